From an optimization exercise on the open Yosys and OpenROAD flow, aimed at small area, a short achievable clock period and few clock cycles; shortcuts taken in it are not production practice.
Where RTL was checked, it was by simulation tests only, not by an equivalence proof against the original.
The runs stand in the order in which they began. Some may have run side by side, so a run need not build on the results above it, and the first need not be the original design.
Some runs may be left out. An edit can pass the tests and still lose a function that they never use.
The RTL of runs 2 to 6, 8, 9, 13 and 19 was laid out without a check of its function.

===== flow/run.sh =====
#!/bin/bash
# synth_recipe.tcl (not shown) runs the flow's synth.tcl, then flattens the netlist and writes it again
# the make line also repeats each setting of config.mk as NAME=value (left out here)
make -C /OpenROAD-flow-scripts/flow DESIGN_CONFIG=/design/flow/config.mk WORK_HOME=/design/flow/orfs CLKGATE_MAP_FILE= SYNTH_SCRIPT=/design/flow/synth_recipe.tcl finish

===== flow/config.mk =====
export PLATFORM = sky130hd
export DESIGN_NAME = divisor_clk
export DESIGN_NICKNAME = divisor_clk
export VERILOG_FILES = /design/flow/design.v
export SDC_FILE = /design/flow/constraint.sdc
export NUM_CORES = 4
export LEC_CHECK = 0
export CAP_MARGIN = 20
export CORE_MARGIN = 2
export CORE_UTILIZATION = 40
export PLACE_DENSITY = 0.6
export SLEW_MARGIN = 20

===== flow/constraint.sdc =====
create_clock -name core_clock -period 110.0 [get_ports {clk}]
set_input_delay 22.0000 -clock core_clock [delete_from_list [all_inputs] [get_ports {clk}]]
set_output_delay 22.0000 -clock core_clock [all_outputs]
set_load 0.01 [all_outputs]

===== flow/design.v =====
`timescale 1ns / 1ps
module divisor_clk #(parameter WIDTH = 24,
                 parameter WIDTHZ = (WIDTH*2)) 
(
    input logic clk,          
    input logic arst,         
    input logic start, 
    input logic [WIDTH-1:0] a, 
    input logic [WIDTH-1:0] b, 
    output logic done, 
    output logic div_by_zero,               
    output logic [WIDTH-1:0] q, 
    output logic [WIDTH-1:0] f,
    output logic [WIDTHZ-1:0] z
);
    typedef enum logic [1:0] {
        IDLE, COMPUTE_INT, COMPUTE_FRAC, DONE
    } state_t;
    state_t state, next_state;
    logic [WIDTH:0] part_r, next_part_r;
    logic [WIDTH:0] d, next_d;
    logic [WIDTH-1:0] q_i, next_q_i; 
    logic [WIDTH-1:0] next_q, next_f;
    logic [5:0] bit_counter, next_bit_counter;
    logic next_done, next_div_by_zero;
    logic [WIDTHZ-1:0] next_z;
    always_comb begin
        next_state = state;
        next_part_r = part_r;
        next_q_i = q_i;
        next_q = q;
        next_f = f;
        next_bit_counter = bit_counter;
        next_done = 0;
        next_div_by_zero = div_by_zero;
        next_d = d;
        next_z = z;
        case (state)
            IDLE: begin
                if (start) begin
                    next_div_by_zero = 0;
                    if (b == 0) begin
                        next_div_by_zero = 1;
                        next_q = 0;
                        next_f = 0;
                        next_state = DONE;
                    end else if (a < b) begin
                        next_q = 0;
                        next_part_r = {1'b0, a};
                        next_bit_counter = 0;
                        next_f = 0;
                        next_state = COMPUTE_FRAC;
                    end else begin
                        next_div_by_zero = 0;
                        next_part_r = 0;
                        next_q_i = 0;
                        next_bit_counter = WIDTH;
                        next_state = COMPUTE_INT;
                    end
                end
            end
            COMPUTE_INT: begin
                if (bit_counter > 0) begin
                    next_part_r = {part_r[WIDTH-1:0], a[bit_counter-1]};
                    next_d = next_part_r - {1'b0, b};
                    if (next_d[WIDTH] == 0) begin
                        next_q_i = {q_i[WIDTH-2:0], 1'b1};
                        next_part_r = next_d;
                    end else begin
                        next_q_i = {q_i[WIDTH-2:0], 1'b0};
                    end
                    next_bit_counter = bit_counter - 1;
                end else begin
                    next_q = q_i;
                    next_bit_counter = 0;
                    next_f = 0;
                    next_state = COMPUTE_FRAC;
                end
            end
            COMPUTE_FRAC: begin
                for (int i = 0; i < WIDTH; i = i + 1) begin
                    next_part_r = next_part_r << 1;
                    if (next_part_r >= {1'b0, b}) begin
                        next_part_r = next_part_r - {1'b0, b};
                        next_f = {next_f[WIDTH-2:0], 1'b1};
                    end else begin
                        next_f = {next_f[WIDTH-2:0], 1'b0};
                    end
                end
                next_state = DONE;
            end
            DONE: begin
                next_done = 1;
                next_z = {next_q, next_f};
                if (!start) begin  
                    next_state = IDLE;
                end
            end
        endcase
    end
    always_ff @(posedge clk or posedge arst) begin
        if (arst) begin
            q <= 0;
            f <= 0;
            part_r <= 0;
            div_by_zero <= 0;
            done <= 0;
            state <= IDLE;
            bit_counter <= 0;
            z <= 0;
        end else begin
            q <= next_q;
            f <= next_f;
            part_r <= next_part_r;
            div_by_zero <= next_div_by_zero;
            done <= next_done;
            state <= next_state;
            bit_counter <= next_bit_counter;
            q_i <= next_q_i;
            d <= next_d;
            z <= next_z;
        end
    end
endmodule

==> results of run 1 <==
-- path summary, 6_finish.rpt --
kind | startpoint | end | depth (start not counted)
max in group asynchronous | arst | z[4] | 3
worst min-delay path | div_by_zero | div_by_zero | 2
worst max-delay path | b[18] | part_r[5] | 466
worst max register to register | part_r[0] | part_r[5] | 465
worst min register to register | div_by_zero | div_by_zero | 2
min in group asynchronous | arst | done | 2
-- kinds of logic (layout without fill, tap and decap cells) --
group,count (synthesis),count (layout),share of synthesized area
compound gates,1803,1803,0.2841
other cells,0,3,0
mux,480,480,0.1291
xor+xnor,389,389,0.08178
fa+ha+maj,586,586,0.1763
simple gates,1705,1705,0.1906
buf+inv,441,2079,0.04265
flops,154,154,0.09538
-- cell type report --
type	instances	area (sq um)	area share
tap	1380	1727	0.02988
sequential	154	3974	0.06877
timing repair buffer	1776	13790	0.2386
multi-input combinational	4963	36650	0.6342
antenna	3	7.507	0.0001299
clock inverter	15	192.7	0.003334
clock buffer	17	425.4	0.007362
inverter	271	1023	0.01771
-- repair_timing --
item                                    4_1_cts  5_1_grt
hold buffers                                  0        0
pin swaps                                     5       53
gates resized for setup                      50      249
hold endpoints to repair                      0        0
gates cloned                                  0        0
endpoints found under the setup margin       25       26
setup buffers                                 1       20
-- critical path, delay by kind of cell --
| kind | cells | cell delay [ps] |
|---|---|---|
| buffers and inverters | 35 | 5220 |
| xor gates and xnor gates | 1 | 220 |
| AOI/OAI and AO/OA | 336 | 56230 |
| adders and majority gates | 24 | 7110 |
| and+or+nand+nor | 52 | 8150 |
| muxes | 18 | 5250 |
-- metrics by stage --
stage	util	hold WS, ps
2_1_floorplan	-	471.9
3_3_place_gp	0.5462	476.5
3_5_place_dp	0.5462	472.5
4_1_cts	0.5530	495.8
5_1_grt	0.5591	520.1
6_report	0.5591	488.3
-- flip-flops by register name, indices dropped and copies added (netlist names) --
register,flops
div_by_zero,1
part_r,24
q,24
z,48
q_i,24
done,1
f,24
bit_counter,6
state,2
-- metal layers --
layer  wire length, um  vias up  part of all wire  GRT usage
li1                  -    23850                 -          -
met4              5683        6             0.031     0.1003
met5                39        -           0.00021          0
met2             76780     1903              0.42     0.4994
met3             16370      327             0.090    0.06103
met1             83780    23576              0.46     0.4684
-- cell usage in the layout (no fill, tap or decap), types with 38 or more instances in the layout --
master,n
nor3_1,114
nor2_1,490
a211oi_1,47
a21o_1,239
and2_1,65
o21bai_1,55
o21a_1,127
inv_1,255
a21oi_1,417
xor2_1,149
buf_4,1618
nand4_1,107
mux2i_1,92
o211ai_1,38
nand3_1,71
a21boi_1,41
dfrtp_1,130
xnor2_1,239
nand2b_1,70
ha_1,582
a31oi_1,43
mux2_2,361
nor2b_1,62
o21ai_1,110
o21ai_0,292
nand2_1,530
clkdlybuf4s50_1,137
and3_1,40
==> summary.md, run 1 <==
| Metric | Value |
|---|---|
| Status | timing/DRC/antenna clean |
| Iter 0 DRT Violations | 4222 |
| Via count | 49662 |
| CP max FO | 14 |
| Count leader, synth | ha_1 |
| Chip width | 326.7 um |
| Number of standard cells after synthesis | 5558 |
| Fin nets | 7820 |
| Starting density of the core | 0.4031 |
| Final Critical Period | 104080 ps |
| Slew Limit Fails | 0 |
| Largest net degree at the start of global routing | 72 |
| Final hold vios | 0 |
| Die area | 106800 sq um |
| Setup total negative slack | 0 ps |
| Most used cell, CP | o21ai_1 |
| Synthesized flop and latch total | 154 |
| First-pass GRT wire length | 275.5 mm |
| Worst slack at placement | -2465 ps |
| Area grow syn2layout | 38.70% |
| Core Rows | 118 |
| Largest stage delay, worst path | 690 ps |
| Seq/Total Area, Yosys | 0.09538 |
| Avg Cell Area, Syn | 7.496 sq um |
| Fraction of layout cells with a size suffix above 1 | 0.3128 |
| Routed WL per cell | 21.29 um |
| Fillers | 9902 |
| Number of global-route vias before repair | 47086 |
| Critical path's slowest cell | clkdlybuf4s50_1 |
| Worst hold path class | register to register |
| Worst Max-Slew Pin Slew | 914.6 ps |
| Root Driver | clkbuf_16 |
| Final std cells w/o fill | 8579 |
| DRC viols | 0 |
| Clock Path Buffers | 2 |
| Syn nets | 6195 |
| Yosys cell types | 110 |
| Post-Place Cells | 8522 |
| Relative slew slack | 0.3856 |
| Tcrit/Tclk final | 0.9462 |
| CTS tree | done |
| Post-route cell area | 57790 sq um |
| Final WL | 182.6 mm |
| Hpwl dp | 146.6 mm |
| Synth area leaders | ha_1, mux2_2, dfrtp_1 |
| Area after DPL | 56450 sq um |
| Mapped Area | 41660 sq um |
| Fmax | 0.009608 GHz |
| Most instantiated cells after synthesis | ha_1, nand2_1, nor2_1 |
| First-pass iteration count of the detailed router | 6 |
| Critical Path RT | 110370 ps |
| Post-synth top area cell | ha_1 |
| Num Clock Sinks | 154 |
| Port bufs | 148 |
| Die Height | 326.7 um |
| Synth top area share | 0.1754 |
| H-tree depth | 4 |
| # IOs | 149 |
| Crit Path Class | primary input to register |
| Final WS setup | 5923 ps |
| EDFF count, synth | 24 |
| Endpoints failing setup | 0 |
| Clock Latency Late Sink | 510 ps |
| Yosys warns | 1 |
| Worst Setup End Kind | register |
| Post-synth ARST share | 0.8442 |
| CTS clk-pin slew, worst paths | 90 ps |
| Slack of the worst reg-to-reg path | 27600 ps |
| Antenna violations before repair | 6 |
| Via density per instance | 5.789 |
| Arr. time, crit path | 104450 ps |
| Gpl congestion | 1.013 |
| Total CTS buffers | 17 |
| Post-DRT Antenna Nets | 0 |
| Gr usage total | 0.3290 |
| Grt ovf | 0 |
| Worst clock skew | 24.21 ps |
| Max cap viols | 0 |
| CP startpoint kind | primary input |
| Synth Flop Type | dfrtp_1 |
| Core area | 103300 sq um |
Testbench counts, summed over its fixed seeds: cycles 46,719.
Power of run 1 is left out: the tool's default activity adds up to more than one toggle a clock period on the data nets, which glitch-free logic cannot reach.
==> run 2: changes to the inputs <==
==> flow/design.v (replaced) <==
`timescale 1ns / 1ps
module divisor_clk #(parameter WIDTH = 24,
                 parameter WIDTHZ = (WIDTH*2))
(
    input logic clk,
    input logic arst,
    input logic start,
    input logic [WIDTH-1:0] a,
    input logic [WIDTH-1:0] b,
    output logic done,
    output logic div_by_zero,
    output logic [WIDTH-1:0] q,
    output logic [WIDTH-1:0] f,
    output logic [WIDTHZ-1:0] z
);
    localparam K = 6;
    logic             busy;
    logic [2:0]       cnt;         
    logic [WIDTH-1:0] rem;         
    logic [WIDTH-1:0] div;         
    logic [WIDTHZ-1:0] qd;         
    logic b_zero;
    logic [WIDTH-1:0]  rem_init;
    logic [WIDTHZ-1:0] qd_init;
    logic [2:0]       cnt_init;
    assign b_zero = (b == 0);
    logic ok18;
    assign ok18 = (a[23:6] < b);
    logic ok24;
    assign ok24 = (a < b);
    always_comb begin
        rem_init = '0;
        qd_init  = {a, 24'b0};
        cnt_init = 3'd7;
        if (ok18) begin
            rem_init = {18'b0, a[23:6]};
            qd_init  = {a[5:0], 42'b0};
            cnt_init = 3'd4;
        end
        if (ok24) begin
            rem_init = a;
            qd_init  = '0;
            cnt_init = 3'd3;
        end
    end
    logic [WIDTH-1:0]  r_s [0:K];
    logic [WIDTHZ-1:0] q_s [0:K];
    assign r_s[0] = rem;
    assign q_s[0] = qd;
    for (genvar i = 0; i < K; i++) begin : g_step
        logic [WIDTH:0] x, y, t;
        logic qb;
        assign x = {r_s[i], q_s[i][WIDTHZ-1]};
        assign y = {1'b0, div};
        logic [WIDTH+1:0] g, p;
        logic [WIDTH+2:0] bw;
        assign g = {1'b0, ~x & y};
        assign p = {1'b0, ~(x ^ y)};
        assign bw[0] = 1'b0;
        for (genvar j = 0; j <= WIDTH; j = j + 2) begin : g_grp
            logic gg, pp;
            assign gg = g[j+1] | (p[j+1] & g[j]);
            assign pp = p[j+1] & p[j];
            assign bw[j+1] = g[j] | (p[j] & bw[j]);
            assign bw[j+2] = gg | (pp & bw[j]);
        end
        assign t = x ^ y ^ bw[WIDTH:0];
        assign qb = ~t[WIDTH];
        assign r_s[i+1] = qb ? t[WIDTH-1:0] : x[WIDTH-1:0];
        assign q_s[i+1] = {q_s[i][WIDTHZ-2:0], qb};
    end
    always_ff @(posedge clk or posedge arst) begin
        if (arst) begin
            busy <= 1'b0;
            done <= 1'b0;
            cnt <= '0;
            div_by_zero <= 1'b0;
        end else begin
            done <= 1'b0;
            if (busy) begin
                if (cnt == 0) begin
                    busy <= 1'b0;
                    done <= 1'b1;
                end
                cnt <= cnt - 1'b1;
            end else if (start) begin
                div_by_zero <= b_zero;
                if (b_zero) begin
                    done <= 1'b1;
                end else begin
                    busy <= 1'b1;
                    cnt <= cnt_init;
                end
            end
        end
    end
    always_ff @(posedge clk) begin
        div <= b;
        if (busy) begin
            rem <= r_s[K];
            qd  <= q_s[K];
        end else if (b_zero) begin
            rem <= '0;
            qd  <= '0;
        end else begin
            rem <= rem_init;
            qd  <= qd_init;
        end
    end
    assign q = qd[WIDTHZ-1:WIDTH];
    assign f = qd[WIDTH-1:0];
    assign z = qd;
endmodule
==> run 2 against run 1 <==
  * Setup slack improved by 76000 ps
  * Non-clock buffer count fell by 1617
  * Clock-buffer cell count shrank 5
  * Critical path type unchanged
  * Final area shrank 74%
  * Synthesized cell count is 74% lower
  * Clock skew decreased by 19 ps
  * Sequential share of layout area up 7.2 points
  * Flip-flop and latch count fell by 52
  * Routed wire length decreased by 80%
  * Synthesized area shrank 69%
  * First-iteration DRC count down 88%
  * Die area down 69%
==> summary.md, run 2 <==
| Metric | Value |
|---|---|
| EDFF count, synth | 0 |
| Largest net degree at the start of global routing | 71 |
| N_diodes | 0 |
| Final WL | 37.18 mm |
| Commonest non-fill, non-tap cell in the layout | ha_1 |
| Area grow syn2layout | 15.16% |
| Synthesized flop and latch total | 102 |
| Tcrit/Tclk final | 0.2516 |
| Delay-heaviest family, CP | compound AO/OA/AOI/OAI gates |
| Clock Path Buffers | 2 |
| Largest regs | qd x48, div x24, rem x24 |
| CTS clk-pin slew, worst paths | 70 ps |
| Critical Path RT | 110230 ps |
| Mapped Area | 12810 sq um |
| Post-synth top area cell | ha_1 |
| Area after DPL | 14430 sq um |
| Crit Path Class | primary input to register |
| Yosys warns | 3 |
| RSZ-0062 raised after global routing | no |
| Endpoints failing setup | 0 |
| Final Critical Period | 27680 ps |
| Setup total negative slack | 0 ps |
| Worst Reg-to-Reg Cells | 71 |
| Via count | 10903 |
| Gpl congestion | 0.8861 |
| Relative slew slack | 0.2519 |
| Worst clock skew | 5.293 ps |
| Core Rows | 65 |
| Via density per instance | 5.583 |
| Port bufs | 148 |
| Syn nets | 1762 |
| Seq/Total Area, Yosys | 0.1617 |
| H-tree depth | 3 |
| Post-CTS Setup Inserts | 0 |
| Die area | 33470 sq um |
| Reg2reg end | rem[6] |
| Fraction of layout cells with a size suffix above 1 | 0.06512 |
| Hold depth | 1 |
| Number of global-route vias before repair | 11270 |
| Hold EP | qd[22] |
| Buf+Inv Stages, Crit Path | 2 |
| Synth Flop Type | dfxtp_1 |
| Yosys cell types | 79 |
| Worst Setup End Kind | register |
| Routed WL per cell | 19.04 um |
| Slack of the worst reg-to-reg path | 89920 ps |
| Hold-fix buffers, CTS | 0 |
| Fmax | 0.03613 GHz |
| Largest stage delay, worst path | 600 ps |
| Fillers | 3035 |
| Total CTS buffers | 9 |
| First-pass iteration count of the detailed router | 5 |
| Root Driver | clkbuf_16 |
| CTS tree | done |
| Iter 0 DRT Violations | 519 |
| First-pass GRT wire length | 59.71 mm |
| Clock Latency Late Sink | 340 ps |
| Status | timing/DRC/antenna clean |
| Fin nets | 1846 |
| Count leader, synth | ha_1 |
| Grt ovf | 0 |
| Largest Register | qd |
| Starting density of the core | 0.4060 |
| Antenna violations before repair | 1 |
| DRC viols | 0 |
| CP startpoint kind | primary input |
| Number of standard cells after synthesis | 1462 |
| Chip width | 183.0 um |
| CP max FO | 17 |
| Hpwl dp | 31.26 mm |
| Die Height | 183.0 um |
| Worst Hold Launch | qd[16] |
| Core area | 31560 sq um |
| Slew Limit Fails | 0 |
| Post-DRT Antenna Nets | 0 |
| R2r startpoint | div[1] |
| Worst Max-Slew Pin Slew | 1113 ps |
| Max cap viols | 0 |
| Commonest cells after routing, fill and taps aside | ha_1, clkdlybuf4s50_1, inv_1 |
| Post-synth ARST share | 0.05882 |
| Worst hold path class | register to register |
| Synth top area share | 0.1787 |
| Arr. time, crit path | 27910 ps |
| Final hold vios | 0 |
| Most instantiated cells after synthesis | ha_1, inv_1, a21oi_1 |
| Post-route cell area | 14750 sq um |
| Post-CTS sizing | 0 |
| Num Clock Sinks | 102 |
| Avg Cell Area, Syn | 8.763 sq um |
| Most used cell, CP | a21o_1 |
| Synth area leaders | ha_1, dfxtp_1, fa_1 |
| Critical path's slowest cell | a21oi_1 |
| # IOs | 149 |
| Max reg flops | 48 |
| Gr usage total | 0.2263 |
## run 2: cell types whose count changed in the layout (fill, tap and decap cells not counted), moves of 140 or more
| cell | before | now |
|---|---|---|
| a21o_1 | 239 | 79 |
| buf_4 | 1618 | 11 |
| nor2_1 | 490 | 69 |
| ha_1 | 582 | 183 |
| nand2_1 | 530 | 98 |
| xnor2_1 | 239 | 59 |
| inv_1 | 255 | 115 |
| o21ai_0 | 292 | 75 |
| mux2_2 | 361 | 43 |
| a21oi_1 | 417 | 103 |
## run 2: cell families (layout without fill, tap and decap cells)
family	count (synthesis)	in the layout	share of synthesized area
xor+xnor	77	77	0.05381
mux	102	102	0.08546
fa+ha+maj	249	249	0.2819
simple gates	320	320	0.1223
flops	102	102	0.1617
buf+inv	202	291	0.07501
compound gates	410	410	0.2198
## run 2: worst max-delay path by stage
| stage | startpoint | to | slack [ps] | cells past startpoint |
|---|---|---|---|---|
| 2_1_floorplan | b[1] | rem[10] | 82970 | 28 |
| 3_3_place_gp | b[1] | rem[3] | 81970 | 28 |
| 3_5_place_dp | b[1] | rem[13] | 81950 | 28 |
| 4_1_cts | b[1] | rem[13] | 82270 | 28 |
| 5_1_grt | b[1] | rem[8] | 82050 | 28 |
| 6_report | b[1] | rem[13] | 82320 | 28 |
## run 2: final cells by class
| type | count | area, sq um | share of cell area |
|---|---|---|---|
| clock buffer | 12 | 267.8 | 0.01815 |
| clock inverter | 4 | 52.55 | 0.003562 |
| inverter | 116 | 435.4 | 0.02951 |
| multi-input combinational | 1158 | 9857 | 0.6681 |
| sequential | 102 | 2073 | 0.1405 |
| tap | 402 | 503.0 | 0.03409 |
| timing repair buffer | 159 | 1564 | 0.1060 |
## run 2: worst reg2reg max path: cells and delay by family, from the launching register on
family,cells,cell delay [ps]
buffers and inverters,8,3100
AO/OA/AOI/OAI,35,8910
flip-flops,1,510
adder cells (fa/ha/maj),6,2300
multiplexers,7,2750
XOR/XNOR,5,980
AND/OR/NAND/NOR,10,1400
## run 2: routing by layer
| metal | share of wire | vias up | track usage |
|---|---|---|---|
| li1 | - | 5337 | - |
| met1 | 0.46 | 5259 | 0.2979 |
| met2 | 0.48 | 272 | 0.4012 |
| met3 | 0.043 | 35 | 0.01946 |
| met4 | 0.019 | 0 | 0.05344 |
| met5 | 0 | - | 0 |
## run 2: per-stage QoR
step / hold WS, ps / worst slack [ps] / utilization / std cells
final: 501.6 / 82320 / 0.4675 / 1953
after global routing: 527.2 / 82050 / 0.4675 / 1953
after CTS: 502.0 / 82270 / 0.4673 / 1953
after detailed placement: 473.9 / 81950 / 0.4572 / 1937
after global placement: 484.1 / 81970 / 0.4572 / 1937
after floorplan: 473.9 / 82970 / - / 1462
Power of run 2 is left out for the same reason.
==> run 3: changes to the inputs <==
--- a/flow/design.v
+++ b/flow/design.v
@@ -13,34 +13,34 @@
     output logic [WIDTH-1:0] f,
     output logic [WIDTHZ-1:0] z
 );
-    localparam K = 6;
+    localparam K = 2;
     logic             busy;
-    logic [2:0]       cnt;         
+    logic [4:0]       cnt;         
     logic [WIDTH-1:0] rem;         
     logic [WIDTH-1:0] div;         
     logic [WIDTHZ-1:0] qd;         
     logic b_zero;
     logic [WIDTH-1:0]  rem_init;
     logic [WIDTHZ-1:0] qd_init;
-    logic [2:0]       cnt_init;
+    logic [4:0]       cnt_init;
     assign b_zero = (b == 0);
-    logic ok18;
-    assign ok18 = (a[23:6] < b);
-    logic ok24;
-    assign ok24 = (a < b);
+    logic ok22;
+    assign ok22 = (a[23:2] < b);
+    logic ok34;
+    assign ok34 = ({a, 10'b0} < {10'b0, b});
     always_comb begin
         rem_init = '0;
         qd_init  = {a, 24'b0};
-        cnt_init = 3'd7;
-        if (ok18) begin
-            rem_init = {18'b0, a[23:6]};
-            qd_init  = {a[5:0], 42'b0};
-            cnt_init = 3'd4;
+        cnt_init = 5'd23;
+        if (ok22) begin
+            rem_init = {22'b0, a[23:2]};
+            qd_init  = {a[1:0], 46'b0};
+            cnt_init = 5'd12;
         end
-        if (ok24) begin
-            rem_init = a;
+        if (ok34) begin
+            rem_init = {a[13:0], 10'b0};
             qd_init  = '0;
-            cnt_init = 3'd3;
+            cnt_init = 5'd6;
         end
     end
     logic [WIDTH-1:0]  r_s [0:K];
@@ -52,17 +52,10 @@
         logic qb;
         assign x = {r_s[i], q_s[i][WIDTHZ-1]};
         assign y = {1'b0, div};
-        logic [WIDTH+1:0] g, p;
-        logic [WIDTH+2:0] bw;
-        assign g = {1'b0, ~x & y};
-        assign p = {1'b0, ~(x ^ y)};
+        logic [WIDTH+1:0] bw;
         assign bw[0] = 1'b0;
-        for (genvar j = 0; j <= WIDTH; j = j + 2) begin : g_grp
-            logic gg, pp;
-            assign gg = g[j+1] | (p[j+1] & g[j]);
-            assign pp = p[j+1] & p[j];
-            assign bw[j+1] = g[j] | (p[j] & bw[j]);
-            assign bw[j+2] = gg | (pp & bw[j]);
+        for (genvar j = 0; j <= WIDTH; j++) begin : g_bit
+            assign bw[j+1] = (~x[j] & y[j]) | (~(x[j] ^ y[j]) & bw[j]);
         end
         assign t = x ^ y ^ bw[WIDTH:0];
         assign qb = ~t[WIDTH];
==> run 3 against run 2 <==
  * Die area fell by 51%
  * Non-clock buffer count shrank 6
  * Clock skew up 0.94 ps
  * Final cell count fell by 56%
  * Critical path type unchanged
  * Global-route usage down 1.7 points
  * Register-to-register slack got worse by 1400 ps
  * Synthesized cell count is 61% lower
  * Largest cell class unchanged
  * Highest routed layer unchanged
==> summary.md, run 3 <==
| Metric | Value |
|---|---|
| Status | timing/DRC/antenna clean |
| Fin nets | 801 |
| Avg Cell Area, Syn | 10.82 sq um |
| Commonest non-fill, non-tap cell in the layout | clkdlybuf4s50_1 |
| Met2 Resource Use GR | 0.3466 |
| Slew Limit Fails | 0 |
| # IOs | 149 |
| Worst Setup End Kind | register |
| Fmax | 0.04022 GHz |
| Synthesized flop and latch total | 104 |
| CTS tree | done |
| Worst hold path class | register to register |
| Hold-fix buffers, CTS | 0 |
| Final hold vios | 0 |
| Starting density of the core | 0.4074 |
| Area grow syn2layout | 25.95% |
| Crit Path Class | primary input to register |
| Post-synth top area cell | dfxtp_1 |
| Yosys cell types | 51 |
| Via count | 4504 |
| Met1 Usage GRT | 0.2812 |
| CTS clk-pin slew, worst paths | 80 ps |
| Relative slew slack | 0.4175 |
| Port bufs | 148 |
| Die area | 16380 sq um |
| Synth area leaders | dfxtp_1, fa_1, ha_1 |
| Mapped Area | 6147 sq um |
| Clock Latency Late Sink | 360 ps |
| Post-CTS sizing | 0 |
| Antenna violations before repair | 0 |
| Commonest cells after routing, fill and taps aside | clkdlybuf4s50_1, dfxtp_1, inv_1 |
| Setup total negative slack | 0 ps |
| Arr. time, crit path | 25160 ps |
| Largest net degree at the start of global routing | 58 |
| RSZ-0062 raised after global routing | no |
| Fraction of layout cells with a size suffix above 1 | 0.07612 |
| Post-CTS Setup Inserts | 0 |
| Hold WS | 476.5 ps |
| Routed WL per cell | 19.16 um |
| Largest Register | qd |
| CP max FO | 12 |
| Critical Path RT | 110300 ps |
| Core Rows | 45 |
| Endpoints failing setup | 0 |
| Most instantiated cells after synthesis | dfxtp_1, inv_1, buf_4 |
| N_diodes | 0 |
| Gr usage total | 0.2089 |
| EDFF count, synth | 0 |
| First-pass GRT wire length | 25.90 mm |
| Post-synth ARST share | 0.07692 |
| Total CTS buffers | 9 |
| Post-DRT Antenna Nets | 0 |
| Final WS setup | 85140 ps |
| Synth Flop Type | dfxtp_1 |
| H-tree depth | 3 |
| Hpwl dp | 12.84 mm |
| Final WL | 16.44 mm |
| Num Clock Sinks | 104 |
| Worst clock skew | 6.229 ps |
| Count leader, synth | dfxtp_1 |
| Synth top area share | 0.3126 |
| DRC viols | 0 |
| CP startpoint kind | primary input |
| Root Driver | clkbuf_16 |
| Clock Path Buffers | 2 |
| Largest regs | qd x48, div x24, rem x24 |
| First-pass iteration count of the detailed router | 4 |
| Seq/Total Area, Yosys | 0.3452 |
| Max cap viols | 0 |
| Iter 0 DRT Violations | 216 |
| Syn nets | 704 |
| Grt peak-use layer | met2 |
| Gpl congestion | 0.8867 |
| Number of global-route vias before repair | 4675 |
| Worst slack at placement | 84810 ps |
| Chip width | 128.0 um |
| Core area | 15090 sq um |
| Final Critical Period | 24860 ps |
| Yosys warns | 3 |
| Via density per instance | 5.249 |
| Worst Max-Slew Pin Slew | 869.1 ps |
| Tcrit/Tclk final | 0.2260 |
| Number of standard cells after synthesis | 568 |
| Die Height | 128.0 um |
| Core Util, Final | 0.5131 |
| Met3 GRT Util | 0.03339 |
| Grt ovf | 0 |
| Max reg flops | 48 |
==> run 3: cell count changes after synthesis, sizes merged, moves of 63 or more <==
cell | previous run | this run
a21o | 80 | 6
a21oi | 105 | 9
ha | 183 | 39
nand2 | 98 | 16
o21ai | 79 | 14
xnor2 | 63 | 0
==> run 3: kinds of logic (layout without fill, tap and decap cells) <==
| group | Yosys count | count (layout) | share of synthesized area |
|---|---|---|---|
| DFF | 104 | 104 | 0.3452 |
| muxes | 46 | 46 | 0.07938 |
| and+or+nand+nor | 107 | 107 | 0.09526 |
| xor gates and xnor gates | 4 | 4 | 0.008142 |
| AOI/OAI and AO/OA | 100 | 100 | 0.1321 |
| buffers and inverters | 122 | 224 | 0.1107 |
| adders and majority gates | 85 | 85 | 0.2292 |
==> run 3: layer usage <==
| layer | vias up | share of wire |
|---|---|---|
| met5 | - | 0 |
| met4 | 0 | 0.016 |
| met3 | 20 | 0.050 |
| met2 | 138 | 0.48 |
| met1 | 2221 | 0.45 |
| li1 | 2125 | - |
==> run 3: layout make-up <==
cell class                 count  area (sq um)
tap                          188         235.2
timing repair buffer         153          1519
clock buffer                   9         225.2
sequential                   104          2122
clock inverter                 7         81.33
fill                        1397          7347
inverter                      55         206.4
multi-input combinational    342          3353
==> run 3: critical path, stage by stage <==
cell and delay, ps:
clkdlybuf4s50_1 700, ha_1 320, a21o_1 180, a221oi_1 550, o211ai_1 260, a21oi_4 360, and2_1 530, a221o_1 250
==> run 3: through the flow <==
step	area [sq um]	instances
after global routing	7742	858
final	7742	858
after CTS	7742	858
after global placement	7427	842
after detailed placement	7436	842
after floorplan	6147	568
==> run 3: final timing paths <==
check / slack [ps] / from / cells after the start / end
min in group asynchronous: 21900 / arst / 2 / div_by_zero
min: 480 / qd[2] / 1 / qd[4]
max in group asynchronous: 87850 / arst / 2 / cnt[0]
min reg2reg: 480 / qd[2] / 1 / qd[4]
max reg2reg: 88560 / qd[47] / 56 / rem[11]
max: 85140 / a[5] / 8 / rem[13]
Power of run 3 is not shown: the default activity estimate is doubtful for this run.
==> run 4: changes to the inputs <==
--- a/flow/design.v
+++ b/flow/design.v
@@ -13,34 +13,34 @@
     output logic [WIDTH-1:0] f,
     output logic [WIDTHZ-1:0] z
 );
-    localparam K = 2;
+    localparam K = 5;
     logic             busy;
-    logic [4:0]       cnt;         
+    logic [3:0]       cnt;         
     logic [WIDTH-1:0] rem;         
     logic [WIDTH-1:0] div;         
     logic [WIDTHZ-1:0] qd;         
     logic b_zero;
     logic [WIDTH-1:0]  rem_init;
     logic [WIDTHZ-1:0] qd_init;
-    logic [4:0]       cnt_init;
+    logic [3:0]       cnt_init;
     assign b_zero = (b == 0);
-    logic ok22;
-    assign ok22 = (a[23:2] < b);
-    logic ok34;
-    assign ok34 = ({a, 10'b0} < {10'b0, b});
+    logic ok13;
+    assign ok13 = (|b[23:13]);
+    logic ok23;
+    assign ok23 = b[23];
     always_comb begin
         rem_init = '0;
-        qd_init  = {a, 24'b0};
-        cnt_init = 5'd23;
-        if (ok22) begin
-            rem_init = {22'b0, a[23:2]};
-            qd_init  = {a[1:0], 46'b0};
-            cnt_init = 5'd12;
+        qd_init  = {2'b0, a, 22'b0};
+        cnt_init = 4'd9;
+        if (ok13) begin
+            rem_init = {13'b0, a[23:11]};
+            qd_init  = {a[10:0], 37'b0};
+            cnt_init = 4'd6;
         end
-        if (ok34) begin
-            rem_init = {a[13:0], 10'b0};
-            qd_init  = '0;
-            cnt_init = 5'd6;
+        if (ok23) begin
+            rem_init = {23'b0, a[23:1]};
+            qd_init  = {a[0:0], 47'b0};
+            cnt_init = 4'd4;
         end
     end
     logic [WIDTH-1:0]  r_s [0:K];
@@ -52,10 +52,17 @@
         logic qb;
         assign x = {r_s[i], q_s[i][WIDTHZ-1]};
         assign y = {1'b0, div};
-        logic [WIDTH+1:0] bw;
+        logic [WIDTH+1:0] g, p;
+        logic [WIDTH+2:0] bw;
+        assign g = {1'b0, ~x & y};
+        assign p = {1'b0, ~(x ^ y)};
         assign bw[0] = 1'b0;
-        for (genvar j = 0; j <= WIDTH; j++) begin : g_bit
-            assign bw[j+1] = (~x[j] & y[j]) | (~(x[j] ^ y[j]) & bw[j]);
+        for (genvar j = 0; j <= WIDTH; j = j + 2) begin : g_grp
+            logic gg, pp;
+            assign gg = g[j+1] | (p[j+1] & g[j]);
+            assign pp = p[j+1] & p[j];
+            assign bw[j+1] = g[j] | (p[j] & bw[j]);
+            assign bw[j+2] = gg | (pp & bw[j]);
         end
         assign t = x ^ y ^ bw[WIDTH:0];
         assign qb = ~t[WIDTH];
==> run 4 against run 3 <==
  * Global-route usage rose by 2.7 points
  * Utilization fell by 3.7 points
  * Routed wire length rose by 99%
  * Sequential share of layout area fell by 10 points
  * Final area rose by 60%
  * Synthesized cell count rose by 110%
  * Fmax rose by 4.1%
  * First-iteration DRC count rose to 2.9 times the previous value
  * Register-to-register slack improved by 3500 ps
  * Final cell count rose by 91%
  * Critical endpoint is now cnt[1]
==> summary.md, run 4 <==
| Metric | Value |
|---|---|
| Clock Latency Late Sink | 360 ps |
| Main combinational cell family by area after synthesis | adder cells |
| Avg Cell Area, Syn | 8.729 sq um |
| Root Driver | clkbuf_16 |
| Yosys cell types | 77 |
| Number of global-route vias before repair | 8869 |
| Worst Hold Launch | qd[13] |
| Max cap viols | 0 |
| First-pass GRT wire length | 51.84 mm |
| Mux share of post-synthesis cell area | 0.08075 |
| Crit Path Class | primary input to register |
| # IOs | 149 |
| Commonest cells after routing, fill and taps aside | clkdlybuf4s50_1, ha_1, dfxtp_1 |
| CP startpoint kind | primary input |
| Relative slew slack | 0.3291 |
| Fin nets | 1521 |
| Largest regs | qd x48, div x24, rem x24 |
| Number of standard cells after synthesis | 1216 |
| Final Critical Period | 23880 ps |
| Reg2reg end | rem[23] |
| Seq/Total Area, Yosys | 0.1976 |
| Setup total negative slack | 0 ps |
| Synth top area share | 0.1811 |
| Count leader, synth | ha_1 |
| Gpl congestion | 0.8774 |
| Most used cell, CP | nor2_1 |
| Gr usage total | 0.2363 |
| WP depth | 8 |
| R2r startpoint | div[1] |
| Slew Limit Fails | 0 |
| Largest stage delay, worst path | 450 ps |
| Slack of the worst reg-to-reg path | 92080 ps |
| Post-CTS sizing | 0 |
| Hold WS | 496.6 ps |
| Most instantiated cells after synthesis | ha_1, dfxtp_1, nand2_1 |
| Hold-fix buffers, CTS | 0 |
| H-tree depth | 3 |
| Num Clock Sinks | 103 |
| Fmax | 0.04188 GHz |
| Post-synth top area cell | dfxtp_1 |
| Routed WL per cell | 19.96 um |
| CTS tree | done |
| Post-CTS Setup Inserts | 0 |
| Critical path's slowest cell | clkdlybuf4s50_1 |
| Final hold vios | 0 |
| CP max FO | 5 |
| Critical Path RT | 110240 ps |
| Synth area leaders | dfxtp_1, ha_1, fa_1 |
| First-pass iteration count of the detailed router | 6 |
| Chip width | 166.9 um |
| Status | timing/DRC/antenna clean |
| Crit path launch | b[1] |
| EDFF count, synth | 0 |
| Synth Flop Type | dfxtp_1 |
| Port bufs | 148 |
| N_diodes | 0 |
| DRC viols | 0 |
| Post-Synth Adder-Cell Area | 0.2457 |
| Arr. time, crit path | 24120 ps |
| Largest net degree at the start of global routing | 67 |
| Hpwl dp | 27.16 mm |
| Delay-heaviest family, CP | simple AND/OR/NAND/NOR gates |
| Starting density of the core | 0.4073 |
| Core area | 26060 sq um |
| Commonest non-fill, non-tap cell in the layout | clkdlybuf4s50_1 |
| Syn nets | 1441 |
| Final WL | 32.65 mm |
| Worst Setup End Kind | register |
| Area grow syn2layout | 16.80% |
| Post-Synth Simple-Gate Area | 0.1312 |
| Worst clock skew | 13.87 ps |
| Antenna violations before repair | 0 |
| Iter 0 DRT Violations | 629 |
| Clock Path Buffers | 2 |
| Fraction of layout cells with a size suffix above 1 | 0.06687 |
| Mapped Area | 10610 sq um |
| Crit path to | cnt[1] |
| Post-synth ARST share | 0.06796 |
| CTS clk-pin slew, worst paths | 90 ps |
| Fillers | 2582 |
| Grt ovf | 0 |
| Tcrit/Tclk final | 0.2171 |
| Largest Register | qd |
| Yosys warns | 3 |
| Total CTS buffers | 9 |
| Worst Max-Slew Pin Slew | 1006 ps |
| Core Rows | 59 |
| Crit path cell chain | clkdlybuf4s50_1 > nor4_1 > nand4_1 > nor2_1 > nor2_1 > mux2_2 > nand2_1 > o21ai_0 |
| Worst Reg-to-Reg Cells | 54 |
| RSZ-0062 raised after global routing | no |
| Worst hold path class | register to register |
| Post-DRT Antenna Nets | 0 |
| Post-Synth XOR/XNOR Area | 0.06024 |
| Synth Area in Compound Gates | 0.2056 |
| Die Height | 166.9 um |
| Die area | 27850 sq um |
| Synthesized flop and latch total | 103 |
| Buf+Inv Stages, Crit Path | 1 |
| Endpoints failing setup | 0 |
| Via density per instance | 5.543 |
| Max reg flops | 48 |
| Via count | 9068 |
## run 4: cells by family (layout without fill, tap and decap cells)
kind of cell / after synthesis / count (layout)
fa+ha+maj: 175 / 175
flops: 103 / 103
simple gates: 293 / 293
buf+inv: 170 / 255
compound gates: 325 / 325
mux: 80 / 80
xor+xnor: 70 / 70
## run 4: how the worst min path moves through the flow
stage,endpoint,slack [ps],depth (start not counted)
2_1_floorplan,cnt[0],480,1
3_3_place_gp,qd[13],470,1
3_5_place_dp,qd[19],470,1
4_1_cts,qd[19],500,1
5_1_grt,qd[19],520,1
6_report,qd[18],500,1
## run 4: final cells by class
class	instances	area [sq um]	area share
clock buffer	9	225.2	0.01817
clock inverter	7	96.34	0.007771
inverter	81	304.0	0.02453
multi-input combinational	943	7697	0.6209
sequential	103	2098	0.1693
tap	335	419.2	0.03381
timing repair buffer	158	1556	0.1256
## run 4: per-layer routing
| metal | GRT usage | wire [um] |
|---|---|---|
| met1 | 0.3302 | 15350 |
| met2 | 0.3969 | 15390 |
| met3 | 0.02329 | 1262 |
| met4 | 0.04910 | 647 |
| met5 | 0 | 0 |
## run 4: worst reg2reg max path: cells and delay by family, from the launching register on
family | cells | cell delay, ps
AO/OA/AOI/OAI | 25 | 7680
adder cells (fa/ha/maj) | 5 | 2000
AND/OR/NAND/NOR | 11 | 2790
buffers and inverters | 6 | 2010
multiplexers | 4 | 1900
XOR/XNOR | 3 | 880
flip-flops | 1 | 520
## run 4: stage by stage
step,setup slack (ps),std cells,area [sq um],util
final,86120,1636,12400,0.4757
after global routing,85980,1636,12400,0.4757
after CTS,86140,1636,12400,0.4757
after detailed placement,85760,1620,12080,0.4634
after global placement,85790,1620,12080,0.4634
after floorplan,86370,1216,10610,-
Power of run 4 is left out: the tool's default activity adds up to more than one toggle a clock period on the data nets, which glitch-free logic cannot reach.
==> run 5: changes to the inputs <==
--- a/flow/design.v
+++ b/flow/design.v
@@ -13,34 +13,34 @@
     output logic [WIDTH-1:0] f,
     output logic [WIDTHZ-1:0] z
 );
-    localparam K = 5;
+    localparam K = 7;
     logic             busy;
-    logic [3:0]       cnt;         
+    logic [2:0]       cnt;         
     logic [WIDTH-1:0] rem;         
     logic [WIDTH-1:0] div;         
     logic [WIDTHZ-1:0] qd;         
     logic b_zero;
     logic [WIDTH-1:0]  rem_init;
     logic [WIDTHZ-1:0] qd_init;
-    logic [3:0]       cnt_init;
+    logic [2:0]       cnt_init;
     assign b_zero = (b == 0);
     logic ok13;
     assign ok13 = (|b[23:13]);
-    logic ok23;
-    assign ok23 = b[23];
+    logic ok20;
+    assign ok20 = (|b[23:20]);
     always_comb begin
         rem_init = '0;
-        qd_init  = {2'b0, a, 22'b0};
-        cnt_init = 4'd9;
+        qd_init  = {1'b0, a, 23'b0};
+        cnt_init = 3'd6;
         if (ok13) begin
             rem_init = {13'b0, a[23:11]};
             qd_init  = {a[10:0], 37'b0};
-            cnt_init = 4'd6;
+            cnt_init = 3'd4;
         end
-        if (ok23) begin
-            rem_init = {23'b0, a[23:1]};
-            qd_init  = {a[0:0], 47'b0};
-            cnt_init = 4'd4;
+        if (ok20) begin
+            rem_init = {20'b0, a[23:4]};
+            qd_init  = {a[3:0], 44'b0};
+            cnt_init = 3'd3;
         end
     end
     logic [WIDTH-1:0]  r_s [0:K];
==> run 5 against run 4 <==
  * Still clean
  * Global-route usage up 1.5 points
  * First-iteration DRC count up 31%
  * Clock-buffer cell count up 1
  * Sequential share of layout area down 3.6 points
  * Utilization down 1.1 points
  * Non-clock buffer count up 9
  * Final cell count up 27%
  * Critical path depth down 1
  * Via count up 33%
  * Routed wire length up 35%
  * Clock skew down 3.7 ps
  * Largest cell class unchanged
  * Highest routed layer unchanged
==> summary.md, run 5 <==
| Metric | Value |
|---|---|
| Status | timing/DRC/antenna clean |
| Post-DRT Antenna Nets | 0 |
| Count leader, synth | ha_1 |
| N_diodes | 0 |
| EDFF count, synth | 0 |
| Arr. time, crit path | 25060 ps |
| Fin nets | 1926 |
| Starting density of the core | 0.4048 |
| Gr usage total | 0.2517 |
| Via count | 12022 |
| Worst Hold Launch | qd[30] |
| Max cap viols | 0 |
| Clock Latency Late Sink | 360 ps |
| Reg2reg end | rem[13] |
| Core Rows | 67 |
| Routed WL per cell | 21.21 um |
| Iter 0 DRT Violations | 823 |
| H-tree depth | 3 |
| Critical Path RT | 110250 ps |
| First-pass iteration count of the detailed router | 5 |
| Crit Path Class | primary input to register |
| CP max FO | 14 |
| Syn nets | 1846 |
| Hold EP | qd[37] |
| Area grow syn2layout | 14.78% |
| Port bufs | 148 |
| Post-synth top area cell | ha_1 |
| Worst hold path class | register to register |
| R2r startpoint | div[1] |
| Core area | 33360 sq um |
| Clock Path Buffers | 2 |
| Number of global-route vias before repair | 12181 |
| Largest Register | qd |
| Commonest non-fill, non-tap cell in the layout | ha_1 |
| # IOs | 149 |
| First-pass GRT wire length | 69.10 mm |
| Num Clock Sinks | 102 |
| Synthesized flop and latch total | 102 |
| Post-CTS sizing | 0 |
| Fmax | 0.04030 GHz |
| Hpwl dp | 36.44 mm |
| Post-synth ARST share | 0.05882 |
| Largest net degree at the start of global routing | 55 |
| Final hold vios | 0 |
| Via density per instance | 5.766 |
| DRC viols | 0 |
| Seq/Total Area, Yosys | 0.1534 |
| Worst Setup End Kind | register |
| Final WL | 44.23 mm |
| Yosys cell types | 94 |
| Commonest cells after routing, fill and taps aside | ha_1, clkdlybuf4s50_1, a21oi_1 |
| Synth area leaders | ha_1, dfxtp_1, fa_1 |
| Hold depth | 2 |
| Most instantiated cells after synthesis | ha_1, a21oi_1, nand2_1 |
| Total CTS buffers | 9 |
| Slew Limit Fails | 0 |
| Worst Max-Slew Pin Slew | 1023 ps |
| CTS tree | done |
| Relative slew slack | 0.3153 |
| Largest regs | qd x48, div x24, rem x24 |
| Setup total negative slack | 0 ps |
| Synth top area share | 0.1547 |
| Worst clock skew | 10.13 ps |
| Grt ovf | 0 |
| Endpoints failing setup | 0 |
| Post-CTS Setup Inserts | 0 |
| Yosys warns | 3 |
| Synth Flop Type | dfxtp_1 |
| Tcrit/Tclk final | 0.2256 |
| Number of standard cells after synthesis | 1552 |
| Fraction of layout cells with a size suffix above 1 | 0.08186 |
| Avg Cell Area, Syn | 8.702 sq um |
| Max reg flops | 48 |
| CP startpoint kind | primary input |
| Root Driver | clkbuf_16 |
| Gpl congestion | 0.9434 |
| Mapped Area | 13510 sq um |
| Die Height | 187.8 um |
| RSZ-0062 raised after global routing | no |
| CTS clk-pin slew, worst paths | 70 ps |
| Hold-fix buffers, CTS | 0 |
| Slack of the worst reg-to-reg path | 85980 ps |
| Final Critical Period | 24820 ps |
| Antenna violations before repair | 0 |
| Worst Reg-to-Reg Cells | 82 |
| Die area | 35250 sq um |
| Chip width | 187.8 um |
-- run 5: cell types whose count changed in the layout (fill, tap and decap cells not counted), moves of 10 or more --
cell,before,now
o21ai_0,81,71
nand3_1,22,32
nand2_1,94,106
fa_1,56,76
a21oi_1,91,119
a21o_1,40,70
nand4_1,11,22
ha_1,118,167
xor2_1,11,23
inv_1,80,99
mux2i_1,43,64
mux2_2,34,55
-- run 5: worst max-delay path by stage --
stage	slack, ps	to	from
2_1_floorplan	85810	qd[27]	b[23]
3_3_place_gp	84800	qd[25]	b[16]
3_5_place_dp	84760	qd[27]	b[16]
4_1_cts	85120	qd[25]	b[16]
5_1_grt	84300	rem[17]	div[1]
6_report	85180	qd[24]	b[16]
-- run 5: per-layer routing --
layer  GRT usage  vias up  share of wire
li1            -     5724              -
met1      0.3191     5808           0.44
met2      0.4365      421           0.47
met3     0.03481       69          0.057
met4     0.08934        0          0.032
met5           0        -              0
-- run 5: cell families after synthesis --
kind of cell             after synthesis  share of synthesized area
multiplexers                         119                    0.09329
adder cells (fa/ha/maj)              244                     0.2681
AO/OA/AOI/OAI                        417                     0.2135
XOR/XNOR                              91                    0.05901
buffers and inverters                199                    0.07106
flip-flops                           102                     0.1534
AND/OR/NAND/NOR                      380                     0.1416
-- run 5: per-stage QoR --
step | hold slack, ps | worst slack [ps] | instances | instance area, sq um | util
global route | 516.3 | 84300 | 2085 | 15500 | 0.4646
global placement | 480.1 | 84800 | 2069 | 15150 | 0.4542
detailed placement | 476.0 | 84760 | 2069 | 15150 | 0.4542
floorplan | 499.6 | 85810 | 1552 | 13510 | -
finish | 494.7 | 85180 | 2085 | 15500 | 0.4646
CTS | 497.3 | 85120 | 2085 | 15500 | 0.4645
-- run 5: layout make-up --
class / count / area [sq um]
sequential: 102 / 2073
inverter: 101 / 379.1
clock inverter: 6 / 115.1
tap: 448 / 560.5
timing repair buffer: 167 / 1624
clock buffer: 10 / 229.0
fill: 3265 / 17860
multi-input combinational: 1251 / 10520
-- run 5: critical path, stage by stage --
cell and delay [ps]:
clkdlybuf4s50_1 460, nor4_1 490, nand3_1 630, nor2_1 540, or3_1 350, nor2_1 300
a22o_1 280
Power of run 5 is left out for the same reason.
==> run 6: changes to the inputs <==
--- a/flow/design.v
+++ b/flow/design.v
@@ -13,34 +13,30 @@
     output logic [WIDTH-1:0] f,
     output logic [WIDTHZ-1:0] z
 );
-    localparam K = 7;
+    localparam K = 5;
     logic             busy;
-    logic [2:0]       cnt;         
+    logic [3:0]       cnt;         
     logic [WIDTH-1:0] rem;         
     logic [WIDTH-1:0] div;         
     logic [WIDTHZ-1:0] qd;         
-    logic b_zero;
+    logic             dz;          
+    assign dz = (div == '0);
     logic [WIDTH-1:0]  rem_init;
     logic [WIDTHZ-1:0] qd_init;
-    logic [2:0]       cnt_init;
-    assign b_zero = (b == 0);
-    logic ok13;
-    assign ok13 = (|b[23:13]);
-    logic ok20;
-    assign ok20 = (|b[23:20]);
+    logic [3:0]       cnt_init;
     always_comb begin
         rem_init = '0;
-        qd_init  = {1'b0, a, 23'b0};
-        cnt_init = 3'd6;
-        if (ok13) begin
+        qd_init  = {2'b0, a, 22'b0};
+        cnt_init = 4'd9;
+        if ((|b[23:13])) begin
             rem_init = {13'b0, a[23:11]};
             qd_init  = {a[10:0], 37'b0};
-            cnt_init = 3'd4;
+            cnt_init = 4'd6;
         end
-        if (ok20) begin
-            rem_init = {20'b0, a[23:4]};
-            qd_init  = {a[3:0], 44'b0};
-            cnt_init = 3'd3;
+        if (b[23]) begin
+            rem_init = {23'b0, a[23:1]};
+            qd_init  = {a[0:0], 47'b0};
+            cnt_init = 4'd4;
         end
     end
     logic [WIDTH-1:0]  r_s [0:K];
@@ -78,19 +74,15 @@
         end else begin
             done <= 1'b0;
             if (busy) begin
-                if (cnt == 0) begin
+                div_by_zero <= dz;
+                if (cnt == 0 || dz) begin
                     busy <= 1'b0;
                     done <= 1'b1;
                 end
                 cnt <= cnt - 1'b1;
             end else if (start) begin
-                div_by_zero <= b_zero;
-                if (b_zero) begin
-                    done <= 1'b1;
-                end else begin
-                    busy <= 1'b1;
-                    cnt <= cnt_init;
-                end
+                busy <= 1'b1;
+                cnt <= cnt_init;
             end
         end
     end
@@ -98,10 +90,7 @@
         div <= b;
         if (busy) begin
             rem <= r_s[K];
-            qd  <= q_s[K];
-        end else if (b_zero) begin
-            rem <= '0;
-            qd  <= '0;
+            qd  <= dz ? '0 : q_s[K];
         end else begin
             rem <= rem_init;
             qd  <= qd_init;
--- a/flow/config.mk
+++ b/flow/config.mk
@@ -5,6 +5,7 @@
 export SDC_FILE = /design/flow/constraint.sdc
 export NUM_CORES = 4
 export LEC_CHECK = 0
+export ABC_AREA = 1
 export CAP_MARGIN = 20
 export CORE_MARGIN = 2
 export CORE_UTILIZATION = 40
==> run 6 against run 5 <==
  * Still clean
  * Via count fell by 29%
  * Non-clock buffer count fell by 14
  * Sequential share of layout area rose by 4.4 points
  * Utilization rose by 0.49 points
==> summary.md, run 6 <==
| Metric | Value |
|---|---|
| Gr usage total | 0.2245 |
| Status | timing/DRC/antenna clean |
| CP startpoint kind | primary input |
| Max cap viols | 0 |
| First-pass iteration count of the detailed router | 5 |
| Slack of the worst reg-to-reg path | 93090 ps |
| CP max FO | 16 |
| CTS tree | done |
| Reg2reg end | rem[10] |
| Largest Register | qd |
| Largest net degree at the start of global routing | 47 |
| Multi-input gate area | 6701 sq um |
| Crit path cell chain | clkdlybuf4s50_1 > or4_1 > nor4_1 > nand2_1 > inv_1 > nor2_1 > a22oi_1 > nand2_1 |
| Worst Setup End Kind | register |
| First-pass GRT wire length | 46.48 mm |
| Area after DPL | 11490 sq um |
| Most used cell, CP | nand2_1 |
| Fillers | 2569 |
| Synthesized flop and latch total | 103 |
| Post-CTS sizing | 0 |
| Post-CTS Setup Inserts | 0 |
| Post-synth top area cell | dfxtp_1 |
| Via count | 8563 |
| Final hold vios | 0 |
| Crit path to | rem[2] |
| Worst Reg-to-Reg Cells | 140 |
| Hold-fix buffers, CTS | 0 |
| Most instantiated cells after synthesis | nand2_1, inv_1, ha_1 |
| Gpl congestion | 0.9100 |
| Grt ovf | 0 |
| Hpwl dp | 22.74 mm |
| R2r startpoint | div[0] |
| Synth area leaders | dfxtp_1, ha_1, fa_1 |
| Number of global-route vias before repair | 8585 |
| Syn nets | 1543 |
| Relative slew slack | 0.4384 |
| Synth Flop Type | dfxtp_1 |
| Worst slack at placement | 84840 ps |
| Synth top area share | 0.1882 |
| Post-synth ARST share | 0.06796 |
| Post-route cell area | 11790 sq um |
| Number of standard cells after synthesis | 1318 |
| Critical path's slowest cell | or4_1 |
| Antenna violations before repair | 0 |
| CTS clk-pin slew, worst paths | 80 ps |
| Iter 0 DRT Violations | 342 |
| Worst clock skew | 10.74 ps |
| Largest regs | qd x48, div x24, rem x24 |
| Fmax | 0.04033 GHz |
| Tcrit/Tclk final | 0.2254 |
| Root Driver | clkbuf_16 |
| Crit path launch | b[23] |
| Fraction of layout cells with a size suffix above 1 | 0.1091 |
| Fin nets | 1623 |
| Via density per instance | 4.941 |
| Total CTS buffers | 9 |
| Final WL | 28.66 mm |
| N_diodes | 0 |
| H-tree depth | 3 |
| Endpoints failing setup | 0 |
| Final Critical Period | 24800 ps |
| Post-DRT Antenna Nets | 0 |
| # IOs | 149 |
| Critical Path RT | 110260 ps |
| Setup total negative slack | 0 ps |
| Register area | 2097 sq um |
| Arr. time, crit path | 25050 ps |
| Commonest non-fill, non-tap cell in the layout | nand2_1 |
| Die area | 26820 sq um |
| Die Height | 163.8 um |
| Worst Max-Slew Pin Slew | 839.3 ps |
| Max reg flops | 48 |
| Count leader, synth | nand2_1 |
| Largest stage delay, worst path | 620 ps |
| Chip width | 163.8 um |
| Core Rows | 58 |
| Commonest cells after routing, fill and taps aside | nand2_1, inv_1, clkdlybuf4s50_1 |
| Routed WL per cell | 16.54 um |
| Seq/Total Area, Yosys | 0.2054 |
| DRC viols | 0 |
| Slew Limit Fails | 0 |
| Num Clock Sinks | 103 |
| Mapped Area | 10210 sq um |
| Starting density of the core | 0.4067 |
| Area grow syn2layout | 15.45% |
| EDFF count, synth | 0 |
| RSZ-0062 raised after global routing | no |
| Avg Cell Area, Syn | 7.747 sq um |
| Crit Path Class | primary input to register |
| Core area | 25110 sq um |
| Yosys warns | 3 |
| Hold WS | 460.7 ps |
| Final WS setup | 85200 ps |
| Yosys cell types | 45 |
| Port bufs | 148 |
| Clock Path Buffers | 2 |
| Worst hold path class | register to register |
| Clock Latency Late Sink | 370 ps |
## run 6: cell count changes in the layout (fill, tap and decap cells not counted), sizes merged, moves of 26 or more
cell / delta
a21o: -70
a21oi: -64
ha: -49
inv: +91
mux2: -44
mux2i: -62
nand2: +259
nand3: +68
nor2: -39
nor3: -30
xnor2: -26
## run 6: kinds of logic (layout without fill, tap and decap cells)
kind of cell	count (synthesis)	count (layout)	share of synthesized area
flip-flops	103	103	0.2054
AO/OA/AOI/OAI	167	167	0.09337
XOR/XNOR	57	57	0.04889
multiplexers	13	13	0.01409
AND/OR/NAND/NOR	519	519	0.2456
adder cells (fa/ha/maj)	174	174	0.2544
buffers and inverters	285	370	0.1383
## run 6: final cells by class
cell class | count | area share
Clock buffer | 9 | 0.01910
Clock inverter | 7 | 0.006580
Multi-Input combinational cell | 930 | 0.5685
Timing Repair Buffer | 153 | 0.1288
Sequential cell | 103 | 0.1779
Tap cell | 330 | 0.03502
Inverter | 201 | 0.06411
## run 6: how the worst min path moves through the flow
stage	end	depth (start not counted)	slack [ps]	from
after floorplan	cnt[1]	2	460	cnt[1]
after global placement	qd[13]	2	440	qd[8]
after detailed placement	qd[13]	2	450	qd[8]
after CTS	qd[13]	2	460	qd[8]
after global routing	qd[5]	2	480	qd[0]
final	qd[13]	2	460	qd[8]
## run 6: stage by stage
step,std cells,utilization
floorplan,1318,-
global placement,1717,0.4574
detailed placement,1717,0.4574
CTS,1733,0.4695
global route,1733,0.4695
finish,1733,0.4695
## run 6: metal layers
| layer | share of wire | track usage | vias to the layer above |
|---|---|---|---|
| met2 | 0.47 | 0.3825 | 236 |
| met4 | 0.018 | 0.05861 | 0 |
| met3 | 0.041 | 0.03005 | 30 |
| met5 | 0 | 0 | - |
| met1 | 0.47 | 0.2994 | 3981 |
| li1 | - | - | 4316 |
## run 6: critical path, delay by kind of cell
family / cells / cell delay, ps
AO/OA/AOI/OAI: 1 / 260
buffers and inverters: 2 / 1070
AND/OR/NAND/NOR: 5 / 1700
Power of run 6 is left out for the same reason.
==> run 7: changes to the inputs <==
--- a/flow/design.v
+++ b/flow/design.v
@@ -13,9 +13,9 @@
     output logic [WIDTH-1:0] f,
     output logic [WIDTHZ-1:0] z
 );
-    localparam K = 5;
+    localparam K = 7;
     logic             busy;
-    logic [3:0]       cnt;         
+    logic [2:0]       cnt;         
     logic [WIDTH-1:0] rem;         
     logic [WIDTH-1:0] div;         
     logic [WIDTHZ-1:0] qd;         
@@ -23,20 +23,20 @@
     assign dz = (div == '0);
     logic [WIDTH-1:0]  rem_init;
     logic [WIDTHZ-1:0] qd_init;
-    logic [3:0]       cnt_init;
+    logic [2:0]       cnt_init;
     always_comb begin
         rem_init = '0;
-        qd_init  = {2'b0, a, 22'b0};
-        cnt_init = 4'd9;
+        qd_init  = {1'b0, a, 23'b0};
+        cnt_init = 3'd6;
         if ((|b[23:13])) begin
             rem_init = {13'b0, a[23:11]};
             qd_init  = {a[10:0], 37'b0};
-            cnt_init = 4'd6;
+            cnt_init = 3'd4;
         end
-        if (b[23]) begin
-            rem_init = {23'b0, a[23:1]};
-            qd_init  = {a[0:0], 47'b0};
-            cnt_init = 4'd4;
+        if ((|b[23:20])) begin
+            rem_init = {20'b0, a[23:4]};
+            qd_init  = {a[3:0], 44'b0};
+            cnt_init = 3'd3;
         end
     end
     logic [WIDTH-1:0]  r_s [0:K];
==> run 7 against run 6 <==
  * Die area grew 22%
  * Non-clock buffer count grew 5
  * Routed wire length grew 24%
  * Final cell count grew 26%
  * Register-to-register slack lost 6300 ps
  * Worst hold slack lost 9.2 ps
==> summary.md, run 7 <==
| Metric | Value |
|---|---|
| Yosys cell types | 43 |
| Avg Cell Area, Syn | 7.350 sq um |
| Final WL | 35.42 mm |
| Hold-fix buffers, CTS | 0 |
| DRT met1 WL | 16.29 mm |
| Core area | 30670 sq um |
| Slack of the worst reg-to-reg path | 86840 ps |
| Largest stage delay, worst path | 610 ps |
| Total CTS buffers | 9 |
| Yosys warns | 3 |
| First-pass iteration count of the detailed router | 5 |
| Worst hold path class | register to register |
| Seq/Total Area, Yosys | 0.1658 |
| CP startpoint kind | primary input |
| Status | timing/DRC/antenna clean |
| # IOs | 149 |
| Most used cell, CP | inv_1 |
| Fin nets | 2070 |
| Mapped Area | 12500 sq um |
| Root Driver | clkbuf_16 |
| Arr. time, crit path | 24170 ps |
| Multi-input gate area | 8766 sq um |
| Number of standard cells after synthesis | 1700 |
| Slew Limit Fails | 0 |
| Final Critical Period | 23900 ps |
| Syn nets | 1994 |
| Hold WS | 451.5 ps |
| Worst clock skew | 13.45 ps |
| Largest regs | qd x48, div x24, rem x24 |
| Max cap viols | 0 |
| Commonest non-fill, non-tap cell in the layout | nand2_1 |
| Commonest cells after routing, fill and taps aside | nand2_1, inv_1, ha_1 |
| CTS tree | done |
| Post-CTS sizing | 0 |
| Post-Place Cells | 2161 |
| Largest net degree at the start of global routing | 47 |
| Clock Path Buffers | 2 |
| Max reg flops | 48 |
| Relative slew slack | 0.3484 |
| Area grow syn2layout | 13.58% |
| Synth Flop Type | dfxtp_1 |
| Port bufs | 148 |
| Fraction of layout cells with a size suffix above 1 | 0.09601 |
| Hpwl dp | 28.36 mm |
| Top sig layer | met4 |
| Clock Latency Late Sink | 380 ps |
| Routed WL per cell | 16.27 um |
| Starting density of the core | 0.4074 |
| Core Rows | 64 |
| Chip width | 180.7 um |
| Via count | 10796 |
| CTS clk-pin slew, worst paths | 80 ps |
| Final std cells w/o fill | 2177 |
| Count leader, synth | nand2_1 |
| Fmax | 0.04184 GHz |
| Crit Path Class | primary input to register |
| Critical Path RT | 110270 ps |
| Tcrit/Tclk final | 0.2173 |
| Gr usage total | 0.2205 |
| Register area | 2072 sq um |
| Worst Max-Slew Pin Slew | 975.1 ps |
| Largest Register | qd |
| Via density per instance | 4.959 |
| Gpl congestion | 0.8730 |
| DRC viols | 0 |
| Most instantiated cells after synthesis | nand2_1, inv_1, ha_1 |
| Final hold vios | 0 |
| First-pass GRT wire length | 57.20 mm |
| DR WL met3 | 1.682 mm |
| Worst Setup End Kind | register |
| Post-synth ARST share | 0.05882 |
| CP max FO | 21 |
| Synth top area share | 0.1672 |
| Iter 0 DRT Violations | 531 |
| Crit path cell chain | clkdlybuf4s50_1 > or4_1 > nor2_1 > nand2_1 > inv_1 > nor2_1 > inv_1 > o22ai_1 > inv_1 > nand2_1 |
| Num Clock Sinks | 102 |
| H-tree depth | 3 |
| EDFF count, synth | 0 |
| Critical path's slowest cell | or4_1 |
| Synthesized flop and latch total | 102 |
| Post-synth top area cell | ha_1 |
| Grt ovf | 0 |
| N_diodes | 0 |
| Number of global-route vias before repair | 10825 |
| RSZ-0062 raised after global routing | no |
| Fillers | 3066 |
| Die Height | 180.7 um |
| Endpoints failing setup | 0 |
| Post-CTS Setup Inserts | 0 |
| Setup total negative slack | 0 ps |
| Die area | 32670 sq um |
| Post-DRT Antenna Nets | 0 |
| Synth area leaders | ha_1, dfxtp_1, nand2_1 |
| Met2 Routed Length | 16.54 mm |
| Antenna violations before repair | 0 |
run 7: cell types whose count changed after synthesis, moves of 15 or more:
| cell | delta |
|---|---|
| a21oi_1 | +21 |
| fa_1 | +20 |
| ha_1 | +49 |
| inv_1 | +58 |
| nand2_1 | +139 |
| nand2_2 | +22 |
| nand3_1 | +15 |
| xnor2_1 | +20 |
run 7: area by class of cell:
class                      instances  share of cell area
multi-input combinational       1238              0.6176
sequential                       102              0.1460
timing repair buffer             158              0.1097
inverter                         267             0.07070
tap                              396             0.03491
clock buffer                      11             0.01781
clock inverter                     5            0.003262
run 7: kinds of logic (layout without fill, tap and decap cells):
| family | after synthesis | in the layout | synth area share |
|---|---|---|---|
| and+or+nand+nor | 692 | 692 | 0.2526 |
| DFF | 102 | 102 | 0.1658 |
| buffers and inverters | 360 | 441 | 0.1327 |
| xor gates and xnor gates | 81 | 81 | 0.05677 |
| AOI/OAI and AO/OA | 210 | 210 | 0.09252 |
| muxes | 12 | 12 | 0.01061 |
| adders and majority gates | 243 | 243 | 0.2890 |
run 7: per-stage QoR:
stage,cell area (sq um),setup WS (ps),util
floorplan,12500,86580,-
detailed placement,13890,85710,0.4530
finish,14190,86100,0.4628
global placement,13890,85740,0.4530
global route,14190,84160,0.4628
CTS,14190,86110,0.4628
run 7: final timing paths:
check                      startpoint  endpoint  cells past startpoint
setup / recovery                b[19]    rem[5]                     10
hold / removal                  qd[4]    qd[11]                      2
setup reg to reg               div[1]   rem[11]                    196
hold reg to reg                 qd[4]    qd[11]                      2
max in group asynchronous        arst    cnt[0]                      2
min in group asynchronous        arst    cnt[1]                      2
run 7: worst max-delay path: cells and delay by family:
family	cells	cell delay, ps
and+or+nand+nor	5	980
buffers and inverters	4	1040
AOI/OAI and AO/OA	1	140
run 7: per-layer routing:
layer  vias up  track usage
met2       267       0.3769
met3        47      0.03044
met5         -            0
li1       5490            -
met4         0      0.06839
met1      4992       0.2876
Testbench counts for the RTL of run 7, summed over its fixed seeds: cycles 16,768.
Power of run 7 is left out for the same reason.
==> run 8: changes to the inputs <==
--- a/flow/design.v
+++ b/flow/design.v
@@ -48,19 +48,31 @@
         logic qb;
         assign x = {r_s[i], q_s[i][WIDTHZ-1]};
         assign y = {1'b0, div};
-        logic [WIDTH+1:0] g, p;
-        logic [WIDTH+2:0] bw;
-        assign g = {1'b0, ~x & y};
-        assign p = {1'b0, ~(x ^ y)};
+        localparam G = 4;
+        localparam NG = (WIDTH + 1 + G - 1) / G;
+        logic [NG*G-1:0] xx, yy, d0, d1;
+        logic [NG:0] bw;
+        assign xx = {{(NG*G-WIDTH-1){1'b0}}, x};
+        assign yy = {{(NG*G-WIDTH-1){1'b0}}, y};
         assign bw[0] = 1'b0;
-        for (genvar j = 0; j <= WIDTH; j = j + 2) begin : g_grp
-            logic gg, pp;
-            assign gg = g[j+1] | (p[j+1] & g[j]);
-            assign pp = p[j+1] & p[j];
-            assign bw[j+1] = g[j] | (p[j] & bw[j]);
-            assign bw[j+2] = gg | (pp & bw[j]);
+        for (genvar j = 0; j < NG; j++) begin : g_grp
+            logic [G:0] b0, b1;
+            assign b0[0] = 1'b0;
+            assign b1[0] = 1'b1;
+            for (genvar k = 0; k < G; k++) begin : g_b
+                assign b0[k+1] = (~xx[j*G+k] & yy[j*G+k]) | (~(xx[j*G+k] ^ yy[j*G+k]) & b0[k]);
+                assign b1[k+1] = (~xx[j*G+k] & yy[j*G+k]) | (~(xx[j*G+k] ^ yy[j*G+k]) & b1[k]);
+            end
+            assign d0[j*G +: G] = xx[j*G +: G] ^ yy[j*G +: G] ^ b0[G-1:0];
+            assign d1[j*G +: G] = xx[j*G +: G] ^ yy[j*G +: G] ^ b1[G-1:0];
+            assign bw[j+1] = bw[j] ? b1[G] : b0[G];
         end
-        assign t = x ^ y ^ bw[WIDTH:0];
+        for (genvar j = 0; j < NG; j++) begin : g_sel
+            if (j*G <= WIDTH) begin : g_s
+                localparam HI = (j*G+G-1 > WIDTH) ? WIDTH : j*G+G-1;
+                assign t[HI:j*G] = bw[j] ? d1[HI:j*G] : d0[HI:j*G];
+            end
+        end
         assign qb = ~t[WIDTH];
         assign r_s[i+1] = qb ? t[WIDTH-1:0] : x[WIDTH-1:0];
         assign q_s[i+1] = {q_s[i][WIDTHZ-2:0], qb};
==> run 8 against run 7 <==
  * Routed wire length decreased by 10%
  * Via count decreased by 13%
  * Critical endpoint is now rem[11]
  * Critical path type is now register to register
  * Worst hold slack improved by 5.5 ps
  * Critical path depth increased by 223
  * Non-clock buffer count decreased by 7
  * Clock-buffer cell count decreased by 2
  * Global-route usage increased by 0.95 points
  * Final cell count decreased by 15%
  * Setup slack got worse by 27000 ps
  * Still clean
  * Fmax decreased by 53%
==> summary.md, run 8 <==
| Metric | Value |
|---|---|
| Fin nets | 1751 |
| N_diodes | 0 |
| Worst Max-Slew Pin Slew | 1083 ps |
| Status | timing/DRC/antenna clean |
| Commonest non-fill, non-tap cell in the layout | nand2_1 |
| Largest stage delay, worst path | 570 ps |
| EDFF count, synth | 0 |
| Max reg flops | 48 |
| # IOs | 149 |
| Slew Limit Fails | 0 |
| First-pass GRT wire length | 51.32 mm |
| Antenna violations before repair | 0 |
| Number of global-route vias before repair | 9339 |
| Hold-fix buffers, CTS | 0 |
| Worst Setup End Kind | register |
| Number of standard cells after synthesis | 1421 |
| Post-synth ARST share | 0.05882 |
| Most instantiated cells after synthesis | nand2_1, inv_1, ha_1 |
| Avg Cell Area, Syn | 7.732 sq um |
| Yosys warns | 3 |
| Clock Latency Late Sink | 380 ps |
| Die area | 28810 sq um |
| Count leader, synth | nand2_1 |
| Yosys cell types | 43 |
| Worst Hold Launch | qd[10] |
| Core Rows | 60 |
| Syn nets | 1677 |
| Largest net degree at the start of global routing | 42 |
| Final WL | 31.80 mm |
| Fraction of layout cells with a size suffix above 1 | 0.05533 |
| Worst clock skew | 21.16 ps |
| Synth area leaders | dfxtp_1, ha_1, fa_1 |
| Final WS setup | 59490 ps |
| DRC viols | 0 |
| Synth Flop Type | dfxtp_1 |
| Port bufs | 148 |
| CP max FO | 41 |
| Chip width | 169.7 um |
| Root Driver | clkbuf_16 |
| Clock Path Buffers | 2 |
| Die Height | 169.7 um |
| Via density per instance | 5.080 |
| Area after DPL | 12340 sq um |
| Fillers | 2644 |
| CTS clk-pin slew, worst paths | 80 ps |
| Area grow syn2layout | 15.03% |
| Largest regs | qd x48, div x24, rem x24 |
| CTS tree | done |
| Post-synth top area cell | dfxtp_1 |
| First-pass iteration count of the detailed router | 5 |
| Worst hold path class | register to register |
| Mapped Area | 10990 sq um |
| Gr usage total | 0.2300 |
| Post-route cell area | 12640 sq um |
| Starting density of the core | 0.4077 |
| Commonest cells after routing, fill and taps aside | nand2_1, inv_1, ha_1 |
| Critical path's slowest cell | dfxtp_1 |
| Synth top area share | 0.1749 |
| Largest Register | qd |
| Relative slew slack | 0.2779 |
| Tcrit/Tclk final | 0.4592 |
| Crit Path Class | register to register |
| Synthesized flop and latch total | 102 |
| Seq/Total Area, Yosys | 0.1886 |
| Critical Path RT | 110240 ps |
| Routed WL per cell | 17.27 um |
| Num Clock Sinks | 102 |
| R2r startpoint | div[0] |
| Iter 0 DRT Violations | 597 |
| Final Critical Period | 50510 ps |
| Worst slack at placement | 59780 ps |
| Core area | 26950 sq um |
| Crit path launch | div[0] |
| Grt ovf | 0 |
| CP startpoint kind | register |
| Most used cell, CP | fa_1 |
| Arr. time, crit path | 50750 ps |
| Via count | 9352 |
| H-tree depth | 3 |
| RSZ-0062 raised after global routing | no |
| Max cap viols | 0 |
| Gpl congestion | 0.8489 |
| Endpoints failing setup | 0 |
| Post-CTS sizing | 0 |
| Total CTS buffers | 9 |
| Post-CTS Setup Inserts | 0 |
| Setup total negative slack | 0 ps |
| Final hold vios | 0 |
| Post-DRT Antenna Nets | 0 |
| Fmax | 0.01980 GHz |
| Hpwl dp | 25.17 mm |
## run 8: cell count changes after synthesis, sizes merged, moves of 14 or more
cell | before | now
nor2 | 42 | 73
xnor2 | 62 | 77
clkinv | 18 | 1
nand3 | 110 | 78
a21o | 0 | 50
ha | 167 | 153
nand2 | 523 | 271
fa | 76 | 52
a22oi | 4 | 20
or2 | 0 | 16
a21oi | 78 | 30
o21a | 0 | 14
inv | 248 | 188
o21ai | 103 | 141
## run 8: metal layers
metal  up-vias  part of all wire  global-route usage
li1       4716                 -                   -
met1      4347              0.49              0.3315
met2       269              0.44              0.3695
met3        20             0.056             0.03078
met4         0             0.011             0.04311
met5         -                 0                   0
## run 8: kinds of logic after synthesis
| logic type | synth area share |
|---|---|
| AOI/OAI and AO/OA | 0.1552 |
| xor gates and xnor gates | 0.07972 |
| adders and majority gates | 0.2690 |
| buffers and inverters | 0.1172 |
| DFF | 0.1886 |
| muxes | 0.001822 |
| and+or+nand+nor | 0.1885 |
## run 8: area by class of cell
type,instances,area (sq um),area share
clock buffers,9,225.2,0.01782
flip-flops and latches,102,2072,0.1639
repair buffers,151,1504,0.1190
multi-input cells,1042,7632,0.6039
inverters,189,711.9,0.05633
clock inverters,7,66.31,0.005247
well taps,341,426.7,0.03376
## run 8: metrics by stage
step	hold slack [ps]	util	cells
after global placement	440.6	0.4579	1825
after floorplan	464.9	-	1421
after global routing	479.8	0.4689	1841
after CTS	454.8	0.4688	1841
after detailed placement	435.6	0.4579	1825
final	457.0	0.4689	1841
## run 8: critical path, delay by kind of cell (launching register included)
| kind | cells | cell delay [ps] |
|---|---|---|
| flip-flops | 1 | 570 |
| XOR/XNOR | 4 | 630 |
| buffers and inverters | 12 | 1320 |
| AO/OA/AOI/OAI | 106 | 18020 |
| AND/OR/NAND/NOR | 54 | 7060 |
| adder cells (fa/ha/maj) | 57 | 22650 |
## run 8: path summary, 6_finish.rpt
kind | endpoint | slack [ps] | cells past startpoint
max in group asynchronous | div_by_zero | 87970 | 2
worst max register to register | rem[11] | 59490 | 233
min in group asynchronous | cnt[0] | 21850 | 2
worst min-delay path | qd[17] | 460 | 2
worst min register to register | qd[17] | 460 | 2
worst max-delay path | rem[11] | 59490 | 233
Power of run 8 is left out for the same reason.
==> run 9: changes to the inputs <==
--- a/flow/design.v
+++ b/flow/design.v
@@ -48,31 +48,7 @@
         logic qb;
         assign x = {r_s[i], q_s[i][WIDTHZ-1]};
         assign y = {1'b0, div};
-        localparam G = 4;
-        localparam NG = (WIDTH + 1 + G - 1) / G;
-        logic [NG*G-1:0] xx, yy, d0, d1;
-        logic [NG:0] bw;
-        assign xx = {{(NG*G-WIDTH-1){1'b0}}, x};
-        assign yy = {{(NG*G-WIDTH-1){1'b0}}, y};
-        assign bw[0] = 1'b0;
-        for (genvar j = 0; j < NG; j++) begin : g_grp
-            logic [G:0] b0, b1;
-            assign b0[0] = 1'b0;
-            assign b1[0] = 1'b1;
-            for (genvar k = 0; k < G; k++) begin : g_b
-                assign b0[k+1] = (~xx[j*G+k] & yy[j*G+k]) | (~(xx[j*G+k] ^ yy[j*G+k]) & b0[k]);
-                assign b1[k+1] = (~xx[j*G+k] & yy[j*G+k]) | (~(xx[j*G+k] ^ yy[j*G+k]) & b1[k]);
-            end
-            assign d0[j*G +: G] = xx[j*G +: G] ^ yy[j*G +: G] ^ b0[G-1:0];
-            assign d1[j*G +: G] = xx[j*G +: G] ^ yy[j*G +: G] ^ b1[G-1:0];
-            assign bw[j+1] = bw[j] ? b1[G] : b0[G];
-        end
-        for (genvar j = 0; j < NG; j++) begin : g_sel
-            if (j*G <= WIDTH) begin : g_s
-                localparam HI = (j*G+G-1 > WIDTH) ? WIDTH : j*G+G-1;
-                assign t[HI:j*G] = bw[j] ? d1[HI:j*G] : d0[HI:j*G];
-            end
-        end
+        assign t = x - y;
         assign qb = ~t[WIDTH];
         assign r_s[i+1] = qb ? t[WIDTH-1:0] : x[WIDTH-1:0];
         assign q_s[i+1] = {q_s[i][WIDTHZ-2:0], qb};
==> run 9 against run 8 <==
  * Final area grew 24%
  * Largest cell class unchanged
  * Clock skew down 7.7 ps
  * Critical path type is now primary input to register
  * Non-clock buffer count increased by 8
  * Setup slack improved by 26000 ps
  * Via count rose by 54%
  * Worst hold slack got worse by 5.2 ps
  * Final cell count rose by 46%
  * Routed wire length grew 52%
  * Highest routed layer unchanged
  * Still clean on timing, DRC and antenna
==> summary.md, run 9 <==
| Metric | Value |
|---|---|
| Status | timing/DRC/antenna clean |
| Largest regs | qd x48, div x24, rem x24 |
| # IOs | 149 |
| Area grow syn2layout | 13.46% |
| Fraction of layout cells with a size suffix above 1 | 0.03747 |
| Post-CTS sizing | 0 |
| Fillers | 3608 |
| First-pass iteration count of the detailed router | 6 |
| Final Critical Period | 24470 ps |
| Grt ovf | 0 |
| Fin nets | 2465 |
| Clock Path Buffers | 2 |
| Hold-fix buffers, CTS | 0 |
| Final hold vios | 0 |
| Yosys cell types | 51 |
| Post-Synth Simple-Gate Area | 0.2728 |
| Commonest cells after routing, fill and taps aside | nand2_1, inv_1, a21oi_1 |
| Number of standard cells after synthesis | 2158 |
| Port bufs | 148 |
| Core Util, Final | 0.4566 |
| Chip width | 189.7 um |
| CP max FO | 14 |
| Endpoints failing setup | 0 |
| Antenna violations before repair | 0 |
| Clock Latency Late Sink | 350 ps |
| RSZ-0062 raised after global routing | no |
| CTS clk-pin slew, worst paths | 80 ps |
| Die area | 36000 sq um |
| Post-synth ARST share | 0.05882 |
| Gr usage total | 0.2637 |
| Mapped Area | 13800 sq um |
| Count leader, synth | nand2_1 |
| Hold depth | 2 |
| Root Driver | clkbuf_16 |
| Mux share of post-synthesis cell area | 0 |
| Crit path launch | b[20] |
| Multi-input gate area | 10130 sq um |
| Synthesized flop and latch total | 102 |
| Via count | 14423 |
| Syn nets | 2386 |
| Commonest non-fill, non-tap cell in the layout | nand2_1 |
| Post-DRT Antenna Nets | 0 |
| Largest Register | qd |
| Slack of the worst reg-to-reg path | 90290 ps |
| Critical Path RT | 110300 ps |
| Max reg flops | 48 |
| Post-Place Cells | 2681 |
| Seq/Total Area, Yosys | 0.1502 |
| Crit Path Class | primary input to register |
| Yosys warns | 3 |
| R2r startpoint | div[1] |
| Avg Cell Area, Syn | 6.394 sq um |
| Core area | 34290 sq um |
| CP startpoint kind | primary input |
| Synth Area in Compound Gates | 0.2022 |
| Hold EP | qd[8] |
| Starting density of the core | 0.4024 |
| Number of global-route vias before repair | 13733 |
| Final WL | 48.26 mm |
| Worst Setup End Kind | register |
| DRC viols | 0 |
| Most instantiated cells after synthesis | nand2_1, inv_1, a21oi_1 |
| Synth top area share | 0.1542 |
| Gpl congestion | 0.9241 |
| Slew Limit Fails | 0 |
| EDFF count, synth | 0 |
| Synth Flop Type | dfxtp_1 |
| Reg2reg end | rem[23] |
| Post-synth top area cell | ha_1 |
| Hpwl dp | 39.36 mm |
| Tcrit/Tclk final | 0.2225 |
| Routed WL per cell | 17.90 um |
| Post-Synth Adder-Cell Area | 0.1643 |
| CTS tree | done |
| Die Height | 189.7 um |
| Arr. time, crit path | 24770 ps |
| Fmax | 0.04086 GHz |
| Via density per instance | 5.348 |
| Register area | 2072 sq um |
| H-tree depth | 3 |
| Setup total negative slack | 0 ps |
| Post-CTS Setup Inserts | 0 |
| Total CTS buffers | 9 |
| Relative slew slack | 0.2615 |
| Main combinational cell family by area after synthesis | simple AND/OR/NAND/NOR gates |
| Core Rows | 68 |
| Worst Reg-to-Reg Cells | 93 |
| Largest net degree at the start of global routing | 51 |
| Worst Max-Slew Pin Slew | 1108 ps |
| Max cap viols | 0 |
| Worst Hold Launch | qd[1] |
| First-pass GRT wire length | 74.02 mm |
| N_diodes | 0 |
| Iter 0 DRT Violations | 1191 |
| Worst hold path class | register to register |
| Synth area leaders | ha_1, nand2_1, dfxtp_1 |
| Worst clock skew | 13.50 ps |
| Post-Synth XOR/XNOR Area | 0.09458 |
| Num Clock Sinks | 102 |
| Final std cells w/o fill | 2697 |
run 9: cell types whose count changed after synthesis, moves of 17 or more:
cell / before / now
a21o_1: 50 / 9
fa_1: 52 / 7
ha_1: 153 / 170
nand2_1: 249 / 519
a21oi_1: 30 / 185
o21ai_0: 95 / 175
o221ai_1: 1 / 18
nor3_1: 3 / 21
xor2_1: 23 / 80
nand3_1: 63 / 117
nor2_1: 73 / 123
inv_1: 182 / 264
run 9: layout make-up:
class                   instances  area share
multi-input cells            1697      0.6468
flip-flops and latches        102      0.1324
repair buffers                159     0.09990
inverters                     268     0.06426
well taps                     455     0.03637
clock buffers                   9     0.01439
clock inverters                 7    0.005914
run 9: worst max-delay path by stage:
| stage | to | slack (ps) | cells past startpoint |
|---|---|---|---|
| 3_3_place_gp | rem[2] | 85250 | 8 |
| 6_report | rem[2] | 85530 | 8 |
| 5_1_grt | rem[1] | 85200 | 8 |
| 2_1_floorplan | rem[1] | 86610 | 8 |
| 4_1_cts | rem[2] | 85610 | 8 |
| 3_5_place_dp | rem[2] | 85240 | 8 |
run 9: cell families after synthesis:
kind of cell	after synthesis
AND/OR/NAND/NOR	871
AO/OA/AOI/OAI	500
adder cells (fa/ha/maj)	177
buffers and inverters	359
XOR/XNOR	149
flip-flops	102
run 9: worst max-delay path, stage by stage:
cell	delay, ps
clkdlybuf4s50_1	420
nor4_1	680
nand2_1	170
nor2_1	730
inv_1	410
o22ai_1	220
inv_1	60
nand2_1	60
run 9: through the flow:
| step | hold WS, ps | setup slack (ps) | cell area, sq um |
|---|---|---|---|
| after floorplan | 464.9 | 86610 | 13800 |
| after global placement | 438.5 | 85250 | 15340 |
| after detailed placement | 437.9 | 85240 | 15340 |
| after CTS | 456.3 | 85610 | 15660 |
| after global routing | 469.8 | 85200 | 15660 |
| final | 451.8 | 85530 | 15660 |
run 9: per-layer routing:
layer,GRT usage,vias to the layer above,share of wire
met4,0.06798,0,0.024
met3,0.03173,68,0.057
met2,0.4491,406,0.46
met1,0.3529,6588,0.46
met5,0,-,0
li1,-,7361,-
Power of run 9 is left out for the same reason.
==> run 10: changes to the inputs <==
--- a/flow/design.v
+++ b/flow/design.v
@@ -48,7 +48,19 @@
         logic qb;
         assign x = {r_s[i], q_s[i][WIDTHZ-1]};
         assign y = {1'b0, div};
-        assign t = x - y;
+        logic [WIDTH+1:0] g, p;
+        logic [WIDTH+2:0] bw;
+        assign g = {1'b0, ~x & y};
+        assign p = {1'b0, ~(x ^ y)};
+        assign bw[0] = 1'b0;
+        for (genvar j = 0; j <= WIDTH; j = j + 2) begin : g_grp
+            logic gg, pp;
+            assign gg = g[j+1] | (p[j+1] & g[j]);
+            assign pp = p[j+1] & p[j];
+            assign bw[j+1] = g[j] | (p[j] & bw[j]);
+            assign bw[j+2] = gg | (pp & bw[j]);
+        end
+        assign t = x ^ y ^ bw[WIDTH:0];
         assign qb = ~t[WIDTH];
         assign r_s[i+1] = qb ? t[WIDTH-1:0] : x[WIDTH-1:0];
         assign q_s[i+1] = {q_s[i][WIDTHZ-2:0], qb};
==> flow/flow/run.sh (new file) <==
#!/bin/bash
set -euo pipefail
export BUFFER_PORTS_ARGS="-buffer_cell sky130_fd_sc_hd__buf_1"
bash standard.sh > standard.log 2>&1
==> flow/standard.sh (new file) <==
#!/bin/bash
# synth_recipe.tcl (not shown) runs the flow's synth.tcl, then flattens the netlist and writes it again
# the make line also repeats each setting of config.mk as NAME=value (left out here)
make -C /OpenROAD-flow-scripts/flow DESIGN_CONFIG=/design/flow/config.mk WORK_HOME=/design/flow/orfs CLKGATE_MAP_FILE= SYNTH_SCRIPT=/design/flow/synth_recipe.tcl "${@:-finish}"
--- a/flow/config.mk
+++ b/flow/config.mk
@@ -6,8 +6,8 @@
 export NUM_CORES = 4
 export LEC_CHECK = 0
 export ABC_AREA = 1
-export CAP_MARGIN = 20
+export CAP_MARGIN = 5
 export CORE_MARGIN = 2
 export CORE_UTILIZATION = 40
 export PLACE_DENSITY = 0.6
-export SLEW_MARGIN = 20
+export SLEW_MARGIN = 5
removed: flow/run.sh
==> run 10 against run 9 <==
  * Critical endpoint is now rem[7]
  * Critical path depth grew 2
  * Still clean
  * Final area fell by 15%
  * Final cell count decreased by 19%
  * Via count shrank 25%
  * Fmax grew 3.8%
  * Clock skew down 1.5 ps
  * Largest cell class unchanged
  * Worst hold slack got worse by 9.2 ps
  * Highest routed layer unchanged
==> summary.md, run 10 <==
| Metric | Value |
|---|---|
| Post-synth ARST share | 0.05882 |
| Relative slew slack | 0.3732 |
| Commonest cells after routing, fill and taps aside | nand2_1, inv_1, ha_1 |
| Setup total negative slack | 0 ps |
| Clock Latency Late Sink | 370 ps |
| Largest Register | qd |
| Final WL | 34.03 mm |
| Starting density of the core | 0.4074 |
| Arr. time, crit path | 23840 ps |
| Status | timing/DRC/antenna clean |
| Gpl congestion | 0.8675 |
| Chip width | 180.7 um |
| Yosys cell types | 43 |
| CTS tree | done |
| Port bufs | 148 |
| Crit path to | rem[7] |
| Number of standard cells after synthesis | 1700 |
| Syn nets | 1994 |
| Via count | 10755 |
| Worst Max-Slew Pin Slew | 937.9 ps |
| Endpoints failing setup | 0 |
| Routed WL per cell | 15.65 um |
| Root Driver | clkbuf_16 |
| Mapped Area | 12500 sq um |
| Core area | 30670 sq um |
| Number of global-route vias before repair | 10448 |
| First-pass iteration count of the detailed router | 7 |
| Max reg flops | 48 |
| R2r startpoint | div[1] |
| Worst Setup End Kind | register |
| Tcrit/Tclk final | 0.2143 |
| CP startpoint kind | primary input |
| Post-DRT Antenna Nets | 0 |
| DRC viols | 0 |
| Worst Reg-to-Reg Cells | 197 |
| Largest regs | qd x48, div x24, rem x24 |
| N_diodes | 0 |
| Crit path launch | b[19] |
| CP max FO | 21 |
| Num Clock Sinks | 102 |
| Synth top area share | 0.1672 |
| Yosys warns | 3 |
| Grt ovf | 0 |
| Fraction of layout cells with a size suffix above 1 | 0.09449 |
| Critical Path RT | 110260 ps |
| Reg2reg end | rem[11] |
| Gr usage total | 0.2126 |
| Iter 0 DRT Violations | 653 |
| Worst clock skew | 12.00 ps |
| Total CTS buffers | 9 |
| Final Critical Period | 23580 ps |
| Hold depth | 2 |
| Area grow syn2layout | 6.138% |
| RSZ-0062 raised after global routing | no |
| Commonest non-fill, non-tap cell in the layout | nand2_1 |
| EDFF count, synth | 0 |
| Die Height | 180.7 um |
| Slack of the worst reg-to-reg path | 86820 ps |
| # IOs | 149 |
| Worst hold path class | register to register |
| Die area | 32670 sq um |
| Post-synth top area cell | ha_1 |
| Avg Cell Area, Syn | 7.350 sq um |
| Largest net degree at the start of global routing | 47 |
| Fin nets | 2067 |
| Max cap viols | 0 |
| Synth area leaders | ha_1, dfxtp_1, nand2_1 |
| Via density per instance | 4.947 |
| Count leader, synth | nand2_1 |
| Hold-fix buffers, CTS | 0 |
| Final hold vios | 0 |
| Most instantiated cells after synthesis | nand2_1, inv_1, ha_1 |
| Seq/Total Area, Yosys | 0.1658 |
| Hpwl dp | 27.50 mm |
| Post-CTS sizing | 0 |
| Synth Flop Type | dfxtp_1 |
| Post-CTS Setup Inserts | 0 |
| Crit Path Class | primary input to register |
| Antenna violations before repair | 0 |
| Synthesized flop and latch total | 102 |
| Fmax | 0.04241 GHz |
| CTS clk-pin slew, worst paths | 70 ps |
| First-pass GRT wire length | 55.14 mm |
| Clock Path Buffers | 2 |
| Core Rows | 64 |
| Slew Limit Fails | 0 |
| H-tree depth | 3 |
==> run 10: final cells by class <==
cell class	instances	area [sq um]
Fill cell	3131	17410
Multi-Input combinational cell	1238	8766
Sequential cell	102	2072
Inverter	267	1003
Timing Repair Buffer	155	608.1
Tap cell	396	495.5
Clock buffer	11	252.7
Clock inverter	5	65.06
==> run 10: kinds of logic (layout without fill, tap and decap cells) <==
logic type	after synthesis	in the layout	synth area share
and+or+nand+nor	692	692	0.2526
buffers and inverters	360	438	0.1327
adders and majority gates	243	243	0.2890
AOI/OAI and AO/OA	210	210	0.09252
DFF	102	102	0.1658
xor gates and xnor gates	81	81	0.05677
muxes	12	12	0.01061
==> run 10: worst min-delay path by stage <==
stage                       from  endpoint
final                      qd[8]    qd[15]
after global routing      qd[12]    qd[19]
after CTS                  qd[8]    qd[15]
after detailed placement   qd[8]    qd[15]
after global placement     qd[9]    qd[16]
after floorplan            qd[3]    qd[10]
==> run 10: through the flow <==
step	hold slack, ps	util	cells	area [sq um]	setup WS [ps]
after floorplan	464.9	-	1700	12500	86580
after global placement	429.8	0.4221	2158	12940	86070
after detailed placement	436.6	0.4221	2158	12940	86030
after CTS	449.4	0.4324	2174	13260	86420
after global routing	469.4	0.4324	2174	13260	84470
final	442.6	0.4324	2174	13260	86420
==> run 10: metal layers <==
metal	up-vias	global-route usage	wire length, um
li1	5484	-	-
met1	4946	0.2741	15490
met2	270	0.3667	16020
met3	55	0.02882	1584
met4	0	0.06839	935
met5	-	0	0
==> run 10: worst max-delay path, cell delays in order <==
cell	delay [ps]
buf_1	80
or4_1	590
nor2_1	120
nand2_1	110
inv_1	90
nor2_1	90
inv_1	480
o22ai_1	150
inv_1	90
nand2_1	50
Testbench counts for the RTL of run 10, summed over its fixed seeds: cycles 16,768.
Power of run 10 is left out for the same reason.
==> run 11: changes to the inputs <==
--- a/flow/config.mk
+++ b/flow/config.mk
@@ -6,8 +6,8 @@
 export NUM_CORES = 4
 export LEC_CHECK = 0
 export ABC_AREA = 1
-export CAP_MARGIN = 5
+export CAP_MARGIN = 20
 export CORE_MARGIN = 2
 export CORE_UTILIZATION = 40
 export PLACE_DENSITY = 0.6
-export SLEW_MARGIN = 5
+export SLEW_MARGIN = 20
==> run 11 against run 10 <==
  * Still clean on timing, DRC and antenna
  * Synthesized cell count stayed put
  * Via count stayed put
  * Final cell count unchanged
  * Highest routed layer unchanged
==> summary.md, run 11 <==
| Metric | Value |
|---|---|
| # IOs | 149 |
| Number of global-route vias before repair | 10448 |
| Iter 0 DRT Violations | 653 |
| Post-CTS Setup Inserts | 0 |
| Final Critical Period | 23580 ps |
| Buf+Inv Stages, Crit Path | 4 |
| Largest net degree at the start of global routing | 47 |
| Total CTS buffers | 9 |
| Antenna violations before repair | 0 |
| CP startpoint kind | primary input |
| Number of standard cells after synthesis | 1700 |
| Area grow syn2layout | 6.138% |
| Seq/Total Area, Yosys | 0.1658 |
| Via count | 10755 |
| Post-route cell area | 13260 sq um |
| Critical path's slowest cell | or4_1 |
| Chip width | 180.7 um |
| EDFF count, synth | 0 |
| Clock Latency Late Sink | 370 ps |
| CTS clk-pin slew, worst paths | 70 ps |
| Final WL | 34.03 mm |
| Synthesized flop and latch total | 102 |
| Largest regs | qd x48, div x24, rem x24 |
| Root Driver | clkbuf_16 |
| Worst hold path class | register to register |
| Count leader, synth | nand2_1 |
| Multi-input gate area | 8766 sq um |
| Slew Limit Fails | 0 |
| Worst Max-Slew Pin Slew | 937.9 ps |
| Commonest non-fill, non-tap cell in the layout | nand2_1 |
| Tcrit/Tclk final | 0.2143 |
| Commonest cells after routing, fill and taps aside | nand2_1, inv_1, ha_1 |
| Largest stage delay, worst path | 590 ps |
| Crit Path Class | primary input to register |
| Grt ovf | 0 |
| Final std cells w/o fill | 2174 |
| Max cap viols | 0 |
| Port bufs | 148 |
| Delay-heaviest family, CP | simple AND/OR/NAND/NOR gates |
| Clock Path Buffers | 2 |
| Post-CTS sizing | 0 |
| Fmax | 0.04241 GHz |
| Die area | 32670 sq um |
| Largest Register | qd |
| Hold-fix buffers, CTS | 0 |
| Die Height | 180.7 um |
| Gr usage total | 0.2126 |
| Hpwl dp | 27.50 mm |
| Most instantiated cells after synthesis | nand2_1, inv_1, ha_1 |
| Fillers | 3131 |
| Yosys cell types | 43 |
| DRC viols | 0 |
| Core Rows | 64 |
| Core area | 30670 sq um |
| Post-DRT Antenna Nets | 0 |
| Setup total negative slack | 0 ps |
| Yosys warns | 3 |
| Endpoints failing setup | 0 |
| Mapped Area | 12500 sq um |
| Avg Cell Area, Syn | 7.350 sq um |
| Fin nets | 2067 |
| Post-synth ARST share | 0.05882 |
| Post-Place Cells | 2158 |
| RSZ-0062 raised after global routing | no |
| Synth Flop Type | dfxtp_1 |
| Synth top area share | 0.1672 |
| Fraction of layout cells with a size suffix above 1 | 0.09449 |
| Most used cell, CP | inv_1 |
| CTS tree | done |
| Area after DPL | 12940 sq um |
| Starting density of the core | 0.4074 |
| Crit path cell chain | buf_1 > or4_1 > nor2_1 > nand2_1 > inv_1 > nor2_1 > inv_1 > o22ai_1 > inv_1 > nand2_1 |
| Gpl congestion | 0.8675 |
| Worst clock skew | 12.00 ps |
| Relative slew slack | 0.3732 |
| Status | timing/DRC/antenna clean |
| Routed WL per cell | 15.65 um |
| First-pass GRT wire length | 55.14 mm |
| N_diodes | 0 |
| Worst Setup End Kind | register |
| Post-synth top area cell | ha_1 |
| Arr. time, crit path | 23840 ps |
| Final hold vios | 0 |
| Max reg flops | 48 |
| Critical Path RT | 110260 ps |
| Via density per instance | 4.947 |
| Synth area leaders | ha_1, dfxtp_1, nand2_1 |
| First-pass iteration count of the detailed router | 7 |
| Syn nets | 1994 |
| Register area | 2072 sq um |
| CP max FO | 21 |
| H-tree depth | 3 |
| Slack of the worst reg-to-reg path | 86820 ps |
| Num Clock Sinks | 102 |
==> run 11: cell counts after synthesis <==
No cell type changed its count.
==> run 11: stage by stage <==
step | setup slack (ps) | hold slack [ps] | utilization
detailed placement | 86030 | 436.6 | 0.4221
floorplan | 86580 | 464.9 | -
global placement | 86070 | 429.8 | 0.4221
CTS | 86420 | 449.4 | 0.4324
global route | 84470 | 469.4 | 0.4324
finish | 86420 | 442.6 | 0.4324
==> run 11: path summary, 6_finish.rpt <==
check,cells after the start,startpoint,to
max in group asynchronous,2,arst,busy
min,2,qd[8],qd[15]
min reg2reg,2,qd[8],qd[15]
min in group asynchronous,2,arst,cnt[2]
max reg2reg,197,div[1],rem[11]
max,10,b[19],rem[7]
==> run 11: cell families (layout without fill, tap and decap cells) <==
family / after synthesis / count (layout) / share of synthesized area
compound gates: 210 / 210 / 0.09252
xor+xnor: 81 / 81 / 0.05677
fa+ha+maj: 243 / 243 / 0.2890
buf+inv: 360 / 438 / 0.1327
flops: 102 / 102 / 0.1658
mux: 12 / 12 / 0.01061
simple gates: 692 / 692 / 0.2526
==> run 11: worst reg2reg max path, delay by kind of cell (launching register included) <==
kind	cells	cell delay, ps
AO/OA/AOI/OAI	10	1600
adder cells (fa/ha/maj)	7	2590
buffers and inverters	13	3040
flip-flops	1	740
multiplexers	1	440
AND/OR/NAND/NOR	166	14820
==> run 11: final cells by class <==
type                            instances  area share
Clock buffer                           11     0.01906
Clock inverter                          5    0.004906
Inverter                              267     0.07566
Multi-Input combinational cell       1238      0.6609
Sequential cell                       102      0.1562
Tap cell                              396     0.03736
Timing Repair Buffer                  155     0.04585
==> run 11: metal layers <==
| layer | global-route usage | wire length (um) | up-vias |
|---|---|---|---|
| met5 | 0 | 0 | - |
| met4 | 0.06839 | 935 | 0 |
| met3 | 0.02882 | 1584 | 55 |
| met2 | 0.3667 | 16020 | 270 |
| met1 | 0.2741 | 15490 | 4946 |
| li1 | - | - | 5484 |
Power of run 11 is left out for the same reason.
==> run 12: changes to the inputs <==
--- a/flow/config.mk
+++ b/flow/config.mk
@@ -9,5 +9,6 @@
 export CAP_MARGIN = 20
 export CORE_MARGIN = 2
 export CORE_UTILIZATION = 40
+export CTS_BUF_LIST = sky130_fd_sc_hd__clkbuf_8
 export PLACE_DENSITY = 0.6
 export SLEW_MARGIN = 20
==> run 12 against run 11 <==
  * Still clean
  * Flip-flop and latch count is the same
  * Via count shrank 0.66%
  * Sequential share of layout area grew 0.12 points
  * Synthesized area is the same
  * Critical path type unchanged
  * Critical endpoint unchanged
  * Largest cell class unchanged
==> summary.md, run 12 <==
| Metric | Value |
|---|---|
| Status | timing/DRC/antenna clean |
| Core Util, Final | 0.4291 |
| Via count | 10684 |
| Synthesized flop and latch total | 102 |
| Most used cell, CP | inv_1 |
| Synth top area share | 0.1672 |
| Die Height | 180.7 um |
| Clock Path Buffers | 2 |
| Yosys warns | 3 |
| Port bufs | 148 |
| Fraction of layout cells with a size suffix above 1 | 0.09449 |
| Area grow syn2layout | 5.327% |
| # IOs | 149 |
| Register area | 2072 sq um |
| Post-synth ARST share | 0.05882 |
| Iter 0 DRT Violations | 580 |
| Final WL | 33.87 mm |
| CTS clk-pin slew, worst paths | 100 ps |
| Max cap viols | 0 |
| Setup total negative slack | 0 ps |
| Synth area leaders | ha_1, dfxtp_1, nand2_1 |
| Via density per instance | 4.914 |
| Crit Path Class | primary input to register |
| Seq/Total Area, Yosys | 0.1658 |
| Final hold vios | 0 |
| H-tree depth | 3 |
| Worst Setup End Kind | register |
| Arr. time, crit path | 23860 ps |
| Post-DRT Antenna Nets | 0 |
| Post-CTS Setup Inserts | 0 |
| Crit path cell chain | buf_1 > or4_1 > nor2_1 > nand2_1 > inv_1 > nor2_1 > inv_1 > o22ai_1 > inv_1 > nand2_1 |
| Commonest non-fill, non-tap cell in the layout | nand2_1 |
| Avg Cell Area, Syn | 7.350 sq um |
| Number of global-route vias before repair | 10464 |
| Commonest cells after routing, fill and taps aside | nand2_1, inv_1, ha_1 |
| Number of standard cells after synthesis | 1700 |
| Routed WL per cell | 15.58 um |
| Largest stage delay, worst path | 590 ps |
| Post-synth top area cell | ha_1 |
| CP max FO | 21 |
| N_diodes | 0 |
| Total CTS buffers | 9 |
| Hold-fix buffers, CTS | 0 |
| Yosys cell types | 43 |
| Endpoints failing setup | 0 |
| Critical path's slowest cell | or4_1 |
| Worst hold path class | register to register |
| Multi-input gate area | 8766 sq um |
| Post-CTS sizing | 0 |
| Root Driver | clkbuf_8 |
| Most instantiated cells after synthesis | nand2_1, inv_1, ha_1 |
| Clock Latency Late Sink | 400 ps |
| Relative slew slack | 0.3789 |
| Die area | 32670 sq um |
| DRC viols | 0 |
| First-pass GRT wire length | 54.95 mm |
| CP startpoint kind | primary input |
| Largest net degree at the start of global routing | 47 |
| Num Clock Sinks | 102 |
| Slew Limit Fails | 0 |
| Core area | 30670 sq um |
| Grt ovf | 0 |
| EDFF count, synth | 0 |
| Largest regs | qd x48, div x24, rem x24 |
| Core Rows | 64 |
| Gpl congestion | 0.8675 |
| Max reg flops | 48 |
| Delay-heaviest family, CP | simple AND/OR/NAND/NOR gates |
| Critical Path RT | 110300 ps |
| Buf+Inv Stages, Crit Path | 4 |
| Worst Max-Slew Pin Slew | 929.4 ps |
| Fmax | 0.04244 GHz |
| Hpwl dp | 27.50 mm |
| Antenna violations before repair | 0 |
| Tcrit/Tclk final | 0.2142 |
| Count leader, synth | nand2_1 |
| Synth Flop Type | dfxtp_1 |
| Chip width | 180.7 um |
| CTS tree | done |
| RSZ-0062 raised after global routing | no |
| Fin nets | 2067 |
| Mapped Area | 12500 sq um |
| Final Critical Period | 23560 ps |
| Largest Register | qd |
| Syn nets | 1994 |
| Fillers | 3148 |
| First-pass iteration count of the detailed router | 6 |
| Worst clock skew | 14.53 ps |
| Gr usage total | 0.2111 |
| Starting density of the core | 0.4074 |
run 12: logic make-up (layout without fill, tap and decap cells):
family          Yosys count  count (layout)  share of synthesized area
fa+ha+maj               243             243                     0.2890
flops                   102             102                     0.1658
simple gates            692             692                     0.2526
buf+inv                 360             438                     0.1327
mux                      12              12                    0.01061
compound gates          210             210                    0.09252
xor+xnor                 81              81                    0.05677
run 12: path summary, 6_finish.rpt:
path                             start       to  slack [ps]  depth (start not counted)
max in group asynchronous         arst   cnt[1]       88330                          2
worst max-delay path             b[19]   rem[7]       86440                         10
worst max register to register  div[1]  rem[11]       86900                        197
worst min register to register   qd[8]   qd[15]         450                          2
min in group asynchronous         arst   cnt[2]       21470                          2
worst min-delay path             qd[8]   qd[15]         450                          2
run 12: final cells by class:
cell class	instances	share of cell area
multi-input cells	1238	0.6660
clock buffers	11	0.01150
flip-flops and latches	102	0.1574
inverters	267	0.07624
well taps	396	0.03765
repair buffers	155	0.04620
clock inverters	5	0.004943
run 12: through the flow:
step / cells / setup WS, ps / hold WS [ps] / instance area [sq um]
final: 2174 / 86440 / 450.3 / 13160
after global routing: 2174 / 84470 / 473.8 / 13160
after CTS: 2174 / 86470 / 453.8 / 13160
after detailed placement: 2158 / 86030 / 436.6 / 12940
after global placement: 2158 / 86070 / 429.8 / 12940
after floorplan: 1700 / 86580 / 464.9 / 12500
run 12: worst reg2reg max path: cells and delay by family, from the launching register on:
family | cells | cell delay [ps]
and+or+nand+nor | 166 | 14760
adders and majority gates | 7 | 2580
buffers and inverters | 13 | 3030
DFF | 1 | 740
AOI/OAI and AO/OA | 10 | 1560
muxes | 1 | 440
run 12: routing by layer:
metal  global-route usage  vias to the layer above  part of all wire
met5                    0                        -                 0
met4              0.06516                        0             0.027
met3              0.02862                       55             0.046
met2               0.3646                      275              0.47
met1               0.2728                     4871              0.46
li1                     -                     5483                 -
Power of run 12 is left out for the same reason.
==> run 13: changes to the inputs <==
--- a/flow/design.v
+++ b/flow/design.v
@@ -37,6 +37,16 @@
             rem_init = {20'b0, a[23:4]};
             qd_init  = {a[3:0], 44'b0};
             cnt_init = 3'd3;
+        end
+        if ((b[23] & ~|a[23:20])) begin
+            rem_init = {a[20:0], 3'b0};
+            qd_init  = '0;
+            cnt_init = 3'd2;
+        end
+        if ((b[23] & ~|a[23:13])) begin
+            rem_init = {a[13:0], 10'b0};
+            qd_init  = '0;
+            cnt_init = 3'd1;
         end
     end
     logic [WIDTH-1:0]  r_s [0:K];
--- a/flow/config.mk
+++ b/flow/config.mk
@@ -9,6 +9,5 @@
 export CAP_MARGIN = 20
 export CORE_MARGIN = 2
 export CORE_UTILIZATION = 40
-export CTS_BUF_LIST = sky130_fd_sc_hd__clkbuf_8
 export PLACE_DENSITY = 0.6
 export SLEW_MARGIN = 20
==> run 13 against run 12 <==
  * Clock skew fell by 0.56 ps
  * Non-clock buffer count rose by 3
  * Via count is 8.8% higher
  * Register-to-register slack got worse by 1200 ps
  * Setup slack worse by 760 ps
  * Final cell count increased by 6.3%
  * Synthesized cell count grew 5.7%
  * Routed wire length up 17%
  * Clock-buffer cell count shrank 2
  * Flip-flop and latch count stayed put
  * Global-route usage is 2.4 points higher
  * Highest routed layer unchanged
==> summary.md, run 13 <==
| Metric | Value |
|---|---|
| Status | timing/DRC/antenna clean |
| Final WL | 39.55 mm |
| Setup total negative slack | 0 ps |
| Hpwl dp | 32.02 mm |
| Slack of the worst reg-to-reg path | 85680 ps |
| First-pass iteration count of the detailed router | 7 |
| Most used cell, CP | nand2_1 |
| Largest net degree at the start of global routing | 47 |
| Die area | 34240 sq um |
| H-tree depth | 3 |
| Worst clock skew | 13.97 ps |
| Iter 0 DRT Violations | 550 |
| Synth top area share | 0.1594 |
| N_diodes | 0 |
| Worst Max-Slew Pin Slew | 867.6 ps |
| Max cap viols | 0 |
| Commonest non-fill, non-tap cell in the layout | nand2_1 |
| Final Critical Period | 24320 ps |
| Most instantiated cells after synthesis | nand2_1, inv_1, ha_1 |
| Port bufs | 148 |
| Arr. time, crit path | 24600 ps |
| Grt ovf | 0 |
| Yosys cell types | 53 |
| CTS clk-pin slew, worst paths | 80 ps |
| Gr usage total | 0.2349 |
| Routed WL per cell | 17.12 um |
| Antenna violations before repair | 0 |
| Avg Cell Area, Syn | 7.296 sq um |
| Synthesized flop and latch total | 102 |
| Largest regs | qd x48, div x24, rem x24 |
| Fillers | 3392 |
| Hold-fix buffers, CTS | 0 |
| Final hold vios | 0 |
| CP startpoint kind | register |
| Post-CTS Setup Inserts | 0 |
| Post-synth ARST share | 0.05882 |
| Crit Path Class | register to register |
| Fraction of layout cells with a size suffix above 1 | 0.1059 |
| Worst Reg-to-Reg Cells | 205 |
| Critical Path RT | 110280 ps |
| # IOs | 149 |
| CTS tree | done |
| CP max FO | 46 |
| R2r startpoint | div[1] |
| Slew Limit Fails | 0 |
| Gpl congestion | 0.9467 |
| Syn nets | 2091 |
| Post-DRT Antenna Nets | 0 |
| DRC viols | 0 |
| Synth area leaders | ha_1, dfxtp_1, nand2_1 |
| Mapped Area | 13110 sq um |
| Largest stage delay, worst path | 680 ps |
| Chip width | 185.0 um |
| Synth Flop Type | dfxtp_1 |
| Clock Latency Late Sink | 350 ps |
| Via count | 11620 |
| Max reg flops | 48 |
| Starting density of the core | 0.4050 |
| Critical path's slowest cell | dfxtp_1 |
| Area grow syn2layout | 6.108% |
| EDFF count, synth | 0 |
| Fmax | 0.04111 GHz |
| Seq/Total Area, Yosys | 0.1580 |
| RSZ-0062 raised after global routing | no |
| Hold EP | qd[20] |
| First-pass GRT wire length | 61.70 mm |
| Post-synth top area cell | ha_1 |
| Count leader, synth | nand2_1 |
| Core Rows | 66 |
| Post-Place Cells | 2295 |
| Commonest cells after routing, fill and taps aside | nand2_1, inv_1, ha_1 |
| Worst Setup End Kind | register |
| Number of standard cells after synthesis | 1797 |
| Yosys warns | 3 |
| Worst Hold Launch | qd[13] |
| Die Height | 185.0 um |
| Fin nets | 2158 |
| Hold depth | 2 |
| Post-CTS sizing | 0 |
| Number of global-route vias before repair | 11069 |
| Relative slew slack | 0.4208 |
| Root Driver | clkbuf_16 |
| Via density per instance | 5.028 |
| Multi-input gate area | 9358 sq um |
| Register area | 2073 sq um |
| Worst hold path class | register to register |
| Endpoints failing setup | 0 |
| Clock Path Buffers | 2 |
| Largest Register | qd |
| Tcrit/Tclk final | 0.2211 |
| Num Clock Sinks | 102 |
| Final std cells w/o fill | 2311 |
| Total CTS buffers | 9 |
| Reg2reg end | rem[23] |
| Core area | 32370 sq um |
run 13: changes by cell type after synthesis, moves of 8 or more:
| cell | before | now |
|---|---|---|
| a32o_1 | 0 | 11 |
| o22ai_1 | 10 | 18 |
| mux2_2 | 10 | 0 |
| nand2_1 | 437 | 450 |
| inv_2 | 14 | 22 |
| o21ai_0 | 82 | 101 |
| nand3_2 | 24 | 41 |
| nor2_1 | 42 | 55 |
run 13: cells by family after synthesis:
logic type	after synthesis	synth area share
AO/OA/AOI/OAI	247	0.1078
XOR/XNOR	81	0.05411
adder cells (fa/ha/maj)	243	0.2754
buffers and inverters	365	0.1283
flip-flops	102	0.1580
multiplexers	2	0.001527
AND/OR/NAND/NOR	757	0.2748
run 13: how the worst max path moves through the flow:
stage / start / endpoint / slack (ps) / depth (start not counted)
6_report: div[1] / rem[23] / 85680 / 205
2_1_floorplan: a[19] / rem[17] / 86330 / 7
5_1_grt: div[1] / rem[23] / 83180 / 205
3_3_place_gp: b[19] / qd[47] / 85480 / 9
4_1_cts: div[1] / rem[23] / 85490 / 205
3_5_place_dp: b[19] / qd[47] / 85440 / 9
run 13: per-stage QoR:
step / area [sq um] / setup WS (ps) / hold WS [ps] / util
2_1_floorplan: 13110 / 86330 / 459.0 / -
3_3_place_gp: 13600 / 85480 / 432.4 / 0.4202
3_5_place_dp: 13600 / 85440 / 437.9 / 0.4202
4_1_cts: 13910 / 85490 / 449.9 / 0.4298
5_1_grt: 13910 / 83180 / 468.8 / 0.4298
6_report: 13910 / 85680 / 446.2 / 0.4298
run 13: cell type report:
cell class	count	share of cell area
multi-input cells	1330	0.6726
flip-flops and latches	102	0.1490
inverters	263	0.07096
repair buffers	158	0.04533
well taps	442	0.03975
clock buffers	9	0.01619
clock inverters	7	0.006116
run 13: critical path: cells and delay by family, from the launching register on:
kind	cells	cell delay, ps
compound gates	7	1050
xor+xnor	1	130
mux	1	390
buf+inv	18	4940
flops	1	680
simple gates	170	13990
fa+ha+maj	8	2930
run 13: per-layer routing:
| metal | global-route usage | vias to the layer above | share of wire |
|---|---|---|---|
| li1 | - | 5840 | - |
| met1 | 0.2919 | 5449 | 0.45 |
| met2 | 0.4213 | 269 | 0.49 |
| met3 | 0.01612 | 62 | 0.029 |
| met4 | 0.09460 | 0 | 0.039 |
| met5 | 0 | - | 0 |
Power of run 13 is left out for the same reason.
==> run 14: changes to the inputs <==
--- a/flow/design.v
+++ b/flow/design.v
@@ -37,16 +37,6 @@
             rem_init = {20'b0, a[23:4]};
             qd_init  = {a[3:0], 44'b0};
             cnt_init = 3'd3;
-        end
-        if ((b[23] & ~|a[23:20])) begin
-            rem_init = {a[20:0], 3'b0};
-            qd_init  = '0;
-            cnt_init = 3'd2;
-        end
-        if ((b[23] & ~|a[23:13])) begin
-            rem_init = {a[13:0], 10'b0};
-            qd_init  = '0;
-            cnt_init = 3'd1;
         end
     end
     logic [WIDTH-1:0]  r_s [0:K];
--- a/flow/config.mk
+++ b/flow/config.mk
@@ -8,6 +8,7 @@
 export ABC_AREA = 1
 export CAP_MARGIN = 20
 export CORE_MARGIN = 2
-export CORE_UTILIZATION = 40
-export PLACE_DENSITY = 0.6
+export CORE_UTILIZATION = 60
+export CTS_BUF_LIST = sky130_fd_sc_hd__clkbuf_8
+export PLACE_DENSITY = 0.75
 export SLEW_MARGIN = 20
==> run 14 against run 13 <==
  * Via count down 5.8%
  * Worst hold slack better by 3.7 ps
  * Critical path depth down 5
  * Routed wire length down 18%
  * Synthesized area down 4.7%
  * Sequential share of layout area up 1.0 points
  * Die area down 36%
  * Synthesized cell count down 5.4%
  * Still clean on timing, DRC and antenna
  * Final area down 6.3%
  * Largest cell class unchanged
==> summary.md, run 14 <==
| Metric | Value |
|---|---|
| Status | timing/DRC/antenna clean |
| Buf+Inv Stages, Crit Path | 15 |
| Worst Max-Slew Pin Slew | 940.9 ps |
| Slew Limit Fails | 0 |
| Max reg flops | 48 |
| CP startpoint kind | register |
| Yosys cell types | 43 |
| Core Util, Final | 0.6400 |
| CP max FO | 46 |
| Worst slack at placement | 85900 ps |
| Largest stage delay, worst path | 660 ps |
| Arr. time, crit path | 24390 ps |
| N_diodes | 0 |
| Core area | 20360 sq um |
| Reg2reg end | rem[9] |
| Area grow syn2layout | 4.306% |
| Port bufs | 148 |
| Post-Synth Simple-Gate Area | 0.2526 |
| Synth Area in Compound Gates | 0.09252 |
| DRC viols | 0 |
| Area after DPL | 12790 sq um |
| Chip width | 148.3 um |
| Total CTS buffers | 9 |
| Die area | 22000 sq um |
| Gr usage total | 0.3011 |
| Core Rows | 52 |
| Gpl congestion | 0.9409 |
| Hpwl dp | 26.18 mm |
| # IOs | 149 |
| Grt ovf | 0 |
| Syn nets | 1994 |
| Fillers | 1861 |
| Crit path launch | div[1] |
| Post-synth ARST share | 0.05882 |
| Die Height | 148.3 um |
| Starting density of the core | 0.6136 |
| Endpoints failing setup | 0 |
| Main combinational cell family by area after synthesis | adder cells |
| WP depth | 200 |
| CTS clk-pin slew, worst paths | 110 ps |
| Post-route cell area | 13030 sq um |
| Largest Register | qd |
| CTS tree | done |
| Crit path to | rem[9] |
| Tcrit/Tclk final | 0.2188 |
| Hold depth | 2 |
| Number of global-route vias before repair | 10559 |
| Antenna violations before repair | 0 |
| Synth Flop Type | dfxtp_1 |
| Avg Cell Area, Syn | 7.350 sq um |
| Routed WL per cell | 15.87 um |
| Post-Synth XOR/XNOR Area | 0.05677 |
| Synth area leaders | ha_1, dfxtp_1, nand2_1 |
| Most instantiated cells after synthesis | nand2_1, inv_1, ha_1 |
| Root Driver | clkbuf_8 |
| Delay-heaviest family, CP | simple AND/OR/NAND/NOR gates |
| Number of standard cells after synthesis | 1700 |
| Most used cell, CP | nand2_1 |
| Final WL | 32.52 mm |
| Count leader, synth | nand2_1 |
| Post-CTS sizing | 0 |
| Fraction of layout cells with a size suffix above 1 | 0.09556 |
| Iter 0 DRT Violations | 651 |
| Post-synth top area cell | ha_1 |
| Final hold vios | 0 |
| EDFF count, synth | 0 |
| R2r startpoint | div[1] |
| First-pass GRT wire length | 52.89 mm |
| Final WS setup | 85940 ps |
| Clock Latency Late Sink | 380 ps |
| Post-DRT Antenna Nets | 0 |
| Largest net degree at the start of global routing | 47 |
| Fmax | 0.04156 GHz |
| Clock Path Buffers | 2 |
| Setup total negative slack | 0 ps |
| Slack of the worst reg-to-reg path | 85940 ps |
| H-tree depth | 3 |
| Post-Synth Adder-Cell Area | 0.2890 |
| RSZ-0062 raised after global routing | no |
| Largest regs | qd x48, div x24, rem x24 |
| Num Clock Sinks | 102 |
| Worst Reg-to-Reg Cells | 200 |
| Final Critical Period | 24060 ps |
| Seq/Total Area, Yosys | 0.1658 |
| Mapped Area | 12500 sq um |
| Post-CTS Setup Inserts | 0 |
| Commonest cells after routing, fill and taps aside | nand2_1, inv_1, ha_1 |
| Hold-fix buffers, CTS | 0 |
| Worst hold path class | register to register |
| Synthesized flop and latch total | 102 |
| First-pass iteration count of the detailed router | 5 |
| Worst Setup End Kind | register |
| Relative slew slack | 0.3718 |
| Mux share of post-synthesis cell area | 0.01061 |
| Critical path's slowest cell | dfxtp_1 |
| Fin nets | 2068 |
| Crit Path Class | register to register |
| Critical Path RT | 110330 ps |
| Via count | 10945 |
| Worst clock skew | 9.742 ps |
| Synth top area share | 0.1672 |
| Yosys warns | 3 |
| Max cap viols | 0 |
| Via density per instance | 5.342 |
| Commonest non-fill, non-tap cell in the layout | nand2_1 |
[run 14: changes by cell type after synthesis, sizes merged, moves of 8 or more]
| cell | change |
|---|---|
| nor2 | -13 |
| nand2 | -21 |
| a32o | -11 |
| clkbuf | -8 |
| nand3 | -25 |
| o21ai | -20 |
| mux2 | +10 |
| o22ai | -8 |
[run 14: worst min-delay path by stage]
| stage | start | to |
|---|---|---|
| floorplan | qd[3] | qd[10] |
| global placement | qd[12] | qd[19] |
| detailed placement | qd[4] | qd[11] |
| CTS | qd[12] | qd[19] |
| global route | qd[3] | qd[10] |
| finish | qd[3] | qd[10] |
[run 14: metrics by stage]
stage	instances	hold slack (ps)
after floorplan	1700	464.9
after global placement	2033	434.5
after detailed placement	2033	433.9
after CTS	2049	453.3
after global routing	2049	475.6
final	2049	449.9
[run 14: layer usage]
layer | wire [um] | vias up | track usage
met2 | 15630 | 356 | 0.5289
met3 | 2147 | 53 | 0.04202
met5 | 0 | - | 0
met1 | 13970 | 5057 | 0.3878
li1 | - | 5479 | -
met4 | 760 | 0 | 0.08524
[run 14: cell families (layout without fill, tap and decap cells)]
group / after synthesis / in the layout
and+or+nand+nor: 692 / 692
buffers and inverters: 360 / 439
adders and majority gates: 243 / 243
AOI/OAI and AO/OA: 210 / 210
DFF: 102 / 102
xor gates and xnor gates: 81 / 81
muxes: 12 / 12
[run 14: worst min-delay path, delay by kind of cell, from the launching register on]
kind | cells | cell delay (ps)
simple gates | 1 | 40
flops | 1 | 340
buf+inv | 1 | 50
[run 14: cell type report]
type / count / area [sq um] / share of cell area
Multi-Input combinational cell: 1238 / 8766 / 0.6726
Sequential cell: 102 / 2073 / 0.1591
Inverter: 267 / 1003 / 0.07699
Timing Repair Buffer: 156 / 615.6 / 0.04723
Tap cell: 270 / 337.8 / 0.02592
Clock buffer: 9 / 123.9 / 0.009504
Clock inverter: 7 / 113.9 / 0.008736
Testbench counts for the RTL of run 14, summed over its fixed seeds: cycles 16,768.
Power of run 14 is left out for the same reason.
==> run 15: changes to the inputs <==
--- a/flow/config.mk
+++ b/flow/config.mk
@@ -8,7 +8,7 @@
 export ABC_AREA = 1
 export CAP_MARGIN = 20
 export CORE_MARGIN = 2
-export CORE_UTILIZATION = 60
+export CORE_UTILIZATION = 75
 export CTS_BUF_LIST = sky130_fd_sc_hd__clkbuf_8
-export PLACE_DENSITY = 0.75
+export PLACE_DENSITY = 0.85
 export SLEW_MARGIN = 20
==> run 15 against run 14 <==
  * Synthesized area is the same
  * Via count grew 3.3%
  * Non-clock buffer count grew 3
  * Clock-buffer cell count is the same
  * Critical path depth grew 5
  * Global-route usage grew 7.6 points
  * Flip-flop and latch count is the same
  * Utilization grew 15 points
  * Final area shrank 0.61%
==> summary.md, run 15 <==
| Metric | Value |
|---|---|
| Die area | 17710 sq um |
| Slack of the worst reg-to-reg path | 85830 ps |
| Post-Place Cells | 1986 |
| Largest stage delay, worst path | 660 ps |
| Core area | 16410 sq um |
| Clock Path Buffers | 2 |
| Gpl congestion | 0.9346 |
| N_diodes | 0 |
| Fraction of layout cells with a size suffix above 1 | 0.09652 |
| Worst Hold Launch | qd[14] |
| Mapped Area | 12500 sq um |
| Hold depth | 2 |
| Worst hold path class | register to register |
| H-tree depth | 3 |
| Most used cell, CP | nand2_1 |
| Number of standard cells after synthesis | 1700 |
| Post-CTS sizing | 0 |
| Slew Limit Fails | 0 |
| Syn nets | 1994 |
| Most instantiated cells after synthesis | nand2_1, inv_1, ha_1 |
| Final Critical Period | 24170 ps |
| Commonest cells after routing, fill and taps aside | nand2_1, inv_1, ha_1 |
| Iter 0 DRT Violations | 853 |
| Max cap viols | 0 |
| Commonest non-fill, non-tap cell in the layout | nand2_1 |
| Critical Path RT | 110280 ps |
| Number of global-route vias before repair | 10772 |
| Synthesized flop and latch total | 102 |
| Post-Synth XOR/XNOR Area | 0.05677 |
| CP max FO | 46 |
| Root Driver | clkbuf_8 |
| Arr. time, crit path | 24440 ps |
| CP startpoint kind | register |
| Main combinational cell family by area after synthesis | adder cells |
| Endpoints failing setup | 0 |
| Post-Synth Simple-Gate Area | 0.2526 |
| Synth Flop Type | dfxtp_1 |
| Synth area leaders | ha_1, dfxtp_1, nand2_1 |
| Final WL | 32.97 mm |
| Relative slew slack | 0.4126 |
| Via count | 11301 |
| Port bufs | 148 |
| Yosys cell types | 43 |
| CTS tree | done |
| Worst slack at placement | 86190 ps |
| Crit Path Class | register to register |
| CTS clk-pin slew, worst paths | 120 ps |
| Fin nets | 2071 |
| Seq/Total Area, Yosys | 0.1658 |
| Gr usage total | 0.3771 |
| Final std cells w/o fill | 2002 |
| Tcrit/Tclk final | 0.2197 |
| Hold-fix buffers, CTS | 0 |
| RSZ-0062 raised after global routing | no |
| Antenna violations before repair | 0 |
| Hpwl dp | 26.27 mm |
| Via density per instance | 5.645 |
| Die Height | 133.1 um |
| Worst Reg-to-Reg Cells | 205 |
| Post-CTS Setup Inserts | 0 |
| Reg2reg end | rem[10] |
| Routed WL per cell | 16.47 um |
| Grt ovf | 0 |
| First-pass iteration count of the detailed router | 7 |
| DRC viols | 0 |
| First-pass GRT wire length | 53.01 mm |
| Critical path's slowest cell | dfxtp_1 |
| Fillers | 1242 |
| Worst Setup End Kind | register |
| Max reg flops | 48 |
| Largest Register | qd |
| Status | timing/DRC/antenna clean |
| # IOs | 149 |
| Worst Max-Slew Pin Slew | 879.9 ps |
| Clock Latency Late Sink | 390 ps |
| Num Clock Sinks | 102 |
| Yosys warns | 3 |
| Starting density of the core | 0.7616 |
| Multi-input gate area | 8766 sq um |
| Area grow syn2layout | 3.665% |
| Area after DPL | 12750 sq um |
| Mux share of post-synthesis cell area | 0.01061 |
| Post-Synth Adder-Cell Area | 0.2890 |
| EDFF count, synth | 0 |
| Post-route cell area | 12950 sq um |
| R2r startpoint | div[1] |
| Final hold vios | 0 |
| Chip width | 133.1 um |
| Fmax | 0.04138 GHz |
| Synth Area in Compound Gates | 0.09252 |
| Largest regs | qd x48, div x24, rem x24 |
| Post-synth ARST share | 0.05882 |
| Core Rows | 47 |
| Setup total negative slack | 0 ps |
| Post-synth top area cell | ha_1 |
| Post-DRT Antenna Nets | 0 |
| Avg Cell Area, Syn | 7.350 sq um |
| Register area | 2072 sq um |
| Hold EP | qd[21] |
| Worst clock skew | 16.92 ps |
| Synth top area share | 0.1672 |
| Largest net degree at the start of global routing | 47 |
| Total CTS buffers | 9 |
| Count leader, synth | nand2_1 |
| Final WS setup | 85830 ps |
run 15: cell counts after synthesis:
Identical to the previous run, type by type.
run 15: worst max-delay path by stage:
stage | start | end | slack, ps | cells after the start
finish | div[1] | rem[10] | 85830 | 205
global route | div[1] | rem[12] | 83870 | 206
CTS | div[1] | rem[10] | 86170 | 205
detailed placement | b[19] | rem[7] | 86190 | 10
global placement | b[19] | rem[9] | 86230 | 10
floorplan | b[19] | rem[1] | 86580 | 10
run 15: final cells by class:
cell class	count	area share
multi-input cells	1238	0.6767
flip-flops and latches	102	0.1600
well taps	220	0.02125
repair buffers	159	0.04926
clock buffers	9	0.009562
clock inverters	7	0.005795
inverters	267	0.07747
run 15: kinds of logic (layout without fill, tap and decap cells):
| family | count (synthesis) | after routing |
|---|---|---|
| and+or+nand+nor | 692 | 692 |
| adders and majority gates | 243 | 243 |
| muxes | 12 | 12 |
| AOI/OAI and AO/OA | 210 | 210 |
| xor gates and xnor gates | 81 | 81 |
| DFF | 102 | 102 |
| buffers and inverters | 360 | 442 |
run 15: metrics by stage:
| stage | utilization | hold slack [ps] |
|---|---|---|
| 2_1_floorplan | - | 464.9 |
| 3_3_place_gp | 0.7774 | 434.0 |
| 3_5_place_dp | 0.7774 | 430.3 |
| 4_1_cts | 0.7895 | 449.3 |
| 5_1_grt | 0.7895 | 469.2 |
| 6_report | 0.7895 | 454.6 |
run 15: worst max-delay path: cells and delay by family, from the launching register on:
kind                     cells  cell delay (ps)
multiplexers                 2              810
AND/OR/NAND/NOR            173            14860
flip-flops                   1              660
AO/OA/AOI/OAI                6              890
buffers and inverters       17             4160
adder cells (fa/ha/maj)      7             2480
run 15: routing by layer:
layer	GRT usage	vias to the layer above	wire, um
met3	0.05211	100	2337
met4	0.1679	0	1383
li1	-	5497	-
met5	0	-	0
met1	0.4767	5248	13660
met2	0.6434	456	15580
Power of run 15 is left out for the same reason.
==> run 16: changes to the inputs <==
--- a/flow/config.mk
+++ b/flow/config.mk
@@ -8,7 +8,8 @@
 export ABC_AREA = 1
 export CAP_MARGIN = 20
 export CORE_MARGIN = 2
-export CORE_UTILIZATION = 75
-export CTS_BUF_LIST = sky130_fd_sc_hd__clkbuf_8
-export PLACE_DENSITY = 0.85
+export CORE_UTILIZATION = 40
+export CTS_CLUSTER_DIAMETER = 200
+export CTS_CLUSTER_SIZE = 40
+export PLACE_DENSITY = 0.6
 export SLEW_MARGIN = 20
==> run 16 against run 15 <==
  * Flip-flop and latch count unchanged
  * Global-route usage decreased by 16 points
  * Die area is 84% higher
  * First-iteration DRC count is 23% lower
  * Setup slack better by 590 ps
  * Largest cell class unchanged
==> summary.md, run 16 <==
| Metric | Value |
|---|---|
| Fraction of layout cells with a size suffix above 1 | 0.09449 |
| Most used cell, CP | inv_1 |
| Commonest cells after routing, fill and taps aside | nand2_1, inv_1, ha_1 |
| Multi-input gate area | 8766 sq um |
| Crit Path Class | primary input to register |
| Final Critical Period | 23580 ps |
| Number of global-route vias before repair | 10448 |
| Met1 Usage GRT | 0.2741 |
| Synthesized flop and latch total | 102 |
| Count leader, synth | nand2_1 |
| Synth area leaders | ha_1, dfxtp_1, nand2_1 |
| Number of standard cells after synthesis | 1700 |
| Critical Path RT | 110260 ps |
| Grt ovf | 0 |
| Final hold vios | 0 |
| N_diodes | 0 |
| EDFF count, synth | 0 |
| Gpl congestion | 0.8675 |
| Fin nets | 2067 |
| Slew Limit Fails | 0 |
| Num Clock Sinks | 102 |
| Hold-fix buffers, CTS | 0 |
| Worst Max-Slew Pin Slew | 937.9 ps |
| Post-synth top area cell | ha_1 |
| Port bufs | 148 |
| Critical path's slowest cell | or4_1 |
| Largest Register | qd |
| Endpoints failing setup | 0 |
| Final WL | 34.03 mm |
| Post-CTS sizing | 0 |
| Met3 GRT Util | 0.02882 |
| First-pass iteration count of the detailed router | 7 |
| Commonest non-fill, non-tap cell in the layout | nand2_1 |
| Clock Path Buffers | 2 |
| Largest regs | qd x48, div x24, rem x24 |
| DRC viols | 0 |
| Worst clock skew | 12.00 ps |
| Core area | 30670 sq um |
| Relative slew slack | 0.3732 |
| Die area | 32670 sq um |
| Register area | 2072 sq um |
| CTS tree | done |
| Clock Latency Late Sink | 370 ps |
| Via count | 10755 |
| Fillers | 3131 |
| Worst Setup End Kind | register |
| Syn nets | 1994 |
| Routed WL per cell | 15.65 um |
| Buf+Inv Stages, Crit Path | 4 |
| Arr. time, crit path | 23840 ps |
| Max reg flops | 48 |
| Die Height | 180.7 um |
| CTS clk-pin slew, worst paths | 70 ps |
| H-tree depth | 3 |
| Antenna violations before repair | 0 |
| Largest stage delay, worst path | 590 ps |
| Synth top area share | 0.1672 |
| Post-CTS Setup Inserts | 0 |
| Met2 Resource Use GR | 0.3667 |
| CP max FO | 21 |
| Yosys warns | 3 |
| Yosys cell types | 43 |
| Delay-heaviest family, CP | simple AND/OR/NAND/NOR gates |
| Gr usage total | 0.2126 |
| Seq/Total Area, Yosys | 0.1658 |
| Starting density of the core | 0.4074 |
| Core Rows | 64 |
| Iter 0 DRT Violations | 653 |
| Mapped Area | 12500 sq um |
| First-pass GRT wire length | 55.14 mm |
| Post-synth ARST share | 0.05882 |
| Total CTS buffers | 9 |
| Hpwl dp | 27.50 mm |
| Setup total negative slack | 0 ps |
| Chip width | 180.7 um |
| Avg Cell Area, Syn | 7.350 sq um |
| Max cap viols | 0 |
| Most instantiated cells after synthesis | nand2_1, inv_1, ha_1 |
| Synth Flop Type | dfxtp_1 |
| Area grow syn2layout | 6.138% |
| Tcrit/Tclk final | 0.2143 |
| Fmax | 0.04241 GHz |
| Status | timing/DRC/antenna clean |
| Post-DRT Antenna Nets | 0 |
| Crit path cell chain | buf_1 > or4_1 > nor2_1 > nand2_1 > inv_1 > nor2_1 > inv_1 > o22ai_1 > inv_1 > nand2_1 |
| # IOs | 149 |
| Via density per instance | 4.947 |
| Largest net degree at the start of global routing | 47 |
| RSZ-0062 raised after global routing | no |
| Worst hold path class | register to register |
| CP startpoint kind | primary input |
| Grt peak-use layer | met2 |
| Root Driver | clkbuf_16 |
-- run 16: area by class of cell --
| cell class | count | share of cell area |
|---|---|---|
| timing repair buffer | 155 | 0.04585 |
| clock buffer | 11 | 0.01906 |
| sequential | 102 | 0.1562 |
| multi-input combinational | 1238 | 0.6609 |
| clock inverter | 5 | 0.004906 |
| tap | 396 | 0.03736 |
| inverter | 267 | 0.07566 |
-- run 16: kinds of logic (layout without fill, tap and decap cells) --
kind of cell	Yosys count	in the layout	share of synthesized area
and+or+nand+nor	692	692	0.2526
buffers and inverters	360	438	0.1327
adders and majority gates	243	243	0.2890
AOI/OAI and AO/OA	210	210	0.09252
DFF	102	102	0.1658
xor gates and xnor gates	81	81	0.05677
muxes	12	12	0.01061
-- run 16: worst reg2reg max path: cells and delay by family, from the launching register on --
kind / cells / cell delay, ps
buffers and inverters: 13 / 3040
AND/OR/NAND/NOR: 166 / 14820
AO/OA/AOI/OAI: 10 / 1600
adder cells (fa/ha/maj): 7 / 2590
flip-flops: 1 / 740
multiplexers: 1 / 440
-- run 16: worst paths after layout --
kind,from,to,slack [ps],cells after the start
max in group asynchronous,arst,busy,88290,2
min in group asynchronous,arst,cnt[2],21520,2
hold / removal,qd[8],qd[15],440,2
hold reg to reg,qd[8],qd[15],440,2
setup reg to reg,div[1],rem[11],86820,197
setup / recovery,b[19],rem[7],86420,10
-- run 16: stage by stage --
step / cells / util / hold WS [ps] / instance area, sq um / worst slack [ps]
2_1_floorplan: 1700 / - / 464.9 / 12500 / 86580
3_3_place_gp: 2158 / 0.4221 / 429.8 / 12940 / 86070
3_5_place_dp: 2158 / 0.4221 / 436.6 / 12940 / 86030
4_1_cts: 2174 / 0.4324 / 449.4 / 13260 / 86420
5_1_grt: 2174 / 0.4324 / 469.4 / 13260 / 84470
6_report: 2174 / 0.4324 / 442.6 / 13260 / 86420
-- run 16: routing by layer --
metal | wire length (um) | vias to the layer above
li1 | - | 5484
met1 | 15490 | 4946
met2 | 16020 | 270
met3 | 1584 | 55
met4 | 935 | 0
met5 | 0 | -
Power of run 16 is left out for the same reason.
==> run 17: changes to the inputs <==
==> flow/config.mk (replaced) <==
export PLATFORM = sky130hd
export DESIGN_NAME = divisor_clk
export DESIGN_NICKNAME = divisor_clk
export VERILOG_FILES = /design/flow/design.v
export SDC_FILE = /design/flow/constraint.sdc
export NUM_CORES = 4
export LEC_CHECK = 0
export ABC_AREA = 0
export CAP_MARGIN = 20
export CORE_MARGIN = 2
export CORE_UTILIZATION = 40
export PLACE_DENSITY = 0.6
export SLEW_MARGIN = 20
==> run 17 against run 16 <==
  * Clock skew increased by 1.4 ps
  * Routed wire length increased by 17%
  * Flip-flop and latch count unchanged
  * Critical path type unchanged
  * Non-clock buffer count increased by 13
  * First-iteration DRC count decreased by 1.7%
  * Critical endpoint is now qd[36]
  * Final cell count decreased by 10%
  * Die area increased by 2.9%
  * Final area increased by 4.6%
  * Fmax decreased by 2.2%
  * Critical path depth decreased by 4
  * Via count increased by 2.7%
  * Largest cell class unchanged
==> summary.md, run 17 <==
| Metric | Value |
|---|---|
| Status | timing/DRC/antenna clean |
| Worst clock skew | 13.41 ps |
| Root Driver | clkbuf_16 |
| Avg Cell Area, Syn | 8.864 sq um |
| Die Height | 183.4 um |
| Worst Max-Slew Pin Slew | 1065 ps |
| Synth Flop Type | dfxtp_1 |
| WP depth | 6 |
| DRC viols | 0 |
| Final hold vios | 0 |
| Crit Path Class | primary input to register |
| Setup total negative slack | 0 ps |
| Post-synth top area cell | ha_1 |
| Total CTS buffers | 9 |
| Post-synth ARST share | 0.05882 |
| Fraction of layout cells with a size suffix above 1 | 0.07498 |
| Critical path's slowest cell | nor2_1 |
| Final Critical Period | 24100 ps |
| Synthesized flop and latch total | 102 |
| Max reg flops | 48 |
| Slew Limit Fails | 0 |
| Core Rows | 65 |
| Number of standard cells after synthesis | 1452 |
| Met2 Resource Use GR | 0.4314 |
| Hold depth | 1 |
| Antenna violations before repair | 0 |
| Number of global-route vias before repair | 10915 |
| Gr usage total | 0.2402 |
| Met3 GRT Util | 0.01966 |
| Largest stage delay, worst path | 1000 ps |
| Relative slew slack | 0.2903 |
| Crit path cell chain | buf_1 > nor4_2 > buf_4 > nand3_1 > nor2_1 > a22o_1 |
| Post-CTS Setup Inserts | 0 |
| Grt peak-use layer | met2 |
| Chip width | 183.4 um |
| Core area | 31640 sq um |
| Gpl congestion | 0.9224 |
| CP startpoint kind | primary input |
| Mapped Area | 12870 sq um |
| Critical Path RT | 110310 ps |
| H-tree depth | 3 |
| Met1 Usage GRT | 0.3103 |
| Die area | 33620 sq um |
| Starting density of the core | 0.4068 |
| Worst Hold Launch | cnt[0] |
| Hold EP | cnt[0] |
| Worst Reg-to-Reg Cells | 92 |
| Yosys warns | 3 |
| First-pass GRT wire length | 61.91 mm |
| Arr. time, crit path | 24410 ps |
| Commonest cells after routing, fill and taps aside | ha_1, buf_1, a21oi_1 |
| EDFF count, synth | 0 |
| Post-DRT Antenna Nets | 0 |
| Most instantiated cells after synthesis | ha_1, a21oi_1, dfxtp_1 |
| Count leader, synth | ha_1 |
| Hpwl dp | 32.73 mm |
| N_diodes | 0 |
| Syn nets | 1746 |
| Worst Setup End Kind | register |
| Seq/Total Area, Yosys | 0.1610 |
| Clock Latency Late Sink | 380 ps |
| Tcrit/Tclk final | 0.2191 |
| # IOs | 149 |
| Port bufs | 148 |
| Synth top area share | 0.1624 |
| Max cap viols | 0 |
| Reg2reg end | rem[7] |
| Delay-heaviest family, CP | simple AND/OR/NAND/NOR gates |
| Num Clock Sinks | 102 |
| Hold-fix buffers, CTS | 0 |
| Slack of the worst reg-to-reg path | 87080 ps |
| Area grow syn2layout | 7.807% |
| First-pass iteration count of the detailed router | 5 |
| CP max FO | 14 |
| CTS clk-pin slew, worst paths | 80 ps |
| Clock Path Buffers | 2 |
| Routed WL per cell | 20.42 um |
| Endpoints failing setup | 0 |
| Iter 0 DRT Violations | 642 |
| Via count | 11044 |
| Fin nets | 1836 |
| Fmax | 0.04149 GHz |
| Via density per instance | 5.666 |
| Largest net degree at the start of global routing | 41 |
| Worst hold path class | register to register |
| Grt ovf | 0 |
| Buf+Inv Stages, Crit Path | 2 |
| Largest Register | qd |
| Synth area leaders | ha_1, dfxtp_1, fa_1 |
| Largest regs | qd x48, div x24, rem x24 |
| Commonest non-fill, non-tap cell in the layout | ha_1 |
| Yosys cell types | 76 |
| CTS tree | done |
| Post-CTS sizing | 0 |
| RSZ-0062 raised after global routing | no |
| R2r startpoint | div[1] |
| Final WL | 39.79 mm |
-- run 17: layout make-up --
type / instances / area, sq um
timing repair buffer: 168 / 705.7
multi-input combinational: 1167 / 9942
tap: 402 / 503.0
fill: 3094 / 17760
clock inverter: 7 / 73.82
sequential: 102 / 2072
clock buffer: 9 / 225.2
inverter: 94 / 352.8
-- run 17: layer usage --
| metal | routed length [um] | part of all wire |
|---|---|---|
| met1 | 17600 | 0.44 |
| met2 | 19590 | 0.49 |
| met3 | 1898 | 0.048 |
| met4 | 703 | 0.018 |
| met5 | 0 | 0 |
-- run 17: cells by family after synthesis --
kind of cell               Yosys count  share of synthesized area
AOI/OAI and AO/OA                  392                     0.2054
and+or+nand+nor                    317                     0.1176
adders and majority gates          246                     0.2830
buffers and inverters              183                    0.06922
muxes                              127                     0.1053
DFF                                102                     0.1610
xor gates and xnor gates            85                    0.05843
-- run 17: worst max path at each step --
stage                      start      to  slack (ps)
final                      b[23]  qd[36]       85900
after global routing      div[1]  rem[7]       85390
after CTS                  b[23]  rem[4]       85880
after detailed placement   b[23]  rem[4]       85510
after global placement     b[23]  qd[36]       85480
after floorplan            b[23]  rem[3]       86030
-- run 17: per-stage QoR --
stage	hold slack (ps)	cell area (sq um)	cells	util	worst slack, ps
floorplan	446.8	12870	1452	-	86030
global route	522.9	13870	1949	0.4386	85390
CTS	490.4	13870	1949	0.4386	85880
finish	489.8	13870	1949	0.4386	85900
global placement	468.5	13580	1933	0.4291	85480
detailed placement	478.7	13580	1933	0.4291	85510
Power of run 17 is left out for the same reason.
==> run 18: changes to the inputs <==
--- a/flow/design.v
+++ b/flow/design.v
@@ -29,12 +29,12 @@
         qd_init  = {1'b0, a, 23'b0};
         cnt_init = 3'd6;
         if ((|b[23:13])) begin
-            rem_init = {13'b0, a[23:11]};
+            rem_init = a >> 11;
             qd_init  = {a[10:0], 37'b0};
             cnt_init = 3'd4;
         end
         if ((|b[23:20])) begin
-            rem_init = {20'b0, a[23:4]};
+            rem_init = a >> 4;
             qd_init  = {a[3:0], 44'b0};
             cnt_init = 3'd3;
         end
--- a/flow/config.mk
+++ b/flow/config.mk
@@ -5,7 +5,7 @@
 export SDC_FILE = /design/flow/constraint.sdc
 export NUM_CORES = 4
 export LEC_CHECK = 0
-export ABC_AREA = 0
+export ABC_AREA = 1
 export CAP_MARGIN = 20
 export CORE_MARGIN = 2
 export CORE_UTILIZATION = 40
==> run 18 against run 17 <==
  * First-iteration DRC count grew 1.7%
  * Setup slack improved by 530 ps
  * Worst hold slack got worse by 47 ps
  * Synthesized cell count rose by 17%
  * Critical path type unchanged
  * Critical endpoint is now rem[7]
  * Final cell count increased by 12%
  * Non-clock buffer count down 13
  * Clock skew down 1.4 ps
  * Register-to-register slack lost 260 ps
  * Largest cell class unchanged
  * Global-route usage fell by 2.8 points
==> summary.md, run 18 <==
| Metric | Value |
|---|---|
| Grt ovf | 0 |
| Final Critical Period | 23580 ps |
| Most instantiated cells after synthesis | nand2_1, inv_1, ha_1 |
| Post-CTS sizing | 0 |
| Final WL | 34.03 mm |
| Die Height | 180.7 um |
| Critical Path RT | 110260 ps |
| Clock Latency Late Sink | 370 ps |
| Synth top area share | 0.1672 |
| Crit Path Class | primary input to register |
| Largest regs | qd x48, div x24, rem x24 |
| Routed WL per cell | 15.65 um |
| Max reg flops | 48 |
| Post-CTS Setup Inserts | 0 |
| # IOs | 149 |
| Crit path launch | b[19] |
| Antenna violations before repair | 0 |
| Final WS setup | 86420 ps |
| Endpoints failing setup | 0 |
| Relative slew slack | 0.3732 |
| Largest Register | qd |
| Register area | 2072 sq um |
| Final hold vios | 0 |
| R2r startpoint | div[1] |
| Fin nets | 2067 |
| Seq/Total Area, Yosys | 0.1658 |
| Via density per instance | 4.947 |
| Chip width | 180.7 um |
| Post-DRT Antenna Nets | 0 |
| Hpwl dp | 27.50 mm |
| H-tree depth | 3 |
| Num Clock Sinks | 102 |
| Yosys warns | 3 |
| Synthesized flop and latch total | 102 |
| Worst Max-Slew Pin Slew | 937.9 ps |
| Avg Cell Area, Syn | 7.350 sq um |
| Iter 0 DRT Violations | 653 |
| Number of standard cells after synthesis | 1700 |
| Commonest cells after routing, fill and taps aside | nand2_1, inv_1, ha_1 |
| Fmax | 0.04241 GHz |
| Worst hold path class | register to register |
| Setup total negative slack | 0 ps |
| CP startpoint kind | primary input |
| DRC viols | 0 |
| Post-synth top area cell | ha_1 |
| N_diodes | 0 |
| Fillers | 3131 |
| Worst Hold Launch | qd[8] |
| Post-synth ARST share | 0.05882 |
| Synth Flop Type | dfxtp_1 |
| Starting density of the core | 0.4074 |
| First-pass iteration count of the detailed router | 7 |
| Arr. time, crit path | 23840 ps |
| Hold-fix buffers, CTS | 0 |
| Commonest non-fill, non-tap cell in the layout | nand2_1 |
| Core area | 30670 sq um |
| Total CTS buffers | 9 |
| Fraction of layout cells with a size suffix above 1 | 0.09449 |
| First-pass GRT wire length | 55.14 mm |
| Count leader, synth | nand2_1 |
| Max cap viols | 0 |
| EDFF count, synth | 0 |
| Yosys cell types | 43 |
| Number of global-route vias before repair | 10448 |
| CTS clk-pin slew, worst paths | 70 ps |
| Largest net degree at the start of global routing | 47 |
| Multi-input gate area | 8766 sq um |
| Root Driver | clkbuf_16 |
| CP max FO | 21 |
| Clock Path Buffers | 2 |
| Die area | 32670 sq um |
| Status | timing/DRC/antenna clean |
| RSZ-0062 raised after global routing | no |
| Hold WS | 442.6 ps |
| Tcrit/Tclk final | 0.2143 |
| Worst slack at placement | 86030 ps |
| Worst clock skew | 12.00 ps |
| Slew Limit Fails | 0 |
| CTS tree | done |
| Core Rows | 64 |
| Gr usage total | 0.2126 |
| Synth area leaders | ha_1, dfxtp_1, nand2_1 |
| Syn nets | 1994 |
| Area grow syn2layout | 6.138% |
| Port bufs | 148 |
| Mapped Area | 12500 sq um |
| Worst Setup End Kind | register |
| Gpl congestion | 0.8675 |
| Via count | 10755 |
## run 18: layout make-up
type	instances	share of cell area
multi-input combinational	1238	0.6609
clock inverter	5	0.004906
clock buffer	11	0.01906
timing repair buffer	155	0.04585
sequential	102	0.1562
tap	396	0.03736
inverter	267	0.07566
## run 18: per-layer routing
| layer | up-vias | wire length, um | part of all wire | track usage |
|---|---|---|---|---|
| li1 | 5484 | - | - | - |
| met1 | 4946 | 15490 | 0.46 | 0.2741 |
| met2 | 270 | 16020 | 0.47 | 0.3667 |
| met3 | 55 | 1584 | 0.047 | 0.02882 |
| met4 | 0 | 935 | 0.027 | 0.06839 |
| met5 | - | 0 | 0 | 0 |
## run 18: worst paths after layout
| kind | end | slack, ps | cells after the start |
|---|---|---|---|
| worst max-delay path | rem[7] | 86420 | 10 |
| worst min-delay path | qd[15] | 440 | 2 |
| worst max register to register | rem[11] | 86820 | 197 |
| worst min register to register | qd[15] | 440 | 2 |
| max in group asynchronous | busy | 88290 | 2 |
| min in group asynchronous | cnt[2] | 21520 | 2 |
## run 18: stage by stage
step                std cells    util  cell area [sq um]
global placement         2158  0.4221              12940
detailed placement       2158  0.4221              12940
finish                   2174  0.4324              13260
CTS                      2174  0.4324              13260
global route             2174  0.4324              13260
floorplan                1700       -              12500
## run 18: cells by family (layout without fill, tap and decap cells)
family                     count (synthesis)  after routing  synth area share
and+or+nand+nor                          692            692            0.2526
buffers and inverters                    360            438            0.1327
adders and majority gates                243            243            0.2890
AOI/OAI and AO/OA                        210            210           0.09252
DFF                                      102            102            0.1658
xor gates and xnor gates                  81             81           0.05677
muxes                                     12             12           0.01061
## run 18: worst max-delay path, cell delays in order
cell     delay [ps]
buf_1            80
or4_1           590
nor2_1          120
nand2_1         110
inv_1            90
nor2_1           90
inv_1           480
o22ai_1         150
inv_1            90
nand2_1          50
Testbench counts for the RTL of run 18, summed over its fixed seeds: cycles 16,768.
Power of run 18 is left out for the same reason.
==> run 19: changes to the inputs <==
--- a/flow/design.v
+++ b/flow/design.v
@@ -37,6 +37,11 @@
             rem_init = a >> 4;
             qd_init  = {a[3:0], 44'b0};
             cnt_init = 3'd3;
+        end
+        if ((b[23] & ~|a[23:20])) begin
+            rem_init = a << 3;
+            qd_init  = '0;
+            cnt_init = 3'd2;
         end
     end
     logic [WIDTH-1:0]  r_s [0:K];
==> run 19 against run 18 <==
  * Largest cell class unchanged
  * Utilization shrank 0.16 points
  * Sequential share of layout area shrank 0.37 points
  * Setup slack lost 440 ps
  * Synthesized area grew 2.6%
  * Worst hold slack gained 7.4 ps
  * Final area grew 2.5%
  * Synthesized cell count grew 4.1%
  * Die area grew 2.6%
  * Critical path depth shrank 2
==> summary.md, run 19 <==
| Metric | Value |
|---|---|
| Post-synth ARST share | 0.05882 |
| Chip width | 183.1 um |
| R2r startpoint | div[1] |
| Met2 Resource Use GR | 0.4186 |
| Tcrit/Tclk final | 0.2184 |
| N_diodes | 0 |
| Core Rows | 65 |
| Grt ovf | 0 |
| Final std cells w/o fill | 2250 |
| Antenna violations before repair | 0 |
| CTS clk-pin slew, worst paths | 70 ps |
| Slew Limit Fails | 0 |
| H-tree depth | 3 |
| Hold depth | 2 |
| Met3 GRT Util | 0.01906 |
| Critical Path RT | 110280 ps |
| Fmax | 0.04163 GHz |
| Fraction of layout cells with a size suffix above 1 | 0.09632 |
| Port bufs | 148 |
| Slack of the worst reg-to-reg path | 86440 ps |
| Final Critical Period | 24020 ps |
| Count leader, synth | nand2_1 |
| Total CTS buffers | 9 |
| Commonest cells after routing, fill and taps aside | nand2_1, inv_1, ha_1 |
| Yosys cell types | 47 |
| Post-CTS sizing | 0 |
| Yosys warns | 3 |
| Iter 0 DRT Violations | 680 |
| Status | timing/DRC/antenna clean |
| Via density per instance | 5.133 |
| Grt peak-use layer | met2 |
| Avg Cell Area, Syn | 7.250 sq um |
| Max cap viols | 0 |
| Final WL | 38.23 mm |
| Num Clock Sinks | 102 |
| Arr. time, crit path | 24300 ps |
| Worst hold path class | register to register |
| Post-Place Cells | 2234 |
| Die area | 33510 sq um |
| Clock Latency Late Sink | 370 ps |
| Hold EP | qd[17] |
| # IOs | 149 |
| Worst Reg-to-Reg Cells | 207 |
| Number of standard cells after synthesis | 1769 |
| Worst clock skew | 13.62 ps |
| Endpoints failing setup | 0 |
| Via count | 11549 |
| Synthesized flop and latch total | 102 |
| Area grow syn2layout | 5.999% |
| Fin nets | 2137 |
| Reg2reg end | rem[9] |
| Crit Path Class | primary input to register |
| Syn nets | 2063 |
| Starting density of the core | 0.4065 |
| First-pass GRT wire length | 60.86 mm |
| Number of global-route vias before repair | 10992 |
| Largest Register | qd |
| Most instantiated cells after synthesis | nand2_1, inv_1, ha_1 |
| Root Driver | clkbuf_16 |
| Synth top area share | 0.1629 |
| CP startpoint kind | primary input |
| Clock Path Buffers | 2 |
| Worst Setup End Kind | register |
| Largest regs | qd x48, div x24, rem x24 |
| Met1 Usage GRT | 0.2971 |
| EDFF count, synth | 0 |
| Worst Max-Slew Pin Slew | 883.8 ps |
| CTS tree | done |
| Mapped Area | 12830 sq um |
| First-pass iteration count of the detailed router | 5 |
| Hold-fix buffers, CTS | 0 |
| CP max FO | 16 |
| Worst Hold Launch | qd[10] |
| Setup total negative slack | 0 ps |
| Relative slew slack | 0.4100 |
| Gpl congestion | 0.9577 |
| Final hold vios | 0 |
| Post-CTS Setup Inserts | 0 |
| Post-DRT Antenna Nets | 0 |
| Commonest non-fill, non-tap cell in the layout | nand2_1 |
| Routed WL per cell | 16.99 um |
| Max reg flops | 48 |
| Hpwl dp | 30.57 mm |
| Fillers | 3262 |
| Synth area leaders | ha_1, dfxtp_1, nand2_1 |
| Seq/Total Area, Yosys | 0.1615 |
| Post-synth top area cell | ha_1 |
| DRC viols | 0 |
| Die Height | 183.1 um |
| Largest net degree at the start of global routing | 58 |
| Synth Flop Type | dfxtp_1 |
| Core area | 31560 sq um |
| RSZ-0062 raised after global routing | no |
| Gr usage total | 0.2335 |
## run 19: how the worst max path moves through the flow
stage | slack, ps | to | cells after the start | startpoint
final | 85980 | qd[28] | 8 | b[23]
after global routing | 83830 | rem[9] | 208 | div[1]
after CTS | 86020 | qd[28] | 8 | b[23]
after detailed placement | 85650 | qd[23] | 8 | b[23]
after global placement | 85710 | qd[31] | 8 | b[23]
after floorplan | 86480 | rem[10] | 10 | b[19]
## run 19: worst max-delay path, stage by stage
cell and delay [ps]:
buf_1 110, nor3_1 240, inv_1 120, nor2_1 380, inv_1 370, nor2_1 440
nand2_1 360, o21ai_0 280
## run 19: layout make-up
| type | count | area, sq um | area share |
|---|---|---|---|
| inverters | 260 | 991.0 | 0.07289 |
| well taps | 402 | 503.0 | 0.03700 |
| clock buffers | 10 | 229.0 | 0.01684 |
| repair buffers | 162 | 660.6 | 0.04859 |
| flip-flops and latches | 102 | 2073 | 0.1525 |
| multi-input cells | 1308 | 9070 | 0.6671 |
| clock inverters | 6 | 68.82 | 0.005062 |
## run 19: kinds of logic after synthesis
logic type | share of synthesized area
and+or+nand+nor | 0.2685
buffers and inverters | 0.1313
adders and majority gates | 0.2815
AOI/OAI and AO/OA | 0.1003
DFF | 0.1615
xor gates and xnor gates | 0.05531
muxes | 0.001561
## run 19: stage by stage
step	hold WS (ps)	utilization	instance area, sq um	worst slack, ps
2_1_floorplan	459.0	-	12830	86480
3_3_place_gp	440.2	0.4214	13300	85710
4_1_cts	454.5	0.4308	13600	86020
5_1_grt	480.3	0.4308	13600	83830
3_5_place_dp	439.2	0.4214	13300	85650
6_report	450.0	0.4308	13600	85980
## run 19: routing by layer
metal / vias up / share of wire
met5: - / 0
met4: 0 / 0.027
met3: 61 / 0.047
met2: 332 / 0.49
met1: 5406 / 0.44
li1: 5750 / -
Power of run 19 is left out for the same reason.
==> run 20: changes to the inputs <==
--- a/flow/design.v
+++ b/flow/design.v
@@ -37,11 +37,6 @@
             rem_init = a >> 4;
             qd_init  = {a[3:0], 44'b0};
             cnt_init = 3'd3;
-        end
-        if ((b[23] & ~|a[23:20])) begin
-            rem_init = a << 3;
-            qd_init  = '0;
-            cnt_init = 3'd2;
         end
     end
     logic [WIDTH-1:0]  r_s [0:K];
==> flow/flow/run.sh (replaced) <==
#!/bin/bash
set -euo pipefail
export BUFFER_PORTS_ARGS="-buffer_cell sky130_fd_sc_hd__buf_1"
RES="$PWD/orfs/results/$FLOW_PLATFORM/divisor_clk/base"
bash standard.sh 3_4_place_resized > standard_place.log 2>&1
ODB="$RES/3_4_place_resized.odb" SDC="$RES/2_floorplan.sdc" \
  PLATFORM_DIR="$FLOW_HOME/platforms/$FLOW_PLATFORM" \
  openroad -no_init -exit flow/downsize.tcl > downsize.log 2>&1
bash standard.sh > standard.log 2>&1
==> flow/flow/downsize.tcl (new file) <==
# Area recovery after placement: swap each upsized logic cell back to its
# smallest drive strength when that makes no path slower than the design's
# worst path, and adds no max-slew or max-capacitance violation.
# usage: ODB=... SDC=... PLATFORM_DIR=... openroad -no_init -exit downsize.tcl
set pdir $::env(PLATFORM_DIR)
read_liberty $pdir/lib/sky130_fd_sc_hd__tt_025C_1v80.lib
read_db $::env(ODB)
read_sdc $::env(SDC)
source $pdir/setRC.tcl
estimate_parasitics -placement

proc wns {} { return [sta::worst_slack_cmd max] }
proc viol {} { return [expr {[sta::max_slew_violation_count] + [sta::max_capacitance_violation_count]}] }

set base [wns]
set base_viol [viol]
puts "downsize: start worst slack $base, slew/cap violations $base_viol"
set block [ord::get_db_block]
set db [ord::get_db]
set saved 0.0
set n 0
foreach inst [$block getInsts] {
  set m [$inst getMaster]
  set mname [$m getName]
  if {![regexp {^(sky130_fd_sc_hd__([a-z0-9]+))_([0-9]+)$} $mname -> stem func drive]} { continue }
  if {$drive <= 1} { continue }
  if {[regexp {^(df|edf|sdf|dl|clk|buf|tap|fill|decap|conb|mux)} $func]} { continue }
  set small ""
  foreach d {1 0} {
    if {[$db findMaster ${stem}_$d] ne "NULL"} { set small ${stem}_$d; break }
  }
  if {$small eq "" || [string equal $small $mname]} { continue }
  set name [$inst getName]
  set a0 [expr {[$m getWidth] * [$m getHeight]}]
  replace_cell $name $small
  estimate_parasitics -placement
  if {[wns] < $base - 1e-13 || [viol] > $base_viol} {
    replace_cell $name $mname
  } else {
    set m2 [$db findMaster $small]
    set saved [expr {$saved + ($a0 - [$m2 getWidth] * [$m2 getHeight]) / 1e6}]
    incr n
  }
}
estimate_parasitics -placement
puts "downsize: resized $n cells, saved $saved um2, worst slack [wns], slew/cap violations [viol]"
write_db $::env(ODB)
==> run 20 against run 19 <==
  * Fmax increased by 0.29%
  * Global-route usage decreased by 2.3 points
  * Clock-buffer cell count decreased by 1
  * Critical path type is now register to register
==> summary.md, run 20 <==
| Metric | Value |
|---|---|
| Root Driver | clkbuf_16 |
| Worst Setup End Kind | register |
| Endpoints failing setup | 0 |
| Mapped Area | 12500 sq um |
| CTS tree | done |
| Num Clock Sinks | 102 |
| Setup total negative slack | 0 ps |
| Fmax | 0.04175 GHz |
| Starting density of the core | 0.4074 |
| Area grow syn2layout | 3.485% |
| Core Rows | 64 |
| Number of global-route vias before repair | 10385 |
| Max reg flops | 48 |
| Reg2reg end | rem[10] |
| Commonest cells after routing, fill and taps aside | nand2_1, inv_1, ha_1 |
| Max cap viols | 0 |
| Worst hold path class | register to register |
| CP startpoint kind | register |
| Status | timing/DRC/antenna clean |
| Most instantiated cells after synthesis | nand2_1, inv_1, ha_1 |
| CTS clk-pin slew, worst paths | 80 ps |
| Synth top area share | 0.1672 |
| Most used cell, CP | nand2_1 |
| Tcrit/Tclk final | 0.2177 |
| Slew Limit Fails | 0 |
| Clock Path Buffers | 2 |
| Synth Flop Type | dfxtp_1 |
| Gr usage total | 0.2107 |
| Port bufs | 148 |
| Routed WL per cell | 15.61 um |
| Final hold vios | 0 |
| Commonest non-fill, non-tap cell in the layout | nand2_1 |
| R2r startpoint | div[1] |
| First-pass GRT wire length | 54.75 mm |
| Final Critical Period | 23950 ps |
| Via density per instance | 4.941 |
| Largest regs | qd x48, div x24, rem x24 |
| RSZ-0062 raised after global routing | no |
| Worst clock skew | 16.34 ps |
| Total CTS buffers | 9 |
| Critical Path RT | 110310 ps |
| Chip width | 180.7 um |
| Seq/Total Area, Yosys | 0.1658 |
| Largest Register | qd |
| Largest net degree at the start of global routing | 47 |
| Post-synth ARST share | 0.05882 |
| Critical path's slowest cell | dfxtp_1 |
| Number of standard cells after synthesis | 1700 |
| Post-DRT Antenna Nets | 0 |
| Arr. time, crit path | 24260 ps |
| Via count | 10742 |
| Syn nets | 1994 |
| Clock Latency Late Sink | 370 ps |
| N_diodes | 0 |
| Post-CTS sizing | 0 |
| Synth area leaders | ha_1, dfxtp_1, nand2_1 |
| Die area | 32670 sq um |
| Fin nets | 2067 |
| Crit path launch | div[1] |
| Hold-fix buffers, CTS | 0 |
| Die Height | 180.7 um |
| Gpl congestion | 0.8675 |
| Iter 0 DRT Violations | 644 |
| Relative slew slack | 0.3883 |
| Final WL | 33.94 mm |
| EDFF count, synth | 0 |
| Worst Reg-to-Reg Cells | 200 |
| First-pass iteration count of the detailed router | 5 |
| H-tree depth | 3 |
| DRC viols | 0 |
| Hpwl dp | 27.36 mm |
| Antenna violations before repair | 0 |
| Yosys cell types | 43 |
| Post-CTS Setup Inserts | 0 |
| Post-synth top area cell | ha_1 |
| Fraction of layout cells with a size suffix above 1 | 0.03937 |
| Slack of the worst reg-to-reg path | 86050 ps |
| Core area | 30670 sq um |
| Synthesized flop and latch total | 102 |
| Worst Max-Slew Pin Slew | 915.3 ps |
| Largest stage delay, worst path | 710 ps |
| Crit path to | rem[10] |
| Avg Cell Area, Syn | 7.350 sq um |
| Yosys warns | 3 |
| Count leader, synth | nand2_1 |
| Crit Path Class | register to register |
| # IOs | 149 |
| Fillers | 3176 |
| Grt ovf | 0 |
| CP max FO | 46 |
-- run 20: changes by cell type after synthesis, moves of 6 or more --
cell / previous run / this run
o21ai_0: 104 / 82
inv_1: 228 / 234
nand3_2: 33 / 24
mux2_2: 0 / 10
nor2_1: 52 / 42
nand3_1: 107 / 85
nand2_1: 457 / 437
clkinv_1: 12 / 18
-- run 20: final cells by class --
| class | count | area (sq um) | area share |
|---|---|---|---|
| repair buffers | 155 | 608.1 | 0.04702 |
| clock buffers | 9 | 225.2 | 0.01742 |
| clock inverters | 7 | 60.06 | 0.004644 |
| inverters | 267 | 1003 | 0.07760 |
| multi-input cells | 1238 | 8467 | 0.6548 |
| flip-flops and latches | 102 | 2072 | 0.1602 |
| well taps | 396 | 495.5 | 0.03832 |
-- run 20: worst min-delay path by stage --
stage          startpoint      to  slack, ps  cells past startpoint
6_report            qd[8]  qd[15]        440                      2
5_1_grt            qd[12]  qd[19]        460                      2
4_1_cts             qd[8]  qd[15]        450                      2
3_5_place_dp        qd[8]  qd[15]        430                      2
3_3_place_gp        qd[9]  qd[16]        430                      2
2_1_floorplan       qd[3]  qd[10]        460                      2
-- run 20: logic make-up (layout without fill, tap and decap cells) --
kind of cell | after synthesis | in the layout | share of synthesized area
simple gates | 692 | 692 | 0.2526
buf+inv | 360 | 438 | 0.1327
fa+ha+maj | 243 | 243 | 0.2890
mux | 12 | 12 | 0.01061
xor+xnor | 81 | 81 | 0.05677
compound gates | 210 | 210 | 0.09252
flops | 102 | 102 | 0.1658
-- run 20: through the flow --
stage	hold WS, ps	cells	util	area (sq um)	setup slack, ps
2_1_floorplan	464.9	1700	-	12500	86580
3_3_place_gp	429.8	2158	0.4221	12940	86070
3_5_place_dp	434.5	2158	0.4123	12650	85890
4_1_cts	452.1	2174	0.4216	12930	85800
5_1_grt	464.8	2174	0.4216	12930	83270
6_report	444.8	2174	0.4216	12930	86050
-- run 20: per-layer routing --
metal | vias to the layer above | global-route usage | routed length, um
li1 | 5478 | - | -
met1 | 4964 | 0.2762 | 15530
met2 | 266 | 0.3706 | 16330
met3 | 34 | 0.02358 | 1525
met4 | 0 | 0.04871 | 555
met5 | - | 0 | 0
-- run 20: worst max-delay path: cells and delay by family (launching register included) --
| kind | cells | cell delay, ps |
|---|---|---|
| and+or+nand+nor | 169 | 15530 |
| buffers and inverters | 14 | 3040 |
| adders and majority gates | 7 | 2480 |
| AOI/OAI and AO/OA | 9 | 1500 |
| DFF | 1 | 710 |
| muxes | 1 | 430 |
Testbench counts for the RTL of run 20, summed over its fixed seeds: cycles 16,768.
Power of run 20 is left out for the same reason.

## re-timing with driven ports
How much do the figures lean on ideal ports? The routed layouts below were timed once more, with nothing changed but the port constraints. Step 1 assumes that a clkbuf_16 drives the clock port and a buf_2 every other input. Step 2 also shifts input and output timing later by t, the mid clock arrival at the registers, as if the neighbouring blocks saw the same clock. Three values: no drivers, after step 1, after step 2; two values: the first two.
run | t, ns | slack for setup (ns) | hold slack, ns | worst setup path after step 2 | cell pins on the clock port's net
run 1 | 0.552 | 5.923 / 5.936 / 5.384 | 0.488 / 0.488 / 0.488 | input to register | 1
run 2 | 0.385 | 82.324 / 82.335 / 81.950 | 0.502 / 0.502 / 0.502 | input to register | 1
run 3 | 0.398 | 85.139 / 85.154 / 84.756 | 0.476 / 0.476 / 0.476 | input to register | 1
run 4 | 0.399 | 86.122 / 86.144 / 85.745 | 0.497 / 0.497 / 0.497 | input to register | 1
run 5 | 0.398 | 85.185 / 85.203 / 84.805 | 0.495 / 0.495 / 0.495 | input to register | 1
run 6 | 0.410 | 85.204 / 85.223 / 84.812 | 0.461 / 0.461 / 0.461 | input to register | 1
run 7 | 0.423 | 86.099 / 86.128 / 85.705 | 0.451 / 0.451 / 0.451 | input to register | 1
run 8 | 0.414 | 59.488 / 59.488 / 59.488 | 0.457 / 0.457 / 0.457 | register to register | 1
run 9 | 0.387 | 85.527 / 85.547 / 85.160 | 0.452 / 0.452 / 0.452 | input to register | 1
run 10 | 0.412 | 86.422 / 86.451 / 86.039 | 0.443 / 0.443 / 0.443 | input to register | 1
run 11 | 0.412 | 86.422 / 86.451 / 86.039 | 0.443 / 0.443 / 0.443 | input to register | 1
run 12 | 0.440 | 86.437 / 86.463 / 86.023 | 0.450 / 0.450 / 0.450 | input to register | 1
run 13 | 0.394 | 85.676 / 85.676 / 85.400 | 0.446 / 0.446 / 0.446 | input to register | 1
run 14 | 0.419 | 85.936 / 85.936 / 85.936 | 0.450 / 0.450 / 0.450 | register to register | 1
run 15 | 0.419 | 85.835 / 85.835 / 85.835 | 0.455 / 0.455 / 0.455 | register to register | 1
run 16 | 0.412 | 86.422 / 86.451 / 86.039 | 0.443 / 0.443 / 0.443 | input to register | 1
run 17 | 0.417 | 85.895 / 85.920 / 85.503 | 0.490 / 0.490 / 0.490 | input to register | 1
run 18 | 0.412 | 86.422 / 86.451 / 86.039 | 0.443 / 0.443 / 0.443 | input to register | 1
run 19 | 0.412 | 85.981 / 86.004 / 85.592 | 0.450 / 0.450 / 0.450 | input to register | 1
run 20 | 0.413 | 86.049 / 86.049 / 86.036 | 0.445 / 0.445 / 0.445 | input to register | 1
After both steps setup and hold are still met in every run listed. For run 1, which loses most, drivers alone change the setup slack by +0.013 ns; drivers and shift together by -0.539 ns.
